From an optimization exercise on the open Yosys and OpenROAD flow, aimed at small area and a short achievable clock period; shortcuts taken in it are not production practice.
RTL that was checked went through simulation tests only; none was proved equivalent to the original.
The runs stand in the order in which they began. Some may have run side by side, so a run need not build on the results above it, and the first need not be the original design.
Not every run is shown, and edits may drop behaviour that the tests do not exercise.
No functional check of the RTL was part of runs 2 and 3.
Power figures rest on the tool's default switching activity, not on a simulated workload.

File: design.v
module alu(
	input[31:0] data1,
	input[31:0] data2,
	input[5:0] alu_ctr,
	input[31:0] instruction,
	output reg zero,
	output reg[31:0] alu_result
);
always @(*)
begin
	alu_result=0;  
	case(alu_ctr)
		1:alu_result=data1+data2;
		2:alu_result=data1-data2;
		3:alu_result=data1<<data2;
		4:alu_result=data1>>data2;
		5:alu_result=data1<data2?1:0;
		6:alu_result=data1^data2;
		7:alu_result=data1|data2;
		8:alu_result=data1&data2;
		9:alu_result=data1+data2;
		10:alu_result=data1^data2;
		11:alu_result=data1|data2;
		12:alu_result=data1&data2;
		13:alu_result=data1<<data2;
		14:alu_result=data1>>data2;
		15:alu_result=data1+data2;
		16:alu_result=data1+{instruction[31:25],instruction[11:7]};
		17:alu_result=data1-data2;
		18:alu_result={instruction[31:12],12'h0};
	endcase
end
always @(*)
begin
	if(alu_result) zero=0;
	else zero=1;
end
endmodule
module decoder(
	input[31:0] instruction,
	output reg [5:0] alu_ctr, 
	output reg alusrc,
	output reg memwrite,
	output reg regwrite,
	output reg memtoreg,
	output reg branch,
	output reg memread
);
wire [6:0] opcode=instruction[6:0];
wire [2:0] f3=instruction[14:12];
wire [6:0] f7=instruction[31:25];
always@(*)
begin
	alu_ctr=0;
	alusrc=0;
	memwrite=0;
	regwrite=0;
	memtoreg=0;
	branch=0;
	memread=0;
	case(opcode)
		7'b0110011: 
		begin
			alusrc=0;
			memtoreg=0;
			regwrite=1;
			memwrite=0;
			branch=0;
			memread=0;
			case(f7)
				7'b0000000:
					case(f3)
						3'b000:alu_ctr=1; 
						3'b001:alu_ctr=3; 
						3'b101:alu_ctr=4; 
						3'b010:alu_ctr=5; 
						3'b100:alu_ctr=6; 
						3'b110:alu_ctr=7; 
						3'b111:alu_ctr=8; 
					endcase
				7'b0100000:
					case(f3)
						3'b000:alu_ctr=2; 
					endcase
			endcase		
		end
		7'b0010011: 
			begin
				alusrc=1;
				memtoreg=0;
				regwrite=1;
				memwrite=0;
				branch=0;
				memread=0;
				case(f3)
					3'b000:alu_ctr=9; 
					3'b100:alu_ctr=10; 
					3'b110:alu_ctr=11; 
					3'b111:alu_ctr=12; 
					3'b001:alu_ctr=13; 
					3'b101:alu_ctr=14; 
				endcase
			end
		7'b0000011: 
			begin
				alusrc=1;
				memtoreg=1;
				regwrite=1;
				memwrite=0;
				branch=0;
				memread=1;
				case(f3)
					3'b011:alu_ctr=15; 
				endcase
			end
		7'b0100011: 
			begin
				regwrite=0;
				memwrite=1;
				branch=0;
				memread=0;
				case(f3)
					3'b010:alu_ctr=16; 
				endcase
			end
		7'b1100011: 
			begin
				alusrc=0;
				regwrite=0;
				memwrite=0;
				branch=1;
				memread=0;	
				case(f3)
					3'b000:alu_ctr=17; 
				endcase
			end
		7'b0110111: 
			begin
				memtoreg=0;
				regwrite=1;
				memwrite=0;
				branch=0;
				memread=0;
				alu_ctr=18; 
			end
	endcase
end
endmodule
module riscv(       
	input clk,       
	input reset,
	output [31:0] iram_addr,
	input  [31:0] iram_data,
	output dram_read,
	output dram_write,
	output [31:0] dram_addr,
	output [31:0] dram_data_out,
	input  [31:0] dram_data_in
);
reg [31:0] pc;
reg [31:0] registers [0:31];  
assign iram_addr = pc;
wire [31:0] instruction= iram_data;
wire [5:0] alu_ctr;
wire zero;
wire alusrc;
wire [31:0]alu_result;
wire memwrite;
wire regwrite;
wire memtoreg;
wire memread;
wire branch;
decoder decoder1(.instruction(instruction),
					.alu_ctr(alu_ctr),
					.alusrc(alusrc),
					.memwrite(memwrite),
					.memread(memread),
					.regwrite(regwrite),
					.memtoreg(memtoreg),
					.branch(branch)
					);
wire [31:0] rs1_val = (instruction[19:15]==5'd0) ? 32'd0 : registers[instruction[19:15]];
wire [31:0] rs2_val = (instruction[24:20]==5'd0) ? 32'd0 : registers[instruction[24:20]];
alu alu1(.data1(rs1_val),
			.data2(alusrc ? {20'd0,instruction[31:20]} : rs2_val), 
			.alu_ctr(alu_ctr),
			.zero(zero),
			.alu_result(alu_result),
			.instruction(instruction)
			);
assign dram_addr=alu_result;
assign dram_data_out=rs2_val;
assign dram_write=memwrite;
assign dram_read=memread;
always@(posedge clk) 
begin
	if(regwrite && instruction[11:7]!=5'd0) begin
		registers[instruction[11:7]]<=memtoreg?dram_data_in:alu_result;
	end
end
always@(posedge clk) 
begin
	if(reset) pc<=0;
	else if(branch&&zero) pc<=pc+{20'd0,instruction[31],instruction[7],instruction[30:25],instruction[11:8]};
	else pc<=pc+1;
end
endmodule
File: run.sh
#!/bin/bash
# synth_recipe.tcl (not shown) runs the flow's synth.tcl, then flattens the netlist and writes it again
# the make line also repeats each setting of config.mk as NAME=value (left out here)
make -C /OpenROAD-flow-scripts/flow DESIGN_CONFIG=/design/flow/config.mk WORK_HOME=/design/flow/orfs CLKGATE_MAP_FILE= SYNTH_SCRIPT=/design/flow/synth_recipe.tcl finish
File: config.mk
export PLATFORM = sky130hd
export DESIGN_NAME = riscv
export DESIGN_NICKNAME = riscv
export VERILOG_FILES = /design/flow/design.v
export SDC_FILE = /design/flow/constraint.sdc
export NUM_CORES = 4
export LEC_CHECK = 0
export CAP_MARGIN = 20
export CORE_MARGIN = 2
export CORE_UTILIZATION = 40
export SLEW_MARGIN = 20
File: constraint.sdc
create_clock -name core_clock -period 12.0 [get_ports {clk}]
set_input_delay 2.4000 -clock core_clock [delete_from_list [all_inputs] [get_ports {clk}]]
set_output_delay 2.4000 -clock core_clock [all_outputs]
set_load 0.01 [all_outputs]
==> impl_results.html, run 1 <==
<table>
<tr><th>Metric</th><th>Value</th></tr>
<tr><th colspan="2">GRT</th></tr>
<tr><td>Total routing resource utilization after global routing</td><td>35.3%</td></tr>
<tr><td>First-pass GRT wire length</td><td>375 mm</td></tr>
<tr><td>Grt total ovfl</td><td>0</td></tr>
<tr><td>Vias in the first global route</td><td>46700</td></tr>
<tr><td>Antenna violations before repair</td><td>21</td></tr>
<tr><td>Pin count of the biggest net entering global routing</td><td>63</td></tr>
<tr><th colspan="2">Pwr</th></tr>
<tr><td>Relative contribution of the clock network to total power</td><td>36.3%</td></tr>
<tr><td>Internal power</td><td>6900 uW</td></tr>
<tr><td>Final Power</td><td>9750 uW</td></tr>
<tr><td>Sequential power share</td><td>41.4%</td></tr>
<tr><td>Power density relative to cell area</td><td>134 nW/um^2</td></tr>
<tr><td>Switching power</td><td>2850 uW</td></tr>
<tr><td>Combinational power share</td><td>22.3%</td></tr>
<tr><td>Fraction of power spent switching nets</td><td>29.2%</td></tr>
<tr><td>Leakage power</td><td>0.0273 uW</td></tr>
<tr><td>VDD IR max</td><td>0.117 mV</td></tr>
<tr><th colspan="2">Synthesis</th></tr>
<tr><td>Post-synthesis sequential area ratio</td><td>52.0%</td></tr>
<tr><td>Asr flop ratio synth</td><td>0%</td></tr>
<tr><td>Count of flip-flops with a built-in enable after synthesis</td><td>1023</td></tr>
<tr><td>Avg Inst Size Synth</td><td>13.2 um^2</td></tr>
<tr><td>Area fraction of the dominant cell type after synthesis</td><td>51.0%</td></tr>
<tr><td>Post-Syn Area</td><td>60300 um^2</td></tr>
<tr><td>Predominant post-synthesis flop cell</td><td>sky130_fd_sc_hd__edfxtp_1</td></tr>
<tr><td>Top cell type by total area after synthesis</td><td>sky130_fd_sc_hd__edfxtp_1</td></tr>
<tr><td>Number of warnings printed during yosys synthesis</td><td>3</td></tr>
<tr><td>Unique masters post-synth</td><td>102</td></tr>
<tr><td>Count of mapped cells out of synthesis</td><td>4557</td></tr>
<tr><td>Register bit count reported by yosys</td><td>1055</td></tr>
<tr><td>Most used standard cells in the synthesized netlist</td><td>1023 x sky130_fd_sc_hd__edfxtp_1, 447 x sky130_fd_sc_hd__mux2i_1, 284 x sky130_fd_sc_hd__mux4_2, 258 x sky130_fd_sc_hd__nor2_1, 240 x sky130_fd_sc_hd__a22oi_1</td></tr>
<tr><td>Count leader, synth</td><td>sky130_fd_sc_hd__edfxtp_1</td></tr>
<tr><td>Top area cells in the synthesized netlist</td><td>sky130_fd_sc_hd__edfxtp_1 51%, sky130_fd_sc_hd__mux4_2 11%, sky130_fd_sc_hd__mux2i_1 7.4%</td></tr>
<tr><th colspan="2">Setup path</th></tr>
<tr><td>Worst-path cell with the longest stage delay</td><td>sky130_fd_sc_hd__o311ai_0</td></tr>
<tr><td>Critical path fanouts, max</td><td>52</td></tr>
<tr><td>Data arrival at the endpoint of the critical path</td><td>9.27 ns</td></tr>
<tr><td>Number of cells on the worst reg-to-reg path</td><td>40</td></tr>
<tr><td>Data required time at the worst endpoint</td><td>9.60 ns</td></tr>
<tr><td>Endpoint type of the worst setup path</td><td>output port</td></tr>
<tr><td>Crit path largest cell delay</td><td>0.60 ns</td></tr>
<tr><td>Cell-by-cell listing of the critical path</td><td>buf_8 &gt; buf_12 &gt; buf_12 &gt; buf_12 &gt; buf_12 &gt; mux4_2 &gt; a22o_1 &gt; a31oi_1 &gt; a21oi_1 &gt; a2111oi_0 &gt; o2111a_1 &gt; and4_1 &gt; nand2_1 &gt; buf_4 &gt; o311ai_0 &gt; buf_4 &gt; a221oi_1 &gt; buf_4 &gt; o21ai_1 &gt; buf_4 &gt; clkdlybuf4s50_1</td></tr>
<tr><td>Type of element launching the critical path</td><td>input port</td></tr>
<tr><td>Worst Setup Path Type</td><td>in2out</td></tr>
<tr><td>Internal reg-to-reg setup slack</td><td>2.35 ns</td></tr>
<tr><th colspan="2">Clock network</th></tr>
<tr><td>Hold buffers post-CTS</td><td>0</td></tr>
<tr><td>Number of H-tree levels</td><td>3</td></tr>
<tr><td>TritonCTS clock tree</td><td>yes</td></tr>
<tr><td>CTS root buf</td><td>sky130_fd_sc_hd__clkbuf_16</td></tr>
<tr><td># clock sinks</td><td>1055</td></tr>
<tr><td>Max Buffers Root-to-Sink</td><td>3</td></tr>
<tr><td>Reg clk slew, reported paths</td><td>0.06 ns</td></tr>
<tr><td>Number of buffers created by CTS</td><td>113</td></tr>
<tr><td>Worst-skew pair later-pin latency</td><td>0.77 ns</td></tr>
<tr><th colspan="2">Timing</th></tr>
<tr><td>Unrepaired setup endpoints after global routing</td><td>false</td></tr>
<tr><td>Largest clock skew in the final design</td><td>0.0630 ns</td></tr>
<tr><td>Final period utilization</td><td>97.3%</td></tr>
<tr><td>Worst slew margin relative to its limit</td><td>26.9%</td></tr>
<tr><td>Final setup vio count</td><td>0</td></tr>
<tr><td>Number of pins with negative max-slew slack in the final report</td><td>0</td></tr>
<tr><td>Transition time of the tightest slew-check pin</td><td>1.10 ns</td></tr>
<tr><td>Final setup slack of the worst path</td><td>0.329 ns</td></tr>
<tr><td>Hold Fails Final Rpt</td><td>0</td></tr>
<tr><td>Setup TNS after final layout</td><td>0 ns</td></tr>
<tr><td>Minimum period implied by the final worst setup slack</td><td>11.67 ns</td></tr>
<tr><td>F_max</td><td>0.0857 GHz</td></tr>
<tr><th colspan="2">Cells and area</th></tr>
<tr><td>Layout Nets</td><td>5472</td></tr>
<tr><td>Reg area</td><td>31400 um^2</td></tr>
<tr><td>P&amp;R area growth vs syn</td><td>21.0%</td></tr>
<tr><td>Share of cells above drive strength 1</td><td>25.2%</td></tr>
<tr><td>Final std cell area, no fill</td><td>72900 um^2</td></tr>
<tr><td>Combined area of the multi-input logic cells</td><td>27200 um^2</td></tr>
<tr><td>Layout fillers</td><td>13100</td></tr>
<tr><th colspan="2">Placement</th></tr>
<tr><td>Cell area reported after detailed placement</td><td>69100 um^2</td></tr>
<tr><td>HPWL after detailed placement</td><td>191 mm</td></tr>
<tr><td>Count of buffers inserted at the top-level ports</td><td>163</td></tr>
<tr><td>Final Wtd Congestion</td><td>1.04</td></tr>
<tr><td>Worst slack, placed</td><td>-0.373 ns</td></tr>
<tr><th colspan="2">Drt</th></tr>
<tr><td>Vias per inst</td><td>6.64</td></tr>
<tr><td>Number of nets with antenna violations after routing</td><td>0</td></tr>
<tr><td>DRT iter0 DRCs</td><td>7000</td></tr>
<tr><td>Wire length per cell after detailed routing</td><td>37.4 um</td></tr>
<tr><td>Post-route DRC violation count</td><td>0</td></tr>
<tr><td>Overall via count from detail_route</td><td>49000</td></tr>
<tr><td>Total routed wirelength</td><td>276 mm</td></tr>
<tr><td>Detailed Routing Iterations Pass 1</td><td>6</td></tr>
<tr><th colspan="2">Floorplanning</th></tr>
<tr><td>Effective utilization at floorplan</td><td>40.2%</td></tr>
<tr><td>Die width</td><td>392 um</td></tr>
<tr><td>DIE HEIGHT</td><td>392 um</td></tr>
<tr><td>Die outline area</td><td>154000 um^2</td></tr>
<tr><td>Ports</td><td>164</td></tr>
<tr><td>Site Rows</td><td>142</td></tr>
<tr><td>Core footprint</td><td>150000 um^2</td></tr>
<tr><th colspan="2">Run</th></tr>
<tr><td>Max Cap Violations</td><td>0</td></tr>
<tr><th colspan="2">Status</th></tr>
<tr><td>Status</td><td>complete, no violations</td></tr>
<tr><th colspan="2">Min path</th></tr>
<tr><td>Hold Path Depth</td><td>2</td></tr>
<tr><td>Worst min-delay path class</td><td>reg2reg</td></tr>
</table>
[final timing paths]
kind,start,endpoint
setup reg to reg,registers[28][2],pc[22]
hold / removal,pc[31],pc[31]
setup / recovery,iram_data[20],dram_addr[28]
hold reg to reg,pc[31],pc[31]
[power groups by stage]
stage | Combinational, uW | Clock, uW | Sequential, uW
final | 2170 | 3540 | 4040
after global routing | 2250 | 3700 | 4040
after CTS | 2100 | 3560 | 4040
after detailed placement | 2100 | 0 | 4120
after global placement | 2110 | 0 | 4120
after floorplan | 1080 | 0 | 4120
[routing by layer]
metal	part of all wire, %	global-route usage (%)	vias to the layer above	wire length, um
li1	-	-	19900	-
met1	37	45.3	25000	103000
met4	6.9	21.2	12	19000
met2	44	54.0	3411	122000
met5	0.025	0	-	69
met3	11	9.00	726	31500
[repair_timing]
action	4_1_cts	5_1_grt
resized for setup	0	8
setup buffers	0	4
endpoints found under the hold margin	0	0
setup endpoints to repair	0	10
[area by class of cell]
cell class / instances / area share (%)
Antenna cell: 8 / 0.0275
Multi-Input combinational cell: 3101 / 37.3
Clock buffer: 136 / 4.03
Clock inverter: 70 / 1.02
Tap cell: 2016 / 3.46
Timing Repair Buffer: 882 / 10.6
Sequential cell: 1055 / 43.0
Inverter: 111 / 0.571
[state kept, by name, indices dropped and copies added (netlist names)]
signal,flops
registers,1023
pc,32
[cells in the final DEF (no fill, tap or decap), drive strengths merged, types with 28 or more instances in the layout]
master         synthesis  layout
edfxtp              1023    1023
buf                  188     725
mux2i                447     447
mux4                 284     284
nor2                 259     259
a22oi                240     240
nand2                229     229
clkdlybuf4s50          0     157
a21oi                149     149
ha                   139     139
o21ai                136     136
clkbuf               132     136
nand3                134     134
inv                  109     116
a31oi                 73      73
mux2                  72      72
nor3                  66      66
clkinv                 2      50
a22o                  49      49
o22ai                 40      40
nand4                 39      39
xnor2                 39      39
a221oi                39      39
nor2b                 38      38
and3                  37      37
a211oi                36      36
o211ai                33      33
dfxtp                 32      32
conb                   1      31
nor4                  31      31
a21o                  28      28
or3                   28      28
[critical path: cells and delay by family]
kind	cells	cell delay (ns)
buf+inv	10	2.97
mux	1	0.55
compound gates	8	2.50
simple gates	2	0.67
[stage by stage]
stage,hold WS (ns),cells,util (%)
3_3_place_gp,0.476,7161,46.2
4_1_cts,0.495,7367,48.6
6_report,0.499,7379,48.7
3_5_place_dp,0.483,7161,46.2
2_1_floorplan,0.502,4587,-
5_1_grt,0.518,7371,48.7
[kinds of logic after synthesis]
logic type / after synthesis / share of synthesized area [%]
AOI/OAI and AO/OA: 1066 / 12.7
muxes: 803 / 19.4
adders and majority gates: 142 / 2.99
and+or+nand+nor: 997 / 8.31
xor gates and xnor gates: 62 / 0.901
other: 1 / 0.00622
buffers and inverters: 431 / 3.71
DFF: 1055 / 52.0
==> inputs of run 2 (changes only) <==
==> design.v (replaced) <==
module alu(
	input  [31:0] data1,       
	input  [31:0] rs2,
	input  [31:0] data2,       
	input  [2:0]  f3,
	input         sub,         
	input         is_rtype,
	input  [31:0] addr_sum,    
	output reg [31:0] alu_result
);
wire        do_sub = sub | f3[1];
wire [32:0] as = {1'b0, data1} + {1'b0, do_sub ? ~rs2 : rs2} + {32'd0, do_sub};
wire        ltu = ~as[32];
wire        big = |data2[31:5];
wire        left = ~f3[2];
reg  [31:0] sh_in, sh_out, rev_out;
integer i;
always @(*) begin
	for (i = 0; i < 32; i = i + 1) sh_in[i] = left ? data1[31-i] : data1[i];
	sh_out = big ? 32'd0 : (sh_in >> data2[4:0]);
	for (i = 0; i < 32; i = i + 1) rev_out[i] = left ? sh_out[31-i] : sh_out[i];
end
always @(*) begin
	case (f3)
		3'b000: alu_result = is_rtype ? as[31:0] : addr_sum;
		3'b010: alu_result = {31'd0, ltu};
		3'b100: alu_result = data1 ^ data2;
		3'b110: alu_result = data1 | data2;
		3'b111: alu_result = data1 & data2;
		default: alu_result = rev_out;    
	endcase
end
endmodule
module rf_bit(
	input  [31:1] sel,
	input  [31:1] val,
	output        q
);
wire [10:0] t;    
genvar k;
generate
	for (k = 0; k < 10; k = k + 1) begin : g3
		ao222_n u(.a1(sel[3*k+1]), .a2(val[3*k+1]), .b1(sel[3*k+2]), .b2(val[3*k+2]),
		          .c1(sel[3*k+3]), .c2(val[3*k+3]), .y(t[k]));
	end
endgenerate
assign t[10] = ~(sel[31] & val[31]);
assign q = ~(&t);
endmodule
module ao222_n(input a1, input a2, input b1, input b2, input c1, input c2, output y);
assign y = ~((a1 & a2) | (b1 & b2) | (c1 & c2));
endmodule
module decoder(
	input  [31:0] instruction,
	output        is_load,
	output        is_store,
	output        is_branch,
	output        is_lui,
	output        is_rtype,
	output        use_imm,     
	output        regwrite
);
wire b2 = instruction[2];
wire b4 = instruction[4];
wire b5 = instruction[5];
wire b6 = instruction[6];
assign is_load   = ~b5 & ~b4;
assign is_store  = b5 & ~b4 & ~b6;
assign is_branch = b6;
assign is_lui    = b2;
assign is_rtype  = b5 & b4 & ~b2;
assign use_imm   = ~b5;
assign regwrite  = b4 | ~b5;    
endmodule
module riscv(
	input clk,
	input reset,
	output [31:0] iram_addr,
	input  [31:0] iram_data,
	output dram_read,
	output dram_write,
	output [31:0] dram_addr,
	output [31:0] dram_data_out,
	input  [31:0] dram_data_in
);
reg [31:0] pc;
reg [31:0] registers [1:31];
assign iram_addr = pc;
wire [31:0] instruction = iram_data;
wire [4:0] rd  = instruction[11:7];
wire [4:0] rs1 = instruction[19:15];
wire [4:0] rs2 = instruction[24:20];
wire is_load, is_store, is_branch, is_lui, is_rtype, use_imm, regwrite;
decoder decoder1(.instruction(instruction), .is_load(is_load), .is_store(is_store),
	.is_branch(is_branch), .is_lui(is_lui), .is_rtype(is_rtype),
	.use_imm(use_imm), .regwrite(regwrite));
wire [31:1] sel1, sel2;
genvar g;
generate
	for (g = 1; g < 32; g = g + 1) begin : dec
		assign sel1[g] = (rs1 == g);
		assign sel2[g] = (rs2 == g);
	end
endgenerate
wire [31:0] rs1_val, rs2_val;
generate
	for (g = 0; g < 32; g = g + 1) begin : rd_bit
		wire [31:1] col;
		genvar k;
		for (k = 1; k < 32; k = k + 1) begin : c
			assign col[k] = registers[k][g];
		end
		rf_bit p1(.sel(sel1), .val(col), .q(rs1_val[g]));
		rf_bit p2(.sel(sel2), .val(col), .q(rs2_val[g]));
	end
endgenerate
wire [11:0] imm12 = is_store ? {instruction[31:25], instruction[11:7]} : instruction[31:20];
wire [31:0] addr_sum = rs1_val + {20'd0, imm12};
wire [31:0] immI = {20'd0, instruction[31:20]};
wire [31:0] data2 = use_imm ? immI : rs2_val;
wire [31:0] alu_result;
alu alu1(.data1(rs1_val), .rs2(rs2_val), .data2(data2), .f3(instruction[14:12]),
	.sub(instruction[30]), .is_rtype(is_rtype), .addr_sum(addr_sum),
	.alu_result(alu_result));
assign dram_addr = addr_sum;
assign dram_data_out = rs2_val;
assign dram_write = is_store;
assign dram_read = is_load;
wire [31:0] wdata = is_load ? dram_data_in :
                    is_lui  ? {instruction[31:12], 12'd0} : alu_result;
always @(posedge clk) begin
	if (regwrite && rd != 5'd0)
		registers[rd] <= wdata;
end
wire take = is_branch && (rs1_val == rs2_val);
wire [11:0] pc_inc = take ? {instruction[31], instruction[7], instruction[30:25], instruction[11:8]} : 12'd1;
always @(posedge clk) begin
	if (reset) pc <= 32'd0;
	else pc <= pc + {20'd0, pc_inc};
end
endmodule
--- a/config.mk
+++ b/config.mk
@@ -11 +11,2 @@
 export SLEW_MARGIN = 20
+export SYNTH_HIERARCHICAL = 1
==> impl_results.html, run 2 <==
<table>
<tr><th>Metric</th><th>Value</th></tr>
<tr><th colspan="2">Synthesis</th></tr>
<tr><td>Register bit count reported by yosys</td><td>1024 (-2.9%)</td></tr>
<tr><td>Number of warnings printed during yosys synthesis</td><td>8 (+5)</td></tr>
<tr><td>Xor/xnor cell area share of the yosys netlist</td><td>2.36% (+1.5 points)</td></tr>
<tr><td>Fraction of the mapped netlist area in simple logic gates</td><td>7.76% (-0.55 points)</td></tr>
<tr><td>Avg Inst Size Synth</td><td>13.9 um^2 (+4.8%)</td></tr>
<tr><td>Post-synthesis sequential area ratio</td><td>60.9% (+8.8 points)</td></tr>
<tr><td>Count of flip-flops with a built-in enable after synthesis</td><td>992 (-3.0%)</td></tr>
<tr><td>Post-Syn Area</td><td>50000 um^2 (-17%)</td></tr>
<tr><td>Predominant post-synthesis flop cell</td><td>sky130_fd_sc_hd__edfxtp_1</td></tr>
<tr><td>Mux cell area share after synthesis</td><td>3.53% (-16 points)</td></tr>
<tr><td>Largest family of logic cells by synthesized area</td><td>compound AO/OA/AOI/OAI gates</td></tr>
<tr><td>Count leader, synth</td><td>sky130_fd_sc_hd__edfxtp_1</td></tr>
<tr><td>Fraction of the mapped netlist area in adder cells</td><td>3.10% (+0.11 points)</td></tr>
<tr><td>Top area cells in the synthesized netlist</td><td>sky130_fd_sc_hd__edfxtp_1 60%, sky130_fd_sc_hd__a222oi_1 13%, sky130_fd_sc_hd__ha_1 3.0%</td></tr>
<tr><td>Most used standard cells in the synthesized netlist</td><td>992 x sky130_fd_sc_hd__edfxtp_1, 644 x sky130_fd_sc_hd__a222oi_1, 209 x sky130_fd_sc_hd__nand2_1, 201 x sky130_fd_sc_hd__nor2_1, 157 x sky130_fd_sc_hd__nand4_1</td></tr>
<tr><td>Complex-gate fraction of the synthesized area</td><td>20.6% (+8.0 points)</td></tr>
<tr><td>Asr flop ratio synth</td><td>0% (unchanged)</td></tr>
<tr><td>Count of mapped cells out of synthesis</td><td>3608 (-21%)</td></tr>
<tr><td>Top cell type by total area after synthesis</td><td>sky130_fd_sc_hd__edfxtp_1</td></tr>
<tr><td>Area fraction of the dominant cell type after synthesis</td><td>59.6% (+8.6 points)</td></tr>
<tr><td>Unique masters post-synth</td><td>98 (-3.9%)</td></tr>
<tr><th colspan="2">GRT</th></tr>
<tr><td>Grt total ovfl</td><td>0 (unchanged)</td></tr>
<tr><td>Vias in the first global route</td><td>38100 (-18%)</td></tr>
<tr><td>Pin count of the biggest net entering global routing</td><td>66 (+4.8%)</td></tr>
<tr><td>Antenna violations before repair</td><td>7 (-67%)</td></tr>
<tr><td>First-pass GRT wire length</td><td>289 mm (-23%)</td></tr>
<tr><td>Total routing resource utilization after global routing</td><td>31.9% (-3.5 points)</td></tr>
<tr><th colspan="2">Status</th></tr>
<tr><td>Status</td><td>complete, no violations</td></tr>
<tr><th colspan="2">Pwr</th></tr>
<tr><td>Final Power</td><td>9100 uW (-6.6%)</td></tr>
<tr><td>Power density relative to cell area</td><td>156 nW/um^2 (+16%)</td></tr>
<tr><td>VDD IR max</td><td>0.110 mV (-5.9%)</td></tr>
<tr><td>Leakage power</td><td>0.0193 uW (-29%)</td></tr>
<tr><th colspan="2">Setup path</th></tr>
<tr><td>Data arrival at the endpoint of the critical path</td><td>8.94 ns (-0.33 ns)</td></tr>
<tr><td>Endpoint type of the worst setup path</td><td>output port</td></tr>
<tr><td>Type of element launching the critical path</td><td>input port</td></tr>
<tr><td>Data required time at the worst endpoint</td><td>9.60 ns (about the same)</td></tr>
<tr><td>Worst Setup Path Type</td><td>in2out</td></tr>
<tr><td>Internal reg-to-reg setup slack</td><td>5.17 ns (+2.82 ns)</td></tr>
<tr><td>Number of cells on the worst reg-to-reg path</td><td>12 (-70%)</td></tr>
<tr><td>Critical path fanouts, max</td><td>22 (-58%)</td></tr>
<tr><th colspan="2">Timing</th></tr>
<tr><td>Worst slew margin relative to its limit</td><td>18.9% (-8.0 points)</td></tr>
<tr><td>Setup TNS after final layout</td><td>0 ns (unchanged)</td></tr>
<tr><td>Largest clock skew in the final design</td><td>0.0351 ns (-0.0279 ns)</td></tr>
<tr><td>Transition time of the tightest slew-check pin</td><td>1.21 ns (+0.115 ns)</td></tr>
<tr><td>Final period utilization</td><td>94.5% (-2.8 points)</td></tr>
<tr><td>Hold Fails Final Rpt</td><td>0 (unchanged)</td></tr>
<tr><td>Unrepaired setup endpoints after global routing</td><td>false</td></tr>
<tr><td>Minimum period implied by the final worst setup slack</td><td>11.34 ns (-0.331 ns)</td></tr>
<tr><td>Number of pins with negative max-slew slack in the final report</td><td>0 (unchanged)</td></tr>
<tr><td>Final setup vio count</td><td>0 (unchanged)</td></tr>
<tr><td>F_max</td><td>0.0882 GHz (+2.9%)</td></tr>
<tr><th colspan="2">Drt</th></tr>
<tr><td>Routed wl met3</td><td>31.3 mm (-0.47%)</td></tr>
<tr><td>Highest routed layer</td><td>met5</td></tr>
<tr><td>Total routed wirelength</td><td>210 mm (-24%)</td></tr>
<tr><td>Routed length on met1</td><td>74.0 mm (-28%)</td></tr>
<tr><td>Overall via count from detail_route</td><td>40900 (-17%)</td></tr>
<tr><td>Wire length per cell after detailed routing</td><td>37.2 um (-0.57%)</td></tr>
<tr><td>Number of nets with antenna violations after routing</td><td>0 (unchanged)</td></tr>
<tr><td>Sum of met2 wire segment lengths after detailed routing</td><td>89.4 mm (-27%)</td></tr>
<tr><td>Post-route DRC violation count</td><td>0 (unchanged)</td></tr>
<tr><td>DRT iter0 DRCs</td><td>9797 (+40%)</td></tr>
<tr><td>Vias per inst</td><td>7.23 (+8.9%)</td></tr>
<tr><td>Detailed Routing Iterations Pass 1</td><td>12 (+6)</td></tr>
<tr><th colspan="2">Floorplanning</th></tr>
<tr><td>Site Rows</td><td>129 (-9.2%)</td></tr>
<tr><td>Ports</td><td>164 (unchanged)</td></tr>
<tr><td>DIE HEIGHT</td><td>358 um (-8.8%)</td></tr>
<tr><td>Core footprint</td><td>124000 um^2 (-17%)</td></tr>
<tr><td>Effective utilization at floorplan</td><td>40.4% (+0.15 points)</td></tr>
<tr><td>Die outline area</td><td>128000 um^2 (-17%)</td></tr>
<tr><td>Die width</td><td>358 um (-8.8%)</td></tr>
<tr><th colspan="2">Cells and area</th></tr>
<tr><td>Most common cell after layout, fill and taps aside</td><td>sky130_fd_sc_hd__edfxtp_1</td></tr>
<tr><td>Layout fillers</td><td>10900 (-17%)</td></tr>
<tr><td>Combined area of the multi-input logic cells</td><td>19400 um^2 (-29%)</td></tr>
<tr><td>Reg area</td><td>30400 um^2 (-3.0%)</td></tr>
<tr><td>Layout Nets</td><td>4122 (-25%)</td></tr>
<tr><td>Flip-flop count of the largest register after layout</td><td>992 (-3.0%)</td></tr>
<tr><td>Commonest cells after routing, fill and taps aside</td><td>992 x sky130_fd_sc_hd__edfxtp_1, 644 x sky130_fd_sc_hd__a222oi_1, 209 x sky130_fd_sc_hd__nand2_1</td></tr>
<tr><td>P&amp;R area growth vs syn</td><td>17.0%</td></tr>
<tr><td>Share of cells above drive strength 1</td><td>13.3% (-12 points)</td></tr>
<tr><th colspan="2">Clock network</th></tr>
<tr><td>Number of buffers created by CTS</td><td>102 (-9.7%)</td></tr>
<tr><td># clock sinks</td><td>1024 (-2.9%)</td></tr>
<tr><td>CTS root buf</td><td>sky130_fd_sc_hd__clkbuf_16</td></tr>
<tr><td>TritonCTS clock tree</td><td>yes</td></tr>
<tr><td>Post-CTS setup buffer count</td><td>0 (unchanged)</td></tr>
<tr><td>Worst-skew pair later-pin latency</td><td>0.71 ns (-0.06 ns)</td></tr>
<tr><td>Max Buffers Root-to-Sink</td><td>3 (unchanged)</td></tr>
<tr><td>Number of H-tree levels</td><td>3 (unchanged)</td></tr>
<tr><td>Hold buffers post-CTS</td><td>0 (unchanged)</td></tr>
<tr><td>Quantity of gates resized following cts</td><td>0 (unchanged)</td></tr>
<tr><td>Reg clk slew, reported paths</td><td>0.06 ns (about the same)</td></tr>
<tr><th colspan="2">Placement</th></tr>
<tr><td>Count of buffers inserted at the top-level ports</td><td>160 (-1.8%)</td></tr>
<tr><td>HPWL after detailed placement</td><td>137 mm (-28%)</td></tr>
<tr><td>Final Wtd Congestion</td><td>1.04 (about the same)</td></tr>
<tr><th colspan="2">Min path</th></tr>
<tr><td>Hold Path Depth</td><td>2 (unchanged)</td></tr>
<tr><td>Worst min-delay path class</td><td>reg2reg</td></tr>
<tr><th colspan="2">Run</th></tr>
<tr><td>Max Cap Violations</td><td>0 (unchanged)</td></tr>
</table>
[run 2: metrics by stage]
| step | hold WS [ns] | area [um^2] | util (%) | cells | setup WS [ns] |
|---|---|---|---|---|---|
| final | 0.546 | 58500 | 47.2 | 5655 | 0.660 |
| after global routing | 0.590 | 58500 | 47.2 | 5654 | 0.694 |
| after CTS | 0.551 | 58400 | 47.2 | 5653 | 0.974 |
| after detailed placement | 0.534 | 55200 | 44.6 | 5466 | 1.01 |
| after global placement | 0.528 | 55200 | 44.6 | 5466 | 1.02 |
| after floorplan | 0.559 | 50000 | - | 3608 | 1.99 |
[run 2: worst max-delay path, cell delays in order]
cell	delay (ns)
sky130_fd_sc_hd__clkdlybuf4s50_1	0.83
sky130_fd_sc_hd__nand2_1	0.80
sky130_fd_sc_hd__nor2_4	0.22
sky130_fd_sc_hd__buf_4	0.33
sky130_fd_sc_hd__a222oi_1	0.43
sky130_fd_sc_hd__nand4_1	0.43
sky130_fd_sc_hd__a2111o_1	0.54
sky130_fd_sc_hd__ha_1	0.38
sky130_fd_sc_hd__o21a_1	0.20
sky130_fd_sc_hd__o31a_1	0.13
sky130_fd_sc_hd__o22a_1	0.28
sky130_fd_sc_hd__a2111o_1	0.71
sky130_fd_sc_hd__nand4_1	0.25
sky130_fd_sc_hd__xnor2_1	0.27
sky130_fd_sc_hd__clkdlybuf4s50_1	0.68
[run 2: path summary, 6_finish.rpt]
check                    startpoint                 to
hold / removal               pc[15]             pc[15]
setup reg to reg  registers[22][16]  registers[24][13]
hold reg to reg              pc[15]             pc[15]
setup / recovery      iram_data[17]      dram_addr[18]
[run 2: logic make-up after synthesis]
logic type,Yosys count
mux,144
simple gates,791
buf+inv,210
fa+ha+maj,122
xor+xnor,135
compound gates,1182
flops,1024
[run 2: layout make-up]
cell class / instances / area share [%]
sequential: 1024 / 52.0
multi-input combinational: 2374 / 33.2
timing repair buffer: 340 / 5.10
clock buffer: 119 / 4.55
tap: 1637 / 3.50
clock inverter: 68 / 0.986
inverter: 92 / 0.591
antenna: 1 / 0.00428
[run 2: routing by layer]
layer,vias to the layer above,GRT usage [%]
li1,16700,-
met1,20300,40.4
met2,3367,46.7
met3,576,10.6
met4,6,20.5
met5,-,0
[run 2: Yosys stat by module (local to each module, per instance)]
module	cells inside	area (um^2)
decoder	7	50.0
rf_bit	4	27.5
alu	1057	7270
ao222_n	1	10.0
riscv	1648	34500
[run 2: where the power goes]
group | switching [uW] | internal [uW]
registers | 17.8 | 4040
clock network | 1370 | 1770
logic | 1290 | 608
total | 2690 | 6420
==> inputs of run 3 (changes only) <==
==> design.v (replaced) <==
module c_inv  (input a, output y);                      assign y = ~a;                          endmodule
module c_nand2(input a, input b, output y);             assign y = ~(a & b);                    endmodule
module c_nor2 (input a, input b, output y);             assign y = ~(a | b);                    endmodule
module c_xor2 (input a, input b, output y);             assign y = a ^ b;                       endmodule
module c_xnor2(input a, input b, output y);             assign y = ~(a ^ b);                    endmodule
module c_aoi21(input a1, input a2, input b1, output y); assign y = ~((a1 & a2) | b1);           endmodule
module c_oai21(input a1, input a2, input b1, output y); assign y = ~((a1 | a2) & b1);           endmodule
module c_nand3(input a, input b, input c, output y);    assign y = ~(a & b & c);                endmodule
module c_nand4(input a, input b, input c, input d, output y); assign y = ~(a & b & c & d);      endmodule
module c_or3  (input a, input b, input c, output y);    assign y = a | b | c;                   endmodule
module c_mux2 (input a, input b, input s, output y);    assign y = s ? b : a;                   endmodule
module ao222_n(input a1, input a2, input b1, input b2, input c1, input c2, output y);
assign y = ~((a1 & a2) | (b1 & b2) | (c1 & c2));
endmodule
module mx2n(input a, input b, input s, output y);
assign y = ~(s ? b : a);
endmodule
module rf_bit(
	input  [31:1] sel,
	input  [31:1] val,
	output        q
);
wire [10:0] t;    
genvar k;
generate
	for (k = 0; k < 10; k = k + 1) begin : g3
		ao222_n u(.a1(sel[3*k+1]), .a2(val[3*k+1]), .b1(sel[3*k+2]), .b2(val[3*k+2]),
		          .c1(sel[3*k+3]), .c2(val[3*k+3]), .y(t[k]));
	end
endgenerate
c_nand2 u10(.a(sel[31]), .b(val[31]), .y(t[10]));
wire h0, h1, h2;
c_nand4 n0(.a(t[0]), .b(t[1]), .c(t[2]), .d(t[3]), .y(h0));
c_nand4 n1(.a(t[4]), .b(t[5]), .c(t[6]), .d(t[7]), .y(h1));
c_nand3 n2(.a(t[8]), .b(t[9]), .c(t[10]), .y(h2));
c_or3   o(.a(h0), .b(h1), .c(h2), .y(q));
endmodule
module dec5(input [4:0] a, output [31:1] y);
wire [3:0] lo = {a[1] & a[0], a[1] & ~a[0], ~a[1] & a[0], ~a[1] & ~a[0]};
wire [7:0] hi;
genvar k;
generate
	for (k = 0; k < 8; k = k + 1) begin : h
		assign hi[k] = (a[4:2] == k);
	end
	for (k = 1; k < 32; k = k + 1) begin : d
		assign y[k] = lo[k % 4] & hi[k / 4];
	end
endgenerate
endmodule
module shifter(input [31:0] x, input rev, input [4:0] s, output [31:0] y);
wire [31:0] x0, l1, l2, l3, l4;
genvar i;
generate
	for (i = 0; i < 32; i = i + 1) begin : b
		mx2n m0(.a(x[i]), .b(x[31-i]), .s(rev), .y(x0[i]));    
		if (i < 31) mx2n m1(.a(x0[i]), .b(x0[i+1]), .s(s[0]), .y(l1[i]));
		else        assign l1[i] = ~(x0[i] | s[0]);
		if (i < 30) mx2n m2(.a(l1[i]), .b(l1[i+2]), .s(s[1]), .y(l2[i]));
		else        assign l2[i] = ~(l1[i] & ~s[1]);
		if (i < 28) mx2n m3(.a(l2[i]), .b(l2[i+4]), .s(s[2]), .y(l3[i]));
		else        assign l3[i] = ~(l2[i] | s[2]);
		if (i < 24) mx2n m4(.a(l3[i]), .b(l3[i+8]), .s(s[3]), .y(l4[i]));
		else        assign l4[i] = ~(l3[i] & ~s[3]);
		if (i < 16) mx2n m5(.a(l4[i]), .b(l4[i+16]), .s(s[4]), .y(y[i]));
		else        assign y[i] = ~(l4[i] | s[4]);
	end
endgenerate
endmodule
module wb_bit(
	input en_add, input v_add,
	input en_srl, input v_srl,
	input en_sll, input v_sll,
	input en_ld, input v_ld,
	input en_lui, input v_lui,
	input lx, input la, input x, input an,   
	output y
);
assign y = (en_add & v_add) | (en_srl & v_srl) | (en_sll & v_sll) |
           (en_ld & v_ld) | (en_lui & v_lui) | (lx & x) | (la & an);
endmodule
module add12z(input [31:0] a, input [11:0] b, output [31:0] s);
wire c12;
add12 lo(.a(a[11:0]), .b(b), .s(s[11:0]), .co(c12));
wire [19:0] pa;
hi_pre hp(.a(a[31:12]), .pa(pa));
hi_inc hi(.a(a[31:12]), .pa(pa), .c(c12), .s(s[31:12]));
endmodule
module hi_pre(input [19:0] a, output [19:0] pa);
genvar j;
assign pa[0] = 1'b1;
generate
	for (j = 1; j < 20; j = j + 1) begin : g
		assign pa[j] = &a[j-1:0];
	end
endgenerate
endmodule
module hi_inc(input [19:0] a, input [19:0] pa, input c, output [19:0] s);
genvar j;
generate
	for (j = 0; j < 20; j = j + 1) begin : g
		wire t;
		c_nand2 n(.a(pa[j]), .b(c), .y(t));
		c_xnor2 x(.a(a[j]), .b(t), .y(s[j]));
	end
endgenerate
endmodule
module pc_next(input [31:0] pc, input [11:0] immb, input take, output [31:0] nxt);
wire cb, c1;
wire [11:0] lb, l1;
add12 lo(.a(pc[11:0]), .b(immb), .s(lb), .co(cb));
assign l1 = pc[11:0] + 12'd1;
assign c1 = &pc[11:0];
wire [19:0] pa;
hi_pre hp(.a(pc[31:12]), .pa(pa));
wire c = take ? cb : c1;
hi_inc hi(.a(pc[31:12]), .pa(pa), .c(c), .s(nxt[31:12]));
assign nxt[11:0] = take ? lb : l1;
endmodule
module alu(
	input  [31:0] a,           
	input  [31:0] b,           
	input  [31:0] instruction,
	input         is_rtype,
	input         is_itype,
	input         is_load,
	input         is_lui,
	input  [31:0] din,         
	output [31:0] wdata,
	output        eq           
);
wire [2:0] f3 = instruction[14:12];
wire [31:0] d = is_itype ? {20'd0, instruction[31:20]} : b;
wire do_sub = is_rtype & (instruction[30] | f3[1]);
wire [31:0] as;
wire co;
add32 u_as(.a(a), .b(d ^ {32{do_sub}}), .ci(do_sub), .s(as), .co(co));
wire ltu = ~co;
wire big = is_itype ? (|instruction[31:25]) : (|b[31:5]);
wire is_shift = (is_rtype | is_itype) & ~f3[1] & f3[0];
wire [31:0] sh;
shifter u_sh(.x(a), .rev(~f3[2]), .s(d[4:0]), .y(sh));
wire [31:0] x = a ^ d;
wire lx = (is_rtype | is_itype) & f3[2] & ~f3[0];           
wire la = (is_rtype | is_itype) & f3[2] & f3[1];            
wire en_add  = (is_rtype | is_itype) & (f3 == 3'b000);
wire en_slt  = is_rtype & (f3 == 3'b010);
wire en_srl  = is_shift & f3[2] & ~big;
wire en_sll  = is_shift & ~f3[2] & ~big;
wire [31:0] wb;
genvar i;
generate
	for (i = 0; i < 32; i = i + 1) begin : w
		wb_bit u(.en_add(en_add), .v_add(as[i]),
		         .en_srl(en_srl), .v_srl(sh[i]), .en_sll(en_sll), .v_sll(sh[31-i]),
		         .en_ld(is_load), .v_ld(din[i]),
		         .en_lui(is_lui), .v_lui(i >= 12 ? instruction[i] : 1'b0),
		         .lx(lx), .la(la), .x(x[i]), .an(a[i] & d[i]), .y(wb[i]));
	end
endgenerate
assign wdata = {wb[31:1], wb[0] | (en_slt & ltu)};
assign eq = ~(|x);
endmodule
module add32(input [31:0] a, input [31:0] b, input ci, output [31:0] s, output co);
wire [31:0] p0 = a ^ b;
wire [31:0] g0 = a & b;
wire gc0 = g0[0] | (p0[0] & ci);
wire G1 = g0[1] | (p0[1] & gc0);
wire P1 = p0[1] & p0[0];
wire G2 = g0[3] | (p0[3] & g0[2]);
wire P2 = p0[3] & p0[2];
wire G3 = g0[5] | (p0[5] & g0[4]);
wire P3 = p0[5] & p0[4];
wire G4 = g0[7] | (p0[7] & g0[6]);
wire P4 = p0[7] & p0[6];
wire G5 = g0[9] | (p0[9] & g0[8]);
wire P5 = p0[9] & p0[8];
wire G6 = g0[11] | (p0[11] & g0[10]);
wire P6 = p0[11] & p0[10];
wire G7 = g0[13] | (p0[13] & g0[12]);
wire P7 = p0[13] & p0[12];
wire G8 = g0[15] | (p0[15] & g0[14]);
wire P8 = p0[15] & p0[14];
wire G9 = g0[17] | (p0[17] & g0[16]);
wire P9 = p0[17] & p0[16];
wire G10 = g0[19] | (p0[19] & g0[18]);
wire P10 = p0[19] & p0[18];
wire G11 = g0[21] | (p0[21] & g0[20]);
wire P11 = p0[21] & p0[20];
wire G12 = g0[23] | (p0[23] & g0[22]);
wire P12 = p0[23] & p0[22];
wire G13 = g0[25] | (p0[25] & g0[24]);
wire P13 = p0[25] & p0[24];
wire G14 = g0[27] | (p0[27] & g0[26]);
wire P14 = p0[27] & p0[26];
wire G15 = g0[29] | (p0[29] & g0[28]);
wire P15 = p0[29] & p0[28];
wire G16 = g0[31] | (p0[31] & g0[30]);
wire P16 = p0[31] & p0[30];
wire G17 = g0[2] | (p0[2] & G1);
wire P17 = p0[2] & P1;
wire G18 = G2 | (P2 & G1);
wire P18 = P2 & P1;
wire G19 = g0[6] | (p0[6] & G3);
wire P19 = p0[6] & P3;
wire G20 = G4 | (P4 & G3);
wire P20 = P4 & P3;
wire G21 = g0[10] | (p0[10] & G5);
wire P21 = p0[10] & P5;
wire G22 = G6 | (P6 & G5);
wire P22 = P6 & P5;
wire G23 = g0[14] | (p0[14] & G7);
wire P23 = p0[14] & P7;
wire G24 = G8 | (P8 & G7);
wire P24 = P8 & P7;
wire G25 = g0[18] | (p0[18] & G9);
wire P25 = p0[18] & P9;
wire G26 = G10 | (P10 & G9);
wire P26 = P10 & P9;
wire G27 = g0[22] | (p0[22] & G11);
wire P27 = p0[22] & P11;
wire G28 = G12 | (P12 & G11);
wire P28 = P12 & P11;
wire G29 = g0[26] | (p0[26] & G13);
wire P29 = p0[26] & P13;
wire G30 = G14 | (P14 & G13);
wire P30 = P14 & P13;
wire G31 = g0[30] | (p0[30] & G15);
wire P31 = p0[30] & P15;
wire G32 = G16 | (P16 & G15);
wire P32 = P16 & P15;
wire G33 = g0[4] | (p0[4] & G18);
wire P33 = p0[4] & P18;
wire G34 = G3 | (P3 & G18);
wire P34 = P3 & P18;
wire G35 = G19 | (P19 & G18);
wire P35 = P19 & P18;
wire G36 = G20 | (P20 & G18);
wire P36 = P20 & P18;
wire G37 = g0[12] | (p0[12] & G22);
wire P37 = p0[12] & P22;
wire G38 = G7 | (P7 & G22);
wire P38 = P7 & P22;
wire G39 = G23 | (P23 & G22);
wire P39 = P23 & P22;
wire G40 = G24 | (P24 & G22);
wire P40 = P24 & P22;
wire G41 = g0[20] | (p0[20] & G26);
wire P41 = p0[20] & P26;
wire G42 = G11 | (P11 & G26);
wire P42 = P11 & P26;
wire G43 = G27 | (P27 & G26);
wire P43 = P27 & P26;
wire G44 = G28 | (P28 & G26);
wire P44 = P28 & P26;
wire G45 = g0[28] | (p0[28] & G30);
wire P45 = p0[28] & P30;
wire G46 = G15 | (P15 & G30);
wire P46 = P15 & P30;
wire G47 = G31 | (P31 & G30);
wire P47 = P31 & P30;
wire G48 = G32 | (P32 & G30);
wire P48 = P32 & P30;
wire G49 = g0[8] | (p0[8] & G36);
wire P49 = p0[8] & P36;
wire G50 = G5 | (P5 & G36);
wire P50 = P5 & P36;
wire G51 = G21 | (P21 & G36);
wire P51 = P21 & P36;
wire G52 = G22 | (P22 & G36);
wire P52 = P22 & P36;
wire G53 = G37 | (P37 & G36);
wire P53 = P37 & P36;
wire G54 = G38 | (P38 & G36);
wire P54 = P38 & P36;
wire G55 = G39 | (P39 & G36);
wire P55 = P39 & P36;
wire G56 = G40 | (P40 & G36);
wire P56 = P40 & P36;
wire G57 = g0[24] | (p0[24] & G44);
wire P57 = p0[24] & P44;
wire G58 = G13 | (P13 & G44);
wire P58 = P13 & P44;
wire G59 = G29 | (P29 & G44);
wire P59 = P29 & P44;
wire G60 = G30 | (P30 & G44);
wire P60 = P30 & P44;
wire G61 = G45 | (P45 & G44);
wire P61 = P45 & P44;
wire G62 = G46 | (P46 & G44);
wire P62 = P46 & P44;
wire G63 = G47 | (P47 & G44);
wire P63 = P47 & P44;
wire G64 = G48 | (P48 & G44);
wire P64 = P48 & P44;
wire G65 = g0[16] | (p0[16] & G56);
wire P65 = p0[16] & P56;
wire G66 = G9 | (P9 & G56);
wire P66 = P9 & P56;
wire G67 = G25 | (P25 & G56);
wire P67 = P25 & P56;
wire G68 = G26 | (P26 & G56);
wire P68 = P26 & P56;
wire G69 = G41 | (P41 & G56);
wire P69 = P41 & P56;
wire G70 = G42 | (P42 & G56);
wire P70 = P42 & P56;
wire G71 = G43 | (P43 & G56);
wire P71 = P43 & P56;
wire G72 = G44 | (P44 & G56);
wire P72 = P44 & P56;
wire G73 = G57 | (P57 & G56);
wire P73 = P57 & P56;
wire G74 = G58 | (P58 & G56);
wire P74 = P58 & P56;
wire G75 = G59 | (P59 & G56);
wire P75 = P59 & P56;
wire G76 = G60 | (P60 & G56);
wire P76 = P60 & P56;
wire G77 = G61 | (P61 & G56);
wire P77 = P61 & P56;
wire G78 = G62 | (P62 & G56);
wire P78 = P62 & P56;
wire G79 = G63 | (P63 & G56);
wire P79 = P63 & P56;
wire G80 = G64 | (P64 & G56);
wire P80 = P64 & P56;
assign s = p0 ^ {G79, G78, G77, G76, G75, G74, G73, G72, G71, G70, G69, G68, G67, G66, G65, G56, G55, G54, G53, G52, G51, G50, G49, G36, G35, G34, G33, G18, G17, G1, gc0, ci};
assign co = G80;
endmodule
module add12(input [11:0] a, input [11:0] b, output [11:0] s, output co);
wire w1;
c_xnor2 u1(.a(a[0]), .b(b[0]), .y(w1));
wire w2;
c_xnor2 u2(.a(a[1]), .b(b[1]), .y(w2));
wire w3;
c_xnor2 u3(.a(a[2]), .b(b[2]), .y(w3));
wire w4;
c_xnor2 u4(.a(a[3]), .b(b[3]), .y(w4));
wire w5;
c_xnor2 u5(.a(a[4]), .b(b[4]), .y(w5));
wire w6;
c_xnor2 u6(.a(a[5]), .b(b[5]), .y(w6));
wire w7;
c_xnor2 u7(.a(a[6]), .b(b[6]), .y(w7));
wire w8;
c_xnor2 u8(.a(a[7]), .b(b[7]), .y(w8));
wire w9;
c_xnor2 u9(.a(a[8]), .b(b[8]), .y(w9));
wire w10;
c_xnor2 u10(.a(a[9]), .b(b[9]), .y(w10));
wire w11;
c_xnor2 u11(.a(a[10]), .b(b[10]), .y(w11));
wire w12;
c_xnor2 u12(.a(a[11]), .b(b[11]), .y(w12));
wire w13;
c_nand2 u13(.a(a[0]), .b(b[0]), .y(w13));
wire w14;
c_nand2 u14(.a(a[1]), .b(b[1]), .y(w14));
wire w15;
c_nand2 u15(.a(a[2]), .b(b[2]), .y(w15));
wire w16;
c_nand2 u16(.a(a[3]), .b(b[3]), .y(w16));
wire w17;
c_nand2 u17(.a(a[4]), .b(b[4]), .y(w17));
wire w18;
c_nand2 u18(.a(a[5]), .b(b[5]), .y(w18));
wire w19;
c_nand2 u19(.a(a[6]), .b(b[6]), .y(w19));
wire w20;
c_nand2 u20(.a(a[7]), .b(b[7]), .y(w20));
wire w21;
c_nand2 u21(.a(a[8]), .b(b[8]), .y(w21));
wire w22;
c_nand2 u22(.a(a[9]), .b(b[9]), .y(w22));
wire w23;
c_nand2 u23(.a(a[10]), .b(b[10]), .y(w23));
wire w24;
c_nand2 u24(.a(a[11]), .b(b[11]), .y(w24));
wire w25;
c_oai21 u25(.a1(w2), .a2(w13), .b1(w14), .y(w25));
wire w26;
c_oai21 u26(.a1(w4), .a2(w15), .b1(w16), .y(w26));
wire w27;
c_nor2 u27(.a(w4), .b(w3), .y(w27));
wire w28;
c_oai21 u28(.a1(w6), .a2(w17), .b1(w18), .y(w28));
wire w29;
c_nor2 u29(.a(w6), .b(w5), .y(w29));
wire w30;
c_oai21 u30(.a1(w8), .a2(w19), .b1(w20), .y(w30));
wire w31;
c_nor2 u31(.a(w8), .b(w7), .y(w31));
wire w32;
c_oai21 u32(.a1(w10), .a2(w21), .b1(w22), .y(w32));
wire w33;
c_nor2 u33(.a(w10), .b(w9), .y(w33));
wire w34;
c_oai21 u34(.a1(w12), .a2(w23), .b1(w24), .y(w34));
wire w35;
c_nor2 u35(.a(w12), .b(w11), .y(w35));
wire w36;
c_inv u36(.a(w25), .y(w36));
wire w37;
c_oai21 u37(.a1(w3), .a2(w36), .b1(w15), .y(w37));
wire w38;
c_aoi21 u38(.a1(w27), .a2(w25), .b1(w26), .y(w38));
wire w39;
c_inv u39(.a(w28), .y(w39));
wire w40;
c_inv u40(.a(w29), .y(w40));
wire w41;
c_oai21 u41(.a1(w7), .a2(w39), .b1(w19), .y(w41));
wire w42;
c_nor2 u42(.a(w7), .b(w40), .y(w42));
wire w43;
c_aoi21 u43(.a1(w31), .a2(w28), .b1(w30), .y(w43));
wire w44;
c_nand2 u44(.a(w31), .b(w29), .y(w44));
wire w45;
c_inv u45(.a(w32), .y(w45));
wire w46;
c_inv u46(.a(w33), .y(w46));
wire w47;
c_oai21 u47(.a1(w11), .a2(w45), .b1(w23), .y(w47));
wire w48;
c_nor2 u48(.a(w11), .b(w46), .y(w48));
wire w49;
c_aoi21 u49(.a1(w35), .a2(w32), .b1(w34), .y(w49));
wire w50;
c_nand2 u50(.a(w35), .b(w33), .y(w50));
wire w51;
c_oai21 u51(.a1(w5), .a2(w38), .b1(w17), .y(w51));
wire w52;
c_inv u52(.a(w38), .y(w52));
wire w53;
c_aoi21 u53(.a1(w29), .a2(w52), .b1(w28), .y(w53));
wire w54;
c_aoi21 u54(.a1(w42), .a2(w52), .b1(w41), .y(w54));
wire w55;
c_oai21 u55(.a1(w44), .a2(w38), .b1(w43), .y(w55));
wire w56;
c_inv u56(.a(w55), .y(w56));
wire w57;
c_oai21 u57(.a1(w9), .a2(w56), .b1(w21), .y(w57));
wire w58;
c_aoi21 u58(.a1(w33), .a2(w55), .b1(w32), .y(w58));
wire w59;
c_aoi21 u59(.a1(w48), .a2(w55), .b1(w47), .y(w59));
wire w60;
c_oai21 u60(.a1(w50), .a2(w56), .b1(w49), .y(w60));
wire w61;
c_inv u61(.a(w1), .y(w61));
assign s[0] = w61;
wire w62;
c_xor2 u62(.a(w2), .b(w13), .y(w62));
assign s[1] = w62;
wire w63;
c_xnor2 u63(.a(w3), .b(w25), .y(w63));
assign s[2] = w63;
wire w64;
c_xnor2 u64(.a(w4), .b(w37), .y(w64));
assign s[3] = w64;
wire w65;
c_xor2 u65(.a(w5), .b(w38), .y(w65));
assign s[4] = w65;
wire w66;
c_xnor2 u66(.a(w6), .b(w51), .y(w66));
assign s[5] = w66;
wire w67;
c_xor2 u67(.a(w7), .b(w53), .y(w67));
assign s[6] = w67;
wire w68;
c_xor2 u68(.a(w8), .b(w54), .y(w68));
assign s[7] = w68;
wire w69;
c_xnor2 u69(.a(w9), .b(w55), .y(w69));
assign s[8] = w69;
wire w70;
c_xnor2 u70(.a(w10), .b(w57), .y(w70));
assign s[9] = w70;
wire w71;
c_xor2 u71(.a(w11), .b(w58), .y(w71));
assign s[10] = w71;
wire w72;
c_xor2 u72(.a(w12), .b(w59), .y(w72));
assign s[11] = w72;
assign co = w60;
endmodule
module decoder(
	input  [31:0] instruction,
	output        is_load,
	output        is_store,
	output        is_branch,
	output        is_lui,
	output        is_rtype,
	output        is_itype,
	output        regwrite
);
wire b2 = instruction[2];
wire b4 = instruction[4];
wire b5 = instruction[5];
wire b6 = instruction[6];
assign is_load   = ~b5 & ~b4;
assign is_store  = b5 & ~b4 & ~b6;
assign is_branch = b6;
assign is_lui    = b2;
assign is_rtype  = b5 & b4 & ~b2;
assign is_itype  = ~b5 & b4;
assign regwrite  = b4 | ~b5;    
endmodule
module riscv(
	input clk,
	input reset,
	output [31:0] iram_addr,
	input  [31:0] iram_data,
	output dram_read,
	output dram_write,
	output [31:0] dram_addr,
	output [31:0] dram_data_out,
	input  [31:0] dram_data_in
);
reg [31:0] pc;
reg [31:0] registers [1:31];
assign iram_addr = pc;
wire [31:0] instruction = iram_data;
wire [4:0] rd  = instruction[11:7];
wire [4:0] rs1 = instruction[19:15];
wire [4:0] rs2 = instruction[24:20];
wire is_load, is_store, is_branch, is_lui, is_rtype, is_itype, regwrite;
decoder decoder1(.instruction(instruction), .is_load(is_load), .is_store(is_store),
	.is_branch(is_branch), .is_lui(is_lui), .is_rtype(is_rtype), .is_itype(is_itype),
	.regwrite(regwrite));
wire [31:1] sel1, sel2;
dec5 d1(.a(rs1), .y(sel1));
dec5 d2(.a(rs2), .y(sel2));
wire [31:0] rs1_val, rs2_val;
genvar g, k;
generate
	for (g = 0; g < 32; g = g + 1) begin : rd_bit
		wire [31:1] col;
		for (k = 1; k < 32; k = k + 1) begin : c
			assign col[k] = registers[k][g];
		end
		rf_bit p1(.sel(sel1), .val(col), .q(rs1_val[g]));
		rf_bit p2(.sel(sel2), .val(col), .q(rs2_val[g]));
	end
endgenerate
wire [11:0] imm12 = is_store ? {instruction[31:25], instruction[11:7]} : instruction[31:20];
wire [31:0] addr_sum;
add12z u_addr(.a(rs1_val), .b(imm12), .s(addr_sum));
wire [31:0] wdata;
wire eq;
alu alu1(.a(rs1_val), .b(rs2_val), .instruction(instruction), .is_rtype(is_rtype),
	.is_itype(is_itype), .is_load(is_load), .is_lui(is_lui),
	.din(dram_data_in), .wdata(wdata), .eq(eq));
assign dram_addr = addr_sum;
assign dram_data_out = rs2_val;
assign dram_write = is_store;
assign dram_read = is_load;
always @(posedge clk) begin
	if (regwrite && rd != 5'd0)
		registers[rd] <= wdata;
end
wire take = is_branch & eq;
wire [31:0] pc_nxt;
pc_next u_pcn(.pc(pc), .immb({instruction[31], instruction[7], instruction[30:25], instruction[11:8]}),
	.take(take), .nxt(pc_nxt));
always @(posedge clk) begin
	if (reset) pc <= 32'd0;
	else pc <= pc_nxt;
end
endmodule
--- a/config.mk
+++ b/config.mk
@@ -10,2 +10,3 @@
 export CORE_UTILIZATION = 40
+export SETUP_SLACK_MARGIN = 3
 export SLEW_MARGIN = 20
==> impl_results.html, run 3 <==
<table>
<tr><th>Metric</th><th>Value</th></tr>
<tr><th colspan="2">Cells and area</th></tr>
<tr><td>Core utilization of the finished layout</td><td>48.5% (+1.2 points)</td></tr>
<tr><td>Final std cell area, no fill</td><td>57200 um^2 (-2.2%)</td></tr>
<tr><td>Flip-flop count of the largest register after layout</td><td>992 (unchanged)</td></tr>
<tr><td>Share of cells above drive strength 1</td><td>17.1% (+3.8 points)</td></tr>
<tr><td>Commonest cells after routing, fill and taps aside</td><td>992 x sky130_fd_sc_hd__edfxtp_1, 672 x sky130_fd_sc_hd__a222oi_1, 246 x sky130_fd_sc_hd__buf_4</td></tr>
<tr><td>Most common cell after layout, fill and taps aside</td><td>sky130_fd_sc_hd__edfxtp_1</td></tr>
<tr><td>P&amp;R area growth vs syn</td><td>20.2%</td></tr>
<tr><td>Layout fillers</td><td>10100 (-6.8%)</td></tr>
<tr><td>Layout Nets</td><td>3800 (-7.8%)</td></tr>
<tr><th colspan="2">Synthesis</th></tr>
<tr><td>Most used standard cells in the synthesized netlist</td><td>992 x sky130_fd_sc_hd__edfxtp_1, 672 x sky130_fd_sc_hd__a222oi_1, 163 x sky130_fd_sc_hd__mux2i_1, 158 x sky130_fd_sc_hd__nor2_1, 154 x sky130_fd_sc_hd__nand2_1</td></tr>
<tr><td>Number of warnings printed during yosys synthesis</td><td>7 (-1)</td></tr>
<tr><td>Area fraction of the dominant cell type after synthesis</td><td>62.6% (+3.1 points)</td></tr>
<tr><td>Count of mapped cells out of synthesis</td><td>3204 (-11%)</td></tr>
<tr><td>Register bit count reported by yosys</td><td>1024 (unchanged)</td></tr>
<tr><td>Count of flip-flops with a built-in enable after synthesis</td><td>992 (unchanged)</td></tr>
<tr><td>Asr flop ratio synth</td><td>0% (unchanged)</td></tr>
<tr><td>Post-Syn Area</td><td>47600 um^2 (-4.9%)</td></tr>
<tr><td>Unique masters post-synth</td><td>74 (-24%)</td></tr>
<tr><td>Top area cells in the synthesized netlist</td><td>sky130_fd_sc_hd__edfxtp_1 63%, sky130_fd_sc_hd__a222oi_1 14%, sky130_fd_sc_hd__mux2i_1 3.4%</td></tr>
<tr><td>Count leader, synth</td><td>sky130_fd_sc_hd__edfxtp_1</td></tr>
<tr><td>Predominant post-synthesis flop cell</td><td>sky130_fd_sc_hd__edfxtp_1</td></tr>
<tr><td>Post-synthesis sequential area ratio</td><td>64.0% (+3.1 points)</td></tr>
<tr><td>Avg Inst Size Synth</td><td>14.8 um^2 (+7.1%)</td></tr>
<tr><td>Top cell type by total area after synthesis</td><td>sky130_fd_sc_hd__edfxtp_1</td></tr>
<tr><th colspan="2">Drt</th></tr>
<tr><td>Number of nets with antenna violations after routing</td><td>0 (unchanged)</td></tr>
<tr><td>Overall via count from detail_route</td><td>37900 (-7.3%)</td></tr>
<tr><td>DRT iter0 DRCs</td><td>8672 (-11%)</td></tr>
<tr><td>Wire length per cell after detailed routing</td><td>36.4 um (-2.1%)</td></tr>
<tr><td>Vias per inst</td><td>7.16 (-0.99%)</td></tr>
<tr><td>Post-route DRC violation count</td><td>0 (unchanged)</td></tr>
<tr><td>Detailed Routing Iterations Pass 1</td><td>12 (unchanged)</td></tr>
<tr><td>Total routed wirelength</td><td>193 mm (-8.3%)</td></tr>
<tr><th colspan="2">Clock network</th></tr>
<tr><td>Reg clk slew, reported paths</td><td>0.06 ns (about the same)</td></tr>
<tr><td># clock sinks</td><td>1024 (unchanged)</td></tr>
<tr><td>Max Buffers Root-to-Sink</td><td>3 (unchanged)</td></tr>
<tr><td>Number of buffers created by CTS</td><td>105 (+2.9%)</td></tr>
<tr><td>Number of H-tree levels</td><td>3 (unchanged)</td></tr>
<tr><td>Hold buffers post-CTS</td><td>0 (unchanged)</td></tr>
<tr><td>TritonCTS clock tree</td><td>yes</td></tr>
<tr><td>CTS root buf</td><td>sky130_fd_sc_hd__clkbuf_16</td></tr>
<tr><td>Worst-skew pair later-pin latency</td><td>0.72 ns (about the same)</td></tr>
<tr><th colspan="2">Placement</th></tr>
<tr><td>Count of buffers inserted at the top-level ports</td><td>160 (unchanged)</td></tr>
<tr><td>HPWL after detailed placement</td><td>118 mm (-14%)</td></tr>
<tr><td>Worst slack, placed</td><td>1.43 ns (+0.425 ns)</td></tr>
<tr><td>Final Wtd Congestion</td><td>1.01 (-2.2%)</td></tr>
<tr><td>Cell area reported after detailed placement</td><td>52400 um^2 (-5.0%)</td></tr>
<tr><th colspan="2">Pwr</th></tr>
<tr><td>VDD IR max</td><td>0.112 mV (+1.9%)</td></tr>
<tr><td>Power density relative to cell area</td><td>157 nW/um^2 (+0.77%)</td></tr>
<tr><td>Leakage power</td><td>0.0189 uW (-2.2%)</td></tr>
<tr><td>Final Power</td><td>8970 uW (-1.5%)</td></tr>
<tr><th colspan="2">Timing</th></tr>
<tr><td>Final setup vio count</td><td>0 (unchanged)</td></tr>
<tr><td>Final period utilization</td><td>77.0% (-18 points)</td></tr>
<tr><td>Number of pins with negative max-slew slack in the final report</td><td>0 (unchanged)</td></tr>
<tr><td>F_max</td><td>0.108 GHz (+23%)</td></tr>
<tr><td>Final setup slack of the worst path</td><td>2.76 ns (+2.10 ns)</td></tr>
<tr><td>Hold Fails Final Rpt</td><td>0 (unchanged)</td></tr>
<tr><td>Largest clock skew in the final design</td><td>0.0351 ns (-0.0000160 ns)</td></tr>
<tr><td>Setup TNS after final layout</td><td>0 ns (unchanged)</td></tr>
<tr><td>Minimum period implied by the final worst setup slack</td><td>9.24 ns (-2.10 ns)</td></tr>
<tr><td>Transition time of the tightest slew-check pin</td><td>1.09 ns (-0.117 ns)</td></tr>
<tr><td>Worst slew margin relative to its limit</td><td>26.4% (+7.4 points)</td></tr>
<tr><td>Unrepaired setup endpoints after global routing</td><td>true</td></tr>
<tr><th colspan="2">Floorplanning</th></tr>
<tr><td>Ports</td><td>164 (unchanged)</td></tr>
<tr><td>Effective utilization at floorplan</td><td>40.3% (-0.063 points)</td></tr>
<tr><td>Die width</td><td>349 um (-2.4%)</td></tr>
<tr><td>Site Rows</td><td>126 (-2.3%)</td></tr>
<tr><td>Die outline area</td><td>122000 um^2 (-4.8%)</td></tr>
<tr><td>Core footprint</td><td>118000 um^2 (-4.7%)</td></tr>
<tr><td>DIE HEIGHT</td><td>349 um (-2.4%)</td></tr>
<tr><th colspan="2">Setup path</th></tr>
<tr><td>Type of element launching the critical path</td><td>input port</td></tr>
<tr><td>Cell-by-cell listing of the critical path</td><td>buf_2 &gt; or3_4 &gt; nor2_4 &gt; buf_4 &gt; a222oi_1 &gt; nand4_1 &gt; or3_4 &gt; xnor2_2 &gt; o21ai_1 &gt; a21oi_2 &gt; o21ai_4 &gt; inv_1 &gt; o21ai_4 &gt; buf_12 &gt; nand2_1 &gt; xnor2_2 &gt; clkdlybuf4s50_1</td></tr>
<tr><td>Worst-path cell with the longest stage delay</td><td>sky130_fd_sc_hd__or3_4</td></tr>
<tr><td>Worst Setup Path Type</td><td>in2out</td></tr>
<tr><td>Critical path fanouts, max</td><td>9 (-59%)</td></tr>
<tr><td>Crit path largest cell delay</td><td>0.64 ns (-0.19 ns)</td></tr>
<tr><td>Data required time at the worst endpoint</td><td>9.60 ns (about the same)</td></tr>
<tr><td>Endpoint type of the worst setup path</td><td>output port</td></tr>
<tr><td>Data arrival at the endpoint of the critical path</td><td>6.84 ns (-2.10 ns)</td></tr>
<tr><th colspan="2">Min path</th></tr>
<tr><td>Worst min-delay path class</td><td>reg2reg</td></tr>
<tr><th colspan="2">GRT</th></tr>
<tr><td>First-pass GRT wire length</td><td>263 mm (-9.2%)</td></tr>
<tr><td>Pin count of the biggest net entering global routing</td><td>38 (-42%)</td></tr>
<tr><td>Antenna violations before repair</td><td>5 (-2)</td></tr>
<tr><td>Grt total ovfl</td><td>0 (unchanged)</td></tr>
<tr><td>Vias in the first global route</td><td>35400 (-6.9%)</td></tr>
<tr><td>Total routing resource utilization after global routing</td><td>30.3% (-1.5 points)</td></tr>
<tr><th colspan="2">Status</th></tr>
<tr><td>Status</td><td>complete, no violations</td></tr>
<tr><th colspan="2">Run</th></tr>
<tr><td>Max Cap Violations</td><td>0 (unchanged)</td></tr>
</table>
==> run 3: changes by cell type in the layout (fill, tap and decap cells not counted), moves of 35 or more <==
cell / delta
sky130_fd_sc_hd__a21oi_1: -114
sky130_fd_sc_hd__or3_1: +40
sky130_fd_sc_hd__nand3_1: +80
sky130_fd_sc_hd__o21ai_0: -71
sky130_fd_sc_hd__buf_4: +67
sky130_fd_sc_hd__nor2_1: -77
sky130_fd_sc_hd__a2111o_1: -65
sky130_fd_sc_hd__nand2_1: -57
sky130_fd_sc_hd__ha_1: -56
sky130_fd_sc_hd__inv_1: -46
sky130_fd_sc_hd__nor2_4: +35
sky130_fd_sc_hd__a22oi_1: +59
sky130_fd_sc_hd__mux2i_1: +83
==> run 3: per-layer routing <==
layer	vias to the layer above	GRT usage, %	part of all wire, %
met3	490	10.4	16
met5	-	0	0.0036
met1	18700	39.6	36
li1	15400	-	-
met2	3291	44.5	43
met4	2	15.9	5.8
==> run 3: final timing paths <==
check | startpoint | slack (ns) | depth (start not counted) | end
worst max-delay path | iram_data[19] | 2.76 | 17 | dram_addr[15]
worst min-delay path | pc[30] | 0.59 | 2 | pc[30]
worst max register to register | registers[16][7] | 5.98 | 17 | registers[16][16]
worst min register to register | pc[30] | 0.59 | 2 | pc[30]
==> run 3: repair_timing <==
| action | 4_1_cts | 5_1_grt |
|---|---|---|
| buffers inserted | 67 | 30 |
| setup endpoints to repair | 141 | 116 |
| resized for setup | 83 | 38 |
| pin swaps | 39 | 26 |
| gates cloned | 8 | 1 |
==> run 3: layout make-up <==
type                    instances  area [um^2]  area share [%]
well taps                    1536         1920            3.36
repair buffers                423         3780            6.61
diodes                          6         15.0          0.0263
flip-flops and latches       1024        30400            53.2
clock inverters                77          729            1.28
inverters                      42          158           0.276
multi-input cells            2069        17400            30.5
clock buffers                 120         2710            4.73
==> run 3: report_power, final <==
part	total (uW)	internal, uW	switching [uW]
sequential	4070	4050	19.4
clock	3270	1840	1420
combinational	1630	546	1090
total	8970	6440	2530
==> run 3: per-module statistics from Yosys, one instance, submodules excluded, excerpt <==
module | area [um^2] | cells | copies in the design
alu | 1500 | 175 | 1
pc_next | 372 | 62 | 1
dec5 | 218 | 46 | 2
shifter | 206 | 34 | 1
add12 | 90.1 | 12 | 2
decoder | 56.3 | 7 | 1
wb_bit | 30.0 | 4 | 32
mx2n | 10.0 | 1 | 161
c_xor2 | 8.76 | 1 | 12
c_nand4 | 6.26 | 1 | 128
c_or3 | 6.26 | 1 | 64
c_nand3 | 5.00 | 1 | 64
==> run 3: worst max-delay path, delay by kind of cell <==
| kind | cells | cell delay [ns] |
|---|---|---|
| xor gates and xnor gates | 2 | 0.39 |
| and+or+nand+nor | 5 | 1.60 |
| AOI/OAI and AO/OA | 5 | 1.11 |
| buffers and inverters | 5 | 1.31 |
==> run 3: logic make-up after synthesis <==
logic type / count (synthesis) / synth area share, %
and+or+nand+nor: 815 / 9.40
DFF: 1024 / 64.0
adders and majority gates: 69 / 1.91
muxes: 181 / 3.86
AOI/OAI and AO/OA: 846 / 16.7
xor gates and xnor gates: 136 / 2.50
buffers and inverters: 130 / 1.60
other: 3 / 0.0237
==> run 3: per-stage QoR <==
| stage | hold slack (ns) | cells |
|---|---|---|
| after CTS | 0.592 | 5260 |
| final | 0.585 | 5297 |
| after global routing | 0.639 | 5291 |
| after detailed placement | 0.578 | 4988 |
| after global placement | 0.574 | 4988 |
| after floorplan | 0.580 | 3215 |
==> inputs of run 4 (changes only) <==
--- a/design.v
+++ b/design.v
@@ -1,18 +1 @@
-module c_inv  (input a, output y);                      assign y = ~a;                          endmodule
-module c_nand2(input a, input b, output y);             assign y = ~(a & b);                    endmodule
-module c_nor2 (input a, input b, output y);             assign y = ~(a | b);                    endmodule
-module c_xor2 (input a, input b, output y);             assign y = a ^ b;                       endmodule
-module c_xnor2(input a, input b, output y);             assign y = ~(a ^ b);                    endmodule
-module c_aoi21(input a1, input a2, input b1, output y); assign y = ~((a1 & a2) | b1);           endmodule
-module c_oai21(input a1, input a2, input b1, output y); assign y = ~((a1 | a2) & b1);           endmodule
-module c_nand3(input a, input b, input c, output y);    assign y = ~(a & b & c);                endmodule
-module c_nand4(input a, input b, input c, input d, output y); assign y = ~(a & b & c & d);      endmodule
-module c_or3  (input a, input b, input c, output y);    assign y = a | b | c;                   endmodule
-module c_mux2 (input a, input b, input s, output y);    assign y = s ? b : a;                   endmodule
-module ao222_n(input a1, input a2, input b1, input b2, input c1, input c2, output y);
-assign y = ~((a1 & a2) | (b1 & b2) | (c1 & c2));
-endmodule
-module mx2n(input a, input b, input s, output y);
-assign y = ~(s ? b : a);
-endmodule
 module rf_bit(
@@ -30,19 +13,13 @@
 endgenerate
-c_nand2 u10(.a(sel[31]), .b(val[31]), .y(t[10]));
-wire h0, h1, h2;
-c_nand4 n0(.a(t[0]), .b(t[1]), .c(t[2]), .d(t[3]), .y(h0));
-c_nand4 n1(.a(t[4]), .b(t[5]), .c(t[6]), .d(t[7]), .y(h1));
-c_nand3 n2(.a(t[8]), .b(t[9]), .c(t[10]), .y(h2));
-c_or3   o(.a(h0), .b(h1), .c(h2), .y(q));
+assign t[10] = ~(sel[31] & val[31]);
+assign q = ~(&t);
+endmodule
+module ao222_n(input a1, input a2, input b1, input b2, input c1, input c2, output y);
+assign y = ~((a1 & a2) | (b1 & b2) | (c1 & c2));
 endmodule
 module dec5(input [4:0] a, output [31:1] y);
-wire [3:0] lo = {a[1] & a[0], a[1] & ~a[0], ~a[1] & a[0], ~a[1] & ~a[0]};
-wire [7:0] hi;
 genvar k;
 generate
-	for (k = 0; k < 8; k = k + 1) begin : h
-		assign hi[k] = (a[4:2] == k);
-	end
 	for (k = 1; k < 32; k = k + 1) begin : d
-		assign y[k] = lo[k % 4] & hi[k / 4];
+		assign y[k] = (a == k);
 	end
@@ -50,2 +27,5 @@
 endmodule
+module mx2n(input a, input b, input s, output y);
+assign y = ~(s ? b : a);
+endmodule
 module shifter(input [31:0] x, input rev, input [4:0] s, output [31:0] y);
@@ -71,2 +51,3 @@
 	input en_add, input v_add,
+	input en_addr, input v_addr,
 	input en_srl, input v_srl,
@@ -78,13 +59,10 @@
 );
-assign y = (en_add & v_add) | (en_srl & v_srl) | (en_sll & v_sll) |
+assign y = (en_add & v_add) | (en_addr & v_addr) | (en_srl & v_srl) | (en_sll & v_sll) |
            (en_ld & v_ld) | (en_lui & v_lui) | (lx & x) | (la & an);
 endmodule
-module add12z(input [31:0] a, input [11:0] b, output [31:0] s);
+module addr_add(input [31:0] a, input [11:0] imm, output [31:0] s);
 wire c12;
-add12 lo(.a(a[11:0]), .b(b), .s(s[11:0]), .co(c12));
-wire [19:0] pa;
-hi_pre hp(.a(a[31:12]), .pa(pa));
-hi_inc hi(.a(a[31:12]), .pa(pa), .c(c12), .s(s[31:12]));
-endmodule
-module hi_pre(input [19:0] a, output [19:0] pa);
+add12 lo(.a(a[11:0]), .b(imm), .ci(1'b0), .s(s[11:0]), .co(c12));
+wire [19:0] ah = a[31:12];
+wire [19:0] pa;    
 genvar j;
@@ -93,27 +71,6 @@
 	for (j = 1; j < 20; j = j + 1) begin : g
-		assign pa[j] = &a[j-1:0];
+		assign pa[j] = &ah[j-1:0];
 	end
 endgenerate
-endmodule
-module hi_inc(input [19:0] a, input [19:0] pa, input c, output [19:0] s);
-genvar j;
-generate
-	for (j = 0; j < 20; j = j + 1) begin : g
-		wire t;
-		c_nand2 n(.a(pa[j]), .b(c), .y(t));
-		c_xnor2 x(.a(a[j]), .b(t), .y(s[j]));
-	end
-endgenerate
-endmodule
-module pc_next(input [31:0] pc, input [11:0] immb, input take, output [31:0] nxt);
-wire cb, c1;
-wire [11:0] lb, l1;
-add12 lo(.a(pc[11:0]), .b(immb), .s(lb), .co(cb));
-assign l1 = pc[11:0] + 12'd1;
-assign c1 = &pc[11:0];
-wire [19:0] pa;
-hi_pre hp(.a(pc[31:12]), .pa(pa));
-wire c = take ? cb : c1;
-hi_inc hi(.a(pc[31:12]), .pa(pa), .c(c), .s(nxt[31:12]));
-assign nxt[11:0] = take ? lb : l1;
+assign s[31:12] = ah ^ (pa & {20{c12}});
 endmodule
@@ -127,2 +84,3 @@
 	input         is_lui,
+	input  [31:0] addr_sum,    
 	input  [31:0] din,         
@@ -133,6 +91,6 @@
 wire [31:0] d = is_itype ? {20'd0, instruction[31:20]} : b;
-wire do_sub = is_rtype & (instruction[30] | f3[1]);
+wire do_sub = instruction[30] | f3[1];
 wire [31:0] as;
 wire co;
-add32 u_as(.a(a), .b(d ^ {32{do_sub}}), .ci(do_sub), .s(as), .co(co));
+add32 u_as(.a(a), .b(b ^ {32{do_sub}}), .ci(do_sub), .s(as), .co(co));
 wire ltu = ~co;
@@ -145,3 +103,4 @@
 wire la = (is_rtype | is_itype) & f3[2] & f3[1];            
-wire en_add  = (is_rtype | is_itype) & (f3 == 3'b000);
+wire en_add  = is_rtype & (f3 == 3'b000);
+wire en_addr = is_itype & (f3 == 3'b000);
 wire en_slt  = is_rtype & (f3 == 3'b010);
@@ -153,3 +112,3 @@
 	for (i = 0; i < 32; i = i + 1) begin : w
-		wb_bit u(.en_add(en_add), .v_add(as[i]),
+		wb_bit u(.en_add(en_add), .v_add(as[i]), .en_addr(en_addr), .v_addr(addr_sum[i]),
 		         .en_srl(en_srl), .v_srl(sh[i]), .en_sll(en_sll), .v_sll(sh[31-i]),
@@ -330,160 +289,48 @@
 endmodule
-module add12(input [11:0] a, input [11:0] b, output [11:0] s, output co);
-wire w1;
-c_xnor2 u1(.a(a[0]), .b(b[0]), .y(w1));
-wire w2;
-c_xnor2 u2(.a(a[1]), .b(b[1]), .y(w2));
-wire w3;
-c_xnor2 u3(.a(a[2]), .b(b[2]), .y(w3));
-wire w4;
-c_xnor2 u4(.a(a[3]), .b(b[3]), .y(w4));
-wire w5;
-c_xnor2 u5(.a(a[4]), .b(b[4]), .y(w5));
-wire w6;
-c_xnor2 u6(.a(a[5]), .b(b[5]), .y(w6));
-wire w7;
-c_xnor2 u7(.a(a[6]), .b(b[6]), .y(w7));
-wire w8;
-c_xnor2 u8(.a(a[7]), .b(b[7]), .y(w8));
-wire w9;
-c_xnor2 u9(.a(a[8]), .b(b[8]), .y(w9));
-wire w10;
-c_xnor2 u10(.a(a[9]), .b(b[9]), .y(w10));
-wire w11;
-c_xnor2 u11(.a(a[10]), .b(b[10]), .y(w11));
-wire w12;
-c_xnor2 u12(.a(a[11]), .b(b[11]), .y(w12));
-wire w13;
-c_nand2 u13(.a(a[0]), .b(b[0]), .y(w13));
-wire w14;
-c_nand2 u14(.a(a[1]), .b(b[1]), .y(w14));
-wire w15;
-c_nand2 u15(.a(a[2]), .b(b[2]), .y(w15));
-wire w16;
-c_nand2 u16(.a(a[3]), .b(b[3]), .y(w16));
-wire w17;
-c_nand2 u17(.a(a[4]), .b(b[4]), .y(w17));
-wire w18;
-c_nand2 u18(.a(a[5]), .b(b[5]), .y(w18));
-wire w19;
-c_nand2 u19(.a(a[6]), .b(b[6]), .y(w19));
-wire w20;
-c_nand2 u20(.a(a[7]), .b(b[7]), .y(w20));
-wire w21;
-c_nand2 u21(.a(a[8]), .b(b[8]), .y(w21));
-wire w22;
-c_nand2 u22(.a(a[9]), .b(b[9]), .y(w22));
-wire w23;
-c_nand2 u23(.a(a[10]), .b(b[10]), .y(w23));
-wire w24;
-c_nand2 u24(.a(a[11]), .b(b[11]), .y(w24));
-wire w25;
-c_oai21 u25(.a1(w2), .a2(w13), .b1(w14), .y(w25));
-wire w26;
-c_oai21 u26(.a1(w4), .a2(w15), .b1(w16), .y(w26));
-wire w27;
-c_nor2 u27(.a(w4), .b(w3), .y(w27));
-wire w28;
-c_oai21 u28(.a1(w6), .a2(w17), .b1(w18), .y(w28));
-wire w29;
-c_nor2 u29(.a(w6), .b(w5), .y(w29));
-wire w30;
-c_oai21 u30(.a1(w8), .a2(w19), .b1(w20), .y(w30));
-wire w31;
-c_nor2 u31(.a(w8), .b(w7), .y(w31));
-wire w32;
-c_oai21 u32(.a1(w10), .a2(w21), .b1(w22), .y(w32));
-wire w33;
-c_nor2 u33(.a(w10), .b(w9), .y(w33));
-wire w34;
-c_oai21 u34(.a1(w12), .a2(w23), .b1(w24), .y(w34));
-wire w35;
-c_nor2 u35(.a(w12), .b(w11), .y(w35));
-wire w36;
-c_inv u36(.a(w25), .y(w36));
-wire w37;
-c_oai21 u37(.a1(w3), .a2(w36), .b1(w15), .y(w37));
-wire w38;
-c_aoi21 u38(.a1(w27), .a2(w25), .b1(w26), .y(w38));
-wire w39;
-c_inv u39(.a(w28), .y(w39));
-wire w40;
-c_inv u40(.a(w29), .y(w40));
-wire w41;
-c_oai21 u41(.a1(w7), .a2(w39), .b1(w19), .y(w41));
-wire w42;
-c_nor2 u42(.a(w7), .b(w40), .y(w42));
-wire w43;
-c_aoi21 u43(.a1(w31), .a2(w28), .b1(w30), .y(w43));
-wire w44;
-c_nand2 u44(.a(w31), .b(w29), .y(w44));
-wire w45;
-c_inv u45(.a(w32), .y(w45));
-wire w46;
-c_inv u46(.a(w33), .y(w46));
-wire w47;
-c_oai21 u47(.a1(w11), .a2(w45), .b1(w23), .y(w47));
-wire w48;
-c_nor2 u48(.a(w11), .b(w46), .y(w48));
-wire w49;
-c_aoi21 u49(.a1(w35), .a2(w32), .b1(w34), .y(w49));
-wire w50;
-c_nand2 u50(.a(w35), .b(w33), .y(w50));
-wire w51;
-c_oai21 u51(.a1(w5), .a2(w38), .b1(w17), .y(w51));
-wire w52;
-c_inv u52(.a(w38), .y(w52));
-wire w53;
-c_aoi21 u53(.a1(w29), .a2(w52), .b1(w28), .y(w53));
-wire w54;
-c_aoi21 u54(.a1(w42), .a2(w52), .b1(w41), .y(w54));
-wire w55;
-c_oai21 u55(.a1(w44), .a2(w38), .b1(w43), .y(w55));
-wire w56;
-c_inv u56(.a(w55), .y(w56));
-wire w57;
-c_oai21 u57(.a1(w9), .a2(w56), .b1(w21), .y(w57));
-wire w58;
-c_aoi21 u58(.a1(w33), .a2(w55), .b1(w32), .y(w58));
-wire w59;
-c_aoi21 u59(.a1(w48), .a2(w55), .b1(w47), .y(w59));
-wire w60;
-c_oai21 u60(.a1(w50), .a2(w56), .b1(w49), .y(w60));
-wire w61;
-c_inv u61(.a(w1), .y(w61));
-assign s[0] = w61;
-wire w62;
-c_xor2 u62(.a(w2), .b(w13), .y(w62));
-assign s[1] = w62;
-wire w63;
-c_xnor2 u63(.a(w3), .b(w25), .y(w63));
-assign s[2] = w63;
-wire w64;
-c_xnor2 u64(.a(w4), .b(w37), .y(w64));
-assign s[3] = w64;
-wire w65;
-c_xor2 u65(.a(w5), .b(w38), .y(w65));
-assign s[4] = w65;
-wire w66;
-c_xnor2 u66(.a(w6), .b(w51), .y(w66));
-assign s[5] = w66;
-wire w67;
-c_xor2 u67(.a(w7), .b(w53), .y(w67));
-assign s[6] = w67;
-wire w68;
-c_xor2 u68(.a(w8), .b(w54), .y(w68));
-assign s[7] = w68;
-wire w69;
-c_xnor2 u69(.a(w9), .b(w55), .y(w69));
-assign s[8] = w69;
-wire w70;
-c_xnor2 u70(.a(w10), .b(w57), .y(w70));
-assign s[9] = w70;
-wire w71;
-c_xor2 u71(.a(w11), .b(w58), .y(w71));
-assign s[10] = w71;
-wire w72;
-c_xor2 u72(.a(w12), .b(w59), .y(w72));
-assign s[11] = w72;
-assign co = w60;
+module add12(input [11:0] a, input [11:0] b, input ci, output [11:0] s, output co);
+wire [11:0] p0 = a ^ b;
+wire [11:0] g0 = a & b;
+wire gc0 = g0[0] | (p0[0] & ci);
+wire G1 = g0[1] | (p0[1] & gc0);
+wire P1 = p0[1] & p0[0];
+wire G2 = g0[3] | (p0[3] & g0[2]);
+wire P2 = p0[3] & p0[2];
+wire G3 = g0[5] | (p0[5] & g0[4]);
+wire P3 = p0[5] & p0[4];
+wire G4 = g0[7] | (p0[7] & g0[6]);
+wire P4 = p0[7] & p0[6];
+wire G5 = g0[9] | (p0[9] & g0[8]);
+wire P5 = p0[9] & p0[8];
+wire G6 = g0[11] | (p0[11] & g0[10]);
+wire P6 = p0[11] & p0[10];
+wire G7 = g0[2] | (p0[2] & G1);
+wire P7 = p0[2] & P1;
+wire G8 = G2 | (P2 & G1);
+wire P8 = P2 & P1;
+wire G9 = g0[6] | (p0[6] & G3);
+wire P9 = p0[6] & P3;
+wire G10 = G4 | (P4 & G3);
+wire P10 = P4 & P3;
+wire G11 = g0[10] | (p0[10] & G5);
+wire P11 = p0[10] & P5;
+wire G12 = G6 | (P6 & G5);
+wire P12 = P6 & P5;
+wire G13 = g0[4] | (p0[4] & G8);
+wire P13 = p0[4] & P8;
+wire G14 = G3 | (P3 & G8);
+wire P14 = P3 & P8;
+wire G15 = G9 | (P9 & G8);
+wire P15 = P9 & P8;
+wire G16 = G10 | (P10 & G8);
+wire P16 = P10 & P8;
+wire G17 = g0[8] | (p0[8] & G16);
+wire P17 = p0[8] & P16;
+wire G18 = G5 | (P5 & G16);
+wire P18 = P5 & P16;
+wire G19 = G11 | (P11 & G16);
+wire P19 = P11 & P16;
+wire G20 = G12 | (P12 & G16);
+wire P20 = P12 & P16;
+assign s = p0 ^ {G19, G18, G17, G16, G15, G14, G13, G8, G7, G1, gc0, ci};
+assign co = G20;
 endmodule
@@ -550,3 +397,3 @@
 wire [31:0] addr_sum;
-add12z u_addr(.a(rs1_val), .b(imm12), .s(addr_sum));
+addr_add u_addr(.a(rs1_val), .imm(imm12), .s(addr_sum));
 wire [31:0] wdata;
@@ -554,3 +401,3 @@
 alu alu1(.a(rs1_val), .b(rs2_val), .instruction(instruction), .is_rtype(is_rtype),
-	.is_itype(is_itype), .is_load(is_load), .is_lui(is_lui),
+	.is_itype(is_itype), .is_load(is_load), .is_lui(is_lui), .addr_sum(addr_sum),
 	.din(dram_data_in), .wdata(wdata), .eq(eq));
@@ -565,8 +412,8 @@
 wire take = is_branch & eq;
-wire [31:0] pc_nxt;
-pc_next u_pcn(.pc(pc), .immb({instruction[31], instruction[7], instruction[30:25], instruction[11:8]}),
-	.take(take), .nxt(pc_nxt));
+wire [11:0] pc_inc = take ? {instruction[31], instruction[7], instruction[30:25], instruction[11:8]} : 12'd1;
+wire [31:0] pc_next;
+addr_add u_pc(.a(pc), .imm(pc_inc), .s(pc_next));
 always @(posedge clk) begin
 	if (reset) pc <= 32'd0;
-	else pc <= pc_nxt;
+	else pc <= pc_next;
 end
==> impl_results.html, run 4 <==
<table>
<tr><th>Metric</th><th>Value</th></tr>
<tr><th colspan="2">Clock network</th></tr>
<tr><td>CTS root buf</td><td>sky130_fd_sc_hd__clkbuf_16</td></tr>
<tr><td>Number of H-tree levels</td><td>3 (unchanged)</td></tr>
<tr><td># clock sinks</td><td>1024 (unchanged)</td></tr>
<tr><td>Reg clk slew, reported paths</td><td>0.06 ns (about the same)</td></tr>
<tr><td>TritonCTS clock tree</td><td>yes</td></tr>
<tr><td>Max Buffers Root-to-Sink</td><td>3 (unchanged)</td></tr>
<tr><td>Number of buffers created by CTS</td><td>104 (-0.95%)</td></tr>
<tr><td>Worst-skew pair later-pin latency</td><td>0.74 ns (+0.02 ns)</td></tr>
<tr><th colspan="2">Setup path</th></tr>
<tr><td>Startpoint of the worst-slack reg-to-reg timing path</td><td>registers[16][2]</td></tr>
<tr><td>Type of element launching the critical path</td><td>input port</td></tr>
<tr><td>Critical path fanouts, max</td><td>7 (-2)</td></tr>
<tr><td>Endpoint type of the worst setup path</td><td>output port</td></tr>
<tr><td>Number of cells on the worst reg-to-reg path</td><td>23 (+6)</td></tr>
<tr><td>Worst Setup Path Type</td><td>in2out</td></tr>
<tr><td>Worst R2R End</td><td>pc[22]</td></tr>
<tr><td>Internal reg-to-reg setup slack</td><td>5.77 ns (-0.21 ns)</td></tr>
<tr><td>Data arrival at the endpoint of the critical path</td><td>7.21 ns (+0.37 ns)</td></tr>
<tr><td>Data required time at the worst endpoint</td><td>9.60 ns (about the same)</td></tr>
<tr><th colspan="2">Synthesis</th></tr>
<tr><td>Count of mapped cells out of synthesis</td><td>3051 (-4.8%)</td></tr>
<tr><td>Count leader, synth</td><td>sky130_fd_sc_hd__edfxtp_1</td></tr>
<tr><td>Mux cell area share after synthesis</td><td>3.86% (+0.0060 points)</td></tr>
<tr><td>Xor/xnor cell area share of the yosys netlist</td><td>1.80% (-0.70 points)</td></tr>
<tr><td>Unique masters post-synth</td><td>76 (+2.7%)</td></tr>
<tr><td>Post-Syn Area</td><td>47200 um^2 (-0.77%)</td></tr>
<tr><td>Top cell type by total area after synthesis</td><td>sky130_fd_sc_hd__edfxtp_1</td></tr>
<tr><td>Register bit count reported by yosys</td><td>1024 (unchanged)</td></tr>
<tr><td>Most used standard cells in the synthesized netlist</td><td>992 x sky130_fd_sc_hd__edfxtp_1, 640 x sky130_fd_sc_hd__a222oi_1, 171 x sky130_fd_sc_hd__nand4_1, 163 x sky130_fd_sc_hd__mux2i_1, 150 x sky130_fd_sc_hd__nor2_1</td></tr>
<tr><td>Number of warnings printed during yosys synthesis</td><td>7 (unchanged)</td></tr>
<tr><td>Complex-gate fraction of the synthesized area</td><td>18.4% (+1.7 points)</td></tr>
<tr><td>Top area cells in the synthesized netlist</td><td>sky130_fd_sc_hd__edfxtp_1 63%, sky130_fd_sc_hd__a222oi_1 14%, sky130_fd_sc_hd__mux2i_1 3.5%</td></tr>
<tr><td>Fraction of the mapped netlist area in simple logic gates</td><td>7.30% (-2.1 points)</td></tr>
<tr><td>Fraction of the mapped netlist area in adder cells</td><td>2.91% (+1.0 points)</td></tr>
<tr><td>Asr flop ratio synth</td><td>0% (unchanged)</td></tr>
<tr><td>Predominant post-synthesis flop cell</td><td>sky130_fd_sc_hd__edfxtp_1</td></tr>
<tr><td>Post-synthesis sequential area ratio</td><td>64.5% (+0.50 points)</td></tr>
<tr><td>Largest family of logic cells by synthesized area</td><td>compound AO/OA/AOI/OAI gates</td></tr>
<tr><td>Area fraction of the dominant cell type after synthesis</td><td>63.1% (+0.48 points)</td></tr>
<tr><td>Avg Inst Size Synth</td><td>15.5 um^2 (+4.2%)</td></tr>
<tr><td>Count of flip-flops with a built-in enable after synthesis</td><td>992 (unchanged)</td></tr>
<tr><th colspan="2">Timing</th></tr>
<tr><td>Setup TNS after final layout</td><td>0 ns (unchanged)</td></tr>
<tr><td>Worst slew margin relative to its limit</td><td>12.9% (-13 points)</td></tr>
<tr><td>Largest clock skew in the final design</td><td>0.0968 ns (+0.0617 ns)</td></tr>
<tr><td>Hold Fails Final Rpt</td><td>0 (unchanged)</td></tr>
<tr><td>Number of pins with negative max-slew slack in the final report</td><td>0 (unchanged)</td></tr>
<tr><td>Unrepaired setup endpoints after global routing</td><td>true</td></tr>
<tr><td>Final setup slack of the worst path</td><td>2.39 ns (-0.378 ns)</td></tr>
<tr><td>Final setup vio count</td><td>0 (unchanged)</td></tr>
<tr><td>F_max</td><td>0.104 GHz (-3.9%)</td></tr>
<tr><td>Minimum period implied by the final worst setup slack</td><td>9.61 ns (+0.378 ns)</td></tr>
<tr><td>Smallest hold slack</td><td>0.573 ns (-0.0119 ns)</td></tr>
<tr><td>Transition time of the tightest slew-check pin</td><td>1.30 ns (+0.210 ns)</td></tr>
<tr><td>Final period utilization</td><td>80.1% (+3.2 points)</td></tr>
<tr><th colspan="2">Drt</th></tr>
<tr><td>Number of nets with antenna violations after routing</td><td>0 (unchanged)</td></tr>
<tr><td>Wire length per cell after detailed routing</td><td>38.3 um (+5.1%)</td></tr>
<tr><td>Post-route DRC violation count</td><td>0 (unchanged)</td></tr>
<tr><td>Total routed wirelength</td><td>199 mm (+3.0%)</td></tr>
<tr><td>Detailed Routing Iterations Pass 1</td><td>14 (+2)</td></tr>
<tr><td>Overall via count from detail_route</td><td>38200 (+0.61%)</td></tr>
<tr><td>DRT iter0 DRCs</td><td>9933 (+15%)</td></tr>
<tr><td>Vias per inst</td><td>7.35 (+2.6%)</td></tr>
<tr><th colspan="2">Run</th></tr>
<tr><td>Max Cap Violations</td><td>0 (unchanged)</td></tr>
<tr><th colspan="2">Status</th></tr>
<tr><td>Status</td><td>complete, no violations</td></tr>
<tr><th colspan="2">Cells and area</th></tr>
<tr><td>Flip-flop count of the largest register after layout</td><td>992 (unchanged)</td></tr>
<tr><td>P&amp;R area growth vs syn</td><td>21.4%</td></tr>
<tr><td>Layout Nets</td><td>3733 (-1.8%)</td></tr>
<tr><td>Layout fillers</td><td>10100 (-0.80%)</td></tr>
<tr><td>Commonest cells after routing, fill and taps aside</td><td>992 x sky130_fd_sc_hd__edfxtp_1, 640 x sky130_fd_sc_hd__a222oi_1, 251 x sky130_fd_sc_hd__buf_4</td></tr>
<tr><td>Final std cell area, no fill</td><td>57300 um^2 (+0.22%)</td></tr>
<tr><td>Core utilization of the finished layout</td><td>48.7% (+0.24 points)</td></tr>
<tr><td>Most common cell after layout, fill and taps aside</td><td>sky130_fd_sc_hd__edfxtp_1</td></tr>
<tr><td>Share of cells above drive strength 1</td><td>19.1% (+1.9 points)</td></tr>
<tr><th colspan="2">GRT</th></tr>
<tr><td>Total routing resource utilization after global routing</td><td>31.6% (+1.2 points)</td></tr>
<tr><td>First-pass GRT wire length</td><td>271 mm (+3.3%)</td></tr>
<tr><td>Grt total ovfl</td><td>0 (unchanged)</td></tr>
<tr><td>Antenna violations before repair</td><td>10 (+5)</td></tr>
<tr><td>Pin count of the biggest net entering global routing</td><td>38 (unchanged)</td></tr>
<tr><td>Vias in the first global route</td><td>36300 (+2.6%)</td></tr>
<tr><th colspan="2">Floorplanning</th></tr>
<tr><td>Site Rows</td><td>126 (unchanged)</td></tr>
<tr><td>Effective utilization at floorplan</td><td>40.1% (-0.20 points)</td></tr>
<tr><td>DIE HEIGHT</td><td>347 um (-0.38%)</td></tr>
<tr><td>Ports</td><td>164 (unchanged)</td></tr>
<tr><td>Die outline area</td><td>121000 um^2 (-0.76%)</td></tr>
<tr><td>Die width</td><td>347 um (-0.38%)</td></tr>
<tr><td>Core footprint</td><td>118000 um^2 (-0.27%)</td></tr>
<tr><th colspan="2">Placement</th></tr>
<tr><td>Cell area reported after detailed placement</td><td>52400 um^2 (about the same)</td></tr>
<tr><td>Worst slack, placed</td><td>0.309 ns (-1.12 ns)</td></tr>
<tr><td>Final Wtd Congestion</td><td>0.966 (-4.8%)</td></tr>
<tr><td>HPWL after detailed placement</td><td>123 mm (+3.8%)</td></tr>
<tr><td>Count of buffers inserted at the top-level ports</td><td>160 (unchanged)</td></tr>
<tr><th colspan="2">Min path</th></tr>
<tr><td>Endpoint of the worst hold path</td><td>pc[31]</td></tr>
<tr><td>Worst min-delay path class</td><td>reg2reg</td></tr>
<tr><td>Startpoint of the worst hold path</td><td>pc[31]</td></tr>
<tr><td>Hold Path Depth</td><td>2 (unchanged)</td></tr>
<tr><th colspan="2">Pwr</th></tr>
<tr><td>Power density relative to cell area</td><td>155 nW/um^2 (-1.2%)</td></tr>
<tr><td>VDD IR max</td><td>0.129 mV (+15%)</td></tr>
<tr><td>Leakage power</td><td>0.0193 uW (+2.0%)</td></tr>
</table>
==> run 4: cell count changes after synthesis, sizes merged, moves of 17 or more <==
| cell | change |
|---|---|
| o21ai | -30 |
| a22oi | +64 |
| or3 | -65 |
| nand4 | +30 |
| xnor2 | -56 |
| nand2 | -61 |
| a222oi | -32 |
| ha | +21 |
| nand3 | -90 |
| xor2 | +17 |
| a2111o | +64 |
| buf | -25 |
==> run 4: layout make-up <==
| type | instances | area (um^2) | share of cell area, % |
|---|---|---|---|
| Antenna cell | 6 | 15.0 | 0.0262 |
| Multi-Input combinational cell | 1938 | 17500 | 30.6 |
| Clock buffer | 125 | 2700 | 4.72 |
| Timing Repair Buffer | 453 | 3990 | 6.96 |
| Sequential cell | 1024 | 30400 | 53.1 |
| Inverter | 46 | 173 | 0.301 |
| Clock inverter | 65 | 543 | 0.948 |
| Tap cell | 1536 | 1920 | 3.35 |
==> run 4: what timing repair did <==
| item | in CTS | in global routing |
|---|---|---|
| endpoints found under the setup margin | 541 | 163 |
| setup buffers | 74 | 34 |
| hold buffers | 0 | 0 |
| resized for setup | 256 | 52 |
| pin swaps | 63 | 62 |
| cloned | 8 | 1 |
==> run 4: modules after synthesis, one instance, submodules excluded <==
module / cells / area (um^2) / flops+latches
addr_add: 55 / 384 / 0
decoder: 7 / 56.3 / 0
riscv: 1125 / 31000 / 1024
mx2n: 1 / 10.0 / 0
shifter: 34 / 206 / 0
add32: 176 / 1340 / 0
add12: 57 / 475 / 0
wb_bit: 5 / 36.3 / 0
dec5: 46 / 218 / 0
ao222_n: 1 / 10.0 / 0
rf_bit: 4 / 27.5 / 0
alu: 176 / 1460 / 0
==> run 4: kinds of logic (layout without fill, tap and decap cells) <==
kind of cell    after synthesis  after routing
xor+xnor                     97             97
compound gates              920            920
mux                         180            180
simple gates                618            627
buf+inv                     109            689
fa+ha+maj                   100            100
flops                      1024           1024
other cells                   3             20
==> run 4: critical path: stages <==
cell and delay (ns):
sky130_fd_sc_hd__buf_12 0.13, sky130_fd_sc_hd__buf_8 0.13, sky130_fd_sc_hd__or3b_4 0.30, sky130_fd_sc_hd__nor2_4 0.07, sky130_fd_sc_hd__buf_6 0.13, sky130_fd_sc_hd__a222oi_1 0.33
sky130_fd_sc_hd__nand4_1 0.54, sky130_fd_sc_hd__a2111o_1 0.66, sky130_fd_sc_hd__ha_4 0.31, sky130_fd_sc_hd__o211ai_1 0.11, sky130_fd_sc_hd__o211a_1 0.30, sky130_fd_sc_hd__o31ai_4 0.30
sky130_fd_sc_hd__a21o_4 0.21, sky130_fd_sc_hd__and4_4 0.26, sky130_fd_sc_hd__nand4_4 0.16, sky130_fd_sc_hd__buf_6 0.22, sky130_fd_sc_hd__nor3_4 0.14, sky130_fd_sc_hd__xor2_2 0.30
sky130_fd_sc_hd__buf_2 0.20
==> run 4: worst max-delay path by stage <==
stage | start | depth (start not counted) | endpoint | slack (ns)
after detailed placement | iram_data[19] | 19 | dram_addr[29] | 0.31
after CTS | iram_data[15] | 20 | dram_addr[31] | 2.59
after floorplan | iram_data[24] | 19 | registers[10][0] | 3.02
after global routing | iram_data[15] | 20 | dram_addr[21] | 2.34
final | iram_data[15] | 19 | dram_addr[29] | 2.39
after global placement | iram_data[19] | 19 | dram_addr[29] | 0.36
==> run 4: through the flow <==
stage          total power, uW  cells
2_1_floorplan             5000   3062
3_3_place_gp              5660   4879
3_5_place_dp              5670   4879
4_1_cts                   8790   5151
5_1_grt                   9100   5187
6_report                  8880   5193
==> run 4: power breakdown <==
group          internal [uW]  switching [uW]  total (uW)  leakage [uW]
Clock                   1700            1420        3130       0.00158
Combinational            582            1100        1690       0.00844
Sequential              4050            19.1        4070       0.00928
==> run 4: metal layers <==
layer | track usage, % | wire length, um | up-vias
li1 | - | - | 15200
met1 | 41.1 | 70700 | 18900
met2 | 45.7 | 82800 | 3468
met3 | 12.6 | 33400 | 646
met4 | 15.7 | 11700 | 10
met5 | 0 | 109 | -
==> inputs of run 5 (changes only) <==
==> design.v (replaced) <==
module c_inv  (input a, output y);                      assign y = ~a;                          endmodule
module c_nand2(input a, input b, output y);             assign y = ~(a & b);                    endmodule
module c_nor2 (input a, input b, output y);             assign y = ~(a | b);                    endmodule
module c_xor2 (input a, input b, output y);             assign y = a ^ b;                       endmodule
module c_xnor2(input a, input b, output y);             assign y = ~(a ^ b);                    endmodule
module c_aoi21(input a1, input a2, input b1, output y); assign y = ~((a1 & a2) | b1);           endmodule
module c_oai21(input a1, input a2, input b1, output y); assign y = ~((a1 | a2) & b1);           endmodule
module c_nand3(input a, input b, input c, output y);    assign y = ~(a & b & c);                endmodule
module c_nand4(input a, input b, input c, input d, output y); assign y = ~(a & b & c & d);      endmodule
module c_or3  (input a, input b, input c, output y);    assign y = a | b | c;                   endmodule
module c_and3 (input a, input b, input c, output y);    assign y = a & b & c;                   endmodule
module c_and4 (input a, input b, input c, input d, output y); assign y = a & b & c & d;         endmodule
module c_a22oi(input a1, input a2, input b1, input b2, output y); assign y = ~((a1 & a2) | (b1 & b2)); endmodule
module c_mux2 (input a, input b, input s, output y);    assign y = s ? b : a;                   endmodule
module ao222_n(input a1, input a2, input b1, input b2, input c1, input c2, output y);
assign y = ~((a1 & a2) | (b1 & b2) | (c1 & c2));
endmodule
module mx2n(input a, input b, input s, output y);
assign y = ~(s ? b : a);
endmodule
module rf_bit(
	input  [31:1] sel,
	input  [31:1] val,
	input         e,
	input         v,
	output        q
);
wire [10:0] t;    
genvar k;
generate
	for (k = 0; k < 10; k = k + 1) begin : g3
		ao222_n u(.a1(sel[3*k+1]), .a2(val[3*k+1]), .b1(sel[3*k+2]), .b2(val[3*k+2]),
		          .c1(sel[3*k+3]), .c2(val[3*k+3]), .y(t[k]));
	end
endgenerate
c_a22oi u10(.a1(sel[31]), .a2(val[31]), .b1(e), .b2(v), .y(t[10]));
wire h0, h1, h2;
c_and4 n0(.a(t[0]), .b(t[1]), .c(t[2]), .d(t[3]), .y(h0));
c_and4 n1(.a(t[4]), .b(t[5]), .c(t[6]), .d(t[7]), .y(h1));
c_and3 n2(.a(t[8]), .b(t[9]), .c(t[10]), .y(h2));
c_nand3 o(.a(h0), .b(h1), .c(h2), .y(q));
endmodule
module dec5(input [4:0] a, input en, output [31:1] y);
wire [3:0] lo = {a[1] & a[0], a[1] & ~a[0], ~a[1] & a[0], ~a[1] & ~a[0]};
wire [7:0] hi;
genvar k;
generate
	for (k = 0; k < 8; k = k + 1) begin : h
		assign hi[k] = en & (a[4:2] == k);
	end
	for (k = 1; k < 32; k = k + 1) begin : d
		assign y[k] = lo[k % 4] & hi[k / 4];
	end
endgenerate
endmodule
module shifter(input [31:0] x, input rev, input [4:0] s, output [31:0] y);
wire [31:0] x0, l1, l2, l3, l4;
genvar i;
generate
	for (i = 0; i < 32; i = i + 1) begin : b
		mx2n m0(.a(x[i]), .b(x[31-i]), .s(rev), .y(x0[i]));    
		if (i < 31) mx2n m1(.a(x0[i]), .b(x0[i+1]), .s(s[0]), .y(l1[i]));
		else        assign l1[i] = ~(x0[i] | s[0]);
		if (i < 30) mx2n m2(.a(l1[i]), .b(l1[i+2]), .s(s[1]), .y(l2[i]));
		else        assign l2[i] = ~(l1[i] & ~s[1]);
		if (i < 28) mx2n m3(.a(l2[i]), .b(l2[i+4]), .s(s[2]), .y(l3[i]));
		else        assign l3[i] = ~(l2[i] | s[2]);
		if (i < 24) mx2n m4(.a(l3[i]), .b(l3[i+8]), .s(s[3]), .y(l4[i]));
		else        assign l4[i] = ~(l3[i] & ~s[3]);
		if (i < 16) mx2n m5(.a(l4[i]), .b(l4[i+16]), .s(s[4]), .y(y[i]));
		else        assign y[i] = ~(l4[i] | s[4]);
	end
endgenerate
endmodule
module wb_bit(
	input en_add, input v_add,
	input en_srl, input v_srl,
	input en_sll, input v_sll,
	input en_ld, input v_ld,
	input en_lui, input v_lui,
	input lx, input la, input x, input an,   
	output y
);
assign y = (en_add & v_add) | (en_srl & v_srl) | (en_sll & v_sll) |
           (en_ld & v_ld) | (en_lui & v_lui) | (lx & x) | (la & an);
endmodule
module add12z(input [31:0] a, input [11:0] b, output [31:0] s);
wire c12;
add12 lo(.a(a[11:0]), .b(b), .s(s[11:0]), .co(c12));
wire [19:0] pa;
hi_pre hp(.a(a[31:12]), .pa(pa));
hi_inc hi(.a(a[31:12]), .pa(pa), .c(c12), .s(s[31:12]));
endmodule
module hi_pre(input [19:0] a, output [19:0] pa);
genvar j;
assign pa[0] = 1'b1;
generate
	for (j = 1; j < 20; j = j + 1) begin : g
		assign pa[j] = &a[j-1:0];
	end
endgenerate
endmodule
module hi_inc(input [19:0] a, input [19:0] pa, input c, output [19:0] s);
genvar j;
generate
	for (j = 0; j < 20; j = j + 1) begin : g
		wire t;
		c_nand2 n(.a(pa[j]), .b(c), .y(t));
		c_xnor2 x(.a(a[j]), .b(t), .y(s[j]));
	end
endgenerate
endmodule
module pc_next(input [31:0] pc, input [11:0] immb, input take, output [31:0] nxt);
wire cb, c1;
wire [11:0] lb, l1;
add12 lo(.a(pc[11:0]), .b(immb), .s(lb), .co(cb));
assign l1 = pc[11:0] + 12'd1;
assign c1 = &pc[11:0];
wire [19:0] pa;
hi_pre hp(.a(pc[31:12]), .pa(pa));
wire c = take ? cb : c1;
hi_inc hi(.a(pc[31:12]), .pa(pa), .c(c), .s(nxt[31:12]));
assign nxt[11:0] = take ? lb : l1;
endmodule
module alu(
	input  [31:0] a,           
	input  [31:0] d,           
	input  [31:0] instruction,
	input         is_rtype,
	input         is_itype,
	input         is_load,
	input         is_lui,
	input  [31:0] din,         
	output [31:0] wdata,
	output        eq           
);
wire [2:0] f3 = instruction[14:12];
wire do_sub = is_rtype & (instruction[30] | f3[1]);
wire [31:0] as;
wire co;
add32 u_as(.a(a), .b(d ^ {32{do_sub}}), .ci(do_sub), .s(as), .co(co));
wire ltu = ~co;
wire big = |d[31:5];
wire is_shift = (is_rtype | is_itype) & ~f3[1] & f3[0];
wire [31:0] sh;
shifter u_sh(.x(a), .rev(~f3[2]), .s(d[4:0]), .y(sh));
wire [31:0] x = a ^ d;
wire lx = (is_rtype | is_itype) & f3[2] & ~f3[0];           
wire la = (is_rtype | is_itype) & f3[2] & f3[1];            
wire en_add  = (is_rtype | is_itype) & (f3 == 3'b000);
wire en_slt  = is_rtype & (f3 == 3'b010);
wire en_srl  = is_shift & f3[2] & ~big;
wire en_sll  = is_shift & ~f3[2] & ~big;
wire [31:0] wb;
genvar i;
generate
	for (i = 0; i < 32; i = i + 1) begin : w
		wb_bit u(.en_add(en_add), .v_add(as[i]),
		         .en_srl(en_srl), .v_srl(sh[i]), .en_sll(en_sll), .v_sll(sh[31-i]),
		         .en_ld(is_load), .v_ld(din[i]),
		         .en_lui(is_lui), .v_lui(i >= 12 ? instruction[i] : 1'b0),
		         .lx(lx), .la(la), .x(x[i]), .an(a[i] & d[i]), .y(wb[i]));
	end
endgenerate
assign wdata = {wb[31:1], wb[0] | (en_slt & ltu)};
assign eq = ~(|x);
endmodule
module add32(input [31:0] a, input [31:0] b, input ci, output [31:0] s, output co);
wire w1;
c_xnor2 u1(.a(a[0]), .b(b[0]), .y(w1));
wire w2;
c_xnor2 u2(.a(a[1]), .b(b[1]), .y(w2));
wire w3;
c_xnor2 u3(.a(a[2]), .b(b[2]), .y(w3));
wire w4;
c_xnor2 u4(.a(a[3]), .b(b[3]), .y(w4));
wire w5;
c_xnor2 u5(.a(a[4]), .b(b[4]), .y(w5));
wire w6;
c_xnor2 u6(.a(a[5]), .b(b[5]), .y(w6));
wire w7;
c_xnor2 u7(.a(a[6]), .b(b[6]), .y(w7));
wire w8;
c_xnor2 u8(.a(a[7]), .b(b[7]), .y(w8));
wire w9;
c_xnor2 u9(.a(a[8]), .b(b[8]), .y(w9));
wire w10;
c_xnor2 u10(.a(a[9]), .b(b[9]), .y(w10));
wire w11;
c_xnor2 u11(.a(a[10]), .b(b[10]), .y(w11));
wire w12;
c_xnor2 u12(.a(a[11]), .b(b[11]), .y(w12));
wire w13;
c_xnor2 u13(.a(a[12]), .b(b[12]), .y(w13));
wire w14;
c_xnor2 u14(.a(a[13]), .b(b[13]), .y(w14));
wire w15;
c_xnor2 u15(.a(a[14]), .b(b[14]), .y(w15));
wire w16;
c_xnor2 u16(.a(a[15]), .b(b[15]), .y(w16));
wire w17;
c_xnor2 u17(.a(a[16]), .b(b[16]), .y(w17));
wire w18;
c_xnor2 u18(.a(a[17]), .b(b[17]), .y(w18));
wire w19;
c_xnor2 u19(.a(a[18]), .b(b[18]), .y(w19));
wire w20;
c_xnor2 u20(.a(a[19]), .b(b[19]), .y(w20));
wire w21;
c_xnor2 u21(.a(a[20]), .b(b[20]), .y(w21));
wire w22;
c_xnor2 u22(.a(a[21]), .b(b[21]), .y(w22));
wire w23;
c_xnor2 u23(.a(a[22]), .b(b[22]), .y(w23));
wire w24;
c_xnor2 u24(.a(a[23]), .b(b[23]), .y(w24));
wire w25;
c_xnor2 u25(.a(a[24]), .b(b[24]), .y(w25));
wire w26;
c_xnor2 u26(.a(a[25]), .b(b[25]), .y(w26));
wire w27;
c_xnor2 u27(.a(a[26]), .b(b[26]), .y(w27));
wire w28;
c_xnor2 u28(.a(a[27]), .b(b[27]), .y(w28));
wire w29;
c_xnor2 u29(.a(a[28]), .b(b[28]), .y(w29));
wire w30;
c_xnor2 u30(.a(a[29]), .b(b[29]), .y(w30));
wire w31;
c_xnor2 u31(.a(a[30]), .b(b[30]), .y(w31));
wire w32;
c_xnor2 u32(.a(a[31]), .b(b[31]), .y(w32));
wire w33;
c_nand2 u33(.a(a[0]), .b(b[0]), .y(w33));
wire w34;
c_nand2 u34(.a(a[1]), .b(b[1]), .y(w34));
wire w35;
c_nand2 u35(.a(a[2]), .b(b[2]), .y(w35));
wire w36;
c_nand2 u36(.a(a[3]), .b(b[3]), .y(w36));
wire w37;
c_nand2 u37(.a(a[4]), .b(b[4]), .y(w37));
wire w38;
c_nand2 u38(.a(a[5]), .b(b[5]), .y(w38));
wire w39;
c_nand2 u39(.a(a[6]), .b(b[6]), .y(w39));
wire w40;
c_nand2 u40(.a(a[7]), .b(b[7]), .y(w40));
wire w41;
c_nand2 u41(.a(a[8]), .b(b[8]), .y(w41));
wire w42;
c_nand2 u42(.a(a[9]), .b(b[9]), .y(w42));
wire w43;
c_nand2 u43(.a(a[10]), .b(b[10]), .y(w43));
wire w44;
c_nand2 u44(.a(a[11]), .b(b[11]), .y(w44));
wire w45;
c_nand2 u45(.a(a[12]), .b(b[12]), .y(w45));
wire w46;
c_nand2 u46(.a(a[13]), .b(b[13]), .y(w46));
wire w47;
c_nand2 u47(.a(a[14]), .b(b[14]), .y(w47));
wire w48;
c_nand2 u48(.a(a[15]), .b(b[15]), .y(w48));
wire w49;
c_nand2 u49(.a(a[16]), .b(b[16]), .y(w49));
wire w50;
c_nand2 u50(.a(a[17]), .b(b[17]), .y(w50));
wire w51;
c_nand2 u51(.a(a[18]), .b(b[18]), .y(w51));
wire w52;
c_nand2 u52(.a(a[19]), .b(b[19]), .y(w52));
wire w53;
c_nand2 u53(.a(a[20]), .b(b[20]), .y(w53));
wire w54;
c_nand2 u54(.a(a[21]), .b(b[21]), .y(w54));
wire w55;
c_nand2 u55(.a(a[22]), .b(b[22]), .y(w55));
wire w56;
c_nand2 u56(.a(a[23]), .b(b[23]), .y(w56));
wire w57;
c_nand2 u57(.a(a[24]), .b(b[24]), .y(w57));
wire w58;
c_nand2 u58(.a(a[25]), .b(b[25]), .y(w58));
wire w59;
c_nand2 u59(.a(a[26]), .b(b[26]), .y(w59));
wire w60;
c_nand2 u60(.a(a[27]), .b(b[27]), .y(w60));
wire w61;
c_nand2 u61(.a(a[28]), .b(b[28]), .y(w61));
wire w62;
c_nand2 u62(.a(a[29]), .b(b[29]), .y(w62));
wire w63;
c_nand2 u63(.a(a[30]), .b(b[30]), .y(w63));
wire w64;
c_nand2 u64(.a(a[31]), .b(b[31]), .y(w64));
wire w65;
c_inv u65(.a(ci), .y(w65));
wire w66;
c_oai21 u66(.a1(w1), .a2(w65), .b1(w33), .y(w66));
wire w67;
c_inv u67(.a(w66), .y(w67));
wire w68;
c_oai21 u68(.a1(w2), .a2(w67), .b1(w34), .y(w68));
wire w69;
c_oai21 u69(.a1(w4), .a2(w35), .b1(w36), .y(w69));
wire w70;
c_nor2 u70(.a(w4), .b(w3), .y(w70));
wire w71;
c_oai21 u71(.a1(w6), .a2(w37), .b1(w38), .y(w71));
wire w72;
c_nor2 u72(.a(w6), .b(w5), .y(w72));
wire w73;
c_oai21 u73(.a1(w8), .a2(w39), .b1(w40), .y(w73));
wire w74;
c_nor2 u74(.a(w8), .b(w7), .y(w74));
wire w75;
c_oai21 u75(.a1(w10), .a2(w41), .b1(w42), .y(w75));
wire w76;
c_nor2 u76(.a(w10), .b(w9), .y(w76));
wire w77;
c_oai21 u77(.a1(w12), .a2(w43), .b1(w44), .y(w77));
wire w78;
c_nor2 u78(.a(w12), .b(w11), .y(w78));
wire w79;
c_oai21 u79(.a1(w14), .a2(w45), .b1(w46), .y(w79));
wire w80;
c_nor2 u80(.a(w14), .b(w13), .y(w80));
wire w81;
c_oai21 u81(.a1(w16), .a2(w47), .b1(w48), .y(w81));
wire w82;
c_nor2 u82(.a(w16), .b(w15), .y(w82));
wire w83;
c_oai21 u83(.a1(w18), .a2(w49), .b1(w50), .y(w83));
wire w84;
c_nor2 u84(.a(w18), .b(w17), .y(w84));
wire w85;
c_oai21 u85(.a1(w20), .a2(w51), .b1(w52), .y(w85));
wire w86;
c_nor2 u86(.a(w20), .b(w19), .y(w86));
wire w87;
c_oai21 u87(.a1(w22), .a2(w53), .b1(w54), .y(w87));
wire w88;
c_nor2 u88(.a(w22), .b(w21), .y(w88));
wire w89;
c_oai21 u89(.a1(w24), .a2(w55), .b1(w56), .y(w89));
wire w90;
c_nor2 u90(.a(w24), .b(w23), .y(w90));
wire w91;
c_oai21 u91(.a1(w26), .a2(w57), .b1(w58), .y(w91));
wire w92;
c_nor2 u92(.a(w26), .b(w25), .y(w92));
wire w93;
c_oai21 u93(.a1(w28), .a2(w59), .b1(w60), .y(w93));
wire w94;
c_nor2 u94(.a(w28), .b(w27), .y(w94));
wire w95;
c_oai21 u95(.a1(w30), .a2(w61), .b1(w62), .y(w95));
wire w96;
c_nor2 u96(.a(w30), .b(w29), .y(w96));
wire w97;
c_oai21 u97(.a1(w32), .a2(w63), .b1(w64), .y(w97));
wire w98;
c_nor2 u98(.a(w32), .b(w31), .y(w98));
wire w99;
c_inv u99(.a(w68), .y(w99));
wire w100;
c_oai21 u100(.a1(w3), .a2(w99), .b1(w35), .y(w100));
wire w101;
c_aoi21 u101(.a1(w70), .a2(w68), .b1(w69), .y(w101));
wire w102;
c_inv u102(.a(w71), .y(w102));
wire w103;
c_inv u103(.a(w72), .y(w103));
wire w104;
c_oai21 u104(.a1(w7), .a2(w102), .b1(w39), .y(w104));
wire w105;
c_nor2 u105(.a(w7), .b(w103), .y(w105));
wire w106;
c_aoi21 u106(.a1(w74), .a2(w71), .b1(w73), .y(w106));
wire w107;
c_nand2 u107(.a(w74), .b(w72), .y(w107));
wire w108;
c_inv u108(.a(w75), .y(w108));
wire w109;
c_inv u109(.a(w76), .y(w109));
wire w110;
c_oai21 u110(.a1(w11), .a2(w108), .b1(w43), .y(w110));
wire w111;
c_nor2 u111(.a(w11), .b(w109), .y(w111));
wire w112;
c_aoi21 u112(.a1(w78), .a2(w75), .b1(w77), .y(w112));
wire w113;
c_nand2 u113(.a(w78), .b(w76), .y(w113));
wire w114;
c_inv u114(.a(w79), .y(w114));
wire w115;
c_inv u115(.a(w80), .y(w115));
wire w116;
c_oai21 u116(.a1(w15), .a2(w114), .b1(w47), .y(w116));
wire w117;
c_nor2 u117(.a(w15), .b(w115), .y(w117));
wire w118;
c_aoi21 u118(.a1(w82), .a2(w79), .b1(w81), .y(w118));
wire w119;
c_nand2 u119(.a(w82), .b(w80), .y(w119));
wire w120;
c_inv u120(.a(w83), .y(w120));
wire w121;
c_inv u121(.a(w84), .y(w121));
wire w122;
c_oai21 u122(.a1(w19), .a2(w120), .b1(w51), .y(w122));
wire w123;
c_nor2 u123(.a(w19), .b(w121), .y(w123));
wire w124;
c_aoi21 u124(.a1(w86), .a2(w83), .b1(w85), .y(w124));
wire w125;
c_nand2 u125(.a(w86), .b(w84), .y(w125));
wire w126;
c_inv u126(.a(w87), .y(w126));
wire w127;
c_inv u127(.a(w88), .y(w127));
wire w128;
c_oai21 u128(.a1(w23), .a2(w126), .b1(w55), .y(w128));
wire w129;
c_nor2 u129(.a(w23), .b(w127), .y(w129));
wire w130;
c_aoi21 u130(.a1(w90), .a2(w87), .b1(w89), .y(w130));
wire w131;
c_nand2 u131(.a(w90), .b(w88), .y(w131));
wire w132;
c_inv u132(.a(w91), .y(w132));
wire w133;
c_inv u133(.a(w92), .y(w133));
wire w134;
c_oai21 u134(.a1(w27), .a2(w132), .b1(w59), .y(w134));
wire w135;
c_nor2 u135(.a(w27), .b(w133), .y(w135));
wire w136;
c_aoi21 u136(.a1(w94), .a2(w91), .b1(w93), .y(w136));
wire w137;
c_nand2 u137(.a(w94), .b(w92), .y(w137));
wire w138;
c_inv u138(.a(w95), .y(w138));
wire w139;
c_inv u139(.a(w96), .y(w139));
wire w140;
c_oai21 u140(.a1(w31), .a2(w138), .b1(w63), .y(w140));
wire w141;
c_nor2 u141(.a(w31), .b(w139), .y(w141));
wire w142;
c_aoi21 u142(.a1(w98), .a2(w95), .b1(w97), .y(w142));
wire w143;
c_nand2 u143(.a(w98), .b(w96), .y(w143));
wire w144;
c_oai21 u144(.a1(w5), .a2(w101), .b1(w37), .y(w144));
wire w145;
c_inv u145(.a(w101), .y(w145));
wire w146;
c_aoi21 u146(.a1(w72), .a2(w145), .b1(w71), .y(w146));
wire w147;
c_aoi21 u147(.a1(w105), .a2(w145), .b1(w104), .y(w147));
wire w148;
c_oai21 u148(.a1(w107), .a2(w101), .b1(w106), .y(w148));
wire w149;
c_oai21 u149(.a1(w13), .a2(w112), .b1(w45), .y(w149));
wire w150;
c_nor2 u150(.a(w13), .b(w113), .y(w150));
wire w151;
c_inv u151(.a(w112), .y(w151));
wire w152;
c_inv u152(.a(w113), .y(w152));
wire w153;
c_aoi21 u153(.a1(w80), .a2(w151), .b1(w79), .y(w153));
wire w154;
c_nand2 u154(.a(w80), .b(w152), .y(w154));
wire w155;
c_aoi21 u155(.a1(w117), .a2(w151), .b1(w116), .y(w155));
wire w156;
c_nand2 u156(.a(w117), .b(w152), .y(w156));
wire w157;
c_oai21 u157(.a1(w119), .a2(w112), .b1(w118), .y(w157));
wire w158;
c_nor2 u158(.a(w119), .b(w113), .y(w158));
wire w159;
c_oai21 u159(.a1(w21), .a2(w124), .b1(w53), .y(w159));
wire w160;
c_nor2 u160(.a(w21), .b(w125), .y(w160));
wire w161;
c_inv u161(.a(w124), .y(w161));
wire w162;
c_inv u162(.a(w125), .y(w162));
wire w163;
c_aoi21 u163(.a1(w88), .a2(w161), .b1(w87), .y(w163));
wire w164;
c_nand2 u164(.a(w88), .b(w162), .y(w164));
wire w165;
c_aoi21 u165(.a1(w129), .a2(w161), .b1(w128), .y(w165));
wire w166;
c_nand2 u166(.a(w129), .b(w162), .y(w166));
wire w167;
c_oai21 u167(.a1(w131), .a2(w124), .b1(w130), .y(w167));
wire w168;
c_nor2 u168(.a(w131), .b(w125), .y(w168));
wire w169;
c_oai21 u169(.a1(w29), .a2(w136), .b1(w61), .y(w169));
wire w170;
c_nor2 u170(.a(w29), .b(w137), .y(w170));
wire w171;
c_inv u171(.a(w136), .y(w171));
wire w172;
c_inv u172(.a(w137), .y(w172));
wire w173;
c_aoi21 u173(.a1(w96), .a2(w171), .b1(w95), .y(w173));
wire w174;
c_nand2 u174(.a(w96), .b(w172), .y(w174));
wire w175;
c_aoi21 u175(.a1(w141), .a2(w171), .b1(w140), .y(w175));
wire w176;
c_nand2 u176(.a(w141), .b(w172), .y(w176));
wire w177;
c_oai21 u177(.a1(w143), .a2(w136), .b1(w142), .y(w177));
wire w178;
c_nor2 u178(.a(w143), .b(w137), .y(w178));
wire w179;
c_inv u179(.a(w148), .y(w179));
wire w180;
c_oai21 u180(.a1(w9), .a2(w179), .b1(w41), .y(w180));
wire w181;
c_aoi21 u181(.a1(w76), .a2(w148), .b1(w75), .y(w181));
wire w182;
c_aoi21 u182(.a1(w111), .a2(w148), .b1(w110), .y(w182));
wire w183;
c_oai21 u183(.a1(w113), .a2(w179), .b1(w112), .y(w183));
wire w184;
c_aoi21 u184(.a1(w150), .a2(w148), .b1(w149), .y(w184));
wire w185;
c_oai21 u185(.a1(w154), .a2(w179), .b1(w153), .y(w185));
wire w186;
c_oai21 u186(.a1(w156), .a2(w179), .b1(w155), .y(w186));
wire w187;
c_aoi21 u187(.a1(w158), .a2(w148), .b1(w157), .y(w187));
wire w188;
c_inv u188(.a(w167), .y(w188));
wire w189;
c_inv u189(.a(w168), .y(w189));
wire w190;
c_oai21 u190(.a1(w25), .a2(w188), .b1(w57), .y(w190));
wire w191;
c_nor2 u191(.a(w25), .b(w189), .y(w191));
wire w192;
c_aoi21 u192(.a1(w92), .a2(w167), .b1(w91), .y(w192));
wire w193;
c_nand2 u193(.a(w92), .b(w168), .y(w193));
wire w194;
c_aoi21 u194(.a1(w135), .a2(w167), .b1(w134), .y(w194));
wire w195;
c_nand2 u195(.a(w135), .b(w168), .y(w195));
wire w196;
c_oai21 u196(.a1(w137), .a2(w188), .b1(w136), .y(w196));
wire w197;
c_nor2 u197(.a(w137), .b(w189), .y(w197));
wire w198;
c_aoi21 u198(.a1(w170), .a2(w167), .b1(w169), .y(w198));
wire w199;
c_nand2 u199(.a(w170), .b(w168), .y(w199));
wire w200;
c_oai21 u200(.a1(w174), .a2(w188), .b1(w173), .y(w200));
wire w201;
c_nor2 u201(.a(w174), .b(w189), .y(w201));
wire w202;
c_oai21 u202(.a1(w176), .a2(w188), .b1(w175), .y(w202));
wire w203;
c_nor2 u203(.a(w176), .b(w189), .y(w203));
wire w204;
c_aoi21 u204(.a1(w178), .a2(w167), .b1(w177), .y(w204));
wire w205;
c_nand2 u205(.a(w178), .b(w168), .y(w205));
wire w206;
c_oai21 u206(.a1(w17), .a2(w187), .b1(w49), .y(w206));
wire w207;
c_inv u207(.a(w187), .y(w207));
wire w208;
c_aoi21 u208(.a1(w84), .a2(w207), .b1(w83), .y(w208));
wire w209;
c_aoi21 u209(.a1(w123), .a2(w207), .b1(w122), .y(w209));
wire w210;
c_oai21 u210(.a1(w125), .a2(w187), .b1(w124), .y(w210));
wire w211;
c_aoi21 u211(.a1(w160), .a2(w207), .b1(w159), .y(w211));
wire w212;
c_oai21 u212(.a1(w164), .a2(w187), .b1(w163), .y(w212));
wire w213;
c_oai21 u213(.a1(w166), .a2(w187), .b1(w165), .y(w213));
wire w214;
c_aoi21 u214(.a1(w168), .a2(w207), .b1(w167), .y(w214));
wire w215;
c_aoi21 u215(.a1(w191), .a2(w207), .b1(w190), .y(w215));
wire w216;
c_oai21 u216(.a1(w193), .a2(w187), .b1(w192), .y(w216));
wire w217;
c_oai21 u217(.a1(w195), .a2(w187), .b1(w194), .y(w217));
wire w218;
c_aoi21 u218(.a1(w197), .a2(w207), .b1(w196), .y(w218));
wire w219;
c_oai21 u219(.a1(w199), .a2(w187), .b1(w198), .y(w219));
wire w220;
c_aoi21 u220(.a1(w201), .a2(w207), .b1(w200), .y(w220));
wire w221;
c_aoi21 u221(.a1(w203), .a2(w207), .b1(w202), .y(w221));
wire w222;
c_oai21 u222(.a1(w205), .a2(w187), .b1(w204), .y(w222));
wire w223;
c_xnor2 u223(.a(w1), .b(ci), .y(w223));
assign s[0] = w223;
wire w224;
c_xnor2 u224(.a(w2), .b(w66), .y(w224));
assign s[1] = w224;
wire w225;
c_xnor2 u225(.a(w3), .b(w68), .y(w225));
assign s[2] = w225;
wire w226;
c_xnor2 u226(.a(w4), .b(w100), .y(w226));
assign s[3] = w226;
wire w227;
c_xor2 u227(.a(w5), .b(w101), .y(w227));
assign s[4] = w227;
wire w228;
c_xnor2 u228(.a(w6), .b(w144), .y(w228));
assign s[5] = w228;
wire w229;
c_xor2 u229(.a(w7), .b(w146), .y(w229));
assign s[6] = w229;
wire w230;
c_xor2 u230(.a(w8), .b(w147), .y(w230));
assign s[7] = w230;
wire w231;
c_xnor2 u231(.a(w9), .b(w148), .y(w231));
assign s[8] = w231;
wire w232;
c_xnor2 u232(.a(w10), .b(w180), .y(w232));
assign s[9] = w232;
wire w233;
c_xor2 u233(.a(w11), .b(w181), .y(w233));
assign s[10] = w233;
wire w234;
c_xor2 u234(.a(w12), .b(w182), .y(w234));
assign s[11] = w234;
wire w235;
c_xnor2 u235(.a(w13), .b(w183), .y(w235));
assign s[12] = w235;
wire w236;
c_xor2 u236(.a(w14), .b(w184), .y(w236));
assign s[13] = w236;
wire w237;
c_xnor2 u237(.a(w15), .b(w185), .y(w237));
assign s[14] = w237;
wire w238;
c_xnor2 u238(.a(w16), .b(w186), .y(w238));
assign s[15] = w238;
wire w239;
c_xor2 u239(.a(w17), .b(w187), .y(w239));
assign s[16] = w239;
wire w240;
c_xnor2 u240(.a(w18), .b(w206), .y(w240));
assign s[17] = w240;
wire w241;
c_xor2 u241(.a(w19), .b(w208), .y(w241));
assign s[18] = w241;
wire w242;
c_xor2 u242(.a(w20), .b(w209), .y(w242));
assign s[19] = w242;
wire w243;
c_xnor2 u243(.a(w21), .b(w210), .y(w243));
assign s[20] = w243;
wire w244;
c_xor2 u244(.a(w22), .b(w211), .y(w244));
assign s[21] = w244;
wire w245;
c_xnor2 u245(.a(w23), .b(w212), .y(w245));
assign s[22] = w245;
wire w246;
c_xnor2 u246(.a(w24), .b(w213), .y(w246));
assign s[23] = w246;
wire w247;
c_xor2 u247(.a(w25), .b(w214), .y(w247));
assign s[24] = w247;
wire w248;
c_xor2 u248(.a(w26), .b(w215), .y(w248));
assign s[25] = w248;
wire w249;
c_xnor2 u249(.a(w27), .b(w216), .y(w249));
assign s[26] = w249;
wire w250;
c_xnor2 u250(.a(w28), .b(w217), .y(w250));
assign s[27] = w250;
wire w251;
c_xor2 u251(.a(w29), .b(w218), .y(w251));
assign s[28] = w251;
wire w252;
c_xnor2 u252(.a(w30), .b(w219), .y(w252));
assign s[29] = w252;
wire w253;
c_xor2 u253(.a(w31), .b(w220), .y(w253));
assign s[30] = w253;
wire w254;
c_xor2 u254(.a(w32), .b(w221), .y(w254));
assign s[31] = w254;
assign co = w222;
endmodule
module add12(input [11:0] a, input [11:0] b, output [11:0] s, output co);
wire w1;
c_xnor2 u1(.a(a[0]), .b(b[0]), .y(w1));
wire w2;
c_xnor2 u2(.a(a[1]), .b(b[1]), .y(w2));
wire w3;
c_xnor2 u3(.a(a[2]), .b(b[2]), .y(w3));
wire w4;
c_xnor2 u4(.a(a[3]), .b(b[3]), .y(w4));
wire w5;
c_xnor2 u5(.a(a[4]), .b(b[4]), .y(w5));
wire w6;
c_xnor2 u6(.a(a[5]), .b(b[5]), .y(w6));
wire w7;
c_xnor2 u7(.a(a[6]), .b(b[6]), .y(w7));
wire w8;
c_xnor2 u8(.a(a[7]), .b(b[7]), .y(w8));
wire w9;
c_xnor2 u9(.a(a[8]), .b(b[8]), .y(w9));
wire w10;
c_xnor2 u10(.a(a[9]), .b(b[9]), .y(w10));
wire w11;
c_xnor2 u11(.a(a[10]), .b(b[10]), .y(w11));
wire w12;
c_xnor2 u12(.a(a[11]), .b(b[11]), .y(w12));
wire w13;
c_nand2 u13(.a(a[0]), .b(b[0]), .y(w13));
wire w14;
c_nand2 u14(.a(a[1]), .b(b[1]), .y(w14));
wire w15;
c_nand2 u15(.a(a[2]), .b(b[2]), .y(w15));
wire w16;
c_nand2 u16(.a(a[3]), .b(b[3]), .y(w16));
wire w17;
c_nand2 u17(.a(a[4]), .b(b[4]), .y(w17));
wire w18;
c_nand2 u18(.a(a[5]), .b(b[5]), .y(w18));
wire w19;
c_nand2 u19(.a(a[6]), .b(b[6]), .y(w19));
wire w20;
c_nand2 u20(.a(a[7]), .b(b[7]), .y(w20));
wire w21;
c_nand2 u21(.a(a[8]), .b(b[8]), .y(w21));
wire w22;
c_nand2 u22(.a(a[9]), .b(b[9]), .y(w22));
wire w23;
c_nand2 u23(.a(a[10]), .b(b[10]), .y(w23));
wire w24;
c_nand2 u24(.a(a[11]), .b(b[11]), .y(w24));
wire w25;
c_oai21 u25(.a1(w2), .a2(w13), .b1(w14), .y(w25));
wire w26;
c_oai21 u26(.a1(w4), .a2(w15), .b1(w16), .y(w26));
wire w27;
c_nor2 u27(.a(w4), .b(w3), .y(w27));
wire w28;
c_oai21 u28(.a1(w6), .a2(w17), .b1(w18), .y(w28));
wire w29;
c_nor2 u29(.a(w6), .b(w5), .y(w29));
wire w30;
c_oai21 u30(.a1(w8), .a2(w19), .b1(w20), .y(w30));
wire w31;
c_nor2 u31(.a(w8), .b(w7), .y(w31));
wire w32;
c_oai21 u32(.a1(w10), .a2(w21), .b1(w22), .y(w32));
wire w33;
c_nor2 u33(.a(w10), .b(w9), .y(w33));
wire w34;
c_oai21 u34(.a1(w12), .a2(w23), .b1(w24), .y(w34));
wire w35;
c_nor2 u35(.a(w12), .b(w11), .y(w35));
wire w36;
c_inv u36(.a(w25), .y(w36));
wire w37;
c_oai21 u37(.a1(w3), .a2(w36), .b1(w15), .y(w37));
wire w38;
c_aoi21 u38(.a1(w27), .a2(w25), .b1(w26), .y(w38));
wire w39;
c_inv u39(.a(w28), .y(w39));
wire w40;
c_inv u40(.a(w29), .y(w40));
wire w41;
c_oai21 u41(.a1(w7), .a2(w39), .b1(w19), .y(w41));
wire w42;
c_nor2 u42(.a(w7), .b(w40), .y(w42));
wire w43;
c_aoi21 u43(.a1(w31), .a2(w28), .b1(w30), .y(w43));
wire w44;
c_nand2 u44(.a(w31), .b(w29), .y(w44));
wire w45;
c_inv u45(.a(w32), .y(w45));
wire w46;
c_inv u46(.a(w33), .y(w46));
wire w47;
c_oai21 u47(.a1(w11), .a2(w45), .b1(w23), .y(w47));
wire w48;
c_nor2 u48(.a(w11), .b(w46), .y(w48));
wire w49;
c_aoi21 u49(.a1(w35), .a2(w32), .b1(w34), .y(w49));
wire w50;
c_nand2 u50(.a(w35), .b(w33), .y(w50));
wire w51;
c_oai21 u51(.a1(w5), .a2(w38), .b1(w17), .y(w51));
wire w52;
c_inv u52(.a(w38), .y(w52));
wire w53;
c_aoi21 u53(.a1(w29), .a2(w52), .b1(w28), .y(w53));
wire w54;
c_aoi21 u54(.a1(w42), .a2(w52), .b1(w41), .y(w54));
wire w55;
c_oai21 u55(.a1(w44), .a2(w38), .b1(w43), .y(w55));
wire w56;
c_inv u56(.a(w55), .y(w56));
wire w57;
c_oai21 u57(.a1(w9), .a2(w56), .b1(w21), .y(w57));
wire w58;
c_aoi21 u58(.a1(w33), .a2(w55), .b1(w32), .y(w58));
wire w59;
c_aoi21 u59(.a1(w48), .a2(w55), .b1(w47), .y(w59));
wire w60;
c_oai21 u60(.a1(w50), .a2(w56), .b1(w49), .y(w60));
wire w61;
c_inv u61(.a(w1), .y(w61));
assign s[0] = w61;
wire w62;
c_xor2 u62(.a(w2), .b(w13), .y(w62));
assign s[1] = w62;
wire w63;
c_xnor2 u63(.a(w3), .b(w25), .y(w63));
assign s[2] = w63;
wire w64;
c_xnor2 u64(.a(w4), .b(w37), .y(w64));
assign s[3] = w64;
wire w65;
c_xor2 u65(.a(w5), .b(w38), .y(w65));
assign s[4] = w65;
wire w66;
c_xnor2 u66(.a(w6), .b(w51), .y(w66));
assign s[5] = w66;
wire w67;
c_xor2 u67(.a(w7), .b(w53), .y(w67));
assign s[6] = w67;
wire w68;
c_xor2 u68(.a(w8), .b(w54), .y(w68));
assign s[7] = w68;
wire w69;
c_xnor2 u69(.a(w9), .b(w55), .y(w69));
assign s[8] = w69;
wire w70;
c_xnor2 u70(.a(w10), .b(w57), .y(w70));
assign s[9] = w70;
wire w71;
c_xor2 u71(.a(w11), .b(w58), .y(w71));
assign s[10] = w71;
wire w72;
c_xor2 u72(.a(w12), .b(w59), .y(w72));
assign s[11] = w72;
assign co = w60;
endmodule
module decoder(
	input  [31:0] instruction,
	output        is_load,
	output        is_store,
	output        is_branch,
	output        is_lui,
	output        is_rtype,
	output        is_itype,
	output        regwrite
);
wire b2 = instruction[2];
wire b4 = instruction[4];
wire b5 = instruction[5];
wire b6 = instruction[6];
assign is_load   = ~b5 & ~b4;
assign is_store  = b5 & ~b4 & ~b6;
assign is_branch = b6;
assign is_lui    = b2;
assign is_rtype  = b5 & b4 & ~b2;
assign is_itype  = ~b5 & b4;
assign regwrite  = b4 | ~b5;    
endmodule
module riscv(
	input clk,
	input reset,
	output [31:0] iram_addr,
	input  [31:0] iram_data,
	output dram_read,
	output dram_write,
	output [31:0] dram_addr,
	output [31:0] dram_data_out,
	input  [31:0] dram_data_in
);
reg [31:0] pc;
reg [31:0] registers [1:31];
assign iram_addr = pc;
wire [31:0] instruction = iram_data;
wire [4:0] rd  = instruction[11:7];
wire [4:0] rs1 = instruction[19:15];
wire [4:0] rs2 = instruction[24:20];
wire is_load, is_store, is_branch, is_lui, is_rtype, is_itype, regwrite;
decoder decoder1(.instruction(instruction), .is_load(is_load), .is_store(is_store),
	.is_branch(is_branch), .is_lui(is_lui), .is_rtype(is_rtype), .is_itype(is_itype),
	.regwrite(regwrite));
wire [31:1] sel1, sel2;
dec5 d1(.a(rs1), .en(1'b1), .y(sel1));
dec5 d2(.a(rs2), .en(~is_itype), .y(sel2));
wire [31:0] immI = {20'd0, instruction[31:20]};
wire [31:0] rs1_val, rs2_val;
genvar g, k;
generate
	for (g = 0; g < 32; g = g + 1) begin : rd_bit
		wire [31:1] col;
		for (k = 1; k < 32; k = k + 1) begin : c
			assign col[k] = registers[k][g];
		end
		rf_bit p1(.sel(sel1), .val(col), .e(1'b0), .v(1'b0), .q(rs1_val[g]));
		rf_bit p2(.sel(sel2), .val(col), .e(is_itype), .v(immI[g]), .q(rs2_val[g]));
	end
endgenerate
wire [11:0] imm12 = is_store ? {instruction[31:25], instruction[11:7]} : instruction[31:20];
wire [31:0] addr_sum;
add12z u_addr(.a(rs1_val), .b(imm12), .s(addr_sum));
wire [31:0] wdata;
wire eq;
alu alu1(.a(rs1_val), .d(rs2_val), .instruction(instruction), .is_rtype(is_rtype),
	.is_itype(is_itype), .is_load(is_load), .is_lui(is_lui),
	.din(dram_data_in), .wdata(wdata), .eq(eq));
assign dram_addr = addr_sum;
assign dram_data_out = rs2_val;
assign dram_write = is_store;
assign dram_read = is_load;
always @(posedge clk) begin
	if (regwrite && rd != 5'd0)
		registers[rd] <= wdata;
end
wire take = is_branch & eq;
wire [31:0] pc_nxt;
pc_next u_pcn(.pc(pc), .immb({instruction[31], instruction[7], instruction[30:25], instruction[11:8]}),
	.take(take), .nxt(pc_nxt));
always @(posedge clk) begin
	if (reset) pc <= 32'd0;
	else pc <= pc_nxt;
end
endmodule
==> flow/run.sh (new file) <==
#!/bin/bash
# The standard layout (standard.sh, all ORFS steps), with one change:
# the port buffers that global placement inserts on every input and output are
# sky130_fd_sc_hd__buf_4 rather than the tool's default pick (a slow delay cell).
set -euo pipefail
export BUFFER_PORTS_ARGS="-buffer_cell sky130_fd_sc_hd__buf_4"
bash standard.sh > standard.log 2>&1
==> standard.sh (new file) <==
#!/bin/bash
# synth_recipe.tcl (not shown) runs the flow's synth.tcl, then flattens the netlist and writes it again
# the make line also repeats each setting of config.mk as NAME=value (left out here)
make -C /OpenROAD-flow-scripts/flow DESIGN_CONFIG=/design/flow/config.mk WORK_HOME=/design/flow/orfs CLKGATE_MAP_FILE= SYNTH_SCRIPT=/design/flow/synth_recipe.tcl "${@:-finish}"
--- a/config.mk
+++ b/config.mk
@@ -10,3 +10,4 @@
 export CORE_UTILIZATION = 40
-export SETUP_SLACK_MARGIN = 3
+export CTS_BUF_LIST = sky130_fd_sc_hd__clkbuf_8
+export SETUP_SLACK_MARGIN = 4
 export SLEW_MARGIN = 20
removed: run.sh
==> impl_results.html, run 5 <==
<table>
<tr><th>Metric</th><th>Value</th></tr>
<tr><th colspan="2">Synthesis</th></tr>
<tr><td>Largest family of logic cells by synthesized area</td><td>compound AO/OA/AOI/OAI gates</td></tr>
<tr><td>Count of mapped cells out of synthesis</td><td>3276 (+7.4%)</td></tr>
<tr><td>Count leader, synth</td><td>sky130_fd_sc_hd__edfxtp_1</td></tr>
<tr><td>Top area cells in the synthesized netlist</td><td>sky130_fd_sc_hd__edfxtp_1 61%, sky130_fd_sc_hd__a222oi_1 14%, sky130_fd_sc_hd__mux2i_1 3.3%</td></tr>
<tr><td>Number of warnings printed during yosys synthesis</td><td>7 (unchanged)</td></tr>
<tr><td>Avg Inst Size Synth</td><td>14.8 um^2 (-4.3%)</td></tr>
<tr><td>Fraction of the mapped netlist area in adder cells</td><td>0.851% (-2.1 points)</td></tr>
<tr><td>Unique masters post-synth</td><td>54 (-29%)</td></tr>
<tr><td>Fraction of the mapped netlist area in simple logic gates</td><td>9.12% (+1.8 points)</td></tr>
<tr><td>Complex-gate fraction of the synthesized area</td><td>18.4% (-0.046 points)</td></tr>
<tr><td>Register bit count reported by yosys</td><td>1024 (unchanged)</td></tr>
<tr><td>Post-synthesis sequential area ratio</td><td>62.7% (-1.8 points)</td></tr>
<tr><td>Mux cell area share after synthesis</td><td>3.46% (-0.40 points)</td></tr>
<tr><td>Top cell type by total area after synthesis</td><td>sky130_fd_sc_hd__edfxtp_1</td></tr>
<tr><td>Xor/xnor cell area share of the yosys netlist</td><td>3.34% (+1.5 points)</td></tr>
<tr><td>Area fraction of the dominant cell type after synthesis</td><td>61.4% (-1.7 points)</td></tr>
<tr><td>Predominant post-synthesis flop cell</td><td>sky130_fd_sc_hd__edfxtp_1</td></tr>
<tr><td>Post-Syn Area</td><td>48500 um^2 (+2.8%)</td></tr>
<tr><td>Asr flop ratio synth</td><td>0% (unchanged)</td></tr>
<tr><td>Count of flip-flops with a built-in enable after synthesis</td><td>992 (unchanged)</td></tr>
<tr><td>Most used standard cells in the synthesized netlist</td><td>992 x sky130_fd_sc_hd__edfxtp_1, 672 x sky130_fd_sc_hd__a222oi_1, 166 x sky130_fd_sc_hd__nor2_1, 161 x sky130_fd_sc_hd__mux2i_1, 157 x sky130_fd_sc_hd__xnor2_1</td></tr>
<tr><th colspan="2">Cells and area</th></tr>
<tr><td>Most common cell after layout, fill and taps aside</td><td>sky130_fd_sc_hd__edfxtp_1</td></tr>
<tr><td>Flip-flop count of the largest register after layout</td><td>992 (unchanged)</td></tr>
<tr><td>P&amp;R area growth vs syn</td><td>22.9%</td></tr>
<tr><td>Final std cell area, no fill</td><td>59600 um^2 (+4.0%)</td></tr>
<tr><td>Layout Nets</td><td>4022 (+7.7%)</td></tr>
<tr><td>Share of cells above drive strength 1</td><td>27.1% (+8.0 points)</td></tr>
<tr><td>Commonest cells after routing, fill and taps aside</td><td>992 x sky130_fd_sc_hd__edfxtp_1, 672 x sky130_fd_sc_hd__a222oi_1, 414 x sky130_fd_sc_hd__buf_4</td></tr>
<tr><td>Final cell count without fillers</td><td>5668 (+9.1%)</td></tr>
<tr><th colspan="2">Status</th></tr>
<tr><td>Status</td><td>complete, no violations</td></tr>
<tr><th colspan="2">Floorplanning</th></tr>
<tr><td>Die width</td><td>352 um (+1.4%)</td></tr>
<tr><td>Site Rows</td><td>127 (+0.79%)</td></tr>
<tr><td>DIE HEIGHT</td><td>352 um (+1.4%)</td></tr>
<tr><td>Die outline area</td><td>124000 um^2 (+2.8%)</td></tr>
<tr><td>Core footprint</td><td>120000 um^2 (+2.1%)</td></tr>
<tr><td>Effective utilization at floorplan</td><td>40.4% (+0.25 points)</td></tr>
<tr><td>Ports</td><td>164 (unchanged)</td></tr>
<tr><th colspan="2">Setup path</th></tr>
<tr><td>Number of cells on the worst reg-to-reg path</td><td>11 (-52%)</td></tr>
<tr><td>Data arrival at the endpoint of the critical path</td><td>5.80 ns (-1.41 ns)</td></tr>
<tr><td>Critical path fanouts, max</td><td>6 (-1)</td></tr>
<tr><td>Buffers and inverters on the worst path</td><td>9 (+4)</td></tr>
<tr><td>Startpoint of the worst-slack reg-to-reg timing path</td><td>registers[7][28]</td></tr>
<tr><td>Cell-by-cell listing of the critical path</td><td>buf_12 &gt; nand2b_4 &gt; buf_12 &gt; nor2_4 &gt; buf_12 &gt; buf_12 &gt; buf_16 &gt; a222oi_1 &gt; and4_4 &gt; nand3_4 &gt; xnor2_4 &gt; nor2_4 &gt; a21oi_4 &gt; buf_12 &gt; o21ai_4 &gt; inv_4 &gt; o21ai_4 &gt; buf_6 &gt; nand2_4 &gt; xnor2_4 &gt; buf_6</td></tr>
<tr><td>Worst-path cell with the longest stage delay</td><td>sky130_fd_sc_hd__a222oi_1</td></tr>
<tr><td>Internal reg-to-reg setup slack</td><td>6.66 ns (+0.89 ns)</td></tr>
<tr><td>Crit path largest cell delay</td><td>0.45 ns (-0.21 ns)</td></tr>
<tr><td>Worst R2R End</td><td>registers[25][21]</td></tr>
<tr><td>Type of element launching the critical path</td><td>input port</td></tr>
<tr><td>Cell repeated most along the worst path</td><td>sky130_fd_sc_hd__buf_12</td></tr>
<tr><td>Data required time at the worst endpoint</td><td>9.60 ns (about the same)</td></tr>
<tr><td>Worst Setup Path Type</td><td>in2out</td></tr>
<tr><td>Endpoint type of the worst setup path</td><td>output port</td></tr>
<tr><td>Kind of cell adding the most delay to the critical path</td><td>buffers and inverters</td></tr>
<tr><th colspan="2">Drt</th></tr>
<tr><td>Overall via count from detail_route</td><td>40100 (+5.1%)</td></tr>
<tr><td>Number of nets with antenna violations after routing</td><td>0 (unchanged)</td></tr>
<tr><td>DRT iter0 DRCs</td><td>9699 (-2.4%)</td></tr>
<tr><td>Detailed Routing Iterations Pass 1</td><td>11 (-3)</td></tr>
<tr><td>Total routed wirelength</td><td>202 mm (+1.7%)</td></tr>
<tr><td>Vias per inst</td><td>7.07 (-3.8%)</td></tr>
<tr><td>Wire length per cell after detailed routing</td><td>35.7 um (-6.8%)</td></tr>
<tr><td>Post-route DRC violation count</td><td>0 (unchanged)</td></tr>
<tr><th colspan="2">GRT</th></tr>
<tr><td>Pin count of the biggest net entering global routing</td><td>38 (unchanged)</td></tr>
<tr><td>Vias in the first global route</td><td>37600 (+3.4%)</td></tr>
<tr><td>Antenna violations before repair</td><td>6 (-4)</td></tr>
<tr><td>Grt total ovfl</td><td>0 (unchanged)</td></tr>
<tr><td>First-pass GRT wire length</td><td>277 mm (+2.0%)</td></tr>
<tr><td>Total routing resource utilization after global routing</td><td>31.0% (-0.54 points)</td></tr>
<tr><th colspan="2">Placement</th></tr>
<tr><td>Cell area reported after detailed placement</td><td>53400 um^2 (+1.9%)</td></tr>
<tr><td>Final Wtd Congestion</td><td>0.962 (-0.43%)</td></tr>
<tr><td>HPWL after detailed placement</td><td>122 mm (-1.0%)</td></tr>
<tr><td>Count of buffers inserted at the top-level ports</td><td>160 (unchanged)</td></tr>
<tr><td># placed instances</td><td>5184 (+6.3%)</td></tr>
<tr><th colspan="2">Timing</th></tr>
<tr><td>Hold Fails Final Rpt</td><td>0 (unchanged)</td></tr>
<tr><td>Unrepaired setup endpoints after global routing</td><td>true</td></tr>
<tr><td>Number of pins with negative max-slew slack in the final report</td><td>0 (unchanged)</td></tr>
<tr><td>Transition time of the tightest slew-check pin</td><td>1.10 ns (-0.201 ns)</td></tr>
<tr><td>Worst slew margin relative to its limit</td><td>26.5% (+14 points)</td></tr>
<tr><td>F_max</td><td>0.122 GHz (+17%)</td></tr>
<tr><td>Setup TNS after final layout</td><td>0 ns (unchanged)</td></tr>
<tr><td>Final setup vio count</td><td>0 (unchanged)</td></tr>
<tr><td>Final period utilization</td><td>68.3% (-12 points)</td></tr>
<tr><td>Minimum period implied by the final worst setup slack</td><td>8.20 ns (-1.42 ns)</td></tr>
<tr><td>Largest clock skew in the final design</td><td>0.0624 ns (-0.0344 ns)</td></tr>
<tr><th colspan="2">Min path</th></tr>
<tr><td>Hold Path Depth</td><td>2 (unchanged)</td></tr>
<tr><td>Worst min-delay path class</td><td>reg2reg</td></tr>
<tr><td>Startpoint of the worst hold path</td><td>pc[31]</td></tr>
<tr><td>Endpoint of the worst hold path</td><td>pc[31]</td></tr>
<tr><th colspan="2">Clock network</th></tr>
<tr><td>TritonCTS clock tree</td><td>yes</td></tr>
<tr><td>CTS root buf</td><td>sky130_fd_sc_hd__clkbuf_8</td></tr>
<tr><td>Number of buffers created by CTS</td><td>167 (+61%)</td></tr>
<tr><td>Number of H-tree levels</td><td>4 (+1)</td></tr>
<tr><td># clock sinks</td><td>1024 (unchanged)</td></tr>
<tr><td>Worst-skew pair later-pin latency</td><td>0.88 ns (+0.14 ns)</td></tr>
<tr><td>Max Buffers Root-to-Sink</td><td>3 (unchanged)</td></tr>
<tr><td>Reg clk slew, reported paths</td><td>0.06 ns (about the same)</td></tr>
<tr><th colspan="2">Pwr</th></tr>
<tr><td>VDD IR max</td><td>0.108 mV (-16%)</td></tr>
<tr><td>Combinational power share</td><td>18.6% (-0.4 points)</td></tr>
<tr><td>Leakage power</td><td>0.0195 uW (+1.2%)</td></tr>
<tr><td>Sequential power share</td><td>45.7% (about the same)</td></tr>
<tr><td>Power density relative to cell area</td><td>149 nW/um^2 (-3.5%)</td></tr>
<tr><td>Switching power</td><td>2610 uW (+2.6%)</td></tr>
<tr><td>Internal power</td><td>6300 uW (-0.56%)</td></tr>
<tr><td>Fraction of power spent switching nets</td><td>29.3% (+0.64 points)</td></tr>
<tr><td>Relative contribution of the clock network to total power</td><td>35.7% (+0.5 points)</td></tr>
<tr><th colspan="2">Run</th></tr>
<tr><td>Max Cap Violations</td><td>0 (unchanged)</td></tr>
</table>
run 5: repair_timing:
action,in CTS,in global routing
cloned,18,2
endpoints found under the hold margin,0,0
buffers inserted,129,33
pin swaps,92,27
resized for setup,212,43
endpoints found under the setup margin,338,317
hold buffers,0,0
run 5: area by class of cell:
| type | count | area [um^2] |
|---|---|---|
| clock buffer | 168 | 2310 |
| inverter | 55 | 213 |
| clock inverter | 129 | 1100 |
| fill | 10300 | 60500 |
| antenna | 5 | 12.5 |
| timing repair buffer | 477 | 4090 |
| multi-input combinational | 2198 | 19400 |
| sequential | 1024 | 30400 |
| tap | 1612 | 2020 |
run 5: cell families after synthesis:
logic type,count (synthesis)
other,5
and+or+nand+nor,751
adders and majority gates,33
buffers and inverters,170
muxes,167
DFF,1024
AOI/OAI and AO/OA,941
xor gates and xnor gates,185
run 5: worst max path at each step:
stage | cells after the start | endpoint | slack (ns) | from
2_1_floorplan | 13 | dram_addr[12] | 4.05 | iram_data[19]
3_3_place_gp | 22 | registers[4][21] | 2.05 | iram_data[5]
3_5_place_dp | 20 | registers[11][25] | 2.00 | iram_data[4]
4_1_cts | 21 | dram_addr[29] | 3.89 | iram_data[16]
5_1_grt | 21 | dram_addr[27] | 3.77 | iram_data[19]
6_report | 21 | dram_addr[29] | 3.80 | iram_data[16]
run 5: power by group through the flow:
stage	Combinational [uW]	Sequential (uW)	Clock, uW
after detailed placement	1440	4150	0
after global placement	1430	4150	0
after CTS	1560	4070	3190
after floorplan	983	4140	0
after global routing	1720	4080	3350
final	1660	4070	3180
run 5: tightest hold or removal path, delay by kind of cell, from the launching register on:
family | cells | cell delay (ns)
flip-flops | 1 | 0.35
XOR/XNOR | 1 | 0.07
AND/OR/NAND/NOR | 1 | 0.12
run 5: through the flow:
step                hold slack [ns]  util (%)  power (uW)  worst slack (ns)
finish                        0.578      49.6        8910              3.80
global route                  0.607      49.6        9140              3.77
CTS                           0.569      49.2        8830              3.89
detailed placement            0.560      44.5        5590              2.00
global placement              0.551      44.5        5580              2.05
floorplan                     0.580         -        5120              4.05
run 5: per-layer routing:
layer,part of all wire (%),wire length [um],up-vias,global-route usage (%)
li1,-,-,16000,-
met1,36,72200,19800,41.4
met2,43,86600,3691,45.9
met3,17,35100,606,11.2
met4,4.1,8310,4,12.2
met5,0.035,70,-,0.346
run 5: per-module statistics from Yosys, one instance, submodules excluded, excerpt:
module	copies in the design	area [um^2]
c_xor2	27	8.76
mx2n	161	10.0
riscv	1	30900
c_oai21	75	5.00
c_nand3	64	5.00
dec5	2	230
c_and3	64	6.26
ao222_n	640	10.0
add12	2	90.1
c_aoi21	46	8.76
c_inv	44	3.75
decoder	1	56.3
==> inputs of run 6 (changes only) <==
--- a/design.v
+++ b/design.v
@@ -9,2 +9,3 @@
 module c_nand4(input a, input b, input c, input d, output y); assign y = ~(a & b & c & d);      endmodule
+module c_nor3 (input a, input b, input c, output y);    assign y = ~(a | b | c);                endmodule
 module c_or3  (input a, input b, input c, output y);    assign y = a | b | c;                   endmodule
@@ -42,2 +43,22 @@
 endmodule
+module rf_bit_n(
+	input  [31:1] sel,
+	input  [31:1] val,
+	output        qn
+);
+wire [10:0] t;    
+genvar k;
+generate
+	for (k = 0; k < 10; k = k + 1) begin : g3
+		ao222_n u(.a1(sel[3*k+1]), .a2(val[3*k+1]), .b1(sel[3*k+2]), .b2(val[3*k+2]),
+		          .c1(sel[3*k+3]), .c2(val[3*k+3]), .y(t[k]));
+	end
+endgenerate
+c_nand2 u10(.a(sel[31]), .b(val[31]), .y(t[10]));
+wire h0, h1, h2;
+c_nand4 n0(.a(t[0]), .b(t[1]), .c(t[2]), .d(t[3]), .y(h0));
+c_nand4 n1(.a(t[4]), .b(t[5]), .c(t[6]), .d(t[7]), .y(h1));
+c_nand3 n2(.a(t[8]), .b(t[9]), .c(t[10]), .y(h2));
+c_nor3  o(.a(h0), .b(h1), .c(h2), .y(qn));
+endmodule
 module dec5(input [4:0] a, input en, output [31:1] y);
@@ -93,2 +114,25 @@
 endmodule
+module add12zn(input [31:0] an, input [11:0] b, output [31:0] s);
+wire c12;
+add12n lo(.an(an[11:0]), .b(b), .s(s[11:0]), .co(c12));
+wire [19:0] pa;
+hi_pre_n hp(.an(an[31:12]), .pa(pa));
+genvar j;
+generate
+	for (j = 0; j < 20; j = j + 1) begin : g
+		wire t;
+		c_nand2 n(.a(pa[j]), .b(c12), .y(t));
+		c_xor2 x(.a(an[12+j]), .b(t), .y(s[12+j]));
+	end
+endgenerate
+endmodule
+module hi_pre_n(input [19:0] an, output [19:0] pa);
+genvar j;
+assign pa[0] = 1'b1;
+generate
+	for (j = 1; j < 20; j = j + 1) begin : g
+		assign pa[j] = ~|an[j-1:0];
+	end
+endgenerate
+endmodule
 module hi_pre(input [19:0] a, output [19:0] pa);
@@ -869,2 +913,185 @@
 endmodule
+module add12n(input [11:0] an, input [11:0] b, output [11:0] s, output co);
+wire w1;
+c_xnor2 u1(.a(an[0]), .b(b[0]), .y(w1));
+wire w2;
+c_xnor2 u2(.a(an[1]), .b(b[1]), .y(w2));
+wire w3;
+c_xnor2 u3(.a(an[2]), .b(b[2]), .y(w3));
+wire w4;
+c_xnor2 u4(.a(an[3]), .b(b[3]), .y(w4));
+wire w5;
+c_xnor2 u5(.a(an[4]), .b(b[4]), .y(w5));
+wire w6;
+c_xnor2 u6(.a(an[5]), .b(b[5]), .y(w6));
+wire w7;
+c_xnor2 u7(.a(an[6]), .b(b[6]), .y(w7));
+wire w8;
+c_xnor2 u8(.a(an[7]), .b(b[7]), .y(w8));
+wire w9;
+c_xnor2 u9(.a(an[8]), .b(b[8]), .y(w9));
+wire w10;
+c_xnor2 u10(.a(an[9]), .b(b[9]), .y(w10));
+wire w11;
+c_xnor2 u11(.a(an[10]), .b(b[10]), .y(w11));
+wire w12;
+c_xnor2 u12(.a(an[11]), .b(b[11]), .y(w12));
+wire w13;
+c_inv u13(.a(b[0]), .y(w13));
+wire w14;
+c_nor2 u14(.a(an[0]), .b(w13), .y(w14));
+wire w15;
+c_inv u15(.a(b[1]), .y(w15));
+wire w16;
+c_nor2 u16(.a(an[1]), .b(w15), .y(w16));
+wire w17;
+c_inv u17(.a(b[2]), .y(w17));
+wire w18;
+c_nor2 u18(.a(an[2]), .b(w17), .y(w18));
+wire w19;
+c_inv u19(.a(b[3]), .y(w19));
+wire w20;
+c_nor2 u20(.a(an[3]), .b(w19), .y(w20));
+wire w21;
+c_inv u21(.a(b[4]), .y(w21));
+wire w22;
+c_nor2 u22(.a(an[4]), .b(w21), .y(w22));
+wire w23;
+c_inv u23(.a(b[5]), .y(w23));
+wire w24;
+c_nor2 u24(.a(an[5]), .b(w23), .y(w24));
+wire w25;
+c_inv u25(.a(b[6]), .y(w25));
+wire w26;
+c_nor2 u26(.a(an[6]), .b(w25), .y(w26));
+wire w27;
+c_inv u27(.a(b[7]), .y(w27));
+wire w28;
+c_nor2 u28(.a(an[7]), .b(w27), .y(w28));
+wire w29;
+c_inv u29(.a(b[8]), .y(w29));
+wire w30;
+c_nor2 u30(.a(an[8]), .b(w29), .y(w30));
+wire w31;
+c_inv u31(.a(b[9]), .y(w31));
+wire w32;
+c_nor2 u32(.a(an[9]), .b(w31), .y(w32));
+wire w33;
+c_inv u33(.a(b[10]), .y(w33));
+wire w34;
+c_nor2 u34(.a(an[10]), .b(w33), .y(w34));
+wire w35;
+c_inv u35(.a(b[11]), .y(w35));
+wire w36;
+c_nor2 u36(.a(an[11]), .b(w35), .y(w36));
+wire w37;
+c_aoi21 u37(.a1(w2), .a2(w14), .b1(w16), .y(w37));
+wire w38;
+c_aoi21 u38(.a1(w4), .a2(w18), .b1(w20), .y(w38));
+wire w39;
+c_nand2 u39(.a(w4), .b(w3), .y(w39));
+wire w40;
+c_aoi21 u40(.a1(w6), .a2(w22), .b1(w24), .y(w40));
+wire w41;
+c_nand2 u41(.a(w6), .b(w5), .y(w41));
+wire w42;
+c_aoi21 u42(.a1(w8), .a2(w26), .b1(w28), .y(w42));
+wire w43;
+c_nand2 u43(.a(w8), .b(w7), .y(w43));
+wire w44;
+c_aoi21 u44(.a1(w10), .a2(w30), .b1(w32), .y(w44));
+wire w45;
+c_nand2 u45(.a(w10), .b(w9), .y(w45));
+wire w46;
+c_aoi21 u46(.a1(w12), .a2(w34), .b1(w36), .y(w46));
+wire w47;
+c_nand2 u47(.a(w12), .b(w11), .y(w47));
+wire w48;
+c_inv u48(.a(w37), .y(w48));
+wire w49;
+c_aoi21 u49(.a1(w3), .a2(w48), .b1(w18), .y(w49));
+wire w50;
+c_oai21 u50(.a1(w39), .a2(w37), .b1(w38), .y(w50));
+wire w51;
+c_inv u51(.a(w40), .y(w51));
+wire w52;
+c_inv u52(.a(w41), .y(w52));
+wire w53;
+c_aoi21 u53(.a1(w7), .a2(w51), .b1(w26), .y(w53));
+wire w54;
+c_nand2 u54(.a(w7), .b(w52), .y(w54));
+wire w55;
+c_oai21 u55(.a1(w43), .a2(w40), .b1(w42), .y(w55));
+wire w56;
+c_nor2 u56(.a(w43), .b(w41), .y(w56));
+wire w57;
+c_inv u57(.a(w44), .y(w57));
+wire w58;
+c_inv u58(.a(w45), .y(w58));
+wire w59;
+c_aoi21 u59(.a1(w11), .a2(w57), .b1(w34), .y(w59));
+wire w60;
+c_nand2 u60(.a(w11), .b(w58), .y(w60));
+wire w61;
+c_oai21 u61(.a1(w47), .a2(w44), .b1(w46), .y(w61));
+wire w62;
+c_nor2 u62(.a(w47), .b(w45), .y(w62));
+wire w63;
+c_aoi21 u63(.a1(w5), .a2(w50), .b1(w22), .y(w63));
+wire w64;
+c_inv u64(.a(w50), .y(w64));
+wire w65;
+c_oai21 u65(.a1(w41), .a2(w64), .b1(w40), .y(w65));
+wire w66;
+c_oai21 u66(.a1(w54), .a2(w64), .b1(w53), .y(w66));
+wire w67;
+c_aoi21 u67(.a1(w56), .a2(w50), .b1(w55), .y(w67));
+wire w68;
+c_inv u68(.a(w67), .y(w68));
+wire w69;
+c_aoi21 u69(.a1(w9), .a2(w68), .b1(w30), .y(w69));
+wire w70;
+c_oai21 u70(.a1(w45), .a2(w67), .b1(w44), .y(w70));
+wire w71;
+c_oai21 u71(.a1(w60), .a2(w67), .b1(w59), .y(w71));
+wire w72;
+c_aoi21 u72(.a1(w62), .a2(w68), .b1(w61), .y(w72));
+assign s[0] = w1;
+wire w73;
+c_xor2 u73(.a(w2), .b(w14), .y(w73));
+assign s[1] = w73;
+wire w74;
+c_xnor2 u74(.a(w3), .b(w37), .y(w74));
+assign s[2] = w74;
+wire w75;
+c_xnor2 u75(.a(w4), .b(w49), .y(w75));
+assign s[3] = w75;
+wire w76;
+c_xor2 u76(.a(w5), .b(w50), .y(w76));
+assign s[4] = w76;
+wire w77;
+c_xnor2 u77(.a(w6), .b(w63), .y(w77));
+assign s[5] = w77;
+wire w78;
+c_xor2 u78(.a(w7), .b(w65), .y(w78));
+assign s[6] = w78;
+wire w79;
+c_xor2 u79(.a(w8), .b(w66), .y(w79));
+assign s[7] = w79;
+wire w80;
+c_xnor2 u80(.a(w9), .b(w67), .y(w80));
+assign s[8] = w80;
+wire w81;
+c_xnor2 u81(.a(w10), .b(w69), .y(w81));
+assign s[9] = w81;
+wire w82;
+c_xor2 u82(.a(w11), .b(w70), .y(w82));
+assign s[10] = w82;
+wire w83;
+c_xor2 u83(.a(w12), .b(w71), .y(w83));
+assign s[11] = w83;
+wire w84;
+c_inv u84(.a(w72), .y(w84));
+assign co = w84;
+endmodule
 module decoder(
@@ -914,6 +1141,8 @@
 wire [31:1] sel1, sel2;
+wire [31:1] sel1b;
 dec5 d1(.a(rs1), .en(1'b1), .y(sel1));
+dec5 d1b(.a(rs1), .en(1'b1), .y(sel1b));
 dec5 d2(.a(rs2), .en(~is_itype), .y(sel2));
 wire [31:0] immI = {20'd0, instruction[31:20]};
-wire [31:0] rs1_val, rs2_val;
+wire [31:0] rs1_n, rs1_val, rs2_val;
 genvar g, k;
@@ -925,3 +1154,4 @@
 		end
-		rf_bit p1(.sel(sel1), .val(col), .e(1'b0), .v(1'b0), .q(rs1_val[g]));
+		rf_bit_n p1(.sel(g < 16 ? sel1 : sel1b), .val(col), .qn(rs1_n[g]));
+		c_inv i1(.a(rs1_n[g]), .y(rs1_val[g]));
 		rf_bit p2(.sel(sel2), .val(col), .e(is_itype), .v(immI[g]), .q(rs2_val[g]));
@@ -931,3 +1161,3 @@
 wire [31:0] addr_sum;
-add12z u_addr(.a(rs1_val), .b(imm12), .s(addr_sum));
+add12zn u_addr(.an(rs1_n), .b(imm12), .s(addr_sum));
 wire [31:0] wdata;
==> flow/run.sh (replaced) <==
#!/bin/bash
# The standard layout (standard.sh, all ORFS steps), with one change:
# the port buffers that global placement inserts on every input and output are
# sky130_fd_sc_hd__buf_2 rather than the tool's default pick (a slow delay cell).
set -euo pipefail
export BUFFER_PORTS_ARGS="-buffer_cell sky130_fd_sc_hd__buf_2"
bash standard.sh > standard.log 2>&1
==> impl_results.html, run 6 <==
<table>
<tr><th>Metric</th><th>Value</th></tr>
<tr><th colspan="2">Setup path</th></tr>
<tr><td>Data arrival at the endpoint of the critical path</td><td>6.02 ns (+0.22 ns)</td></tr>
<tr><td>Crit path largest cell delay</td><td>0.37 ns (-0.08 ns)</td></tr>
<tr><td>Endpoint type of the worst setup path</td><td>output port</td></tr>
<tr><td>Worst Setup Path Type</td><td>in2out</td></tr>
<tr><td>Buffers and inverters on the worst path</td><td>8 (-1)</td></tr>
<tr><td>Kind of cell adding the most delay to the critical path</td><td>buffers and inverters</td></tr>
<tr><td>Type of element launching the critical path</td><td>input port</td></tr>
<tr><td>Cell-by-cell listing of the critical path</td><td>buf_8 &gt; or2_4 &gt; nor2_1 &gt; buf_6 &gt; buf_4 &gt; buf_4 &gt; a222oi_1 &gt; nand4_1 &gt; nor3_4 &gt; xnor2_2 &gt; a21oi_2 &gt; o21ai_1 &gt; a21oi_2 &gt; inv_2 &gt; a21oi_4 &gt; buf_12 &gt; clkinvlp_4 &gt; nand2_2 &gt; xor2_2 &gt; buf_2</td></tr>
<tr><td>Data required time at the worst endpoint</td><td>9.60 ns (about the same)</td></tr>
<tr><td>Critical path fanouts, max</td><td>9 (+3)</td></tr>
<tr><td>Worst-path cell with the longest stage delay</td><td>sky130_fd_sc_hd__nand4_1</td></tr>
<tr><th colspan="2">Synthesis</th></tr>
<tr><td>Top area cells in the synthesized netlist</td><td>sky130_fd_sc_hd__edfxtp_1 61%, sky130_fd_sc_hd__a222oi_1 14%, sky130_fd_sc_hd__mux2i_1 3.3%</td></tr>
<tr><td>Unique masters post-synth</td><td>56 (+3.7%)</td></tr>
<tr><td>Predominant post-synthesis flop cell</td><td>sky130_fd_sc_hd__edfxtp_1</td></tr>
<tr><td>Register bit count reported by yosys</td><td>1024 (unchanged)</td></tr>
<tr><td>Count leader, synth</td><td>sky130_fd_sc_hd__edfxtp_1</td></tr>
<tr><td>Post-synthesis sequential area ratio</td><td>62.6% (-0.084 points)</td></tr>
<tr><td>Asr flop ratio synth</td><td>0% (unchanged)</td></tr>
<tr><td>Count of mapped cells out of synthesis</td><td>3371 (+2.9%)</td></tr>
<tr><td>Post-Syn Area</td><td>48600 um^2 (+0.13%)</td></tr>
<tr><td>Count of flip-flops with a built-in enable after synthesis</td><td>992 (unchanged)</td></tr>
<tr><td>Top cell type by total area after synthesis</td><td>sky130_fd_sc_hd__edfxtp_1</td></tr>
<tr><td>Most used standard cells in the synthesized netlist</td><td>992 x sky130_fd_sc_hd__edfxtp_1, 672 x sky130_fd_sc_hd__a222oi_1, 209 x sky130_fd_sc_hd__nor2_1, 161 x sky130_fd_sc_hd__mux2i_1, 159 x sky130_fd_sc_hd__nand2_1</td></tr>
<tr><td>Avg Inst Size Synth</td><td>14.4 um^2 (-2.7%)</td></tr>
<tr><td>Area fraction of the dominant cell type after synthesis</td><td>61.3% (-0.082 points)</td></tr>
<tr><td>Number of warnings printed during yosys synthesis</td><td>7 (unchanged)</td></tr>
<tr><th colspan="2">Cells and area</th></tr>
<tr><td>Most common cell after layout, fill and taps aside</td><td>sky130_fd_sc_hd__edfxtp_1</td></tr>
<tr><td>Share of cells above drive strength 1</td><td>22.9% (-4.2 points)</td></tr>
<tr><td>Combined area of the multi-input logic cells</td><td>18200 um^2 (-6.3%)</td></tr>
<tr><td>Layout fillers</td><td>10700 (+3.8%)</td></tr>
<tr><td>P&amp;R area growth vs syn</td><td>17.5%</td></tr>
<tr><td>Flip-flop count of the largest register after layout</td><td>992 (unchanged)</td></tr>
<tr><td>Reg area</td><td>30400 um^2 (unchanged)</td></tr>
<tr><td>Core utilization of the finished layout</td><td>47.5% (-2.1 points)</td></tr>
<tr><td>Layout Nets</td><td>3980 (-1.0%)</td></tr>
<tr><td>Commonest cells after routing, fill and taps aside</td><td>992 x sky130_fd_sc_hd__edfxtp_1, 672 x sky130_fd_sc_hd__a222oi_1, 210 x sky130_fd_sc_hd__buf_4</td></tr>
<tr><th colspan="2">Floorplanning</th></tr>
<tr><td>Die width</td><td>352 um (about the same)</td></tr>
<tr><td>Die outline area</td><td>124000 um^2 (+0.13%)</td></tr>
<tr><td>Site Rows</td><td>127 (unchanged)</td></tr>
<tr><td>DIE HEIGHT</td><td>352 um (about the same)</td></tr>
<tr><td>Core footprint</td><td>120000 um^2 (unchanged)</td></tr>
<tr><td>Ports</td><td>164 (unchanged)</td></tr>
<tr><td>Effective utilization at floorplan</td><td>40.4% (+0.054 points)</td></tr>
<tr><th colspan="2">Pwr</th></tr>
<tr><td>Power density relative to cell area</td><td>145 nW/um^2 (-3.0%)</td></tr>
<tr><td>Leakage power</td><td>0.0188 uW (-3.8%)</td></tr>
<tr><td>VDD IR max</td><td>0.119 mV (+10%)</td></tr>
<tr><th colspan="2">Drt</th></tr>
<tr><td>Wire length per cell after detailed routing</td><td>35.5 um (-0.55%)</td></tr>
<tr><td>Vias per inst</td><td>7.10 (+0.29%)</td></tr>
<tr><td>Detailed Routing Iterations Pass 1</td><td>11 (unchanged)</td></tr>
<tr><td>Number of nets with antenna violations after routing</td><td>0 (unchanged)</td></tr>
<tr><td>DRT iter0 DRCs</td><td>9690 (-0.093%)</td></tr>
<tr><td>Post-route DRC violation count</td><td>0 (unchanged)</td></tr>
<tr><td>Total routed wirelength</td><td>200 mm (-1.2%)</td></tr>
<tr><td>Overall via count from detail_route</td><td>40000 (-0.34%)</td></tr>
<tr><th colspan="2">Clock network</th></tr>
<tr><td>Number of buffers created by CTS</td><td>164 (-1.8%)</td></tr>
<tr><td>CTS root buf</td><td>sky130_fd_sc_hd__clkbuf_8</td></tr>
<tr><td>Reg clk slew, reported paths</td><td>0.06 ns (about the same)</td></tr>
<tr><td>Number of H-tree levels</td><td>4 (unchanged)</td></tr>
<tr><td>Hold buffers post-CTS</td><td>0 (unchanged)</td></tr>
<tr><td>Worst-skew pair later-pin latency</td><td>0.89 ns (about the same)</td></tr>
<tr><td>Max Buffers Root-to-Sink</td><td>3 (unchanged)</td></tr>
<tr><td>TritonCTS clock tree</td><td>yes</td></tr>
<tr><td># clock sinks</td><td>1024 (unchanged)</td></tr>
<tr><th colspan="2">GRT</th></tr>
<tr><td>Pin count of the biggest net entering global routing</td><td>39 (+2.6%)</td></tr>
<tr><td>First-pass GRT wire length</td><td>272 mm (-1.8%)</td></tr>
<tr><td>Antenna violations before repair</td><td>12 (+6)</td></tr>
<tr><td>Total routing resource utilization after global routing</td><td>30.6% (-0.39 points)</td></tr>
<tr><td>Grt total ovfl</td><td>0 (unchanged)</td></tr>
<tr><td>Vias in the first global route</td><td>36800 (-2.1%)</td></tr>
<tr><th colspan="2">Timing</th></tr>
<tr><td>Largest clock skew in the final design</td><td>0.0683 ns (+0.00588 ns)</td></tr>
<tr><td>F_max</td><td>0.119 GHz (-2.6%)</td></tr>
<tr><td>Number of pins with negative max-slew slack in the final report</td><td>0 (unchanged)</td></tr>
<tr><td>Worst slew margin relative to its limit</td><td>17.6% (-8.9 points)</td></tr>
<tr><td>Setup TNS after final layout</td><td>0 ns (unchanged)</td></tr>
<tr><td>Transition time of the tightest slew-check pin</td><td>1.23 ns (+0.127 ns)</td></tr>
<tr><td>Hold Fails Final Rpt</td><td>0 (unchanged)</td></tr>
<tr><td>Final period utilization</td><td>70.1% (+1.8 points)</td></tr>
<tr><td>Minimum period implied by the final worst setup slack</td><td>8.42 ns (+0.221 ns)</td></tr>
<tr><td>Unrepaired setup endpoints after global routing</td><td>true</td></tr>
<tr><td>Final setup vio count</td><td>0 (unchanged)</td></tr>
<tr><th colspan="2">Min path</th></tr>
<tr><td>Worst min-delay path class</td><td>reg2reg</td></tr>
<tr><th colspan="2">Placement</th></tr>
<tr><td>Count of buffers inserted at the top-level ports</td><td>160 (unchanged)</td></tr>
<tr><td>Final Wtd Congestion</td><td>1.06 (+11%)</td></tr>
<tr><td>HPWL after detailed placement</td><td>123 mm (+1.2%)</td></tr>
<tr><th colspan="2">Run</th></tr>
<tr><td>Max Cap Violations</td><td>0 (unchanged)</td></tr>
<tr><th colspan="2">Status</th></tr>
<tr><td>Status</td><td>complete, no violations</td></tr>
</table>
-- run 6: cell types whose count changed after synthesis, sizes merged, moves of 27 or more --
| cell | previous run | this run |
|---|---|---|
| nor3 | 3 | 39 |
| nor2 | 166 | 209 |
| nand2 | 132 | 159 |
| and4 | 134 | 67 |
| inv | 55 | 103 |
| a22oi | 128 | 96 |
| and3 | 75 | 38 |
| nand4 | 16 | 77 |
-- run 6: metal layers --
metal  track usage (%)  routed length, um
met1              40.1              71500
met2              43.5              82300
met3              11.6              32900
met4              17.0              12800
met5             0.346                197
-- run 6: repair_timing --
| action | in CTS | in global routing |
|---|---|---|
| cloned | 8 | 2 |
| setup buffers | 61 | 28 |
| pin swaps | 55 | 37 |
| gates resized for setup | 111 | 34 |
| endpoints found under the setup margin | 491 | 361 |
-- run 6: Yosys stat by module, one instance, submodules excluded, excerpt --
module | times used | flops+latches | area, um^2
c_nand4 | 64 | 0 | 6.26
pc_next | 1 | 0 | 372
c_nand3 | 64 | 0 | 5.00
c_aoi21 | 52 | 0 | 8.76
add32 | 1 | 0 | 240
c_nor3 | 32 | 0 | 10.0
wb_bit | 32 | 0 | 30.0
add12n | 1 | 0 | 90.1
shifter | 1 | 0 | 206
c_xnor2 | 103 | 0 | 8.76
add12 | 1 | 0 | 90.1
hi_pre | 1 | 0 | 209
decoder | 1 | 0 | 56.3
c_nand2 | 142 | 0 | 3.75
-- run 6: cells by family (layout without fill, tap and decap cells) --
kind of cell / count (synthesis) / in the layout / share of synthesized area [%]
compound gates: 909 / 909 / 17.6
xor+xnor: 185 / 185 / 3.34
fa+ha+maj: 33 / 33 / 0.850
buf+inv: 220 / 816 / 2.46
flops: 1024 / 1024 / 62.6
mux: 167 / 167 / 3.46
other cells: 5 / 55 / 0.0386
simple gates: 828 / 831 / 9.64
-- run 6: cell type report --
type | count | share of cell area [%]
antenna | 5 | 0.0219
inverter | 103 | 0.691
sequential | 1024 | 53.3
timing repair buffer | 410 | 5.20
multi-input combinational | 2175 | 31.9
timing repair inverter | 3 | 0.0395
clock buffer | 167 | 4.03
tap | 1612 | 3.54
clock inverter | 133 | 1.26
-- run 6: report_power, final --
part | switching [uW] | internal (uW) | leakage [uW]
Sequential | 19.3 | 4050 | 0.00928
Clock | 1440 | 1390 | 0.00171
Combinational | 962 | 407 | 0.00778
Total | 2430 | 5850 | 0.0188
-- run 6: tightest hold or removal path, cell delays in order (launching register included) --
cell,delay (ns)
sky130_fd_sc_hd__dfxtp_1,0.34
sky130_fd_sc_hd__xnor2_1,0.07
sky130_fd_sc_hd__nor2b_1,0.12
-- run 6: final timing paths --
kind | end | cells past startpoint | startpoint | slack, ns
max reg2reg | registers[6][21] | 15 | registers[22][14] | 6.28
min | pc[31] | 2 | pc[31] | 0.58
min reg2reg | pc[31] | 2 | pc[31] | 0.58
max | dram_addr[22] | 20 | iram_data[15] | 3.58
-- run 6: through the flow --
stage	instances	cell area [um^2]	setup WS, ns	hold slack [ns]	power (uW)
after detailed placement	5227	52500	2.24	0.570	5380
after global placement	5225	52500	2.39	0.545	5370
after floorplan	3416	48900	4.12	0.580	4990
final	5632	57100	3.58	0.578	8270
after global routing	5629	57000	3.53	0.621	8500
after CTS	5596	56600	3.71	0.586	8220
==> inputs of run 7 (changes only) <==
==> design.v: back to that of run 5 <==
==> impl_results.html, run 7 <==
<table>
<tr><th>Metric</th><th>Value</th></tr>
<tr><th colspan="2">Drt</th></tr>
<tr><td>Total routed wirelength</td><td>198 mm (-0.75%)</td></tr>
<tr><td>Overall via count from detail_route</td><td>39700 (-0.74%)</td></tr>
<tr><td>DRT iter0 DRCs</td><td>9392 (-3.1%)</td></tr>
<tr><td>Detailed Routing Iterations Pass 1</td><td>16 (+5)</td></tr>
<tr><td>Post-route DRC violation count</td><td>0 (unchanged)</td></tr>
<tr><td>Number of nets with antenna violations after routing</td><td>0 (unchanged)</td></tr>
<tr><td>Vias per inst</td><td>7.00 (-1.3%)</td></tr>
<tr><td>Wire length per cell after detailed routing</td><td>35.0 um (-1.3%)</td></tr>
<tr><th colspan="2">Cells and area</th></tr>
<tr><td>Most common cell after layout, fill and taps aside</td><td>sky130_fd_sc_hd__edfxtp_1</td></tr>
<tr><td>Layout Nets</td><td>4025 (+1.1%)</td></tr>
<tr><td>Commonest cells after routing, fill and taps aside</td><td>992 x sky130_fd_sc_hd__edfxtp_1, 672 x sky130_fd_sc_hd__a222oi_1, 274 x sky130_fd_sc_hd__buf_4</td></tr>
<tr><td>Share of cells above drive strength 1</td><td>27.2% (+4.3 points)</td></tr>
<tr><td>Layout fillers</td><td>10400 (-2.3%)</td></tr>
<tr><td>Final cell count without fillers</td><td>5665 (+0.59%)</td></tr>
<tr><td>P&amp;R area growth vs syn</td><td>21.5%</td></tr>
<tr><td>Flip-flop count of the largest register after layout</td><td>992 (unchanged)</td></tr>
<tr><td>Reg area</td><td>30400 um^2 (unchanged)</td></tr>
<tr><td>Combined area of the multi-input logic cells</td><td>19400 um^2 (+6.7%)</td></tr>
<tr><th colspan="2">Pwr</th></tr>
<tr><td>VDD IR max</td><td>0.112 mV (-6.3%)</td></tr>
<tr><td>Final Power</td><td>8570 uW (+3.6%)</td></tr>
<tr><td>Leakage power</td><td>0.0193 uW (+2.6%)</td></tr>
<tr><td>Power density relative to cell area</td><td>145 nW/um^2 (+0.28%)</td></tr>
<tr><th colspan="2">Setup path</th></tr>
<tr><td>Data arrival at the endpoint of the critical path</td><td>5.65 ns (-0.37 ns)</td></tr>
<tr><td>Worst Setup Path Type</td><td>in2out</td></tr>
<tr><td>Number of cells on the worst reg-to-reg path</td><td>17 (+2)</td></tr>
<tr><td>Worst R2R End</td><td>registers[6][21]</td></tr>
<tr><td>Type of element launching the critical path</td><td>input port</td></tr>
<tr><td>Internal reg-to-reg setup slack</td><td>6.67 ns (+0.39 ns)</td></tr>
<tr><td>Data required time at the worst endpoint</td><td>9.60 ns (about the same)</td></tr>
<tr><td>Launch point of the critical path</td><td>iram_data[15]</td></tr>
<tr><td>Crit path to</td><td>dram_addr[3]</td></tr>
<tr><td>Critical path fanouts, max</td><td>19 (+10)</td></tr>
<tr><td>Endpoint type of the worst setup path</td><td>output port</td></tr>
<tr><td>Startpoint of the worst-slack reg-to-reg timing path</td><td>registers[16][0]</td></tr>
<tr><th colspan="2">Clock network</th></tr>
<tr><td># clock sinks</td><td>1024 (unchanged)</td></tr>
<tr><td>Number of H-tree levels</td><td>4 (unchanged)</td></tr>
<tr><td>Reg clk slew, reported paths</td><td>0.05 ns (about the same)</td></tr>
<tr><td>Number of buffers created by CTS</td><td>165 (+0.61%)</td></tr>
<tr><td>CTS root buf</td><td>sky130_fd_sc_hd__clkbuf_8</td></tr>
<tr><td>Worst-skew pair later-pin latency</td><td>0.86 ns (-0.03 ns)</td></tr>
<tr><td>Max Buffers Root-to-Sink</td><td>3 (unchanged)</td></tr>
<tr><td>Hold buffers post-CTS</td><td>0 (unchanged)</td></tr>
<tr><td>TritonCTS clock tree</td><td>yes</td></tr>
<tr><th colspan="2">Synthesis</th></tr>
<tr><td>Count leader, synth</td><td>sky130_fd_sc_hd__edfxtp_1</td></tr>
<tr><td>Count of flip-flops with a built-in enable after synthesis</td><td>992 (unchanged)</td></tr>
<tr><td>Unique masters post-synth</td><td>54 (-3.6%)</td></tr>
<tr><td>Area fraction of the dominant cell type after synthesis</td><td>61.4% (+0.082 points)</td></tr>
<tr><td>Register bit count reported by yosys</td><td>1024 (unchanged)</td></tr>
<tr><td>Asr flop ratio synth</td><td>0% (unchanged)</td></tr>
<tr><td>Avg Inst Size Synth</td><td>14.8 um^2 (+2.8%)</td></tr>
<tr><td>Number of warnings printed during yosys synthesis</td><td>7 (unchanged)</td></tr>
<tr><td>Post-synthesis sequential area ratio</td><td>62.7% (+0.084 points)</td></tr>
<tr><td>Top cell type by total area after synthesis</td><td>sky130_fd_sc_hd__edfxtp_1</td></tr>
<tr><td>Top area cells in the synthesized netlist</td><td>sky130_fd_sc_hd__edfxtp_1 61%, sky130_fd_sc_hd__a222oi_1 14%, sky130_fd_sc_hd__mux2i_1 3.3%</td></tr>
<tr><td>Post-Syn Area</td><td>48500 um^2 (-0.13%)</td></tr>
<tr><td>Count of mapped cells out of synthesis</td><td>3276 (-2.8%)</td></tr>
<tr><td>Predominant post-synthesis flop cell</td><td>sky130_fd_sc_hd__edfxtp_1</td></tr>
<tr><td>Most used standard cells in the synthesized netlist</td><td>992 x sky130_fd_sc_hd__edfxtp_1, 672 x sky130_fd_sc_hd__a222oi_1, 166 x sky130_fd_sc_hd__nor2_1, 161 x sky130_fd_sc_hd__mux2i_1, 157 x sky130_fd_sc_hd__xnor2_1</td></tr>
<tr><th colspan="2">Placement</th></tr>
<tr><td>Final Wtd Congestion</td><td>0.938 (-12%)</td></tr>
<tr><td># placed instances</td><td>5180 (-0.90%)</td></tr>
<tr><td>Count of buffers inserted at the top-level ports</td><td>160 (unchanged)</td></tr>
<tr><td>HPWL after detailed placement</td><td>119 mm (-3.0%)</td></tr>
<tr><td>Worst slack, placed</td><td>1.97 ns (-0.272 ns)</td></tr>
<tr><th colspan="2">GRT</th></tr>
<tr><td>Antenna violations before repair</td><td>7 (-5)</td></tr>
<tr><td>Pin count of the biggest net entering global routing</td><td>39 (unchanged)</td></tr>
<tr><td>Grt total ovfl</td><td>0 (unchanged)</td></tr>
<tr><td>First-pass GRT wire length</td><td>271 mm (-0.28%)</td></tr>
<tr><td>Vias in the first global route</td><td>37200 (+1.0%)</td></tr>
<tr><td>Total routing resource utilization after global routing</td><td>30.2% (-0.43 points)</td></tr>
<tr><th colspan="2">Timing</th></tr>
<tr><td>Final setup vio count</td><td>0 (unchanged)</td></tr>
<tr><td>Worst slew margin relative to its limit</td><td>13.5% (-4.1 points)</td></tr>
<tr><td>Unrepaired setup endpoints after global routing</td><td>true</td></tr>
<tr><td>Final setup slack of the worst path</td><td>3.95 ns (+0.366 ns)</td></tr>
<tr><td>Setup TNS after final layout</td><td>0 ns (unchanged)</td></tr>
<tr><td>Minimum period implied by the final worst setup slack</td><td>8.05 ns (-0.366 ns)</td></tr>
<tr><td>Smallest hold slack</td><td>0.569 ns (-0.00934 ns)</td></tr>
<tr><td>Largest clock skew in the final design</td><td>0.0430 ns (-0.0252 ns)</td></tr>
<tr><td>Transition time of the tightest slew-check pin</td><td>1.30 ns (+0.0677 ns)</td></tr>
<tr><td>Hold Fails Final Rpt</td><td>0 (unchanged)</td></tr>
<tr><td>Number of pins with negative max-slew slack in the final report</td><td>0 (unchanged)</td></tr>
<tr><td>F_max</td><td>0.124 GHz (+4.5%)</td></tr>
<tr><td>Final period utilization</td><td>67.1% (-3.0 points)</td></tr>
<tr><th colspan="2">Min path</th></tr>
<tr><td>Worst min-delay path class</td><td>reg2reg</td></tr>
<tr><th colspan="2">Floorplanning</th></tr>
<tr><td>Site Rows</td><td>127 (unchanged)</td></tr>
<tr><td>Die width</td><td>352 um (about the same)</td></tr>
<tr><td>Effective utilization at floorplan</td><td>40.4% (-0.054 points)</td></tr>
<tr><td>DIE HEIGHT</td><td>352 um (about the same)</td></tr>
<tr><td>Ports</td><td>164 (unchanged)</td></tr>
<tr><td>Die outline area</td><td>124000 um^2 (-0.13%)</td></tr>
<tr><td>Core footprint</td><td>120000 um^2 (unchanged)</td></tr>
<tr><th colspan="2">Run</th></tr>
<tr><td>Max Cap Violations</td><td>0 (unchanged)</td></tr>
<tr><th colspan="2">Status</th></tr>
<tr><td>Status</td><td>complete, no violations</td></tr>
</table>
-- run 7: cell count changes in the layout (fill, tap and decap cells not counted), moves of 33 or more --
cell / before / now
sky130_fd_sc_hd__inv_1: 149 / 96
sky130_fd_sc_hd__buf_4: 210 / 274
sky130_fd_sc_hd__and3_1: 37 / 70
sky130_fd_sc_hd__and4_1: 67 / 102
sky130_fd_sc_hd__conb_1: 50 / 106
sky130_fd_sc_hd__nor2_1: 131 / 64
sky130_fd_sc_hd__nand4_1: 73 / 9
-- run 7: cell type report --
class	count	share of cell area, %
Tap cell	1612	3.42
Inverter	55	0.354
Multi-Input combinational cell	2191	33.0
Clock buffer	169	3.95
Clock inverter	120	1.21
Sequential cell	1024	51.6
Timing Repair Buffer	489	6.47
Antenna cell	5	0.0212
-- run 7: worst max-delay path, cell delays in order --
cell	delay [ns]
sky130_fd_sc_hd__buf_8	0.13
sky130_fd_sc_hd__nand2b_4	0.17
sky130_fd_sc_hd__buf_12	0.17
sky130_fd_sc_hd__nor2_4	0.05
sky130_fd_sc_hd__buf_6	0.19
sky130_fd_sc_hd__a222oi_1	0.36
sky130_fd_sc_hd__and4_4	0.36
sky130_fd_sc_hd__nand3_4	0.11
sky130_fd_sc_hd__buf_4	0.15
sky130_fd_sc_hd__nand2_1	0.10
sky130_fd_sc_hd__o21ai_4	0.08
sky130_fd_sc_hd__buf_4	0.14
sky130_fd_sc_hd__buf_4	0.13
sky130_fd_sc_hd__inv_1	0.04
sky130_fd_sc_hd__o21ai_1	0.07
sky130_fd_sc_hd__xnor2_1	0.72
sky130_fd_sc_hd__buf_2	0.27
-- run 7: how the worst min path moves through the flow --
stage            from     end  cells after the start
4_1_cts        pc[31]  pc[31]                      2
6_report       pc[31]  pc[31]                      2
5_1_grt        pc[31]  pc[31]                      2
3_3_place_gp   pc[31]  pc[31]                      2
3_5_place_dp   pc[31]  pc[31]                      2
2_1_floorplan  pc[31]  pc[31]                      2
-- run 7: metrics by stage --
stage	util, %	instance area, um^2
floorplan	-	49500
global route	49.1	58900
detailed placement	44.1	53000
CTS	48.3	58100
finish	49.1	58900
global placement	44.1	53000
-- run 7: cell families after synthesis --
family / count (synthesis) / share of synthesized area (%)
flip-flops: 1024 / 62.7
other: 5 / 0.0387
XOR/XNOR: 185 / 3.34
adder cells (fa/ha/maj): 33 / 0.851
multiplexers: 167 / 3.46
AND/OR/NAND/NOR: 751 / 9.12
AO/OA/AOI/OAI: 941 / 18.4
buffers and inverters: 170 / 2.08
-- run 7: Yosys stat by module, one instance, submodules excluded, a selection --
module   cells inside  copies in the design  cell area [um^2]
c_a22oi             1                    64              12.5
c_and4              1                   128              8.76
c_nand3             1                    64              5.00
decoder             7                     1              56.3
hi_pre             25                     2               209
shifter            34                     1               206
-- run 7: report_power, final --
group / internal [uW] / switching [uW]
clock network: 1440 / 1420
registers: 4050 / 20.1
logic: 528 / 1110
-- run 7: what timing repair did --
item | CTS | global route
gates cloned | 7 | 5
setup buffers | 132 | 47
gates resized for setup | 196 | 100
pin swaps | 106 | 89
endpoints found under the setup margin | 333 | 287
-- run 7: routing by layer --
metal  share of wire, %  GRT usage, %  vias to the layer above
met2                 42          44.3                     3398
met3                 17          13.1                      497
li1                   -             -                    16000
met5              0.023         0.885                        -
met1                 37          39.6                    19800
met4                3.7          11.0                        8
==> inputs of run 8 (changes only) <==
--- a/design.v
+++ b/design.v
@@ -9,2 +9,3 @@
 module c_nand4(input a, input b, input c, input d, output y); assign y = ~(a & b & c & d);      endmodule
+module c_nor3 (input a, input b, input c, output y);    assign y = ~(a | b | c);                endmodule
 module c_or3  (input a, input b, input c, output y);    assign y = a | b | c;                   endmodule
@@ -42,2 +43,22 @@
 endmodule
+module rf_bit_n(
+	input  [31:1] sel,
+	input  [31:1] val,
+	output        qn
+);
+wire [10:0] t;    
+genvar k;
+generate
+	for (k = 0; k < 10; k = k + 1) begin : g3
+		ao222_n u(.a1(sel[3*k+1]), .a2(val[3*k+1]), .b1(sel[3*k+2]), .b2(val[3*k+2]),
+		          .c1(sel[3*k+3]), .c2(val[3*k+3]), .y(t[k]));
+	end
+endgenerate
+c_nand2 u10(.a(sel[31]), .b(val[31]), .y(t[10]));
+wire h0, h1, h2;
+c_nand4 n0(.a(t[0]), .b(t[1]), .c(t[2]), .d(t[3]), .y(h0));
+c_nand4 n1(.a(t[4]), .b(t[5]), .c(t[6]), .d(t[7]), .y(h1));
+c_nand3 n2(.a(t[8]), .b(t[9]), .c(t[10]), .y(h2));
+c_nor3  o(.a(h0), .b(h1), .c(h2), .y(qn));
+endmodule
 module dec5(input [4:0] a, input en, output [31:1] y);
@@ -93,2 +114,25 @@
 endmodule
+module add12zn(input [31:0] an, input [11:0] b, output [31:0] s);
+wire c12;
+add12n lo(.an(an[11:0]), .b(b), .s(s[11:0]), .co(c12));
+wire [19:0] pa;
+hi_pre_n hp(.an(an[31:12]), .pa(pa));
+genvar j;
+generate
+	for (j = 0; j < 20; j = j + 1) begin : g
+		wire t;
+		c_nand2 n(.a(pa[j]), .b(c12), .y(t));
+		c_xor2 x(.a(an[12+j]), .b(t), .y(s[12+j]));
+	end
+endgenerate
+endmodule
+module hi_pre_n(input [19:0] an, output [19:0] pa);
+genvar j;
+assign pa[0] = 1'b1;
+generate
+	for (j = 1; j < 20; j = j + 1) begin : g
+		assign pa[j] = ~|an[j-1:0];
+	end
+endgenerate
+endmodule
 module hi_pre(input [19:0] a, output [19:0] pa);
@@ -112,2 +156,17 @@
 endmodule
+module c_fa(input a, input b, input ci, output s, output co);
+assign s = a ^ b ^ ci;
+assign co = (a & b) | (ci & (a ^ b));
+endmodule
+module rca12(input [11:0] a, input [11:0] b, output [11:0] s, output co);
+wire [12:0] c;
+assign c[0] = 1'b0;
+genvar i;
+generate
+	for (i = 0; i < 12; i = i + 1) begin : f
+		c_fa u(.a(a[i]), .b(b[i]), .ci(c[i]), .s(s[i]), .co(c[i+1]));
+	end
+endgenerate
+assign co = c[12];
+endmodule
 module pc_next(input [31:0] pc, input [11:0] immb, input take, output [31:0] nxt);
@@ -115,3 +174,3 @@
 wire [11:0] lb, l1;
-add12 lo(.a(pc[11:0]), .b(immb), .s(lb), .co(cb));
+rca12 lo(.a(pc[11:0]), .b(immb), .s(lb), .co(cb));
 assign l1 = pc[11:0] + 12'd1;
@@ -869,2 +928,185 @@
 endmodule
+module add12n(input [11:0] an, input [11:0] b, output [11:0] s, output co);
+wire w1;
+c_xnor2 u1(.a(an[0]), .b(b[0]), .y(w1));
+wire w2;
+c_xnor2 u2(.a(an[1]), .b(b[1]), .y(w2));
+wire w3;
+c_xnor2 u3(.a(an[2]), .b(b[2]), .y(w3));
+wire w4;
+c_xnor2 u4(.a(an[3]), .b(b[3]), .y(w4));
+wire w5;
+c_xnor2 u5(.a(an[4]), .b(b[4]), .y(w5));
+wire w6;
+c_xnor2 u6(.a(an[5]), .b(b[5]), .y(w6));
+wire w7;
+c_xnor2 u7(.a(an[6]), .b(b[6]), .y(w7));
+wire w8;
+c_xnor2 u8(.a(an[7]), .b(b[7]), .y(w8));
+wire w9;
+c_xnor2 u9(.a(an[8]), .b(b[8]), .y(w9));
+wire w10;
+c_xnor2 u10(.a(an[9]), .b(b[9]), .y(w10));
+wire w11;
+c_xnor2 u11(.a(an[10]), .b(b[10]), .y(w11));
+wire w12;
+c_xnor2 u12(.a(an[11]), .b(b[11]), .y(w12));
+wire w13;
+c_inv u13(.a(b[0]), .y(w13));
+wire w14;
+c_nor2 u14(.a(an[0]), .b(w13), .y(w14));
+wire w15;
+c_inv u15(.a(b[1]), .y(w15));
+wire w16;
+c_nor2 u16(.a(an[1]), .b(w15), .y(w16));
+wire w17;
+c_inv u17(.a(b[2]), .y(w17));
+wire w18;
+c_nor2 u18(.a(an[2]), .b(w17), .y(w18));
+wire w19;
+c_inv u19(.a(b[3]), .y(w19));
+wire w20;
+c_nor2 u20(.a(an[3]), .b(w19), .y(w20));
+wire w21;
+c_inv u21(.a(b[4]), .y(w21));
+wire w22;
+c_nor2 u22(.a(an[4]), .b(w21), .y(w22));
+wire w23;
+c_inv u23(.a(b[5]), .y(w23));
+wire w24;
+c_nor2 u24(.a(an[5]), .b(w23), .y(w24));
+wire w25;
+c_inv u25(.a(b[6]), .y(w25));
+wire w26;
+c_nor2 u26(.a(an[6]), .b(w25), .y(w26));
+wire w27;
+c_inv u27(.a(b[7]), .y(w27));
+wire w28;
+c_nor2 u28(.a(an[7]), .b(w27), .y(w28));
+wire w29;
+c_inv u29(.a(b[8]), .y(w29));
+wire w30;
+c_nor2 u30(.a(an[8]), .b(w29), .y(w30));
+wire w31;
+c_inv u31(.a(b[9]), .y(w31));
+wire w32;
+c_nor2 u32(.a(an[9]), .b(w31), .y(w32));
+wire w33;
+c_inv u33(.a(b[10]), .y(w33));
+wire w34;
+c_nor2 u34(.a(an[10]), .b(w33), .y(w34));
+wire w35;
+c_inv u35(.a(b[11]), .y(w35));
+wire w36;
+c_nor2 u36(.a(an[11]), .b(w35), .y(w36));
+wire w37;
+c_aoi21 u37(.a1(w2), .a2(w14), .b1(w16), .y(w37));
+wire w38;
+c_aoi21 u38(.a1(w4), .a2(w18), .b1(w20), .y(w38));
+wire w39;
+c_nand2 u39(.a(w4), .b(w3), .y(w39));
+wire w40;
+c_aoi21 u40(.a1(w6), .a2(w22), .b1(w24), .y(w40));
+wire w41;
+c_nand2 u41(.a(w6), .b(w5), .y(w41));
+wire w42;
+c_aoi21 u42(.a1(w8), .a2(w26), .b1(w28), .y(w42));
+wire w43;
+c_nand2 u43(.a(w8), .b(w7), .y(w43));
+wire w44;
+c_aoi21 u44(.a1(w10), .a2(w30), .b1(w32), .y(w44));
+wire w45;
+c_nand2 u45(.a(w10), .b(w9), .y(w45));
+wire w46;
+c_aoi21 u46(.a1(w12), .a2(w34), .b1(w36), .y(w46));
+wire w47;
+c_nand2 u47(.a(w12), .b(w11), .y(w47));
+wire w48;
+c_inv u48(.a(w37), .y(w48));
+wire w49;
+c_aoi21 u49(.a1(w3), .a2(w48), .b1(w18), .y(w49));
+wire w50;
+c_oai21 u50(.a1(w39), .a2(w37), .b1(w38), .y(w50));
+wire w51;
+c_inv u51(.a(w40), .y(w51));
+wire w52;
+c_inv u52(.a(w41), .y(w52));
+wire w53;
+c_aoi21 u53(.a1(w7), .a2(w51), .b1(w26), .y(w53));
+wire w54;
+c_nand2 u54(.a(w7), .b(w52), .y(w54));
+wire w55;
+c_oai21 u55(.a1(w43), .a2(w40), .b1(w42), .y(w55));
+wire w56;
+c_nor2 u56(.a(w43), .b(w41), .y(w56));
+wire w57;
+c_inv u57(.a(w44), .y(w57));
+wire w58;
+c_inv u58(.a(w45), .y(w58));
+wire w59;
+c_aoi21 u59(.a1(w11), .a2(w57), .b1(w34), .y(w59));
+wire w60;
+c_nand2 u60(.a(w11), .b(w58), .y(w60));
+wire w61;
+c_oai21 u61(.a1(w47), .a2(w44), .b1(w46), .y(w61));
+wire w62;
+c_nor2 u62(.a(w47), .b(w45), .y(w62));
+wire w63;
+c_aoi21 u63(.a1(w5), .a2(w50), .b1(w22), .y(w63));
+wire w64;
+c_inv u64(.a(w50), .y(w64));
+wire w65;
+c_oai21 u65(.a1(w41), .a2(w64), .b1(w40), .y(w65));
+wire w66;
+c_oai21 u66(.a1(w54), .a2(w64), .b1(w53), .y(w66));
+wire w67;
+c_aoi21 u67(.a1(w56), .a2(w50), .b1(w55), .y(w67));
+wire w68;
+c_inv u68(.a(w67), .y(w68));
+wire w69;
+c_aoi21 u69(.a1(w9), .a2(w68), .b1(w30), .y(w69));
+wire w70;
+c_oai21 u70(.a1(w45), .a2(w67), .b1(w44), .y(w70));
+wire w71;
+c_oai21 u71(.a1(w60), .a2(w67), .b1(w59), .y(w71));
+wire w72;
+c_aoi21 u72(.a1(w62), .a2(w68), .b1(w61), .y(w72));
+assign s[0] = w1;
+wire w73;
+c_xor2 u73(.a(w2), .b(w14), .y(w73));
+assign s[1] = w73;
+wire w74;
+c_xnor2 u74(.a(w3), .b(w37), .y(w74));
+assign s[2] = w74;
+wire w75;
+c_xnor2 u75(.a(w4), .b(w49), .y(w75));
+assign s[3] = w75;
+wire w76;
+c_xor2 u76(.a(w5), .b(w50), .y(w76));
+assign s[4] = w76;
+wire w77;
+c_xnor2 u77(.a(w6), .b(w63), .y(w77));
+assign s[5] = w77;
+wire w78;
+c_xor2 u78(.a(w7), .b(w65), .y(w78));
+assign s[6] = w78;
+wire w79;
+c_xor2 u79(.a(w8), .b(w66), .y(w79));
+assign s[7] = w79;
+wire w80;
+c_xnor2 u80(.a(w9), .b(w67), .y(w80));
+assign s[8] = w80;
+wire w81;
+c_xnor2 u81(.a(w10), .b(w69), .y(w81));
+assign s[9] = w81;
+wire w82;
+c_xor2 u82(.a(w11), .b(w70), .y(w82));
+assign s[10] = w82;
+wire w83;
+c_xor2 u83(.a(w12), .b(w71), .y(w83));
+assign s[11] = w83;
+wire w84;
+c_inv u84(.a(w72), .y(w84));
+assign co = w84;
+endmodule
 module decoder(
@@ -914,6 +1156,8 @@
 wire [31:1] sel1, sel2;
+wire [31:1] sel1b;
 dec5 d1(.a(rs1), .en(1'b1), .y(sel1));
+dec5 d1b(.a(rs1), .en(1'b1), .y(sel1b));
 dec5 d2(.a(rs2), .en(~is_itype), .y(sel2));
 wire [31:0] immI = {20'd0, instruction[31:20]};
-wire [31:0] rs1_val, rs2_val;
+wire [31:0] rs1_n, rs1_val, rs2_val;
 genvar g, k;
@@ -925,3 +1169,4 @@
 		end
-		rf_bit p1(.sel(sel1), .val(col), .e(1'b0), .v(1'b0), .q(rs1_val[g]));
+		rf_bit_n p1(.sel(g < 16 ? sel1 : sel1b), .val(col), .qn(rs1_n[g]));
+		c_inv i1(.a(rs1_n[g]), .y(rs1_val[g]));
 		rf_bit p2(.sel(sel2), .val(col), .e(is_itype), .v(immI[g]), .q(rs2_val[g]));
@@ -931,3 +1176,3 @@
 wire [31:0] addr_sum;
-add12z u_addr(.a(rs1_val), .b(imm12), .s(addr_sum));
+add12zn u_addr(.an(rs1_n), .b(imm12), .s(addr_sum));
 wire [31:0] wdata;
--- a/config.mk
+++ b/config.mk
@@ -11,2 +11,4 @@
 export CTS_BUF_LIST = sky130_fd_sc_hd__clkbuf_8
+export CTS_CLUSTER_DIAMETER = 90
+export CTS_CLUSTER_SIZE = 14
 export SETUP_SLACK_MARGIN = 4
==> impl_results.html, run 8 <==
<table>
<tr><th>Metric</th><th>Value</th></tr>
<tr><th colspan="2">GRT</th></tr>
<tr><td>Grt total ovfl</td><td>0 (unchanged)</td></tr>
<tr><td>Pin count of the biggest net entering global routing</td><td>40 (+2.6%)</td></tr>
<tr><td>Antenna violations before repair</td><td>1 (-6)</td></tr>
<tr><td>Vias in the first global route</td><td>35700 (-3.9%)</td></tr>
<tr><td>First-pass GRT wire length</td><td>255 mm (-6.0%)</td></tr>
<tr><td>Total routing resource utilization after global routing</td><td>28.7% (-1.5 points)</td></tr>
<tr><th colspan="2">Clock network</th></tr>
<tr><td>Worst-skew pair later-pin latency</td><td>0.79 ns (-0.07 ns)</td></tr>
<tr><td># clock sinks</td><td>1024 (unchanged)</td></tr>
<tr><td>TritonCTS clock tree</td><td>yes</td></tr>
<tr><td>Max Buffers Root-to-Sink</td><td>3 (unchanged)</td></tr>
<tr><td>CTS root buf</td><td>sky130_fd_sc_hd__clkbuf_8</td></tr>
<tr><td>Reg clk slew, reported paths</td><td>0.11 ns (+0.06 ns)</td></tr>
<tr><td>Hold buffers post-CTS</td><td>0 (unchanged)</td></tr>
<tr><td>Number of H-tree levels</td><td>3 (-1)</td></tr>
<tr><td>Number of buffers created by CTS</td><td>83 (-50%)</td></tr>
<tr><th colspan="2">Pwr</th></tr>
<tr><td>Sequential power share</td><td>56.7% (+9.2 points)</td></tr>
<tr><td>Relative contribution of the clock network to total power</td><td>24.9% (-8.5 points)</td></tr>
<tr><td>Switching power</td><td>2070 uW (-19%)</td></tr>
<tr><td>Power density relative to cell area</td><td>129 nW/um^2 (-11%)</td></tr>
<tr><td>Combinational power share</td><td>18.5% (-0.6 points)</td></tr>
<tr><td>Leakage power</td><td>0.0179 uW (-7.1%)</td></tr>
<tr><td>VDD IR max</td><td>0.0965 mV (-13%)</td></tr>
<tr><td>Fraction of power spent switching nets</td><td>28.8% (-0.87 points)</td></tr>
<tr><td>Final Power</td><td>7160 uW (-16%)</td></tr>
<tr><td>Internal power</td><td>5100 uW (-15%)</td></tr>
<tr><th colspan="2">Timing</th></tr>
<tr><td>Largest clock skew in the final design</td><td>0.0793 ns (+0.0362 ns)</td></tr>
<tr><td>Transition time of the tightest slew-check pin</td><td>1.05 ns (-0.250 ns)</td></tr>
<tr><td>Number of pins with negative max-slew slack in the final report</td><td>0 (unchanged)</td></tr>
<tr><td>Final period utilization</td><td>71.4% (+4.4 points)</td></tr>
<tr><td>F_max</td><td>0.117 GHz (-6.1%)</td></tr>
<tr><td>Final setup vio count</td><td>0 (unchanged)</td></tr>
<tr><td>Setup TNS after final layout</td><td>0 ns (unchanged)</td></tr>
<tr><td>Minimum period implied by the final worst setup slack</td><td>8.57 ns (+0.523 ns)</td></tr>
<tr><td>Unrepaired setup endpoints after global routing</td><td>true</td></tr>
<tr><td>Hold Fails Final Rpt</td><td>0 (unchanged)</td></tr>
<tr><td>Worst slew margin relative to its limit</td><td>30.1% (+17 points)</td></tr>
<tr><th colspan="2">Synthesis</th></tr>
<tr><td>Avg Inst Size Synth</td><td>14.6 um^2 (-1.2%)</td></tr>
<tr><td>Top area cells in the synthesized netlist</td><td>sky130_fd_sc_hd__edfxtp_1 62%, sky130_fd_sc_hd__a222oi_1 14%, sky130_fd_sc_hd__mux2i_1 3.3%</td></tr>
<tr><td>Area fraction of the dominant cell type after synthesis</td><td>61.7% (+0.28 points)</td></tr>
<tr><td>Number of warnings printed during yosys synthesis</td><td>7 (unchanged)</td></tr>
<tr><td>Post-synthesis sequential area ratio</td><td>63.0% (+0.28 points)</td></tr>
<tr><td>Unique masters post-synth</td><td>57 (+5.6%)</td></tr>
<tr><td>Count leader, synth</td><td>sky130_fd_sc_hd__edfxtp_1</td></tr>
<tr><td>Count of flip-flops with a built-in enable after synthesis</td><td>992 (unchanged)</td></tr>
<tr><td>Predominant post-synthesis flop cell</td><td>sky130_fd_sc_hd__edfxtp_1</td></tr>
<tr><td>Count of mapped cells out of synthesis</td><td>3300 (+0.73%)</td></tr>
<tr><td>Post-Syn Area</td><td>48300 um^2 (-0.45%)</td></tr>
<tr><td>Top cell type by total area after synthesis</td><td>sky130_fd_sc_hd__edfxtp_1</td></tr>
<tr><td>Register bit count reported by yosys</td><td>1024 (unchanged)</td></tr>
<tr><td>Most used standard cells in the synthesized netlist</td><td>992 x sky130_fd_sc_hd__edfxtp_1, 672 x sky130_fd_sc_hd__a222oi_1, 202 x sky130_fd_sc_hd__nor2_1, 161 x sky130_fd_sc_hd__mux2i_1, 145 x sky130_fd_sc_hd__nand2_1</td></tr>
<tr><td>Asr flop ratio synth</td><td>0% (unchanged)</td></tr>
<tr><th colspan="2">Cells and area</th></tr>
<tr><td>Most common cell after layout, fill and taps aside</td><td>sky130_fd_sc_hd__edfxtp_1</td></tr>
<tr><td>Commonest cells after routing, fill and taps aside</td><td>992 x sky130_fd_sc_hd__edfxtp_1, 672 x sky130_fd_sc_hd__a222oi_1, 223 x sky130_fd_sc_hd__buf_4</td></tr>
<tr><td>Layout fillers</td><td>10700 (+2.2%)</td></tr>
<tr><td>Flip-flop count of the largest register after layout</td><td>992 (unchanged)</td></tr>
<tr><td>Layout Nets</td><td>3869 (-3.9%)</td></tr>
<tr><td>P&amp;R area growth vs syn</td><td>14.6%</td></tr>
<tr><td>Share of cells above drive strength 1</td><td>21.5% (-5.7 points)</td></tr>
<tr><th colspan="2">Setup path</th></tr>
<tr><td>Worst Setup Path Type</td><td>in2out</td></tr>
<tr><td>Endpoint type of the worst setup path</td><td>output port</td></tr>
<tr><td>Type of element launching the critical path</td><td>input port</td></tr>
<tr><td>Critical path fanouts, max</td><td>6 (-13)</td></tr>
<tr><td>Data required time at the worst endpoint</td><td>9.60 ns (about the same)</td></tr>
<tr><td>Data arrival at the endpoint of the critical path</td><td>6.17 ns (+0.52 ns)</td></tr>
<tr><th colspan="2">Floorplanning</th></tr>
<tr><td>Die width</td><td>351 um (-0.22%)</td></tr>
<tr><td>Die outline area</td><td>124000 um^2 (-0.44%)</td></tr>
<tr><td>Core footprint</td><td>120000 um^2 (-0.26%)</td></tr>
<tr><td>Site Rows</td><td>127 (unchanged)</td></tr>
<tr><td>Effective utilization at floorplan</td><td>40.3% (-0.075 points)</td></tr>
<tr><td>Ports</td><td>164 (unchanged)</td></tr>
<tr><td>DIE HEIGHT</td><td>351 um (-0.22%)</td></tr>
<tr><th colspan="2">Placement</th></tr>
<tr><td>Count of buffers inserted at the top-level ports</td><td>160 (unchanged)</td></tr>
<tr><td>HPWL after detailed placement</td><td>115 mm (-3.4%)</td></tr>
<tr><td>Final Wtd Congestion</td><td>0.973 (+3.7%)</td></tr>
<tr><th colspan="2">Drt</th></tr>
<tr><td>Number of nets with antenna violations after routing</td><td>0 (unchanged)</td></tr>
<tr><td>Vias per inst</td><td>7.04 (+0.54%)</td></tr>
<tr><td>Post-route DRC violation count</td><td>0 (unchanged)</td></tr>
<tr><td>Wire length per cell after detailed routing</td><td>34.2 um (-2.2%)</td></tr>
<tr><td>Total routed wirelength</td><td>185 mm (-6.9%)</td></tr>
<tr><td>Overall via count from detail_route</td><td>38000 (-4.3%)</td></tr>
<tr><td>DRT iter0 DRCs</td><td>8712 (-7.2%)</td></tr>
<tr><td>Detailed Routing Iterations Pass 1</td><td>13 (-3)</td></tr>
<tr><th colspan="2">Run</th></tr>
<tr><td>Max Cap Violations</td><td>0 (unchanged)</td></tr>
<tr><th colspan="2">Status</th></tr>
<tr><td>Status</td><td>complete, no violations</td></tr>
<tr><th colspan="2">Min path</th></tr>
<tr><td>Worst min-delay path class</td><td>reg2reg</td></tr>
</table>
## run 8: critical path: stages
cell and delay [ns]:
sky130_fd_sc_hd__buf_16 0.11, sky130_fd_sc_hd__nand4b_1 0.12, sky130_fd_sc_hd__buf_4 0.16, sky130_fd_sc_hd__nor2_4 0.05, sky130_fd_sc_hd__buf_4 0.14, sky130_fd_sc_hd__buf_2 0.19, sky130_fd_sc_hd__a222oi_1 0.40, sky130_fd_sc_hd__nand4_1 0.48
sky130_fd_sc_hd__nor3_4 0.38, sky130_fd_sc_hd__xnor2_2 0.15, sky130_fd_sc_hd__a21oi_2 0.17, sky130_fd_sc_hd__o21ai_2 0.07, sky130_fd_sc_hd__a21oi_2 0.19, sky130_fd_sc_hd__inv_2 0.09, sky130_fd_sc_hd__a21oi_4 0.23, sky130_fd_sc_hd__clkinvlp_4 0.22
sky130_fd_sc_hd__buf_12 0.19, sky130_fd_sc_hd__nand2_4 0.07, sky130_fd_sc_hd__xor2_2 0.17, sky130_fd_sc_hd__buf_2 0.17
## run 8: modules after synthesis (local to each module, per instance), a selection
module,flops+latches,cells,cell area [um^2]
rca12,0,1,3.75
c_nand4,0,1,6.26
decoder,0,7,56.3
riscv,1024,1114,30900
c_and3,0,1,6.26
c_nor3,0,1,10.0
## run 8: through the flow
step           setup WS [ns]  util [%]  hold slack [ns]  cell area (um^2)  instances
5_1_grt                 3.41      46.2            0.620             55300       5388
2_1_floorplan           4.12         -            0.580             48600       3345
4_1_cts                 3.69      45.8            0.578             54800       5353
3_3_place_gp            1.86      43.7            0.549             52300       5173
3_5_place_dp            1.94      43.7            0.562             52400       5174
6_report                3.43      46.2            0.571             55300       5393
## run 8: layer usage
metal	global-route usage, %	part of all wire [%]
met5	0	0
met2	44.1	44
met3	7.66	14
met1	37.7	36
met4	14.3	5.3
## run 8: cell families after synthesis
logic type	synth area share, %
flip-flops	63.0
AO/OA/AOI/OAI	17.4
AND/OR/NAND/NOR	9.53
buffers and inverters	2.22
multiplexers	3.48
XOR/XNOR	2.94
adder cells (fa/ha/maj)	1.35
other	0.0466
## run 8: worst paths after layout
check / start / endpoint / slack [ns] / depth (start not counted)
worst max-delay path: iram_data[19] / dram_addr[18] / 3.43 / 20
worst min-delay path: pc[31] / pc[31] / 0.57 / 2
worst max register to register: pc[0] / pc[25] / 5.89 / 18
worst min register to register: pc[31] / pc[31] / 0.57 / 2
## run 8: power by group through the flow
stage	clock network [uW]	logic, uW	registers [uW]
2_1_floorplan	0	843	4130
3_3_place_gp	0	1190	4140
3_5_place_dp	0	1200	4140
4_1_cts	1800	1270	4060
5_1_grt	1920	1390	4060
6_report	1780	1320	4060
## run 8: layout make-up
| class | count | area (um^2) | area share (%) |
|---|---|---|---|
| diodes | 6 | 15.0 | 0.0271 |
| inverters | 95 | 360 | 0.651 |
| clock buffers | 84 | 1160 | 2.09 |
| clock inverters | 18 | 118 | 0.213 |
| repair buffers | 428 | 3130 | 5.66 |
| multi-input cells | 2124 | 18100 | 32.7 |
| well taps | 1612 | 2020 | 3.64 |
| flip-flops and latches | 1024 | 30400 | 55.0 |
| repair inverters | 2 | 15.0 | 0.0271 |
## run 8: what timing repair did
| action | 4_1_cts | 5_1_grt |
|---|---|---|
| buffers inserted | 67 | 34 |
| gates cloned | 10 | 0 |
| endpoints found under the setup margin | 1081 | 516 |
| pin swaps | 63 | 21 |
| gates resized for setup | 127 | 47 |
==> inputs of run 9 (changes only) <==
--- a/design.v
+++ b/design.v
@@ -9,3 +9,2 @@
 module c_nand4(input a, input b, input c, input d, output y); assign y = ~(a & b & c & d);      endmodule
-module c_nor3 (input a, input b, input c, output y);    assign y = ~(a | b | c);                endmodule
 module c_or3  (input a, input b, input c, output y);    assign y = a | b | c;                   endmodule
@@ -43,22 +42,2 @@
 endmodule
-module rf_bit_n(
-	input  [31:1] sel,
-	input  [31:1] val,
-	output        qn
-);
-wire [10:0] t;    
-genvar k;
-generate
-	for (k = 0; k < 10; k = k + 1) begin : g3
-		ao222_n u(.a1(sel[3*k+1]), .a2(val[3*k+1]), .b1(sel[3*k+2]), .b2(val[3*k+2]),
-		          .c1(sel[3*k+3]), .c2(val[3*k+3]), .y(t[k]));
-	end
-endgenerate
-c_nand2 u10(.a(sel[31]), .b(val[31]), .y(t[10]));
-wire h0, h1, h2;
-c_nand4 n0(.a(t[0]), .b(t[1]), .c(t[2]), .d(t[3]), .y(h0));
-c_nand4 n1(.a(t[4]), .b(t[5]), .c(t[6]), .d(t[7]), .y(h1));
-c_nand3 n2(.a(t[8]), .b(t[9]), .c(t[10]), .y(h2));
-c_nor3  o(.a(h0), .b(h1), .c(h2), .y(qn));
-endmodule
 module dec5(input [4:0] a, input en, output [31:1] y);
@@ -114,25 +93,2 @@
 endmodule
-module add12zn(input [31:0] an, input [11:0] b, output [31:0] s);
-wire c12;
-add12n lo(.an(an[11:0]), .b(b), .s(s[11:0]), .co(c12));
-wire [19:0] pa;
-hi_pre_n hp(.an(an[31:12]), .pa(pa));
-genvar j;
-generate
-	for (j = 0; j < 20; j = j + 1) begin : g
-		wire t;
-		c_nand2 n(.a(pa[j]), .b(c12), .y(t));
-		c_xor2 x(.a(an[12+j]), .b(t), .y(s[12+j]));
-	end
-endgenerate
-endmodule
-module hi_pre_n(input [19:0] an, output [19:0] pa);
-genvar j;
-assign pa[0] = 1'b1;
-generate
-	for (j = 1; j < 20; j = j + 1) begin : g
-		assign pa[j] = ~|an[j-1:0];
-	end
-endgenerate
-endmodule
 module hi_pre(input [19:0] a, output [19:0] pa);
@@ -928,185 +884,2 @@
 endmodule
-module add12n(input [11:0] an, input [11:0] b, output [11:0] s, output co);
-wire w1;
-c_xnor2 u1(.a(an[0]), .b(b[0]), .y(w1));
-wire w2;
-c_xnor2 u2(.a(an[1]), .b(b[1]), .y(w2));
-wire w3;
-c_xnor2 u3(.a(an[2]), .b(b[2]), .y(w3));
-wire w4;
-c_xnor2 u4(.a(an[3]), .b(b[3]), .y(w4));
-wire w5;
-c_xnor2 u5(.a(an[4]), .b(b[4]), .y(w5));
-wire w6;
-c_xnor2 u6(.a(an[5]), .b(b[5]), .y(w6));
-wire w7;
-c_xnor2 u7(.a(an[6]), .b(b[6]), .y(w7));
-wire w8;
-c_xnor2 u8(.a(an[7]), .b(b[7]), .y(w8));
-wire w9;
-c_xnor2 u9(.a(an[8]), .b(b[8]), .y(w9));
-wire w10;
-c_xnor2 u10(.a(an[9]), .b(b[9]), .y(w10));
-wire w11;
-c_xnor2 u11(.a(an[10]), .b(b[10]), .y(w11));
-wire w12;
-c_xnor2 u12(.a(an[11]), .b(b[11]), .y(w12));
-wire w13;
-c_inv u13(.a(b[0]), .y(w13));
-wire w14;
-c_nor2 u14(.a(an[0]), .b(w13), .y(w14));
-wire w15;
-c_inv u15(.a(b[1]), .y(w15));
-wire w16;
-c_nor2 u16(.a(an[1]), .b(w15), .y(w16));
-wire w17;
-c_inv u17(.a(b[2]), .y(w17));
-wire w18;
-c_nor2 u18(.a(an[2]), .b(w17), .y(w18));
-wire w19;
-c_inv u19(.a(b[3]), .y(w19));
-wire w20;
-c_nor2 u20(.a(an[3]), .b(w19), .y(w20));
-wire w21;
-c_inv u21(.a(b[4]), .y(w21));
-wire w22;
-c_nor2 u22(.a(an[4]), .b(w21), .y(w22));
-wire w23;
-c_inv u23(.a(b[5]), .y(w23));
-wire w24;
-c_nor2 u24(.a(an[5]), .b(w23), .y(w24));
-wire w25;
-c_inv u25(.a(b[6]), .y(w25));
-wire w26;
-c_nor2 u26(.a(an[6]), .b(w25), .y(w26));
-wire w27;
-c_inv u27(.a(b[7]), .y(w27));
-wire w28;
-c_nor2 u28(.a(an[7]), .b(w27), .y(w28));
-wire w29;
-c_inv u29(.a(b[8]), .y(w29));
-wire w30;
-c_nor2 u30(.a(an[8]), .b(w29), .y(w30));
-wire w31;
-c_inv u31(.a(b[9]), .y(w31));
-wire w32;
-c_nor2 u32(.a(an[9]), .b(w31), .y(w32));
-wire w33;
-c_inv u33(.a(b[10]), .y(w33));
-wire w34;
-c_nor2 u34(.a(an[10]), .b(w33), .y(w34));
-wire w35;
-c_inv u35(.a(b[11]), .y(w35));
-wire w36;
-c_nor2 u36(.a(an[11]), .b(w35), .y(w36));
-wire w37;
-c_aoi21 u37(.a1(w2), .a2(w14), .b1(w16), .y(w37));
-wire w38;
-c_aoi21 u38(.a1(w4), .a2(w18), .b1(w20), .y(w38));
-wire w39;
-c_nand2 u39(.a(w4), .b(w3), .y(w39));
-wire w40;
-c_aoi21 u40(.a1(w6), .a2(w22), .b1(w24), .y(w40));
-wire w41;
-c_nand2 u41(.a(w6), .b(w5), .y(w41));
-wire w42;
-c_aoi21 u42(.a1(w8), .a2(w26), .b1(w28), .y(w42));
-wire w43;
-c_nand2 u43(.a(w8), .b(w7), .y(w43));
-wire w44;
-c_aoi21 u44(.a1(w10), .a2(w30), .b1(w32), .y(w44));
-wire w45;
-c_nand2 u45(.a(w10), .b(w9), .y(w45));
-wire w46;
-c_aoi21 u46(.a1(w12), .a2(w34), .b1(w36), .y(w46));
-wire w47;
-c_nand2 u47(.a(w12), .b(w11), .y(w47));
-wire w48;
-c_inv u48(.a(w37), .y(w48));
-wire w49;
-c_aoi21 u49(.a1(w3), .a2(w48), .b1(w18), .y(w49));
-wire w50;
-c_oai21 u50(.a1(w39), .a2(w37), .b1(w38), .y(w50));
-wire w51;
-c_inv u51(.a(w40), .y(w51));
-wire w52;
-c_inv u52(.a(w41), .y(w52));
-wire w53;
-c_aoi21 u53(.a1(w7), .a2(w51), .b1(w26), .y(w53));
-wire w54;
-c_nand2 u54(.a(w7), .b(w52), .y(w54));
-wire w55;
-c_oai21 u55(.a1(w43), .a2(w40), .b1(w42), .y(w55));
-wire w56;
-c_nor2 u56(.a(w43), .b(w41), .y(w56));
-wire w57;
-c_inv u57(.a(w44), .y(w57));
-wire w58;
-c_inv u58(.a(w45), .y(w58));
-wire w59;
-c_aoi21 u59(.a1(w11), .a2(w57), .b1(w34), .y(w59));
-wire w60;
-c_nand2 u60(.a(w11), .b(w58), .y(w60));
-wire w61;
-c_oai21 u61(.a1(w47), .a2(w44), .b1(w46), .y(w61));
-wire w62;
-c_nor2 u62(.a(w47), .b(w45), .y(w62));
-wire w63;
-c_aoi21 u63(.a1(w5), .a2(w50), .b1(w22), .y(w63));
-wire w64;
-c_inv u64(.a(w50), .y(w64));
-wire w65;
-c_oai21 u65(.a1(w41), .a2(w64), .b1(w40), .y(w65));
-wire w66;
-c_oai21 u66(.a1(w54), .a2(w64), .b1(w53), .y(w66));
-wire w67;
-c_aoi21 u67(.a1(w56), .a2(w50), .b1(w55), .y(w67));
-wire w68;
-c_inv u68(.a(w67), .y(w68));
-wire w69;
-c_aoi21 u69(.a1(w9), .a2(w68), .b1(w30), .y(w69));
-wire w70;
-c_oai21 u70(.a1(w45), .a2(w67), .b1(w44), .y(w70));
-wire w71;
-c_oai21 u71(.a1(w60), .a2(w67), .b1(w59), .y(w71));
-wire w72;
-c_aoi21 u72(.a1(w62), .a2(w68), .b1(w61), .y(w72));
-assign s[0] = w1;
-wire w73;
-c_xor2 u73(.a(w2), .b(w14), .y(w73));
-assign s[1] = w73;
-wire w74;
-c_xnor2 u74(.a(w3), .b(w37), .y(w74));
-assign s[2] = w74;
-wire w75;
-c_xnor2 u75(.a(w4), .b(w49), .y(w75));
-assign s[3] = w75;
-wire w76;
-c_xor2 u76(.a(w5), .b(w50), .y(w76));
-assign s[4] = w76;
-wire w77;
-c_xnor2 u77(.a(w6), .b(w63), .y(w77));
-assign s[5] = w77;
-wire w78;
-c_xor2 u78(.a(w7), .b(w65), .y(w78));
-assign s[6] = w78;
-wire w79;
-c_xor2 u79(.a(w8), .b(w66), .y(w79));
-assign s[7] = w79;
-wire w80;
-c_xnor2 u80(.a(w9), .b(w67), .y(w80));
-assign s[8] = w80;
-wire w81;
-c_xnor2 u81(.a(w10), .b(w69), .y(w81));
-assign s[9] = w81;
-wire w82;
-c_xor2 u82(.a(w11), .b(w70), .y(w82));
-assign s[10] = w82;
-wire w83;
-c_xor2 u83(.a(w12), .b(w71), .y(w83));
-assign s[11] = w83;
-wire w84;
-c_inv u84(.a(w72), .y(w84));
-assign co = w84;
-endmodule
 module decoder(
@@ -1156,8 +929,6 @@
 wire [31:1] sel1, sel2;
-wire [31:1] sel1b;
 dec5 d1(.a(rs1), .en(1'b1), .y(sel1));
-dec5 d1b(.a(rs1), .en(1'b1), .y(sel1b));
 dec5 d2(.a(rs2), .en(~is_itype), .y(sel2));
 wire [31:0] immI = {20'd0, instruction[31:20]};
-wire [31:0] rs1_n, rs1_val, rs2_val;
+wire [31:0] rs1_val, rs2_val;
 genvar g, k;
@@ -1169,4 +940,3 @@
 		end
-		rf_bit_n p1(.sel(g < 16 ? sel1 : sel1b), .val(col), .qn(rs1_n[g]));
-		c_inv i1(.a(rs1_n[g]), .y(rs1_val[g]));
+		rf_bit p1(.sel(sel1), .val(col), .e(1'b0), .v(1'b0), .q(rs1_val[g]));
 		rf_bit p2(.sel(sel2), .val(col), .e(is_itype), .v(immI[g]), .q(rs2_val[g]));
@@ -1176,3 +946,3 @@
 wire [31:0] addr_sum;
-add12zn u_addr(.an(rs1_n), .b(imm12), .s(addr_sum));
+add12z u_addr(.a(rs1_val), .b(imm12), .s(addr_sum));
 wire [31:0] wdata;
==> impl_results.html, run 9 <==
<table>
<tr><th>Metric</th><th>Value</th></tr>
<tr><th colspan="2">Cells and area</th></tr>
<tr><td>Share of cells above drive strength 1</td><td>25.2% (+3.7 points)</td></tr>
<tr><td>Commonest cells after routing, fill and taps aside</td><td>992 x sky130_fd_sc_hd__edfxtp_1, 672 x sky130_fd_sc_hd__a222oi_1, 234 x sky130_fd_sc_hd__buf_4</td></tr>
<tr><td>Layout Nets</td><td>3865 (-0.10%)</td></tr>
<tr><td>Flip-flop count of the largest register after layout</td><td>992 (unchanged)</td></tr>
<tr><td>Most common cell after layout, fill and taps aside</td><td>sky130_fd_sc_hd__edfxtp_1</td></tr>
<tr><td>P&amp;R area growth vs syn</td><td>17.7%</td></tr>
<tr><th colspan="2">Clock network</th></tr>
<tr><td>Hold buffers post-CTS</td><td>0 (unchanged)</td></tr>
<tr><td>Worst-skew pair later-pin latency</td><td>0.78 ns (about the same)</td></tr>
<tr><td>Max Buffers Root-to-Sink</td><td>3 (unchanged)</td></tr>
<tr><td>TritonCTS clock tree</td><td>yes</td></tr>
<tr><td>Number of buffers created by CTS</td><td>84 (+1.2%)</td></tr>
<tr><td>Number of H-tree levels</td><td>3 (unchanged)</td></tr>
<tr><td># clock sinks</td><td>1024 (unchanged)</td></tr>
<tr><td>CTS root buf</td><td>sky130_fd_sc_hd__clkbuf_8</td></tr>
<tr><td>Reg clk slew, reported paths</td><td>0.09 ns (-0.02 ns)</td></tr>
<tr><th colspan="2">Pwr</th></tr>
<tr><td>Relative contribution of the clock network to total power</td><td>24.3% (-0.6 points)</td></tr>
<tr><td>VDD IR max</td><td>0.0708 mV (-27%)</td></tr>
<tr><td>Power density relative to cell area</td><td>132 nW/um^2 (+2.0%)</td></tr>
<tr><td>Final Power</td><td>7490 uW (+4.6%)</td></tr>
<tr><td>Combinational power share</td><td>21.4% (+2.9 points)</td></tr>
<tr><td>Switching power</td><td>2260 uW (+9.6%)</td></tr>
<tr><td>Sequential power share</td><td>54.3% (-2.4 points)</td></tr>
<tr><td>Internal power</td><td>5230 uW (+2.6%)</td></tr>
<tr><td>Fraction of power spent switching nets</td><td>30.2% (+1.4 points)</td></tr>
<tr><td>Leakage power</td><td>0.0181 uW (+0.93%)</td></tr>
<tr><th colspan="2">GRT</th></tr>
<tr><td>Pin count of the biggest net entering global routing</td><td>39 (-2.5%)</td></tr>
<tr><td>Antenna violations before repair</td><td>7 (+6)</td></tr>
<tr><td>Grt total ovfl</td><td>0 (unchanged)</td></tr>
<tr><td>Total routing resource utilization after global routing</td><td>31.5% (+2.7 points)</td></tr>
<tr><td>Vias in the first global route</td><td>36400 (+1.9%)</td></tr>
<tr><td>First-pass GRT wire length</td><td>273 mm (+7.0%)</td></tr>
<tr><th colspan="2">Run</th></tr>
<tr><td>Max Cap Violations</td><td>0 (unchanged)</td></tr>
<tr><th colspan="2">Floorplanning</th></tr>
<tr><td>Die width</td><td>351 um (about the same)</td></tr>
<tr><td>Die outline area</td><td>123000 um^2 (-0.13%)</td></tr>
<tr><td>DIE HEIGHT</td><td>351 um (about the same)</td></tr>
<tr><td>Effective utilization at floorplan</td><td>40.2% (-0.054 points)</td></tr>
<tr><td>Site Rows</td><td>127 (unchanged)</td></tr>
<tr><td>Core footprint</td><td>120000 um^2 (unchanged)</td></tr>
<tr><td>Ports</td><td>164 (unchanged)</td></tr>
<tr><th colspan="2">Timing</th></tr>
<tr><td>Final setup slack of the worst path</td><td>3.92 ns (+0.492 ns)</td></tr>
<tr><td>Largest clock skew in the final design</td><td>0.0486 ns (-0.0307 ns)</td></tr>
<tr><td>Setup TNS after final layout</td><td>0 ns (unchanged)</td></tr>
<tr><td>Transition time of the tightest slew-check pin</td><td>1.01 ns (-0.0405 ns)</td></tr>
<tr><td>Hold Fails Final Rpt</td><td>0 (unchanged)</td></tr>
<tr><td>Unrepaired setup endpoints after global routing</td><td>true</td></tr>
<tr><td>Final period utilization</td><td>67.3% (-4.1 points)</td></tr>
<tr><td>F_max</td><td>0.124 GHz (+6.1%)</td></tr>
<tr><td>Number of pins with negative max-slew slack in the final report</td><td>0 (unchanged)</td></tr>
<tr><td>Worst slew margin relative to its limit</td><td>32.2% (+2.1 points)</td></tr>
<tr><td>Minimum period implied by the final worst setup slack</td><td>8.08 ns (-0.492 ns)</td></tr>
<tr><td>Final setup vio count</td><td>0 (unchanged)</td></tr>
<tr><td>Smallest hold slack</td><td>0.578 ns (+0.00606 ns)</td></tr>
<tr><th colspan="2">Synthesis</th></tr>
<tr><td>Most used standard cells in the synthesized netlist</td><td>992 x sky130_fd_sc_hd__edfxtp_1, 672 x sky130_fd_sc_hd__a222oi_1, 161 x sky130_fd_sc_hd__mux2i_1, 159 x sky130_fd_sc_hd__nor2_1, 140 x sky130_fd_sc_hd__xnor2_1</td></tr>
<tr><td>Area fraction of the dominant cell type after synthesis</td><td>61.8% (+0.083 points)</td></tr>
<tr><td>Post-synthesis sequential area ratio</td><td>63.1% (+0.085 points)</td></tr>
<tr><td>Top cell type by total area after synthesis</td><td>sky130_fd_sc_hd__edfxtp_1</td></tr>
<tr><td>Number of warnings printed during yosys synthesis</td><td>7 (unchanged)</td></tr>
<tr><td>Asr flop ratio synth</td><td>0% (unchanged)</td></tr>
<tr><td>Count of flip-flops with a built-in enable after synthesis</td><td>992 (unchanged)</td></tr>
<tr><td>Count leader, synth</td><td>sky130_fd_sc_hd__edfxtp_1</td></tr>
<tr><td>Unique masters post-synth</td><td>55 (-3.5%)</td></tr>
<tr><td>Post-Syn Area</td><td>48200 um^2 (-0.13%)</td></tr>
<tr><td>Top area cells in the synthesized netlist</td><td>sky130_fd_sc_hd__edfxtp_1 62%, sky130_fd_sc_hd__a222oi_1 14%, sky130_fd_sc_hd__mux2i_1 3.3%</td></tr>
<tr><td>Avg Inst Size Synth</td><td>15.0 um^2 (+2.8%)</td></tr>
<tr><td>Predominant post-synthesis flop cell</td><td>sky130_fd_sc_hd__edfxtp_1</td></tr>
<tr><td>Count of mapped cells out of synthesis</td><td>3205 (-2.9%)</td></tr>
<tr><td>Register bit count reported by yosys</td><td>1024 (unchanged)</td></tr>
<tr><th colspan="2">Setup path</th></tr>
<tr><td>Type of element launching the critical path</td><td>input port</td></tr>
<tr><td>Endpoint type of the worst setup path</td><td>output port</td></tr>
<tr><td>Worst-path cell with the longest stage delay</td><td>sky130_fd_sc_hd__a222oi_1</td></tr>
<tr><td>Worst Setup Path Type</td><td>in2out</td></tr>
<tr><td>Cell-by-cell listing of the critical path</td><td>buf_12 &gt; or2_4 &gt; buf_12 &gt; nor2_4 &gt; buf_4 &gt; a222oi_1 &gt; and4_4 &gt; nand3_4 &gt; xnor2_4 &gt; o21ai_4 &gt; a21oi_4 &gt; o21ai_4 &gt; clkinv_4 &gt; buf_12 &gt; o21ai_4 &gt; nand2_2 &gt; xnor2_2 &gt; buf_2</td></tr>
<tr><td>Critical path fanouts, max</td><td>6 (unchanged)</td></tr>
<tr><td>Crit path largest cell delay</td><td>0.41 ns (-0.07 ns)</td></tr>
<tr><td>Buffers and inverters on the worst path</td><td>6 (-2)</td></tr>
<tr><td>Data required time at the worst endpoint</td><td>9.60 ns (about the same)</td></tr>
<tr><td>Kind of cell adding the most delay to the critical path</td><td>compound AO/OA/AOI/OAI gates</td></tr>
<tr><td>Data arrival at the endpoint of the critical path</td><td>5.68 ns (-0.49 ns)</td></tr>
<tr><th colspan="2">Drt</th></tr>
<tr><td>Overall via count from detail_route</td><td>38900 (+2.5%)</td></tr>
<tr><td>Wire length per cell after detailed routing</td><td>37.4 um (+9.1%)</td></tr>
<tr><td>DRT iter0 DRCs</td><td>9081 (+4.2%)</td></tr>
<tr><td>Detailed Routing Iterations Pass 1</td><td>15 (+2)</td></tr>
<tr><td>Total routed wirelength</td><td>202 mm (+9.2%)</td></tr>
<tr><td>Post-route DRC violation count</td><td>0 (unchanged)</td></tr>
<tr><td>Number of nets with antenna violations after routing</td><td>0 (unchanged)</td></tr>
<tr><td>Vias per inst</td><td>7.21 (+2.4%)</td></tr>
<tr><th colspan="2">Placement</th></tr>
<tr><td>HPWL after detailed placement</td><td>120 mm (+4.2%)</td></tr>
<tr><td>Count of buffers inserted at the top-level ports</td><td>160 (unchanged)</td></tr>
<tr><td>Worst slack, placed</td><td>2.04 ns (+0.101 ns)</td></tr>
<tr><td>Final Wtd Congestion</td><td>0.989 (+1.6%)</td></tr>
<tr><th colspan="2">Min path</th></tr>
<tr><td>Worst min-delay path class</td><td>reg2reg</td></tr>
<tr><th colspan="2">Status</th></tr>
<tr><td>Status</td><td>complete, no violations</td></tr>
</table>
run 9: changes by cell type after synthesis, sizes merged, moves of 20 or more:
| cell | before | now |
|---|---|---|
| and4 | 67 | 134 |
| nand4 | 77 | 16 |
| inv | 95 | 47 |
| nor2 | 202 | 159 |
| and3 | 38 | 75 |
| nor3 | 39 | 3 |
| a22oi | 96 | 128 |
| nand2 | 145 | 118 |
| xnor2 | 120 | 140 |
| xor2 | 42 | 22 |
run 9: worst register-to-register path, delay by kind of cell, from the launching register on:
| kind | cells | cell delay, ns |
|---|---|---|
| adder cells (fa/ha/maj) | 12 | 4.85 |
| AO/OA/AOI/OAI | 1 | 0.08 |
| XOR/XNOR | 1 | 0.07 |
| AND/OR/NAND/NOR | 3 | 0.29 |
| flip-flops | 1 | 0.40 |
| buffers and inverters | 1 | 0.23 |
run 9: cell families (layout without fill, tap and decap cells):
family | after synthesis | after routing | synth area share [%]
xor gates and xnor gates | 162 | 162 | 2.94
buffers and inverters | 150 | 612 | 1.84
and+or+nand+nor | 730 | 739 | 9.01
other | 6 | 113 | 0.0467
AOI/OAI and AO/OA | 921 | 923 | 18.2
muxes | 167 | 167 | 3.48
adders and majority gates | 45 | 45 | 1.35
DFF | 1024 | 1024 | 63.1
run 9: layout make-up:
cell class | instances | area [um^2]
Multi-Input combinational cell | 2143 | 19200
Fill cell | 10500 | 63100
Sequential cell | 1024 | 30400
Inverter | 47 | 185
Clock inverter | 24 | 129
Timing Repair Buffer | 454 | 3570
Tap cell | 1612 | 2020
Antenna cell | 6 | 15.0
Clock buffer | 87 | 1200
run 9: per-layer routing:
metal  vias to the layer above  share of wire [%]  GRT usage [%]
met3                       687                 15           9.76
met4                         8                7.7           21.7
met2                      3467                 43           46.8
met5                         -              0.084              0
met1                     19300                 34           39.1
li1                      15500                  -              -
run 9: path summary, 6_finish.rpt:
check | startpoint | end | slack (ns) | cells after the start
max reg2reg | pc[0] | pc[19] | 5.97 | 18
min reg2reg | pc[31] | pc[31] | 0.58 | 2
max | iram_data[15] | dram_addr[29] | 3.92 | 18
min | pc[31] | pc[31] | 0.58 | 2
run 9: repair_timing:
item	CTS	global route
gates resized for setup	165	110
pin swaps	79	90
buffers inserted	100	37
gates cloned	12	3
setup endpoints to repair	604	312
run 9: power by group through the flow:
| stage | Sequential, uW | Clock [uW] | Combinational (uW) |
|---|---|---|---|
| 6_report | 4070 | 1820 | 1610 |
| 5_1_grt | 4070 | 1970 | 1670 |
| 4_1_cts | 4070 | 1830 | 1480 |
| 3_5_place_dp | 4150 | 0 | 1390 |
| 3_3_place_gp | 4150 | 0 | 1380 |
| 2_1_floorplan | 4140 | 0 | 971 |
run 9: modules after synthesis, one instance, submodules excluded, a selection:
| module | flops+latches | copies in the design |
|---|---|---|
| pc_next | 0 | 1 |
| dec5 | 0 | 2 |
| add12 | 0 | 1 |
| wb_bit | 0 | 32 |
| ao222_n | 0 | 640 |
| mx2n | 0 | 161 |
| c_xor2 | 0 | 21 |
| c_nand2 | 0 | 103 |
run 9: stage by stage:
| stage | instance area (um^2) | utilization (%) | std cells |
|---|---|---|---|
| final | 56700 | 47.4 | 5397 |
| after global routing | 56700 | 47.3 | 5393 |
| after CTS | 55900 | 46.6 | 5347 |
| after detailed placement | 52800 | 44.1 | 5124 |
| after global placement | 52800 | 44.1 | 5124 |
| after floorplan | 49200 | - | 3306 |
==> inputs of run 10 (changes only) <==
--- a/design.v
+++ b/design.v
@@ -929,3 +929,5 @@
 wire [31:1] sel1, sel2;
+wire [31:1] sel1b;
 dec5 d1(.a(rs1), .en(1'b1), .y(sel1));
+dec5 d1b(.a(rs1), .en(1'b1), .y(sel1b));
 dec5 d2(.a(rs2), .en(~is_itype), .y(sel2));
@@ -940,3 +942,3 @@
 		end
-		rf_bit p1(.sel(sel1), .val(col), .e(1'b0), .v(1'b0), .q(rs1_val[g]));
+		rf_bit p1(.sel(g < 16 ? sel1 : sel1b), .val(col), .e(1'b0), .v(1'b0), .q(rs1_val[g]));
 		rf_bit p2(.sel(sel2), .val(col), .e(is_itype), .v(immI[g]), .q(rs2_val[g]));
==> impl_results.html, run 10 <==
<table>
<tr><th>Metric</th><th>Value</th></tr>
<tr><th colspan="2">Setup path</th></tr>
<tr><td>Worst-path cell with the longest stage delay</td><td>sky130_fd_sc_hd__a222oi_1</td></tr>
<tr><td>Crit path largest cell delay</td><td>0.48 ns (+0.07 ns)</td></tr>
<tr><td>Data required time at the worst endpoint</td><td>9.60 ns (about the same)</td></tr>
<tr><td>Worst Setup Path Type</td><td>in2out</td></tr>
<tr><td>Internal reg-to-reg setup slack</td><td>5.93 ns (-0.04 ns)</td></tr>
<tr><td>Buffers and inverters on the worst path</td><td>5 (-1)</td></tr>
<tr><td>Data arrival at the endpoint of the critical path</td><td>5.58 ns (-0.10 ns)</td></tr>
<tr><td>Count of cell instances traversed by the critical path</td><td>17 (-1)</td></tr>
<tr><td>Type of element launching the critical path</td><td>input port</td></tr>
<tr><td>Kind of cell adding the most delay to the critical path</td><td>simple AND/OR/NAND/NOR gates</td></tr>
<tr><td>Critical path fanouts, max</td><td>16 (+10)</td></tr>
<tr><td>Endpoint type of the worst setup path</td><td>output port</td></tr>
<tr><td>Number of cells on the worst reg-to-reg path</td><td>18 (unchanged)</td></tr>
<tr><td>Cell-by-cell listing of the critical path</td><td>buf_12 &gt; or2_4 &gt; nor2_2 &gt; buf_4 &gt; a222oi_1 &gt; and4_4 &gt; nand3_4 &gt; xnor2_4 &gt; nor2_2 &gt; nand2_2 &gt; o21ai_4 &gt; inv_4 &gt; o21ai_4 &gt; clkbuf_16 &gt; nand2_1 &gt; xnor2_1 &gt; buf_2</td></tr>
<tr><th colspan="2">GRT</th></tr>
<tr><td>Vias in the first global route</td><td>35900 (-1.4%)</td></tr>
<tr><td>Grt total ovfl</td><td>0 (unchanged)</td></tr>
<tr><td>First-pass GRT wire length</td><td>260 mm (-4.9%)</td></tr>
<tr><td>Pin count of the biggest net entering global routing</td><td>40 (+2.6%)</td></tr>
<tr><td>Antenna violations before repair</td><td>5 (-2)</td></tr>
<tr><td>Total routing resource utilization after global routing</td><td>28.8% (-2.7 points)</td></tr>
<tr><th colspan="2">Timing</th></tr>
<tr><td>Final period utilization</td><td>66.5% (-0.87 points)</td></tr>
<tr><td>Largest clock skew in the final design</td><td>0.0566 ns (+0.00806 ns)</td></tr>
<tr><td>F_max</td><td>0.125 GHz (+1.3%)</td></tr>
<tr><td>Transition time of the tightest slew-check pin</td><td>1.07 ns (+0.0641 ns)</td></tr>
<tr><td>Hold Fails Final Rpt</td><td>0 (unchanged)</td></tr>
<tr><td>Minimum period implied by the final worst setup slack</td><td>7.98 ns (-0.105 ns)</td></tr>
<tr><td>Worst slew margin relative to its limit</td><td>27.9% (-4.3 points)</td></tr>
<tr><td>Unrepaired setup endpoints after global routing</td><td>true</td></tr>
<tr><td>Final setup slack of the worst path</td><td>4.02 ns (+0.105 ns)</td></tr>
<tr><td>Setup TNS after final layout</td><td>0 ns (unchanged)</td></tr>
<tr><td>Final setup vio count</td><td>0 (unchanged)</td></tr>
<tr><td>Number of pins with negative max-slew slack in the final report</td><td>0 (unchanged)</td></tr>
<tr><th colspan="2">Synthesis</th></tr>
<tr><td>Number of warnings printed during yosys synthesis</td><td>7 (unchanged)</td></tr>
<tr><td>Unique masters post-synth</td><td>55 (unchanged)</td></tr>
<tr><td>Register bit count reported by yosys</td><td>1024 (unchanged)</td></tr>
<tr><td>Count of flip-flops with a built-in enable after synthesis</td><td>992 (unchanged)</td></tr>
<tr><td>Area fraction of the dominant cell type after synthesis</td><td>61.5% (-0.29 points)</td></tr>
<tr><td>Asr flop ratio synth</td><td>0% (unchanged)</td></tr>
<tr><td>Most used standard cells in the synthesized netlist</td><td>992 x sky130_fd_sc_hd__edfxtp_1, 672 x sky130_fd_sc_hd__a222oi_1, 190 x sky130_fd_sc_hd__nor2_1, 161 x sky130_fd_sc_hd__mux2i_1, 140 x sky130_fd_sc_hd__xnor2_1</td></tr>
<tr><td>Avg Inst Size Synth</td><td>14.9 um^2 (-0.94%)</td></tr>
<tr><td>Post-synthesis sequential area ratio</td><td>62.8% (-0.30 points)</td></tr>
<tr><td>Top area cells in the synthesized netlist</td><td>sky130_fd_sc_hd__edfxtp_1 61%, sky130_fd_sc_hd__a222oi_1 14%, sky130_fd_sc_hd__mux2i_1 3.3%</td></tr>
<tr><td>Predominant post-synthesis flop cell</td><td>sky130_fd_sc_hd__edfxtp_1</td></tr>
<tr><td>Top cell type by total area after synthesis</td><td>sky130_fd_sc_hd__edfxtp_1</td></tr>
<tr><td>Count leader, synth</td><td>sky130_fd_sc_hd__edfxtp_1</td></tr>
<tr><td>Count of mapped cells out of synthesis</td><td>3251 (+1.4%)</td></tr>
<tr><td>Post-Syn Area</td><td>48500 um^2 (+0.48%)</td></tr>
<tr><th colspan="2">Placement</th></tr>
<tr><td>Count of buffers inserted at the top-level ports</td><td>160 (unchanged)</td></tr>
<tr><td>HPWL after detailed placement</td><td>116 mm (-3.5%)</td></tr>
<tr><td>Worst slack, placed</td><td>2.13 ns (+0.0906 ns)</td></tr>
<tr><td>Final Wtd Congestion</td><td>0.962 (-2.7%)</td></tr>
<tr><th colspan="2">Clock network</th></tr>
<tr><td>Number of buffers created by CTS</td><td>83 (-1.2%)</td></tr>
<tr><td>Worst-skew pair later-pin latency</td><td>0.79 ns (about the same)</td></tr>
<tr><td># clock sinks</td><td>1024 (unchanged)</td></tr>
<tr><td>CTS root buf</td><td>sky130_fd_sc_hd__clkbuf_8</td></tr>
<tr><td>Number of H-tree levels</td><td>3 (unchanged)</td></tr>
<tr><td>Reg clk slew, reported paths</td><td>0.09 ns (about the same)</td></tr>
<tr><td>TritonCTS clock tree</td><td>yes</td></tr>
<tr><td>Max Buffers Root-to-Sink</td><td>3 (unchanged)</td></tr>
<tr><th colspan="2">Pwr</th></tr>
<tr><td>Power density relative to cell area</td><td>132 nW/um^2 (about the same)</td></tr>
<tr><td>VDD IR max</td><td>0.0785 mV (+11%)</td></tr>
<tr><td>Leakage power</td><td>0.0175 uW (-2.9%)</td></tr>
<tr><th colspan="2">Floorplanning</th></tr>
<tr><td>Site Rows</td><td>127 (unchanged)</td></tr>
<tr><td>DIE HEIGHT</td><td>352 um (+0.24%)</td></tr>
<tr><td>Die width</td><td>352 um (+0.24%)</td></tr>
<tr><td>Die outline area</td><td>124000 um^2 (+0.47%)</td></tr>
<tr><td>Ports</td><td>164 (unchanged)</td></tr>
<tr><td>Core footprint</td><td>120000 um^2 (+0.13%)</td></tr>
<tr><td>Effective utilization at floorplan</td><td>40.4% (+0.14 points)</td></tr>
<tr><th colspan="2">Drt</th></tr>
<tr><td>Detailed Routing Iterations Pass 1</td><td>14 (-1)</td></tr>
<tr><td>Number of nets with antenna violations after routing</td><td>0 (unchanged)</td></tr>
<tr><td>Overall via count from detail_route</td><td>38000 (-2.5%)</td></tr>
<tr><td>Post-route DRC violation count</td><td>0 (unchanged)</td></tr>
<tr><td>Vias per inst</td><td>7.05 (-2.2%)</td></tr>
<tr><td>DRT iter0 DRCs</td><td>8326 (-8.3%)</td></tr>
<tr><td>Wire length per cell after detailed routing</td><td>34.8 um (-7.0%)</td></tr>
<tr><td>Total routed wirelength</td><td>187 mm (-7.3%)</td></tr>
<tr><th colspan="2">Status</th></tr>
<tr><td>Status</td><td>complete, no violations</td></tr>
<tr><th colspan="2">Cells and area</th></tr>
<tr><td>Combined area of the multi-input logic cells</td><td>18900 um^2 (-1.4%)</td></tr>
<tr><td>P&amp;R area growth vs syn</td><td>15.2%</td></tr>
<tr><td>Reg area</td><td>30400 um^2 (unchanged)</td></tr>
<tr><td>Commonest cells after routing, fill and taps aside</td><td>992 x sky130_fd_sc_hd__edfxtp_1, 672 x sky130_fd_sc_hd__a222oi_1, 188 x sky130_fd_sc_hd__buf_4</td></tr>
<tr><td>Most common cell after layout, fill and taps aside</td><td>sky130_fd_sc_hd__edfxtp_1</td></tr>
<tr><td>Flip-flop count of the largest register after layout</td><td>992 (unchanged)</td></tr>
<tr><td>Share of cells above drive strength 1</td><td>22.3% (-2.9 points)</td></tr>
<tr><td>Layout fillers</td><td>10400 (-0.99%)</td></tr>
<tr><td>Layout Nets</td><td>3854 (-0.28%)</td></tr>
<tr><th colspan="2">Min path</th></tr>
<tr><td>Hold Path Depth</td><td>2 (unchanged)</td></tr>
<tr><td>Worst min-delay path class</td><td>reg2reg</td></tr>
<tr><th colspan="2">Run</th></tr>
<tr><td>Max Cap Violations</td><td>0 (unchanged)</td></tr>
</table>
-- run 10: cell types whose count changed after synthesis, sizes merged, moves of 2 or more --
cell,change
nand4bb,+3
nand4b,+3
nand2b,+2
clkbuf,+3
nor2,+31
-- run 10: cell type report --
cell class                 count  share of cell area, %
antenna                        3                 0.0134
multi-input combinational   2187                   33.9
clock inverter                22                  0.197
tap                         1612                   3.61
timing repair buffer         400                   5.34
clock buffer                  86                   2.12
inverter                      47                  0.327
sequential                  1024                   54.5
-- run 10: worst paths after layout --
kind	end	from
min	pc[31]	pc[31]
min reg2reg	pc[31]	pc[31]
max	dram_addr[18]	iram_data[15]
max reg2reg	pc[25]	pc[0]
-- run 10: repair_timing --
item	4_1_cts	5_1_grt
resized for setup	146	93
endpoints found under the setup margin	696	458
hold buffers	0	0
pin swaps	38	37
cloned	4	2
buffers inserted	43	28
-- run 10: per-layer routing --
| layer | wire (um) | share of wire (%) | track usage, % | vias to the layer above |
|---|---|---|---|---|
| met5 | 13 | 0.0069 | 0 | - |
| met4 | 8690 | 4.6 | 13.2 | 2 |
| met3 | 27900 | 15 | 8.93 | 479 |
| met2 | 84000 | 45 | 44.5 | 3106 |
| met1 | 66600 | 36 | 37.1 | 18900 |
| li1 | - | - | - | 15500 |
-- run 10: cells by family after synthesis --
logic type	after synthesis	share of synthesized area [%]
and+or+nand+nor	773	9.42
adders and majority gates	45	1.35
muxes	167	3.47
other	6	0.0465
xor gates and xnor gates	162	2.93
AOI/OAI and AO/OA	921	18.1
DFF	1024	62.8
buffers and inverters	153	1.86
-- run 10: power by group --
| group | internal (uW) | switching, uW | leakage (uW) |
|---|---|---|---|
| sequential | 4050 | 19.6 | 0.00928 |
| clock | 654 | 1150 | 0.000722 |
| combinational | 483 | 1020 | 0.00754 |
| total | 5180 | 2190 | 0.0175 |
-- run 10: metrics by stage --
step	util (%)	hold slack, ns	cell area, um^2	instances	total power [uW]
finish	46.5	0.567	55800	5381	7370
global route	46.5	0.594	55800	5379	7590
CTS	46.0	0.576	55200	5348	7310
detailed placement	44.0	0.561	52800	5193	5500
global placement	44.0	0.545	52800	5190	5490
floorplan	-	0.580	49100	3360	5100
-- run 10: worst reg2reg max path: cells and delay by family, from the launching register on --
family	cells	cell delay, ns
buffers and inverters	1	0.23
and+or+nand+nor	3	0.29
DFF	1	0.40
AOI/OAI and AO/OA	1	0.07
adders and majority gates	12	4.85
xor gates and xnor gates	1	0.07
-- run 10: per-module statistics from Yosys, one instance, submodules excluded, excerpt --
module / flip-flops and latches / cell area (um^2) / times used / cells inside
c_and3: 0 / 6.26 / 64 / 1
decoder: 0 / 56.3 / 1 / 7
alu: 0 / 1140 / 1 / 134
riscv: 1024 / 30900 / 1 / 1114
c_and4: 0 / 8.76 / 128 / 1
dec5: 0 / 230 / 3 / 46
shifter: 0 / 206 / 1 / 34
wb_bit: 0 / 30.0 / 32 / 4
c_nand3: 0 / 5.00 / 64 / 1
==> inputs of run 11 (changes only) <==
--- a/design.v
+++ b/design.v
@@ -932,3 +932,5 @@
 dec5 d1b(.a(rs1), .en(1'b1), .y(sel1b));
+wire [31:1] sel2b;
 dec5 d2(.a(rs2), .en(~is_itype), .y(sel2));
+dec5 d2b(.a(rs2), .en(~is_itype), .y(sel2b));
 wire [31:0] immI = {20'd0, instruction[31:20]};
@@ -943,3 +945,3 @@
 		rf_bit p1(.sel(g < 16 ? sel1 : sel1b), .val(col), .e(1'b0), .v(1'b0), .q(rs1_val[g]));
-		rf_bit p2(.sel(sel2), .val(col), .e(is_itype), .v(immI[g]), .q(rs2_val[g]));
+		rf_bit p2(.sel(g < 16 ? sel2 : sel2b), .val(col), .e(is_itype), .v(immI[g]), .q(rs2_val[g]));
 	end
==> impl_results.html, run 11 <==
<table>
<tr><th>Metric</th><th>Value</th></tr>
<tr><th colspan="2">GRT</th></tr>
<tr><td>Total routing resource utilization after global routing</td><td>29.1% (+0.30 points)</td></tr>
<tr><td>Grt total ovfl</td><td>0 (unchanged)</td></tr>
<tr><td>First-pass GRT wire length</td><td>263 mm (+1.1%)</td></tr>
<tr><td>Vias in the first global route</td><td>35800 (-0.37%)</td></tr>
<tr><td>Antenna violations before repair</td><td>7 (+2)</td></tr>
<tr><td>Pin count of the biggest net entering global routing</td><td>40 (unchanged)</td></tr>
<tr><th colspan="2">Synthesis</th></tr>
<tr><td>Post-Syn Area</td><td>48700 um^2 (+0.48%)</td></tr>
<tr><td>Fraction of the mapped netlist area in adder cells</td><td>1.34% (-0.0064 points)</td></tr>
<tr><td>Register bit count reported by yosys</td><td>1024 (unchanged)</td></tr>
<tr><td>Number of warnings printed during yosys synthesis</td><td>7 (unchanged)</td></tr>
<tr><td>Asr flop ratio synth</td><td>0% (unchanged)</td></tr>
<tr><td>Post-synthesis sequential area ratio</td><td>62.5% (-0.30 points)</td></tr>
<tr><td>Top cell type by total area after synthesis</td><td>sky130_fd_sc_hd__edfxtp_1</td></tr>
<tr><td>Predominant post-synthesis flop cell</td><td>sky130_fd_sc_hd__edfxtp_1</td></tr>
<tr><td>Complex-gate fraction of the synthesized area</td><td>18.0% (-0.086 points)</td></tr>
<tr><td>Avg Inst Size Synth</td><td>14.8 um^2 (-0.93%)</td></tr>
<tr><td>Unique masters post-synth</td><td>55 (unchanged)</td></tr>
<tr><td>Area fraction of the dominant cell type after synthesis</td><td>61.2% (-0.29 points)</td></tr>
<tr><td>Largest family of logic cells by synthesized area</td><td>compound AO/OA/AOI/OAI gates</td></tr>
<tr><td>Mux cell area share after synthesis</td><td>3.45% (-0.016 points)</td></tr>
<tr><td>Count of mapped cells out of synthesis</td><td>3297 (+1.4%)</td></tr>
<tr><td>Top area cells in the synthesized netlist</td><td>sky130_fd_sc_hd__edfxtp_1 61%, sky130_fd_sc_hd__a222oi_1 14%, sky130_fd_sc_hd__mux2i_1 3.3%</td></tr>
<tr><td>Fraction of the mapped netlist area in simple logic gates</td><td>9.82% (+0.41 points)</td></tr>
<tr><td>Count leader, synth</td><td>sky130_fd_sc_hd__edfxtp_1</td></tr>
<tr><td>Count of flip-flops with a built-in enable after synthesis</td><td>992 (unchanged)</td></tr>
<tr><td>Most used standard cells in the synthesized netlist</td><td>992 x sky130_fd_sc_hd__edfxtp_1, 672 x sky130_fd_sc_hd__a222oi_1, 221 x sky130_fd_sc_hd__nor2_1, 161 x sky130_fd_sc_hd__mux2i_1, 140 x sky130_fd_sc_hd__xnor2_1</td></tr>
<tr><td>Xor/xnor cell area share of the yosys netlist</td><td>2.91% (-0.014 points)</td></tr>
<tr><th colspan="2">Setup path</th></tr>
<tr><td>Data required time at the worst endpoint</td><td>9.60 ns (about the same)</td></tr>
<tr><td>Data arrival at the endpoint of the critical path</td><td>5.61 ns (+0.03 ns)</td></tr>
<tr><td>Critical path fanouts, max</td><td>10 (-6)</td></tr>
<tr><td>Number of cells on the worst reg-to-reg path</td><td>18 (unchanged)</td></tr>
<tr><td>Type of element launching the critical path</td><td>input port</td></tr>
<tr><td>Endpoint type of the worst setup path</td><td>output port</td></tr>
<tr><td>Worst Setup Path Type</td><td>in2out</td></tr>
<tr><th colspan="2">Clock network</th></tr>
<tr><td>Max Buffers Root-to-Sink</td><td>3 (unchanged)</td></tr>
<tr><td>CTS root buf</td><td>sky130_fd_sc_hd__clkbuf_8</td></tr>
<tr><td>TritonCTS clock tree</td><td>yes</td></tr>
<tr><td># clock sinks</td><td>1024 (unchanged)</td></tr>
<tr><td>Worst-skew pair later-pin latency</td><td>0.77 ns (-0.02 ns)</td></tr>
<tr><td>Number of buffers created by CTS</td><td>84 (+1.2%)</td></tr>
<tr><td>Number of H-tree levels</td><td>3 (unchanged)</td></tr>
<tr><td>Reg clk slew, reported paths</td><td>0.10 ns (about the same)</td></tr>
<tr><td>Hold buffers post-CTS</td><td>0 (unchanged)</td></tr>
<tr><th colspan="2">Timing</th></tr>
<tr><td>Final period utilization</td><td>66.7% (+0.28 points)</td></tr>
<tr><td>F_max</td><td>0.125 GHz (-0.42%)</td></tr>
<tr><td>Number of pins with negative max-slew slack in the final report</td><td>0 (unchanged)</td></tr>
<tr><td>Setup TNS after final layout</td><td>0 ns (unchanged)</td></tr>
<tr><td>Hold Fails Final Rpt</td><td>0 (unchanged)</td></tr>
<tr><td>Worst slew margin relative to its limit</td><td>22.6% (-5.3 points)</td></tr>
<tr><td>Final setup slack of the worst path</td><td>3.99 ns (-0.0333 ns)</td></tr>
<tr><td>Transition time of the tightest slew-check pin</td><td>1.15 ns (+0.0783 ns)</td></tr>
<tr><td>Largest clock skew in the final design</td><td>0.0512 ns (-0.00539 ns)</td></tr>
<tr><td>Unrepaired setup endpoints after global routing</td><td>true</td></tr>
<tr><td>Final setup vio count</td><td>0 (unchanged)</td></tr>
<tr><td>Minimum period implied by the final worst setup slack</td><td>8.01 ns (+0.0333 ns)</td></tr>
<tr><th colspan="2">Cells and area</th></tr>
<tr><td>Combined area of the multi-input logic cells</td><td>18900 um^2 (about the same)</td></tr>
<tr><td>Most common cell after layout, fill and taps aside</td><td>sky130_fd_sc_hd__edfxtp_1</td></tr>
<tr><td>Reg area</td><td>30400 um^2 (unchanged)</td></tr>
<tr><td>P&amp;R area growth vs syn</td><td>15.4%</td></tr>
<tr><td>Commonest cells after routing, fill and taps aside</td><td>992 x sky130_fd_sc_hd__edfxtp_1, 672 x sky130_fd_sc_hd__a222oi_1, 240 x sky130_fd_sc_hd__buf_4</td></tr>
<tr><td>Layout fillers</td><td>10500 (+0.95%)</td></tr>
<tr><td>Layout Nets</td><td>3945 (+2.4%)</td></tr>
<tr><td>Share of cells above drive strength 1</td><td>22.0% (-0.26 points)</td></tr>
<tr><td>Flip-flop count of the largest register after layout</td><td>992 (unchanged)</td></tr>
<tr><th colspan="2">Floorplanning</th></tr>
<tr><td>Core footprint</td><td>120000 um^2 (+0.27%)</td></tr>
<tr><td>Ports</td><td>164 (unchanged)</td></tr>
<tr><td>Die width</td><td>353 um (+0.23%)</td></tr>
<tr><td>Die outline area</td><td>125000 um^2 (+0.47%)</td></tr>
<tr><td>Effective utilization at floorplan</td><td>40.5% (+0.085 points)</td></tr>
<tr><td>Site Rows</td><td>127 (unchanged)</td></tr>
<tr><td>DIE HEIGHT</td><td>353 um (+0.23%)</td></tr>
<tr><th colspan="2">Drt</th></tr>
<tr><td>Vias per inst</td><td>7.07 (+0.24%)</td></tr>
<tr><td>Detailed Routing Iterations Pass 1</td><td>13 (-1)</td></tr>
<tr><td>DRT iter0 DRCs</td><td>8647 (+3.9%)</td></tr>
<tr><td>Post-route DRC violation count</td><td>0 (unchanged)</td></tr>
<tr><td>Wire length per cell after detailed routing</td><td>35.3 um (+1.4%)</td></tr>
<tr><td>Overall via count from detail_route</td><td>38700 (+1.9%)</td></tr>
<tr><td>Total routed wirelength</td><td>193 mm (+3.1%)</td></tr>
<tr><td>Number of nets with antenna violations after routing</td><td>0 (unchanged)</td></tr>
<tr><th colspan="2">Placement</th></tr>
<tr><td>HPWL after detailed placement</td><td>121 mm (+4.0%)</td></tr>
<tr><td>Count of buffers inserted at the top-level ports</td><td>160 (unchanged)</td></tr>
<tr><td>Final Wtd Congestion</td><td>0.969 (+0.65%)</td></tr>
<tr><td>Worst slack, placed</td><td>1.88 ns (-0.253 ns)</td></tr>
<tr><th colspan="2">Pwr</th></tr>
<tr><td>Combinational power share</td><td>21.2% (+0.8 points)</td></tr>
<tr><td>Power density relative to cell area</td><td>133 nW/um^2 (+0.82%)</td></tr>
<tr><td>Fraction of power spent switching nets</td><td>30.3% (+0.63 points)</td></tr>
<tr><td>Switching power</td><td>2270 uW (+3.6%)</td></tr>
<tr><td>Relative contribution of the clock network to total power</td><td>24.5% (about the same)</td></tr>
<tr><td>Leakage power</td><td>0.0178 uW (+1.6%)</td></tr>
<tr><td>VDD IR max</td><td>0.0667 mV (-15%)</td></tr>
<tr><td>Sequential power share</td><td>54.4% (-0.7 points)</td></tr>
<tr><td>Internal power</td><td>5210 uW (+0.56%)</td></tr>
<tr><th colspan="2">Run</th></tr>
<tr><td>Max Cap Violations</td><td>0 (unchanged)</td></tr>
<tr><th colspan="2">Min path</th></tr>
<tr><td>Worst min-delay path class</td><td>reg2reg</td></tr>
<tr><td>Hold Path Depth</td><td>2 (unchanged)</td></tr>
<tr><th colspan="2">Status</th></tr>
<tr><td>Status</td><td>complete, no violations</td></tr>
</table>
[run 11: cell count changes after synthesis]
cell,change
sky130_fd_sc_hd__nand4b_1,+3
sky130_fd_sc_hd__clkbuf_1,+3
sky130_fd_sc_hd__nor2_1,+31
sky130_fd_sc_hd__or4b_4,+1
sky130_fd_sc_hd__nand2b_1,+2
sky130_fd_sc_hd__or2_2,+1
sky130_fd_sc_hd__nand2_1,+1
sky130_fd_sc_hd__nand4bb_1,+3
sky130_fd_sc_hd__nand4_1,+1
[run 11: power by group through the flow]
stage                     combinational, uW  clock, uW  sequential [uW]
after floorplan                         962          0             4140
after global placement                 1400          0             4150
after detailed placement               1410          0             4150
after CTS                              1470       1850             4070
after global routing                   1640       1970             4070
final                                  1580       1830             4070
[run 11: critical path: stages]
cell and delay, ns:
sky130_fd_sc_hd__buf_12 0.14, sky130_fd_sc_hd__or2_4 0.24, sky130_fd_sc_hd__buf_6 0.16, sky130_fd_sc_hd__nor2_4 0.07, sky130_fd_sc_hd__buf_8 0.16, sky130_fd_sc_hd__a222oi_1 0.41, sky130_fd_sc_hd__and4_2 0.35, sky130_fd_sc_hd__nand3_4 0.14
sky130_fd_sc_hd__xnor2_4 0.19, sky130_fd_sc_hd__nor2_4 0.12, sky130_fd_sc_hd__a21oi_4 0.10, sky130_fd_sc_hd__o21ai_4 0.18, sky130_fd_sc_hd__inv_4 0.07, sky130_fd_sc_hd__o21ai_4 0.27, sky130_fd_sc_hd__buf_12 0.19, sky130_fd_sc_hd__nand2_1 0.09
sky130_fd_sc_hd__xnor2_2 0.16, sky130_fd_sc_hd__buf_2 0.15
[run 11: routing by layer]
metal  up-vias  GRT usage (%)  routed length, um  part of all wire (%)
li1      15700              -                  -                     -
met1     19200           38.3              69800                    36
met2      3238           44.4              84600                    44
met3       500           9.24              29300                    15
met4         6           12.0               9230                   4.8
met5         -              0                 44                 0.023
[run 11: final cells by class]
| type | instances | area share (%) |
|---|---|---|
| clock buffers | 84 | 2.06 |
| clock inverters | 24 | 0.318 |
| flip-flops and latches | 1024 | 54.1 |
| multi-input cells | 2232 | 33.7 |
| diodes | 4 | 0.0178 |
| well taps | 1612 | 3.59 |
| inverters | 47 | 0.332 |
| repair buffers | 445 | 5.85 |
[run 11: what timing repair did]
action / CTS / global route
resized for setup: 128 / 95
endpoints found under the setup margin: 1024 / 302
gates cloned: 5 / 6
setup buffers: 30 / 37
pin swaps: 29 / 47
[run 11: through the flow]
| stage | util (%) | instance area (um^2) | cells | power, uW | hold slack, ns |
|---|---|---|---|---|---|
| 6_report | 46.7 | 56200 | 5472 | 7480 | 0.575 |
| 3_5_place_dp | 44.2 | 53200 | 5282 | 5550 | 0.565 |
| 2_1_floorplan | - | 49200 | 3406 | 5100 | 0.580 |
| 3_3_place_gp | 44.2 | 53200 | 5282 | 5540 | 0.550 |
| 4_1_cts | 46.0 | 55300 | 5425 | 7380 | 0.582 |
| 5_1_grt | 46.7 | 56200 | 5470 | 7680 | 0.613 |
[run 11: worst paths after layout]
kind            startpoint            end  slack, ns
min                 pc[31]         pc[31]       0.57
max reg2reg          pc[0]         pc[16]       5.97
min reg2reg         pc[31]         pc[31]       0.57
max          iram_data[16]  dram_addr[15]       3.99
[run 11: modules after synthesis, one instance, submodules excluded, a selection]
module,flops+latches,cell area (um^2),copies in the design,cells
c_and4,0,8.76,128,1
c_fa,0,20.0,12,1
pc_next,0,372,1,62
c_xnor2,0,8.76,106,1
shifter,0,206,1,34
c_nor2,0,3.75,39,1
hi_pre,0,209,2,25
alu,0,1140,1,134
c_xor2,0,8.76,21,1
decoder,0,56.3,1,7
c_nand3,0,5.00,64,1
c_inv,0,3.75,36,1
[run 11: cell families after synthesis]
family | count (synthesis)
other | 6
adders and majority gates | 45
xor gates and xnor gates | 162
AOI/OAI and AO/OA | 921
buffers and inverters | 156
and+or+nand+nor | 816
DFF | 1024
muxes | 167
==> inputs of run 12 (changes only) <==
--- a/design.v
+++ b/design.v
@@ -932,5 +932,3 @@
 dec5 d1b(.a(rs1), .en(1'b1), .y(sel1b));
-wire [31:1] sel2b;
-dec5 d2(.a(rs2), .en(~is_itype), .y(sel2));
-dec5 d2b(.a(rs2), .en(~is_itype), .y(sel2b));
+dec5 d2(.a(rs2), .en(instruction[5] | ~instruction[4]), .y(sel2));    
 wire [31:0] immI = {20'd0, instruction[31:20]};
@@ -945,3 +943,3 @@
 		rf_bit p1(.sel(g < 16 ? sel1 : sel1b), .val(col), .e(1'b0), .v(1'b0), .q(rs1_val[g]));
-		rf_bit p2(.sel(g < 16 ? sel2 : sel2b), .val(col), .e(is_itype), .v(immI[g]), .q(rs2_val[g]));
+		rf_bit p2(.sel(sel2), .val(col), .e(is_itype), .v(immI[g]), .q(rs2_val[g]));
 	end
==> impl_results.html, run 12 <==
<table>
<tr><th>Metric</th><th>Value</th></tr>
<tr><th colspan="2">Synthesis</th></tr>
<tr><td>Predominant post-synthesis flop cell</td><td>sky130_fd_sc_hd__edfxtp_1</td></tr>
<tr><td>Unique masters post-synth</td><td>55 (unchanged)</td></tr>
<tr><td>Register bit count reported by yosys</td><td>1024 (unchanged)</td></tr>
<tr><td>Number of warnings printed during yosys synthesis</td><td>7 (unchanged)</td></tr>
<tr><td>Post-Syn Area</td><td>48500 um^2 (-0.47%)</td></tr>
<tr><td>Asr flop ratio synth</td><td>0% (unchanged)</td></tr>
<tr><td>Top area cells in the synthesized netlist</td><td>sky130_fd_sc_hd__edfxtp_1 61%, sky130_fd_sc_hd__a222oi_1 14%, sky130_fd_sc_hd__mux2i_1 3.3%</td></tr>
<tr><td>Count of mapped cells out of synthesis</td><td>3251 (-1.4%)</td></tr>
<tr><td>Post-synthesis sequential area ratio</td><td>62.8% (+0.29 points)</td></tr>
<tr><td>Count of flip-flops with a built-in enable after synthesis</td><td>992 (unchanged)</td></tr>
<tr><td>Area fraction of the dominant cell type after synthesis</td><td>61.5% (+0.29 points)</td></tr>
<tr><td>Count leader, synth</td><td>sky130_fd_sc_hd__edfxtp_1</td></tr>
<tr><td>Avg Inst Size Synth</td><td>14.9 um^2 (+0.94%)</td></tr>
<tr><td>Most used standard cells in the synthesized netlist</td><td>992 x sky130_fd_sc_hd__edfxtp_1, 672 x sky130_fd_sc_hd__a222oi_1, 190 x sky130_fd_sc_hd__nor2_1, 161 x sky130_fd_sc_hd__mux2i_1, 140 x sky130_fd_sc_hd__xnor2_1</td></tr>
<tr><td>Top cell type by total area after synthesis</td><td>sky130_fd_sc_hd__edfxtp_1</td></tr>
<tr><th colspan="2">Drt</th></tr>
<tr><td>DRT iter0 DRCs</td><td>8717 (+0.81%)</td></tr>
<tr><td>Vias per inst</td><td>7.09 (+0.29%)</td></tr>
<tr><td>Wire length per cell after detailed routing</td><td>35.0 um (-0.74%)</td></tr>
<tr><td>Post-route DRC violation count</td><td>0 (unchanged)</td></tr>
<tr><td>Number of nets with antenna violations after routing</td><td>0 (unchanged)</td></tr>
<tr><td>Overall via count from detail_route</td><td>38000 (-1.7%)</td></tr>
<tr><td>Detailed Routing Iterations Pass 1</td><td>14 (+1)</td></tr>
<tr><td>Total routed wirelength</td><td>188 mm (-2.7%)</td></tr>
<tr><th colspan="2">Setup path</th></tr>
<tr><td>Endpoint type of the worst setup path</td><td>output port</td></tr>
<tr><td>Data required time at the worst endpoint</td><td>9.60 ns (about the same)</td></tr>
<tr><td>Number of cells on the worst reg-to-reg path</td><td>18 (unchanged)</td></tr>
<tr><td>Worst R2R End</td><td>pc[18]</td></tr>
<tr><td>Cell-by-cell listing of the critical path</td><td>buf_6 &gt; or2_4 &gt; nor2_2 &gt; buf_4 &gt; a222oi_1 &gt; and4_4 &gt; nand3_4 &gt; xnor2_4 &gt; nor2_4 &gt; nand2_2 &gt; o21ai_4 &gt; buf_12 &gt; nand2_1 &gt; xnor2_1 &gt; buf_2</td></tr>
<tr><td>Type of element launching the critical path</td><td>input port</td></tr>
<tr><td>Internal reg-to-reg setup slack</td><td>5.95 ns (-0.02 ns)</td></tr>
<tr><td>Data arrival at the endpoint of the critical path</td><td>5.58 ns (-0.03 ns)</td></tr>
<tr><td>Crit path largest cell delay</td><td>0.45 ns (+0.04 ns)</td></tr>
<tr><td>Startpoint of the worst-slack reg-to-reg timing path</td><td>pc[0]</td></tr>
<tr><td>Worst-path cell with the longest stage delay</td><td>sky130_fd_sc_hd__a222oi_1</td></tr>
<tr><td>Launch point of the critical path</td><td>iram_data[16]</td></tr>
<tr><td>Buffers and inverters on the worst path</td><td>4 (-2)</td></tr>
<tr><td>Critical path fanouts, max</td><td>16 (+6)</td></tr>
<tr><td>Worst Setup Path Type</td><td>in2out</td></tr>
<tr><td>Kind of cell adding the most delay to the critical path</td><td>simple AND/OR/NAND/NOR gates</td></tr>
<tr><th colspan="2">GRT</th></tr>
<tr><td>Grt total ovfl</td><td>0 (unchanged)</td></tr>
<tr><td>Pin count of the biggest net entering global routing</td><td>39 (-2.5%)</td></tr>
<tr><td>First-pass GRT wire length</td><td>257 mm (-2.3%)</td></tr>
<tr><td>Total routing resource utilization after global routing</td><td>28.3% (-0.75 points)</td></tr>
<tr><td>Vias in the first global route</td><td>35000 (-2.2%)</td></tr>
<tr><td>Antenna violations before repair</td><td>3 (-4)</td></tr>
<tr><th colspan="2">Clock network</th></tr>
<tr><td>Hold buffers post-CTS</td><td>0 (unchanged)</td></tr>
<tr><td>Reg clk slew, reported paths</td><td>0.11 ns (about the same)</td></tr>
<tr><td>Worst-skew pair later-pin latency</td><td>0.79 ns (+0.02 ns)</td></tr>
<tr><td>TritonCTS clock tree</td><td>yes</td></tr>
<tr><td>Number of H-tree levels</td><td>3 (unchanged)</td></tr>
<tr><td>Number of buffers created by CTS</td><td>83 (-1.2%)</td></tr>
<tr><td>CTS root buf</td><td>sky130_fd_sc_hd__clkbuf_8</td></tr>
<tr><td>Max Buffers Root-to-Sink</td><td>3 (unchanged)</td></tr>
<tr><td># clock sinks</td><td>1024 (unchanged)</td></tr>
<tr><th colspan="2">Cells and area</th></tr>
<tr><td>Most common cell after layout, fill and taps aside</td><td>sky130_fd_sc_hd__edfxtp_1</td></tr>
<tr><td>Layout Nets</td><td>3840 (-2.7%)</td></tr>
<tr><td>Final std cell area, no fill</td><td>55600 um^2 (-1.1%)</td></tr>
<tr><td>Commonest cells after routing, fill and taps aside</td><td>992 x sky130_fd_sc_hd__edfxtp_1, 672 x sky130_fd_sc_hd__a222oi_1, 196 x sky130_fd_sc_hd__buf_4</td></tr>
<tr><td>P&amp;R area growth vs syn</td><td>14.7%</td></tr>
<tr><td>Final cell count without fillers</td><td>5363 (-2.0%)</td></tr>
<tr><td>Core utilization of the finished layout</td><td>46.3% (-0.39 points)</td></tr>
<tr><td>Share of cells above drive strength 1</td><td>21.8% (-0.21 points)</td></tr>
<tr><td>Flip-flop count of the largest register after layout</td><td>992 (unchanged)</td></tr>
<tr><th colspan="2">Floorplanning</th></tr>
<tr><td>Site Rows</td><td>127 (unchanged)</td></tr>
<tr><td>Core footprint</td><td>120000 um^2 (-0.26%)</td></tr>
<tr><td>Die outline area</td><td>124000 um^2 (-0.46%)</td></tr>
<tr><td>DIE HEIGHT</td><td>352 um (-0.23%)</td></tr>
<tr><td>Effective utilization at floorplan</td><td>40.4% (-0.083 points)</td></tr>
<tr><td>Die width</td><td>352 um (-0.23%)</td></tr>
<tr><td>Ports</td><td>164 (unchanged)</td></tr>
<tr><th colspan="2">Pwr</th></tr>
<tr><td>Power density relative to cell area</td><td>133 nW/um^2 (-0.14%)</td></tr>
<tr><td>Leakage power</td><td>0.0174 uW (-2.2%)</td></tr>
<tr><td>VDD IR max</td><td>0.0701 mV (+5.0%)</td></tr>
<tr><th colspan="2">Timing</th></tr>
<tr><td>Largest clock skew in the final design</td><td>0.0627 ns (+0.0115 ns)</td></tr>
<tr><td>Final setup vio count</td><td>0 (unchanged)</td></tr>
<tr><td>F_max</td><td>0.125 GHz (+0.34%)</td></tr>
<tr><td>Final period utilization</td><td>66.5% (-0.22 points)</td></tr>
<tr><td>Transition time of the tightest slew-check pin</td><td>1.20 ns (+0.0552 ns)</td></tr>
<tr><td>Unrepaired setup endpoints after global routing</td><td>false</td></tr>
<tr><td>Worst slew margin relative to its limit</td><td>19.7% (-3.0 points)</td></tr>
<tr><td>Minimum period implied by the final worst setup slack</td><td>7.98 ns (-0.0269 ns)</td></tr>
<tr><td>Hold Fails Final Rpt</td><td>0 (unchanged)</td></tr>
<tr><td>Setup TNS after final layout</td><td>0 ns (unchanged)</td></tr>
<tr><td>Number of pins with negative max-slew slack in the final report</td><td>0 (unchanged)</td></tr>
<tr><td>Final setup slack of the worst path</td><td>4.02 ns (+0.0269 ns)</td></tr>
<tr><th colspan="2">Min path</th></tr>
<tr><td>Worst min-delay path class</td><td>reg2reg</td></tr>
<tr><td>Startpoint of the worst hold path</td><td>pc[31]</td></tr>
<tr><td>Hold Path Depth</td><td>2 (unchanged)</td></tr>
<tr><td>Endpoint of the worst hold path</td><td>pc[31]</td></tr>
<tr><th colspan="2">Placement</th></tr>
<tr><td>Final Wtd Congestion</td><td>0.933 (-3.7%)</td></tr>
<tr><td>Count of buffers inserted at the top-level ports</td><td>160 (unchanged)</td></tr>
<tr><td>Cell area reported after detailed placement</td><td>52800 um^2 (-0.75%)</td></tr>
<tr><td># placed instances</td><td>5192 (-1.7%)</td></tr>
<tr><td>Worst slack, placed</td><td>2.13 ns (+0.253 ns)</td></tr>
<tr><td>HPWL after detailed placement</td><td>116 mm (-4.1%)</td></tr>
<tr><th colspan="2">Run</th></tr>
<tr><td>Max Cap Violations</td><td>0 (unchanged)</td></tr>
<tr><th colspan="2">Status</th></tr>
<tr><td>Status</td><td>complete, no violations</td></tr>
</table>
run 12: cell count changes after synthesis, sizes merged:
cell     delta
clkbuf      -3
inv         -1
nand2       -1
nand2b      -1
nand4       -1
nand4b      -3
nand4bb     -3
nor2       -31
or2         -1
or4b        -1
run 12: how the worst max path moves through the flow:
stage,endpoint,slack [ns],depth (start not counted)
2_1_floorplan,dram_addr[12],4.05,13
3_3_place_gp,registers[4][25],2.24,20
3_5_place_dp,registers[7][31],2.13,20
4_1_cts,dram_addr[30],3.99,17
5_1_grt,dram_addr[13],3.99,18
6_report,dram_addr[24],4.02,15
run 12: power by group:
part           switching, uW  internal (uW)  leakage [uW]
combinational           1040            466       0.00745
sequential              19.8           4050       0.00928
clock                   1150            659      0.000697
total                   2220           5170        0.0174
run 12: timing repair:
action,CTS,global route
gates cloned,1,4
pin swaps,27,56
setup buffers,29,30
endpoints found under the hold margin,0,0
resized for setup,139,60
setup endpoints to repair,443,404
run 12: per-module statistics from Yosys (local to each module, per instance), a selection:
| module | area, um^2 | flops+latches | copies in the design | cells inside |
|---|---|---|---|---|
| add32 | 240 | 0 | 1 | 32 |
| c_xnor2 | 8.76 | 0 | 106 | 1 |
| c_and4 | 8.76 | 0 | 128 | 1 |
| shifter | 206 | 0 | 1 | 34 |
| c_and3 | 6.26 | 0 | 64 | 1 |
| c_inv | 3.75 | 0 | 36 | 1 |
| c_nand2 | 3.75 | 0 | 103 | 1 |
| add12 | 90.1 | 0 | 1 | 12 |
| dec5 | 230 | 0 | 3 | 46 |
| wb_bit | 30.0 | 0 | 32 | 4 |
| mx2n | 10.0 | 0 | 161 | 1 |
run 12: cells by family (layout without fill, tap and decap cells):
family	after synthesis	count (layout)	synth area share, %
DFF	1024	1024	62.8
AOI/OAI and AO/OA	921	922	18.1
muxes	167	167	3.47
adders and majority gates	45	45	1.35
buffers and inverters	152	534	1.85
xor gates and xnor gates	162	162	2.93
and+or+nand+nor	774	778	9.43
other	6	119	0.0465
run 12: area by class of cell:
type,count,area [um^2]
repair buffers,385,2720
inverters,46,175
diodes,4,10.0
flip-flops and latches,1024,30400
well taps,1612,2020
fillers,10500,64400
clock buffers,83,1140
multi-input cells,2189,18900
clock inverters,20,145
run 12: tightest hold or removal path, cell delays in order (launching register included):
cell,delay [ns]
sky130_fd_sc_hd__dfxtp_1,0.36
sky130_fd_sc_hd__xnor2_1,0.06
sky130_fd_sc_hd__nor2b_1,0.11
run 12: stage by stage:
stage          power [uW]  hold slack, ns
2_1_floorplan        5100           0.580
4_1_cts              7310           0.574
5_1_grt              7590           0.602
3_3_place_gp         5510           0.547
6_report             7390           0.565
3_5_place_dp         5510           0.556
run 12: per-layer routing:
layer / up-vias / track usage, % / part of all wire, %
met2: 3206 / 43.8 / 44
li1: 15400 / - / -
met1: 18900 / 38.7 / 37
met5: - / 0 / 0.013
met4: 4 / 10.7 / 4.0
met3: 450 / 6.90 / 14

[what the ideal ports hide]
The results above use ideal ports. As a check the final layouts listed here were re-extracted and re-timed, cells and wires unchanged.
Step 1 assumes that a clkbuf_16 drives the clock port and a buf_2 every other input.
Step 2 also shifts input and output timing later by t, the mid clock arrival at the registers, as if the neighbouring blocks saw the same clock.
Slacks: ideal ports / drivers / drivers and shift; pairs: ideal ports / drivers.
| run | t, ns | setup WS [ns] | latest minus earliest clock arrival (ns) | worst register clock-pin slew, ns | cell pins on the clock port's net |
|---|---|---|---|---|---|
| run 1 | 0.825 | 0.329 / 0.274 / -0.147 | 0.063 / 0.063 | 0.07 / 0.07 | 1 |
| run 2 | 0.762 | 0.660 / 0.625 / 0.625 | 0.035 / 0.035 | 0.07 / 0.07 | 1 |
| run 3 | 0.778 | 2.764 / 2.740 / 2.649 | 0.036 / 0.035 | 0.07 / 0.07 | 1 |
| run 4 | 0.772 | 2.386 / 2.251 / 2.251 | 0.096 / 0.096 | 0.06 / 0.06 | 1 |
| run 5 | 0.925 | 3.805 / 3.738 / 3.323 | 0.063 / 0.063 | 0.07 / 0.07 | 1 |
| run 6 | 0.931 | 3.584 / 3.324 / 3.132 | 0.068 / 0.068 | 0.07 / 0.07 | 1 |
| run 7 | 0.901 | 3.949 / 3.765 / 3.216 | 0.043 / 0.043 | 0.07 / 0.07 | 1 |
| run 8 | 0.834 | 3.426 / 3.197 / 3.197 | 0.080 / 0.079 | 0.11 / 0.11 | 1 |
| run 9 | 0.819 | 3.919 / 3.781 / 3.294 | 0.049 / 0.049 | 0.11 / 0.11 | 1 |
| run 10 | 0.835 | 4.023 / 3.896 / 3.340 | 0.057 / 0.057 | 0.10 / 0.10 | 1 |
| run 11 | 0.804 | 3.990 / 3.782 / 3.352 | 0.051 / 0.051 | 0.11 / 0.11 | 1 |
| run 12 | 0.828 | 4.017 / 3.915 / 3.382 | 0.063 / 0.062 | 0.11 / 0.11 | 1 |
Met with ideal ports but missed after step 2: setup timing in run 1. For run 7, which loses most, drivers alone change the setup slack by -0.184 ns; drivers and shift together by -0.733 ns.
